This design comes from an exercise in tuning for a short achievable clock period and few clock cycles on the open sky130 flow, not from production work.
Only simulation tests tie the RTL to the original design; equivalence was not proved.
The runs stand in the order in which they began. Some may have run side by side, so a run need not build on the results above it, and the first need not be the original design.
The series may have gaps, and a smaller design here may also do less where the tests do not look.
No activity file was given, so power comes from the tool's default toggle rates.

### flow/run.sh
#!/bin/bash
# synth_recipe.tcl (not shown) runs the flow's synth.tcl, then flattens the netlist and writes it again
# the make line also repeats each setting of config.mk as NAME=value (left out here)
make -C /OpenROAD-flow-scripts/flow DESIGN_CONFIG=/design/flow/config.mk WORK_HOME=/design/flow/orfs CLKGATE_MAP_FILE= SYNTH_SCRIPT=/design/flow/synth_recipe.tcl finish
### flow/config.mk
export PLATFORM = sky130hd
export DESIGN_NAME = CHIP
export DESIGN_NICKNAME = CHIP
export VERILOG_FILES = /design/flow/design.v
export SDC_FILE = /design/flow/constraint.sdc
export NUM_CORES = 4
export LEC_CHECK = 0
export CAP_MARGIN = 20
export CORE_MARGIN = 2
export CORE_UTILIZATION = 40
export SLEW_MARGIN = 20
### flow/constraint.sdc
create_clock -name core_clock -period 10.5 [get_ports {clk}]
set_input_delay 2.1000 -clock core_clock [delete_from_list [all_inputs] [get_ports {clk}]]
set_output_delay 2.1000 -clock core_clock [all_outputs]
set_load 0.01 [all_outputs]
### flow/design.v
module CHIP(clk,
            rst_n,
            mem_wen_D,
            mem_addr_D,
            mem_wdata_D,
            mem_rdata_D,
            mem_addr_I,
            mem_rdata_I
    );
    parameter width = 32;
    input         clk, rst_n ;
    output        mem_wen_D  ;   
    output [31:0] mem_addr_D ;   
    output [31:0] mem_wdata_D;   
    input  [31:0] mem_rdata_D;   
    output [31:0] mem_addr_I ;   
    input  [31:0] mem_rdata_I;   
    reg  [width-1:0] PC_r,PC_w ;
    wire [width-1:0] reg_rdata_1 , reg_rdata_2, alusrc_data , o_immgen ,alu_result ,write_data_reg,final_read;
    wire [width-1:0] i_r_instruction  ,o_addr_mem,i_data_mem ,PC_PLUS4;
    wire [6:0] i_opcode,i_func7;
    wire [4:0] i_rs1,i_rs2,i_rd_or_imm;
    wire [3:0] o_aluctrol;
    wire [2:0] i_func3;
    wire [1:0] aluop;
    wire zero , jalr,jal, jal_or_jalr, branch ,memread,memtoreg ,memwrite,alusrc,regwrite;
    wire PCINS_CTRL;
    assign mem_addr_I    = PC_r;
    assign mem_addr_D    = alu_result;  
    assign mem_wdata_D   = o_addr_mem;
    assign mem_wen_D     = memwrite ;
    assign i_opcode      = i_r_instruction[6:0];
    assign i_rd_or_imm   = i_r_instruction[11:7];
    assign i_func3       = i_r_instruction[14:12];
    assign i_rs1         = i_r_instruction[19:15];
    assign i_rs2         = i_r_instruction[24:20];
    assign i_func7       = i_r_instruction[31:25];
    assign PCINS_CTRL    = jal | (branch & zero);
    assign PC_PLUS4      = PC_r+32'd4;
    REG_FILE #(.BITS(5),.WIDTH(32)) registerfile_01(.read_reg_1(i_rs1),.read_reg_2(i_rs2),.write_reg(i_rd_or_imm),
                                                    .regWrite(regwrite),.clk(clk),.rst_n(rst_n),.write_data(write_data_reg),
                                                    .read_data_1(reg_rdata_1),.read_data_2(reg_rdata_2));
    ALU #(.BITS(32)) chipalu01(.i_a(reg_rdata_1),.i_b(alusrc_data),.i_ctrl(o_aluctrol),.o_zero(zero),.o_result(alu_result));
    ENDIAN_CONV endconv01(.i_endians(mem_rdata_I),.o_endians(i_r_instruction));  
    ENDIAN_CONV endconv02(.i_endians(reg_rdata_2),.o_endians(o_addr_mem));   
    ENDIAN_CONV endconv03(.i_endians(mem_rdata_D),.o_endians(i_data_mem));   
    MUX2to1 #(.BITS(32)) MUX_01(.i_a(PC_PLUS4),.i_b(final_read),.muxctrol(jal_or_jalr),.o_result(write_data_reg));
    MUX2to1 #(.BITS(32)) MUX_02(.i_a(o_immgen),.i_b(reg_rdata_2),.muxctrol(alusrc),.o_result(alusrc_data));  
    MUX2to1 #(.BITS(32)) MUX_03(.i_a(i_data_mem),.i_b(alu_result),.muxctrol(memtoreg),.o_result(final_read));   
    immGEN #(.WIDTH(32)) immedgene01(.i_instruction(i_r_instruction),.gen_instruction(o_immgen));
    ALU_CTRL alu_control(.OP(aluop),.funct3(i_func3),.funct7(i_func7[5]),.alu_control(o_aluctrol));
    INS_CONTROL insCtrol01(.opcode(i_opcode),.jalr(jalr),.jal(jal),.jal_or_jalr(jal_or_jalr),.branch(branch),
                           .memread(memread),.memtoreg(memtoreg),.aluop(aluop),
                           .memwrite(memwrite),.alusrc(alusrc),.regwrite(regwrite));
    always @(*) begin 
         PC_w       = (jalr) ? reg_rdata_1 + o_immgen : (PCINS_CTRL) ? PC_r + o_immgen : PC_r + 4 ;
    end
    always @(posedge clk) begin 
          if(!rst_n) begin  
            PC_r <= 32'd0; 
          end
          else  begin       
            PC_r <= PC_w;
          end
    end
endmodule
module INS_CONTROL(
        input [6:0]opcode,
        output jalr,
        output jal,
        output jal_or_jalr,
        output branch,
        output memread,
        output memtoreg,
        output memwrite,
        output alusrc,
        output regwrite,
        output [1:0] aluop
 );
 reg [10:0] control;
 assign {jalr,jal,jal_or_jalr,branch,memread,memtoreg,memwrite,alusrc,regwrite,aluop[1:0]} = control;
 parameter JAL        = 7'b1101111;    
 parameter JALR       = 7'b1100111;    
 parameter BRANCH     = 7'b1100011;    
 parameter LOAD       = 7'b0000011;    
 parameter STORE      = 7'b0100011;    
 parameter ARITH      = 7'b0110011;    
 always@(*)
 begin
  case (opcode)  
    JAL:     control = 11'b01100101100;   
    JALR:    control = 11'b10100101100;   
    BRANCH:  control = 11'b00010000000;    
    LOAD:    control = 11'b00001101100;  
    STORE:   control = 11'b00000011000;  
    ARITH:   control = 11'b00000000110;  
    default: control = 11'b00000000000; 
  endcase
 end
endmodule
module REG_FILE #( parameter BITS=5,parameter WIDTH =32)(  
    input  [BITS-1:0] read_reg_1,
    input  [BITS-1:0] read_reg_2,
    input  [BITS-1:0] write_reg,
    input  regWrite,
    input  clk,
    input  rst_n,
    input  [WIDTH-1:0] write_data,
    output [WIDTH-1:0] read_data_1,
    output [WIDTH-1:0] read_data_2
 );
  integer  idx;
  reg [WIDTH-1:0] reg_r [0:WIDTH-1];
  reg [WIDTH-1:0] reg_w [0:WIDTH-1];
  assign  read_data_1  =   reg_r[read_reg_1];
  assign  read_data_2  =   reg_r[read_reg_2];
  always @(*) begin
    for(idx=0; idx<WIDTH; idx=idx+1) begin 
         reg_w[idx]  = reg_r[idx]; 
      end
  end
 always @(posedge clk   ) begin
  if(!rst_n) begin
    for(idx=0; idx<WIDTH; idx=idx+1) begin 
         reg_r[idx] <= 32'd0; 
    end
  end
  else begin 
      if(regWrite == 1'b1 & write_reg != 5'd0) begin
        reg_r[ write_reg ] <= write_data;
      end
      else begin 
          for(idx=0; idx<WIDTH; idx=idx+1) begin 
              reg_r[idx] <= reg_w[idx]; 
           end
      end
  end
 end
endmodule
module ALU #( parameter BITS =32
 )(
    input [BITS-1:0] i_a,
    input [BITS-1:0] i_b,
    input [3:0] i_ctrl,
    output  o_zero,  
    output  [BITS-1:0] o_result
 );
   parameter AND      = 4'b0000;
   parameter OR       = 4'b0001;
   parameter ADD      = 4'b0010;  
   parameter SUBTRACT = 4'b0110;   
   parameter SLT      = 4'b1000;
  reg [31:0 ] in_result ;
  reg in_zero;
   assign   o_result = in_result ;
   assign   o_zero   = in_zero  ;
    always @(*) begin
      case(i_ctrl)
        AND:begin
            in_zero     = 1'b0;
            in_result   = i_a & i_b;
        end
        OR: begin
            in_zero     = 1'b0;
            in_result   = i_a | i_b;
        end
        ADD :begin 
             in_zero     = 1'b0;
             in_result = i_a + i_b;
        end
        SUBTRACT: begin 
            in_zero     =  (i_a == i_b) ? 1'b1 : 1'b0;
            in_result   =  i_a - i_b;
        end
        SLT : begin 
            in_zero     = 1'b0 ;
            in_result   = ($signed(i_a) < $signed(i_b)) ? 32'd1 : 32'd0;
        end
        default: begin 
            in_zero     = 1'b0;
            in_result   = 32'd0;
        end
      endcase
    end
endmodule
module immGEN #(parameter WIDTH =32)(    
    input [WIDTH-1:0] i_instruction,
    output [WIDTH-1:0] gen_instruction
 );
 reg [WIDTH-1:0] gened;
 assign gen_instruction = gened;
 always @(*) begin
    case(i_instruction[6:0]) 
    7'b1100011:  begin  
         gened  = {{{WIDTH-12}{i_instruction[31]}},i_instruction[7],i_instruction[30:25],i_instruction[11:8],1'b0};
    end
    7'b1101111: begin   
         gened  = {{{WIDTH-20}{i_instruction[31]}},i_instruction[19:12], i_instruction[20] ,i_instruction[30:25],i_instruction[24:21],1'b0};
    end
    7'b1100111: begin   
        gened  ={{{WIDTH-11}{i_instruction[31]}},i_instruction[30:25],i_instruction[24:21],i_instruction[20]};
    end
    7'b0000011: begin   
        gened  ={{{WIDTH-11}{i_instruction[31]}},i_instruction[30:25],i_instruction[24:21],i_instruction[20]};
    end
    7'b0100011: begin   
        gened  ={{{WIDTH-11}{i_instruction[31]}},i_instruction[30:25],i_instruction[11:8],i_instruction[7]};
    end
    default: begin
         gened  = {WIDTH{1'b0}};
    end
  endcase
 end
endmodule
module ALU_CTRL(  
   input [1:0] OP,  
   input [2:0] funct3,
   input   funct7,
   output [3:0]alu_control
 );  
  assign  alu_control[0] = OP[1] & funct3[2] & funct3[1] & (!funct3[0]);
  assign  alu_control[1] = !(OP[1] & (!OP[0]) & funct3[1]);
  assign  alu_control[2] = ((!OP[1])  & (!funct3[1])) | (funct7 & OP[1]);
  assign  alu_control[3] = OP[1] & (!funct3[2]) & funct3[1];
endmodule
module  ENDIAN_CONV(
    input [31:0] i_endians,
    output [31:0] o_endians
 );
 assign  o_endians ={{i_endians[7:0]} ,{i_endians[15:8]} ,{i_endians[23:16]} ,{i_endians[31:24]}};
endmodule
module MUX2to1#(parameter BITS=32) ( 
 input [BITS-1:0] i_a ,
 input [BITS-1:0] i_b ,
 input muxctrol,
 output [BITS-1:0] o_result
 );
 assign o_result =(muxctrol) ? i_a : i_b ;
endmodule
module adder #(parameter BITS=32) (
 input [BITS-1:0] i_a ,
 input [BITS-1:0] i_b,
 output o_result
 );
 assign o_result = i_a + i_b;
endmodule
==> results.yml, run 1 <==
sta:
  fin_setup_tns_ns: 0
  fmax_mhz: 97.0
  period_minus_slack_ns: 10.31
  period_share: 0.982
  tightestPinTransition_ns: 1.16
  timing.hold.ws_ns: 0.693
  rsz0062_at_grt: "no"
  relSlewSlack: 0.223
  hold_viol: 0
  skew_ns: 0.0461
  timing_max_transition_violations_final: 0
  setup-violations-final: 0
floorplanning:
  die_area_um2: 160000
  fp.coreArea_um2: 156000
  pin_count: 163
  die_h_um: 400
  initial_utilization: 0.402
  fp.dieW_um: 400
  core.rowCount: 145
global_route:
  grt.overflow.total: 0
  grt_max_degree: 65
  grt_util_all_layers: 0.316
  grt_pass1_wl_um: 351000
  antenna_found_initial: 9
  grt_pass1_vias: 45100
place:
  numPortBuffers: 162
  gp_congestion: 1.03
  dpl.hpwl_um: 162000
  placed_cell_area_um2: 67700
clock_network:
  cts_sinks: 1056
  clock-root-buffer: "clkbuf_16"
  clockBufferDepth: 3
  h-tree-depth: 3
  clk_latency_ns: 0.76
  cts_hold_buffers: 0
  cts.repair.resized: 0
  cts_buffers: 108
  cts_setup_buffers: 0
  clk_pin_slew_ns: 0.06
  cts_tree: "done"
detailed_routing:
  drt_iter0_markers: 7361
  remaining_drc_errors: 0
  wl_um: 255000
  drtPass1Iterations: 8
  postRouteAntennaNets: 0
  num_vias: 46800
  wl_per_cell_um: 36.2
  vias_per_cell: 6.65
yosys:
  synthArstFlopShare: 0
  synth-seq-area-share: 0.501
  synth_compound_area_frac: 0.0724
  syn-cell-area_um2: 62700
  synth_xor_area_frac: 0.0113
  synth_edf_count: 1024
  synthAdderAreaFrac: 0.0330
  synth.avg_cell_area_um2: 13.1
  synth.area.mux_share: 0.243
  synth_top_family_by_area: "multiplexers"
  syn-instance-count: 4785
  synthSimpleGateAreaFrac: 0.104
  yosys.cell_types.count: 92
  yosys_warnings: 6
  synth-main-ff-cell: "edfxtp_1"
  ys_ff_latch: 1056
worst_setup_path:
  critPathRequiredTime_ns: 8.40
  cp_slowest_cell: "clkdlybuf4s50_1"
  start_kind: "input port"
  crit_top_cell: "or3_1"
  arrival_ns: 8.21
  slowest_delay_ns: 0.59
  endpoint_kind: "output port"
  crit_chain: "clkdlybuf4s50_1 > or3_1 > or2_2 > or3_1 > nand2_1 > a22o_1 > o21ai_0 > buf_4 > inv_1 > ha_1 > a211oi_1 > o31ai_1 > and3_1 > a211o_1 > a21boi_0 > buf_4 > o311ai_1 > xor2_1 > o22ai_1 > or3_1 > clkdlybuf4s50_1"
  critPathKind: "input port to output port"
  path_max_fanout: 7
cells_and_area:
  n_fill_cell: 13800
  mostFrequentLayoutCells: "nor2_1, edfxtp_1, mux4_2"
  final_cell_area_um2: 71300
  area_growth_pct: 13.7
  nets: 5113
  drive_gt1_frac: 0.252
  final_common_cell: "nor2_1"
run_status:
  status: "finished clean"
flow_run:
  drv_cap: 0
power:
  power.leakage_nw: 25.5
  p_per_area_nw_per_um2: 170
  peakVddDrop_mv: 0.137
  power_w: 0.0121
hold_path:
  hold_class: "flip-flop to flip-flop"
[final timing paths]
check / to / slack, ns / startpoint / cells past startpoint
setup / recovery: mem_addr_D[29] / 0.19 / mem_rdata_I[27] / 21
hold / removal: PC_r[0] / 0.69 / PC_r[0] / 2
setup reg to reg: registerfile_01.reg_r[5][24] / 3.70 / registerfile_01.reg_r[31][0] / 19
hold reg to reg: PC_r[0] / 0.69 / PC_r[0] / 2
[cells in the mapped netlist, types with 8 or more instances]
master | instances | share of area
a22o_1 | 9 | 0.0013
o31ai_1 | 9 | 0.0011
a31oi_1 | 16 | 0.0016
nor2_1 | 1071 | 0.064
o21a_1 | 27 | 0.0032
or3_1 | 10 | 0.0010
a21oi_1 | 177 | 0.014
o221a_2 | 9 | 0.0016
o22ai_1 | 23 | 0.0023
xnor2_1 | 50 | 0.0070
and2_1 | 13 | 0.0013
nand4_1 | 15 | 0.0015
xor2_1 | 31 | 0.0043
nor3_1 | 81 | 0.0065
dfxtp_1 | 32 | 0.010
inv_1 | 111 | 0.0067
clkbuf_1 | 319 | 0.019
nor4_1 | 36 | 0.0036
mux4_2 | 640 | 0.23
and3_1 | 21 | 0.0021
a211oi_1 | 43 | 0.0052
or2_2 | 25 | 0.0025
nand3_1 | 37 | 0.0030
mux2_2 | 56 | 0.010
o21ai_0 | 114 | 0.0091
o211ai_1 | 11 | 0.0013
mux2i_1 | 16 | 0.0026
nand2b_1 | 23 | 0.0023
ha_1 | 159 | 0.032
o31a_1 | 8 | 0.0011
buf_1 | 67 | 0.0040
a221oi_1 | 25 | 0.0035
nor2b_1 | 16 | 0.0016
o21bai_1 | 20 | 0.0024
a21o_1 | 59 | 0.0071
buf_2 | 48 | 0.0038
nand2_1 | 177 | 0.011
edfxtp_1 | 1024 | 0.49
[area by class of cell]
cell class / instances / area (um^2) / area share
multi-input combinational: 3206 / 29700 / 0.417
clock buffer: 135 / 2830 / 0.0396
sequential: 1056 / 31400 / 0.441
clock inverter: 67 / 674 / 0.00946
inverter: 111 / 418 / 0.00586
tap: 2058 / 2570 / 0.0361
timing repair buffer: 401 / 3650 / 0.0512
antenna: 7 / 17.5 / 0.000246
[worst max-delay path, delay by kind of cell]
kind / cells / cell delay (ns)
adder cells (fa/ha/maj): 1 / 0.20
AO/OA/AOI/OAI: 8 / 2.05
AND/OR/NAND/NOR: 6 / 2.14
buffers and inverters: 5 / 1.55
XOR/XNOR: 1 / 0.18
[layer usage]
layer | part of all wire | GRT usage
met1 | 0.36 | 0.415
met2 | 0.45 | 0.483
met3 | 0.13 | 0.0852
met4 | 0.058 | 0.158
met5 | 0.00013 | 0
[logic make-up after synthesis]
logic type	count (synthesis)
AOI/OAI and AO/OA	662
xor gates and xnor gates	81
adders and majority gates	163
buffers and inverters	554
DFF	1056
muxes	712
other	1
and+or+nand+nor	1556
[sequential cells by signal (all words and copies together) (netlist names)]
name and flops:
PC_r 32, registerfile_01.reg_r 1024
[per-stage QoR]
stage / util / std cells / setup WS (ns)
floorplan: - / 4816 / 1.06
global placement: 0.435 / 6832 / 0.393
detailed placement: 0.435 / 6832 / 0.334
CTS: 0.457 / 7034 / 0.324
global route: 0.457 / 7035 / 0.0268
finish: 0.457 / 7041 / 0.194
[power by group]
group,total [W],switching [W],internal (W)
clock,0.00392,0.00174,0.00218
combinational,0.00334,0.00219,0.00115
sequential,0.00484,0.0000758,0.00476
Testbench counts, summed over its fixed seeds: cycles 86,026.
==> inputs of run 2 (changes only) <==
==> flow/design.v (replaced) <==
module CHIP(clk,
            rst_n,
            mem_wen_D,
            mem_addr_D,
            mem_wdata_D,
            mem_rdata_D,
            mem_addr_I,
            mem_rdata_I
    );
    input         clk, rst_n ;
    output        mem_wen_D  ;
    output [31:0] mem_addr_D ;
    output [31:0] mem_wdata_D;
    input  [31:0] mem_rdata_D;
    output [31:0] mem_addr_I ;
    input  [31:0] mem_rdata_I;
    localparam [31:0] NOP = 32'h00000033;    
    function [31:0] bswap(input [31:0] v);
        bswap = {v[7:0], v[15:8], v[23:16], v[31:24]};
    endfunction
    reg  [31:0] pc_f;
    reg  [31:0] ir_d;
    reg  [31:0] pc_d;
    reg  [31:0] a_e, b_e, imm_e, link_e, alt_e;
    reg         fwda_e, fwdb_e;
    reg         use_imm_e, is_sub_e, is_and_e, is_or_e, is_slt_e, is_link_e;
    reg         is_lw_e, is_sw_e, is_beq_e, is_jalr_e, pred_e;
    reg         wen_e;
    reg  [4:0]  rd_e;
    reg  [31:0] res_m, addr_m, wdata_m;
    reg         st_m, lw_m, wen_m;
    reg  [4:0]  rd_m;
    reg  [31:0] rf [1:31];
    wire [31:0] ld_m = bswap(mem_rdata_D);
    wire [31:0] wb_m = lw_m ? ld_m : res_m;
    assign mem_addr_I  = pc_f;
    assign mem_addr_D  = addr_m;
    assign mem_wdata_D = wdata_m;
    assign mem_wen_D   = st_m;
    wire [6:0] op_d  = ir_d[6:0];
    wire [4:0] rd_d  = ir_d[11:7];
    wire [4:0] rs1_d = ir_d[19:15];
    wire [4:0] rs2_d = ir_d[24:20];
    wire d_alu  = op_d == 7'b0110011;
    wire d_lw   = op_d == 7'b0000011;
    wire d_sw   = op_d == 7'b0100011;
    wire d_beq  = op_d == 7'b1100011;
    wire d_jal  = op_d == 7'b1101111;
    wire d_jalr = op_d == 7'b1100111;
    wire use1_d = d_alu | d_lw | d_sw | d_beq | d_jalr;
    wire use2_d = d_alu | d_sw | d_beq;
    wire wr_d   = (d_alu | d_lw | d_jal | d_jalr) & (rd_d != 5'd0);
    wire [31:0] imm_i = {{21{ir_d[31]}}, ir_d[30:20]};
    wire [31:0] imm_s = {{21{ir_d[31]}}, ir_d[30:25], ir_d[11:7]};
    wire [31:0] imm_b = {{20{ir_d[31]}}, ir_d[7], ir_d[30:25], ir_d[11:8], 1'b0};
    wire [31:0] imm_j = {{12{ir_d[31]}}, ir_d[19:12], ir_d[20], ir_d[30:21], 1'b0};
    wire [31:0] tgt_b  = pc_d + imm_b;
    wire [31:0] tgt_j  = pc_d + imm_j;
    wire [31:0] link_d = pc_d + 32'd4;
    wire back_d = d_beq & ir_d[31];       
    wire [31:0] rf1 = (rs1_d == 5'd0) ? 32'd0 : rf[rs1_d];
    wire [31:0] rf2 = (rs2_d == 5'd0) ? 32'd0 : rf[rs2_d];
    wire hit1_m = wen_m & (rd_m == rs1_d);
    wire hit2_m = wen_m & (rd_m == rs2_d);
    wire hit1_e = wen_e & (rd_e == rs1_d);
    wire hit2_e = wen_e & (rd_e == rs2_d);
    wire stall = is_lw_e & ((hit1_e & use1_d) | (hit2_e & use2_d));
    wire [31:0] a_x  = fwda_e ? res_m : a_e;
    wire [31:0] b_x  = fwdb_e ? res_m : b_e;
    wire [31:0] op2  = use_imm_e ? imm_e : b_x;
    wire [31:0] sum  = a_x + op2;
    wire [31:0] diff = a_x - b_x;
    wire        lt   = $signed(a_x) < $signed(b_x);
    wire        eq   = a_x == b_x;
    reg  [31:0] alu;
    always @(*) begin
        if (is_link_e)     alu = link_e;
        else if (is_sub_e) alu = diff;
        else if (is_and_e) alu = a_x & b_x;
        else if (is_or_e)  alu = a_x | b_x;
        else if (is_slt_e) alu = {31'd0, lt};
        else               alu = sum;
    end
    wire br_miss = is_beq_e & (eq != pred_e);
    wire redir_e = br_miss | is_jalr_e;
    wire [31:0] tgt_e = is_jalr_e ? sum : alt_e;
    wire redir_d = !redir_e & !stall & (d_jal | back_d);
    wire [31:0] tgt_d = d_jal ? tgt_j : tgt_b;
    integer i;
    always @(posedge clk) begin
        if (!rst_n) begin
            pc_f <= 32'd0;
            ir_d <= NOP;
            pc_d <= 32'd0;
            a_e <= 32'd0; b_e <= 32'd0; imm_e <= 32'd0; link_e <= 32'd0; alt_e <= 32'd0;
            fwda_e <= 1'b0; fwdb_e <= 1'b0;
            use_imm_e <= 1'b0; is_sub_e <= 1'b0; is_and_e <= 1'b0; is_or_e <= 1'b0;
            is_slt_e <= 1'b0; is_link_e <= 1'b0; is_lw_e <= 1'b0; is_sw_e <= 1'b0;
            is_beq_e <= 1'b0; is_jalr_e <= 1'b0; pred_e <= 1'b0; wen_e <= 1'b0; rd_e <= 5'd0;
            res_m <= 32'd0; addr_m <= 32'd0; wdata_m <= 32'd0;
            st_m <= 1'b0; lw_m <= 1'b0; wen_m <= 1'b0; rd_m <= 5'd0;
            for (i = 1; i < 32; i = i + 1) rf[i] <= 32'd0;
        end else begin
            if (redir_e)      pc_f <= tgt_e;
            else if (redir_d) pc_f <= tgt_d;
            else if (!stall)  pc_f <= pc_f + 32'd4;
            if (redir_e | redir_d) ir_d <= NOP;
            else if (!stall)       ir_d <= bswap(mem_rdata_I);
            if (!stall) pc_d <= pc_f;
            a_e    <= hit1_m ? wb_m : rf1;
            b_e    <= hit2_m ? wb_m : rf2;
            fwda_e <= hit1_e;
            fwdb_e <= hit2_e;
            imm_e  <= d_sw ? imm_s : imm_i;
            link_e <= link_d;
            alt_e  <= back_d ? link_d : tgt_b;
            rd_e   <= rd_d;
            pred_e <= back_d;
            if (redir_e | stall) begin
                use_imm_e <= 1'b0; is_sub_e <= 1'b0; is_and_e <= 1'b0; is_or_e <= 1'b0;
                is_slt_e <= 1'b0; is_link_e <= 1'b0; is_lw_e <= 1'b0; is_sw_e <= 1'b0;
                is_beq_e <= 1'b0; is_jalr_e <= 1'b0; wen_e <= 1'b0;
            end else begin
                use_imm_e <= d_lw | d_sw | d_jalr;
                is_sub_e  <= d_alu & (ir_d[14:12] == 3'b000) & ir_d[30];
                is_and_e  <= d_alu & (ir_d[14:12] == 3'b111);
                is_or_e   <= d_alu & (ir_d[14:12] == 3'b110);
                is_slt_e  <= d_alu & (ir_d[14:12] == 3'b010);
                is_link_e <= d_jal | d_jalr;
                is_lw_e   <= d_lw;
                is_sw_e   <= d_sw;
                is_beq_e  <= d_beq;
                is_jalr_e <= d_jalr;
                wen_e     <= wr_d;
            end
            res_m   <= alu;
            addr_m  <= sum;
            wdata_m <= bswap(b_x);
            st_m    <= is_sw_e;
            lw_m    <= is_lw_e;
            wen_m   <= wen_e;
            rd_m    <= rd_e;
            if (wen_m) rf[rd_m] <= wb_m;
        end
    end
endmodule
==> run 2 against run 1 <==
  * Wire length rose by 3.2%
  * Design area rose by 17%
  * Sequential cell count rose by 336
  * Clock power rose by 42%
  * First-iteration DRC count fell by 14%
  * Register-to-register slack improved by 1.0 ns
  * Clock-buffer cell count rose by 61
  * Sequential power rose by about 30%
  * Fmax rose by 78%
  * Sequential share of layout area rose by 1.6 points
  * Non-clock buffer count fell by 118
==> results.yml, run 2 <==
floorplanning:
  fp.coreArea_um2: 183000
  pin_count: 163
  die_area_um2: 188000
  fp.dieW_um: 434
  initial_utilization: 0.403
  die_h_um: 434
  core.rowCount: 157
place:
  dp.cells: 8181
  gp_congestion: 0.959
  numPortBuffers: 162
  dpl.hpwl_um: 175000
detailed_routing:
  postRouteAntennaNets: 0
  remaining_drc_errors: 0
  vias_per_cell: 6.15
  num_vias: 52100
  wl_um: 263000
  wl_per_cell_um: 31.1
  drt_iter0_markers: 6355
  drtPass1Iterations: 8
sta:
  timing_max_transition_violations_final: 0
  period_minus_slack_ns: 5.78
  hold_viol: 0
  skew_ns: 0.0535
  setup-violations-final: 0
  rsz0062_at_grt: "no"
  tightestPinTransition_ns: 1.25
  fin_setup_tns_ns: 0
  relSlewSlack: 0.162
  period_share: 0.550
  fmax_mhz: 173
yosys:
  synth_common_cells: "nor2_1, edfxtp_1, mux4_2"
  synth_top_area_frac: 0.417
  yosys_warnings: 1
  syn-instance-count: 5937
  synth-main-ff-cell: "edfxtp_1"
  synth_edf_count: 1024
  synth_most_common_cell: "nor2_1"
  synth_area_leader_cell: "edfxtp_1"
  synthArstFlopShare: 0
  syn-cell-area_um2: 73800
  ys_ff_latch: 1392
  yosys.cell_types.count: 83
  synth.avg_cell_area_um2: 12.4
  synth_area_leaders: "edfxtp_1, mux4_2, dfxtp_1"
  synth-seq-area-share: 0.516
cells_and_area:
  largest_register_ffs: 1024
  fin_cells: 8468
  mostFrequentLayoutCells: "nor2_1, edfxtp_1, mux4_2"
  multi_input_area_um2: 33800
  final_common_cell: "nor2_1"
  seq_area_um2: 38200
  area_growth_pct: 13.1
  top_register: "rf"
  n_fill_cell: 16500
  nets: 6119
  post-route-util: 0.456
  drive_gt1_frac: 0.190
clock_network:
  h-tree-depth: 4
  clockBufferDepth: 3
  clk_pin_slew_ns: 0.06
  cts_sinks: 1392
  cts_setup_buffers: 0
  clk_latency_ns: 0.83
  clock-root-buffer: "clkbuf_16"
  cts_tree: "done"
  cts.repair.resized: 0
  cts_hold_buffers: 0
  cts_buffers: 156
power:
  peakVddDrop_mv: 0.139
  power.leakage_nw: 28.9
  power_w: 0.0140
  p_per_area_nw_per_um2: 167
worst_setup_path:
  crit_chain: "buf_4 > mux2i_1 > ha_1 > or3_1 > or4_4 > o41a_1 > a2111oi_4 > o21a_4 > and2_1 > nand2_1 > o41ai_2 > a221oi_1 > a21oi_1"
  path_max_fanout: 32
  start_kind: "flip-flop"
  endpoint_kind: "flip-flop"
  arrival_ns: 6.52
  cp_slowest_cell: "a2111oi_4"
  critPathRequiredTime_ns: 11.24
  r2r_slack_ns: 4.72
  cpLargestDelayFamily: "compound AO/OA/AOI/OAI gates"
  critPathKind: "flip-flop to flip-flop"
  crit_buf_inv: 1
  slowest_delay_ns: 0.92
global_route:
  grt_max_degree: 138
  grt_util_all_layers: 0.278
  antenna_found_initial: 9
  grt.overflow.total: 0
  grt_pass1_vias: 51600
  grt_pass1_wl_um: 374000
hold_path:
  hold_class: "flip-flop to flip-flop"
run_status:
  status: "finished clean"
flow_run:
  drv_cap: 0
-- run 2: routing by layer --
layer  part of all wire  global-route usage  vias up
met5           0.000046                   0        -
met4              0.064               0.152        4
met3               0.10              0.0635      568
met2               0.46               0.437     2902
met1               0.37               0.358    26600
li1                   -                   -    22000
-- run 2: worst register-to-register path: cells and delay by family (launching register included) --
family,cells,cell delay (ns)
DFF,1,0.31
AOI/OAI and AO/OA,6,2.34
buffers and inverters,1,0.56
and+or+nand+nor,4,1.65
adders and majority gates,1,0.36
muxes,1,0.48
-- run 2: stage by stage --
stage | setup WS [ns] | cell area, um^2 | hold slack, ns
2_1_floorplan | 6.03 | 73800 | 0.401
5_1_grt | 4.50 | 83500 | 0.479
3_5_place_dp | 4.73 | 78300 | 0.454
4_1_cts | 4.79 | 83400 | 0.461
3_3_place_gp | 4.82 | 78200 | 0.446
6_report | 4.72 | 83500 | 0.461
-- run 2: where the power goes --
group          internal, W  switching, W
Clock              0.00316       0.00241
Sequential         0.00611      0.000187
Combinational     0.000790       0.00133
Total               0.0101       0.00393
-- run 2: cell families after synthesis --
family / Yosys count / share of synthesized area
buffers and inverters: 666 / 0.0342
DFF: 1392 / 0.516
AOI/OAI and AO/OA: 758 / 0.0702
adders and majority gates: 176 / 0.0302
xor gates and xnor gates: 168 / 0.0199
and+or+nand+nor: 1956 / 0.109
muxes: 821 / 0.220
-- run 2: area by class of cell --
type                    count  share of cell area
flip-flops and latches   1392               0.457
multi-input cells        3879               0.405
clock buffers             196              0.0503
well taps                2464              0.0369
repair buffers            283              0.0322
clock inverters            85              0.0109
inverters                 165             0.00751
diodes                      4            0.000120
-- run 2: final timing paths --
| kind | start | to | cells past startpoint |
|---|---|---|---|
| min | link_e[29] | res_m[29] | 2 |
| min reg2reg | link_e[29] | res_m[29] | 2 |
| max | fwdb_e | pc_f[28] | 13 |
| max reg2reg | fwdb_e | pc_f[28] | 13 |
Testbench counts for the RTL of run 2, summed over its fixed seeds: cycles 106,108.
==> inputs of run 3 (changes only) <==
--- a/flow/config.mk
+++ b/flow/config.mk
@@ -6,6 +6,8 @@
 export NUM_CORES = 4
 export LEC_CHECK = 0
+export ABC_CLOCK_PERIOD_IN_PS = 3000
 export CAP_MARGIN = 20
 export CORE_MARGIN = 2
 export CORE_UTILIZATION = 40
+export SETUP_SLACK_MARGIN = 5
 export SLEW_MARGIN = 20
==> run 3 against run 2 <==
  * Still clean on timing, DRC and antenna
  * Critical path depth rose by 1
  * Via count rose by 0.25%
  * Design area about the same
  * Register-to-register slack better by 0.68 ns
  * Non-clock buffer count grew 4
  * Global-route usage barely moved
==> results.yml, run 3 <==
cells_and_area:
  area_growth_pct: 13.1
  multi_input_area_um2: 33800
  final_common_cell: "nor2_1"
  largest_register_ffs: 1024
  mostFrequentLayoutCells: "nor2_1, edfxtp_1, mux4_2"
  final_cell_area_um2: 83500
  n_fill_cell: 16500
  seq_area_um2: 38200
  top_register: "rf"
  nets: 6123
  drive_gt1_frac: 0.190
clock_network:
  cts_hold_buffers: 0
  cts_sinks: 1392
  clock-root-buffer: "clkbuf_16"
  clk_latency_ns: 0.83
  clk_pin_slew_ns: 0.06
  cts_tree: "done"
  clockBufferDepth: 3
  h-tree-depth: 4
  cts_buffers: 156
global_route:
  antenna_found_initial: 10
  top_usage_layer: "met2"
  grt_pass1_wl_um: 374000
  met2_usage: 0.436
  grtUsageMet3: 0.0631
  grt_util_all_layers: 0.278
  grt_pass1_vias: 51600
  grt_use_met1: 0.359
  grt.overflow.total: 0
  grt_max_degree: 138
worst_setup_path:
  endpoint_kind: "flip-flop"
  critPathKind: "flip-flop to flip-flop"
  startpoint: "fwda_e"
  start_kind: "flip-flop"
  r2r_slack_ns: 5.40
  arrival_ns: 5.84
  r2r_end: "pc_f[28]"
  path_max_fanout: 32
  reg2reg_depth: 14
  critPathRequiredTime_ns: 11.24
  r2r_start: "fwda_e"
sta:
  hold_viol: 0
  timing_max_transition_violations_final: 0
  tightestPinTransition_ns: 1.21
  skew_ns: 0.0572
  fin_setup_tns_ns: 0
  period_minus_slack_ns: 5.10
  relSlewSlack: 0.189
  rsz0062_at_grt: "no"
  period_share: 0.486
  fmax_mhz: 196
  setup-violations-final: 0
  timing.hold.ws_ns: 0.465
detailed_routing:
  drtPass1Iterations: 10
  num_vias: 52200
  wl_um: 263000
  drt_iter0_markers: 6384
  remaining_drc_errors: 0
  vias_per_cell: 6.17
  postRouteAntennaNets: 0
  wl_per_cell_um: 31.0
yosys:
  synth-main-ff-cell: "edfxtp_1"
  syn-cell-area_um2: 73800
  synth_area_leader_cell: "edfxtp_1"
  synth.avg_cell_area_um2: 12.4
  yosys_warnings: 1
  synth_edf_count: 1024
  synth_top_area_frac: 0.417
  synth_common_cells: "nor2_1, edfxtp_1, mux4_2"
  synthArstFlopShare: 0
  synth_area_leaders: "edfxtp_1, mux4_2, dfxtp_1"
  syn-instance-count: 5937
  ys_ff_latch: 1392
  yosys.cell_types.count: 83
  synth-seq-area-share: 0.516
  synth_most_common_cell: "nor2_1"
power:
  power_w: 0.0140
  p_per_area_nw_per_um2: 167
  power.leakage_nw: 28.9
  peakVddDrop_mv: 0.139
place:
  numPortBuffers: 162
  placed_cell_area_um2: 78300
  dpl.hpwl_um: 175000
  gp_congestion: 0.959
floorplanning:
  die_h_um: 434
  initial_utilization: 0.403
  pin_count: 163
  core.rowCount: 157
  die_area_um2: 188000
  fp.coreArea_um2: 183000
  fp.dieW_um: 434
flow_run:
  drv_cap: 0
hold_path:
  hold_end: "res_m[29]"
  hold_class: "flip-flop to flip-flop"
  worstHoldStart: "link_e[29]"
  hold_depth: 2
run_status:
  status: "finished clean"
run 3: cell counts after synthesis:
No cell type changed its count.
run 3: per-stage QoR:
stage	cells	util	setup slack, ns
finish	8470	0.456	5.40
global route	8468	0.456	5.15
CTS	8466	0.455	5.32
detailed placement	8181	0.427	4.73
global placement	8178	0.427	4.82
floorplan	5937	-	6.03
run 3: cells by family after synthesis:
| group | share of synthesized area |
|---|---|
| flops | 0.516 |
| compound gates | 0.0702 |
| fa+ha+maj | 0.0302 |
| buf+inv | 0.0342 |
| mux | 0.220 |
| simple gates | 0.109 |
| xor+xnor | 0.0199 |
run 3: report_power, final:
group          switching (W)  total (W)  internal [W]
registers           0.000187    0.00630       0.00611
logic                0.00133    0.00212      0.000790
clock network        0.00241    0.00557       0.00316
total                0.00393     0.0140        0.0101
run 3: final cells by class:
| cell class | instances | share of cell area |
|---|---|---|
| multi-input cells | 3879 | 0.405 |
| clock buffers | 196 | 0.0503 |
| flip-flops and latches | 1392 | 0.457 |
| repair buffers | 287 | 0.0326 |
| well taps | 2464 | 0.0369 |
| diodes | 2 | 0.0000599 |
| clock inverters | 85 | 0.0109 |
| inverters | 165 | 0.00751 |
run 3: how the worst max path moves through the flow:
stage	slack [ns]	to	depth (start not counted)
2_1_floorplan	6.03	rf[1][0]	6
3_3_place_gp	4.82	rf[7][20]	5
3_5_place_dp	4.73	rf[7][20]	5
4_1_cts	5.32	pc_f[28]	14
5_1_grt	5.15	pc_f[28]	15
6_report	5.40	pc_f[28]	14
run 3: critical path, cell delays in order, from the launching register on:
cell       delay [ns]
dfxtp_2          0.31
buf_4            0.55
mux2i_1          0.34
ha_1             0.36
or3_1            0.40
or4_4            0.50
o41a_1           0.48
a2111oi_4        0.27
buf_4            0.21
o21a_4           0.25
and2_1           0.53
nand2_1          0.19
o41ai_2          0.33
a221oi_1         0.09
a21oi_1          0.16
run 3: per-layer routing:
metal	up-vias	routed length (um)
li1	22000	-
met1	26600	97400
met2	2970	122000
met4	4	16600
met5	-	22
met3	575	27300
run 3: timing repair:
action | CTS | global route
pin swaps | 1 | 0
resized for setup | 0 | 1
buffers inserted | 4 | 0
setup endpoints to repair | 3 | 1
==> inputs of run 4 (changes only) <==
--- a/flow/design.v
+++ b/flow/design.v
@@ -15,15 +15,16 @@
     output [31:0] mem_addr_I ;
     input  [31:0] mem_rdata_I;
-    localparam [31:0] NOP = 32'h00000033;    
     function [31:0] bswap(input [31:0] v);
         bswap = {v[7:0], v[15:8], v[23:16], v[31:24]};
     endfunction
     reg  [31:0] pc_f;
+    reg  [31:0] ll_f;             
     reg  [31:0] ir_d;
     reg  [31:0] pc_d;
-    reg  [31:0] a_e, b_e, imm_e, link_e, alt_e;
+    reg         v_d, pt_d;
+    reg  [31:0] a_e, b_e, imm_e, link_e, tgt_e, chk_e;
     reg         fwda_e, fwdb_e;
     reg         use_imm_e, is_sub_e, is_and_e, is_or_e, is_slt_e, is_link_e;
-    reg         is_lw_e, is_sw_e, is_beq_e, is_jalr_e, pred_e;
+    reg         is_lw_e, is_sw_e, is_beq_e, is_jalr_e, pt_e;
     reg         wen_e;
     reg  [4:0]  rd_e;
@@ -38,14 +39,27 @@
     assign mem_wdata_D = wdata_m;
     assign mem_wen_D   = st_m;
+    wire [31:0] in_f   = bswap(mem_rdata_I);
+    wire        f_jal  = in_f[6:0] == 7'b1101111;
+    wire        f_beq  = in_f[6:0] == 7'b1100011;
+    wire        f_jalr = in_f[6:0] == 7'b1100111;
+    wire        f_btk  = f_beq & (in_f[31] | (in_f[19:15] == in_f[24:20]));
+    wire [31:0] fimm_j = {{12{in_f[31]}}, in_f[19:12], in_f[20], in_f[30:21], 1'b0};
+    wire [31:0] fimm_b = {{20{in_f[31]}}, in_f[7], in_f[30:25], in_f[11:8], 1'b0};
+    wire [31:0] fimm_i = {{21{in_f[31]}}, in_f[30:20]};
+    wire [31:0] seq_f  = pc_f + 32'd4;
+    wire [31:0] pred_f = f_jal  ? pc_f + fimm_j :
+                         f_btk  ? pc_f + fimm_b :
+                         f_jalr ? ll_f + fimm_i : seq_f;
+    wire        ptk_f  = f_btk;
     wire [6:0] op_d  = ir_d[6:0];
     wire [4:0] rd_d  = ir_d[11:7];
     wire [4:0] rs1_d = ir_d[19:15];
     wire [4:0] rs2_d = ir_d[24:20];
-    wire d_alu  = op_d == 7'b0110011;
-    wire d_lw   = op_d == 7'b0000011;
-    wire d_sw   = op_d == 7'b0100011;
-    wire d_beq  = op_d == 7'b1100011;
-    wire d_jal  = op_d == 7'b1101111;
-    wire d_jalr = op_d == 7'b1100111;
+    wire d_alu  = v_d & (op_d == 7'b0110011);
+    wire d_lw   = v_d & (op_d == 7'b0000011);
+    wire d_sw   = v_d & (op_d == 7'b0100011);
+    wire d_beq  = v_d & (op_d == 7'b1100011);
+    wire d_jal  = v_d & (op_d == 7'b1101111);
+    wire d_jalr = v_d & (op_d == 7'b1100111);
     wire use1_d = d_alu | d_lw | d_sw | d_beq | d_jalr;
     wire use2_d = d_alu | d_sw | d_beq;
@@ -54,9 +68,4 @@
     wire [31:0] imm_s = {{21{ir_d[31]}}, ir_d[30:25], ir_d[11:7]};
     wire [31:0] imm_b = {{20{ir_d[31]}}, ir_d[7], ir_d[30:25], ir_d[11:8], 1'b0};
-    wire [31:0] imm_j = {{12{ir_d[31]}}, ir_d[19:12], ir_d[20], ir_d[30:21], 1'b0};
-    wire [31:0] tgt_b  = pc_d + imm_b;
-    wire [31:0] tgt_j  = pc_d + imm_j;
-    wire [31:0] link_d = pc_d + 32'd4;
-    wire back_d = d_beq & ir_d[31];       
     wire [31:0] rf1 = (rs1_d == 5'd0) ? 32'd0 : rf[rs1_d];
     wire [31:0] rf2 = (rs2_d == 5'd0) ? 32'd0 : rf[rs2_d];
@@ -82,30 +91,38 @@
         else               alu = sum;
     end
-    wire br_miss = is_beq_e & (eq != pred_e);
-    wire redir_e = br_miss | is_jalr_e;
-    wire [31:0] tgt_e = is_jalr_e ? sum : alt_e;
-    wire redir_d = !redir_e & !stall & (d_jal | back_d);
-    wire [31:0] tgt_d = d_jal ? tgt_j : tgt_b;
+    wire br_miss   = is_beq_e & (eq != pt_e);
+    wire jalr_miss = is_jalr_e & (a_x != chk_e);
+    wire redir_e   = br_miss | jalr_miss;
+    wire [31:0] tgx_e = is_jalr_e ? sum : eq ? tgt_e : link_e;
     integer i;
     always @(posedge clk) begin
         if (!rst_n) begin
             pc_f <= 32'd0;
-            ir_d <= NOP;
+            ll_f <= 32'd0;
+            ir_d <= 32'd0;
             pc_d <= 32'd0;
-            a_e <= 32'd0; b_e <= 32'd0; imm_e <= 32'd0; link_e <= 32'd0; alt_e <= 32'd0;
+            v_d  <= 1'b0;
+            pt_d <= 1'b0;
+            a_e <= 32'd0; b_e <= 32'd0; imm_e <= 32'd0; link_e <= 32'd0; tgt_e <= 32'd0;
+            chk_e <= 32'd0;
             fwda_e <= 1'b0; fwdb_e <= 1'b0;
             use_imm_e <= 1'b0; is_sub_e <= 1'b0; is_and_e <= 1'b0; is_or_e <= 1'b0;
             is_slt_e <= 1'b0; is_link_e <= 1'b0; is_lw_e <= 1'b0; is_sw_e <= 1'b0;
-            is_beq_e <= 1'b0; is_jalr_e <= 1'b0; pred_e <= 1'b0; wen_e <= 1'b0; rd_e <= 5'd0;
+            is_beq_e <= 1'b0; is_jalr_e <= 1'b0; pt_e <= 1'b0;
+            wen_e <= 1'b0; rd_e <= 5'd0;
             res_m <= 32'd0; addr_m <= 32'd0; wdata_m <= 32'd0;
             st_m <= 1'b0; lw_m <= 1'b0; wen_m <= 1'b0; rd_m <= 5'd0;
             for (i = 1; i < 32; i = i + 1) rf[i] <= 32'd0;
         end else begin
-            if (redir_e)      pc_f <= tgt_e;
-            else if (redir_d) pc_f <= tgt_d;
-            else if (!stall)  pc_f <= pc_f + 32'd4;
-            if (redir_e | redir_d) ir_d <= NOP;
-            else if (!stall)       ir_d <= bswap(mem_rdata_I);
-            if (!stall) pc_d <= pc_f;
+            if (redir_e)     pc_f <= tgx_e;
+            else if (!stall) pc_f <= pred_f;
+            if (!redir_e && !stall && f_jal && in_f[11:7] != 5'd0) ll_f <= seq_f;
+            if (!stall) begin
+                ir_d <= in_f;
+                pc_d <= pc_f;
+                pt_d <= ptk_f;
+            end
+            if (redir_e)     v_d <= 1'b0;
+            else if (!stall) v_d <= 1'b1;
             a_e    <= hit1_m ? wb_m : rf1;
             b_e    <= hit2_m ? wb_m : rf2;
@@ -113,8 +130,9 @@
             fwdb_e <= hit2_e;
             imm_e  <= d_sw ? imm_s : imm_i;
-            link_e <= link_d;
-            alt_e  <= back_d ? link_d : tgt_b;
+            link_e <= pc_d + 32'd4;
+            tgt_e  <= pc_d + imm_b;
+            chk_e  <= pc_f - imm_i;
+            pt_e   <= pt_d;
             rd_e   <= rd_d;
-            pred_e <= back_d;
             if (redir_e | stall) begin
                 use_imm_e <= 1'b0; is_sub_e <= 1'b0; is_and_e <= 1'b0; is_or_e <= 1'b0;
==> flow/flow/run.sh (new file) <==
#!/bin/bash
# Standard ORFS layout, with timing repair aimed below the clock period:
# repair_timing keeps working until the setup slack reaches the margin.
set -euo pipefail
MARGIN=${MARGIN:-7.0}
bash standard.sh SETUP_SLACK_MARGIN=$MARGIN finish > flow_standard.log 2>&1
==> flow/standard.sh (new file) <==
#!/bin/bash
# synth_recipe.tcl (not shown) runs the flow's synth.tcl, then flattens the netlist and writes it again
# the make line also repeats each setting of config.mk as NAME=value (left out here)
make -C /OpenROAD-flow-scripts/flow DESIGN_CONFIG=/design/flow/config.mk WORK_HOME=/design/flow/orfs CLKGATE_MAP_FILE= SYNTH_SCRIPT=/design/flow/synth_recipe.tcl "${@:-finish}"
--- a/flow/config.mk
+++ b/flow/config.mk
@@ -6,8 +6,6 @@
 export NUM_CORES = 4
 export LEC_CHECK = 0
-export ABC_CLOCK_PERIOD_IN_PS = 3000
 export CAP_MARGIN = 20
 export CORE_MARGIN = 2
 export CORE_UTILIZATION = 40
-export SETUP_SLACK_MARGIN = 5
 export SLEW_MARGIN = 20
removed: flow/run.sh
==> run 4 against run 3 <==
  * Non-clock buffer count grew 383
  * Die area up 10%
  * Critical endpoint is now pc_f[24]
  * Clock skew fell by 0.0047 ns
  * Via count grew 21%
  * Clock-buffer cell count increased by 23
  * Sequential power increased by 4.6%
  * Highest routed layer unchanged
  * Clock power up 3%
  * Largest cell class is now multi-input gates
==> results.yml, run 4 <==
run_status:
  status: "finished clean"
clock_network:
  clk_pin_slew_ns: 0.06
  clockBufferDepth: 3
  clk_latency_ns: 0.84
  cts_tree: "done"
  clock-root-buffer: "clkbuf_16"
  cts_buffers: 165
  cts_sinks: 1458
  cts_hold_buffers: 0
  h-tree-depth: 4
worst_setup_path:
  r2r_start: "fwdb_e"
  crit_chain: "buf_12 > buf_12 > buf_16 > buf_12 > buf_12 > buf_6 > mux2i_1 > buf_4 > buf_6 > ha_4 > or3_4 > nor3_4 > nand4_1 > buf_12 > xnor2_4 > nand2_4 > buf_4 > buf_6 > buf_4 > a21oi_4 > o211ai_1 > o211ai_1"
  arrival_ns: 5.00
  slowest_delay_ns: 0.41
  endpoint_kind: "flip-flop"
  start_kind: "flip-flop"
  startpoint: "fwdb_e"
  path_max_fanout: 5
  critPathRequiredTime_ns: 11.22
  critPathKind: "flip-flop to flip-flop"
  crit_top_cell: "buf_12"
  cp_slowest_cell: "or3_4"
power:
  power_w: 0.0151
  power.leakage_nw: 36.4
  peakVddDrop_mv: 0.179
  p_per_area_nw_per_um2: 150
sta:
  skew_ns: 0.0525
  fin_setup_tns_ns: 0
  setup-violations-final: 0
  period_share: 0.407
  tightestPinTransition_ns: 1.13
  fmax_mhz: 234
  finalWorstSetupSlack_ns: 6.22
  rsz0062_at_grt: "yes"
  hold_viol: 0
  period_minus_slack_ns: 4.28
  timing_max_transition_violations_final: 0
  relSlewSlack: 0.230
place:
  dpl.hpwl_um: 195000
  gp_congestion: 0.956
  numPortBuffers: 162
  place_ws_ns: 4.47
yosys:
  synth_edf_count: 1024
  synth_common_cells: "nor2_1, edfxtp_1, mux4_2"
  ys_ff_latch: 1458
  yosys.cell_types.count: 95
  synth-seq-area-share: 0.484
  syn-instance-count: 6911
  yosys_warnings: 1
  synth_area_leaders: "edfxtp_1, mux4_2, dfxtp_1"
  synth_area_leader_cell: "edfxtp_1"
  synth_most_common_cell: "nor2_1"
  syn-cell-area_um2: 81400
  synth-main-ff-cell: "edfxtp_1"
  synth.avg_cell_area_um2: 11.8
  synthArstFlopShare: 0
  synth_top_area_frac: 0.378
detailed_routing:
  wl_um: 323000
  drtPass1Iterations: 5
  num_vias: 63300
  vias_per_cell: 6.30
  remaining_drc_errors: 0
  postRouteAntennaNets: 0
  drt_iter0_markers: 7692
  wl_per_cell_um: 32.1
global_route:
  grt_util_all_layers: 0.305
  grt_pass1_wl_um: 453000
  grt_max_degree: 130
  grt_pass1_vias: 62500
  antenna_found_initial: 18
  grt.overflow.total: 0
floorplanning:
  core.rowCount: 165
  die_h_um: 455
  pin_count: 163
  initial_utilization: 0.402
  fp.dieW_um: 455
  fp.coreArea_um2: 202000
  die_area_um2: 207000
cells_and_area:
  mostFrequentLayoutCells: "nor2_1, edfxtp_1, mux4_2"
  drive_gt1_frac: 0.302
  nets: 7570
  area_growth_pct: 23.8
  top_register: "rf"
  final_common_cell: "nor2_1"
  largest_register_ffs: 1024
hold_path:
  worstHoldStart: "is_sw_e"
  hold_class: "flip-flop to flip-flop"
flow_run:
  drv_cap: 0
[run 4: cell types whose count changed after synthesis, sizes merged, moves of 56 or more]
cell and change:
nand2 +56, mux2i +56, nor2 +143, ha +92, a21oi +69, dfxtp +66
a21o +57, xnor2 +58
[run 4: cells by family (layout without fill, tap and decap cells)]
logic type / after synthesis / after routing / share of synthesized area
compound gates: 1021 / 1025 / 0.0840
xor+xnor: 273 / 273 / 0.0294
fa+ha+maj: 271 / 271 / 0.0423
buf+inv: 732 / 1177 / 0.0348
flops: 1458 / 1458 / 0.484
mux: 880 / 880 / 0.208
other cells: 0 / 11 / 0
simple gates: 2276 / 2288 / 0.118
[run 4: layout make-up]
cell class              count  area, um^2
fillers                 17500      102000
inverters                 200         764
flip-flops and latches   1458       39600
repair inverters            1        5.00
well taps                2672        3340
clock inverters            87         828
multi-input cells        4737       44500
clock buffers             219        4480
diodes                     11        27.5
repair buffers            670        7190
[run 4: per-layer routing]
layer  wire (um)  global-route usage  up-vias
met5          44                   0        -
met4       23500               0.185        8
met3       30500              0.0629      974
met2      151000               0.491     3762
met1      118000               0.380    32100
li1            -                   -    26400
[run 4: path summary, 6_finish.rpt]
kind | cells past startpoint | endpoint | slack [ns]
worst max register to register | 22 | pc_f[24] | 6.22
worst max-delay path | 22 | pc_f[24] | 6.22
worst min-delay path | 1 | st_m | 0.45
worst min register to register | 1 | st_m | 0.45
[run 4: critical path, delay by kind of cell (launching register included)]
| family | cells | cell delay [ns] |
|---|---|---|
| AO/OA/AOI/OAI | 3 | 0.83 |
| AND/OR/NAND/NOR | 4 | 0.83 |
| flip-flops | 1 | 0.37 |
| buffers and inverters | 12 | 1.65 |
| adder cells (fa/ha/maj) | 1 | 0.21 |
| XOR/XNOR | 1 | 0.15 |
| multiplexers | 1 | 0.10 |
[run 4: power breakdown]
group          total, W  switching (W)  internal (W)
Clock           0.00575        0.00257       0.00318
Sequential      0.00659       0.000225       0.00637
Combinational   0.00280        0.00162       0.00119
Total            0.0151        0.00441        0.0107
[run 4: through the flow]
| stage | hold WS [ns] | util | cells | instance area, um^2 |
|---|---|---|---|---|
| after CTS | 0.443 | 0.485 | 9934 | 98100 |
| after global routing | 0.481 | 0.498 | 10100 | 101000 |
| after global placement | 0.420 | 0.428 | 9319 | 86700 |
| final | 0.452 | 0.498 | 10100 | 101000 |
| after detailed placement | 0.429 | 0.429 | 9324 | 86800 |
| after floorplan | 0.412 | - | 6911 | 82600 |
[run 4: timing repair]
item                                    in CTS  in global routing
endpoints found under the setup margin    1303                316
hold endpoints to repair                     0                  0
cloned                                      32                  2
pin swaps                                  236                180
buffers inserted                           272                 85
resized for setup                         1105                312
Testbench counts for the RTL of run 4, summed over its fixed seeds: cycles 89,464.
==> inputs of run 5 (changes only) <==
--- a/flow/config.mk
+++ b/flow/config.mk
@@ -8,4 +8,4 @@
 export CAP_MARGIN = 20
 export CORE_MARGIN = 2
-export CORE_UTILIZATION = 40
+export CORE_UTILIZATION = 60
 export SLEW_MARGIN = 20
==> run 5 against run 4 <==
  * Final cell count decreased by 8.7%
  * Sequential power about the same
  * Power fell by 0.51%
  * Critical path type unchanged
  * Register-to-register slack worse by 0.08 ns
  * Worst hold slack better by 0.0074 ns
  * Worst setup slack lost 0.081 ns
==> results.yml, run 5 <==
worst_setup_path:
  slowest_delay_ns: 0.42
  critPathRequiredTime_ns: 11.17
  crit_top_cell: "buf_6"
  start_kind: "flip-flop"
  path_max_fanout: 6
  critPathKind: "flip-flop to flip-flop"
  cp_slowest_cell: "o31ai_4"
  arrival_ns: 5.02
  crit_buf_inv: 9
  cpLargestDelayFamily: "compound AO/OA/AOI/OAI gates"
  r2r_slack_ns: 6.14
  endpoint_kind: "flip-flop"
  crit_chain: "buf_12 > buf_6 > buf_8 > buf_16 > buf_12 > mux2i_4 > inv_2 > nor2_2 > nor2_2 > ha_4 > and3_4 > a31o_4 > a2111oi_4 > o21ai_4 > buf_4 > a31oi_4 > buf_6 > buf_6 > nand2_4 > xor2_4 > a221oi_4 > o31ai_4"
detailed_routing:
  wl_um: 323000
  drt_iter0_markers: 10200
  num_vias: 65400
  postRouteAntennaNets: 0
  wl_per_cell_um: 35.2
  vias_per_cell: 7.13
  remaining_drc_errors: 0
  drtPass1Iterations: 6
clock_network:
  cts_buffers: 156
  clk_pin_slew_ns: 0.06
  clockBufferDepth: 3
  clock-root-buffer: "clkbuf_16"
  cts_hold_buffers: 0
  cts_sinks: 1458
  cts_tree: "done"
  h-tree-depth: 4
  clk_latency_ns: 0.83
global_route:
  grt.overflow.total: 0
  grt_pass1_vias: 62700
  antenna_found_initial: 6
  grt_util_all_layers: 0.453
  grt_pass1_wl_um: 442000
  grt_max_degree: 113
yosys:
  yosys.cell_types.count: 95
  synth-main-ff-cell: "edfxtp_1"
  syn-instance-count: 6911
  synth_edf_count: 1024
  synth_area_leader_cell: "edfxtp_1"
  synth_most_common_cell: "nor2_1"
  synth-seq-area-share: 0.484
  ys_ff_latch: 1458
  synth_area_leaders: "edfxtp_1, mux4_2, dfxtp_1"
  syn-cell-area_um2: 81400
  synth_common_cells: "nor2_1, edfxtp_1, mux4_2"
  yosys_warnings: 1
  synth_top_area_frac: 0.378
  synthArstFlopShare: 0
  synth.avg_cell_area_um2: 11.8
sta:
  rsz0062_at_grt: "yes"
  timing_max_transition_violations_final: 0
  setup-violations-final: 0
  timing.hold.ws_ns: 0.459
  fmax_mhz: 229
  hold_viol: 0
  fin_setup_tns_ns: 0
  relSlewSlack: 0.261
  period_minus_slack_ns: 4.36
  tightestPinTransition_ns: 1.11
  period_share: 0.415
  skew_ns: 0.0391
cells_and_area:
  num_antenna_cells: 0
  n_fill_cell: 8776
  area_growth_pct: 22.5
  drive_gt1_frac: 0.306
  fin_cells: 9185
  final_common_cell: "nor2_1"
  largest_register_ffs: 1024
  nets: 7612
  mostFrequentLayoutCells: "nor2_1, edfxtp_1, mux4_2"
  top_register: "rf"
  post-route-util: 0.738
run_status:
  status: "finished clean"
floorplanning:
  fp.coreArea_um2: 135000
  die_area_um2: 139000
  pin_count: 163
  fp.dieW_um: 372
  initial_utilization: 0.602
  die_h_um: 372
  core.rowCount: 135
power:
  peakVddDrop_mv: 0.196
  power.leakage_nw: 36.6
  p_per_area_nw_per_um2: 151
hold_path:
  hold_class: "flip-flop to flip-flop"
flow_run:
  drv_cap: 0
place:
  gp_congestion: 1.03
  dpl.hpwl_um: 188000
  dp.cells: 8458
  numPortBuffers: 162
-- run 5: cell counts after synthesis --
Identical to the previous run, type by type.
-- run 5: worst register-to-register path: cells and delay by family, from the launching register on --
| family | cells | cell delay, ns |
|---|---|---|
| compound gates | 6 | 1.50 |
| xor+xnor | 1 | 0.32 |
| fa+ha+maj | 1 | 0.23 |
| buf+inv | 9 | 1.15 |
| flops | 1 | 0.36 |
| mux | 1 | 0.27 |
| simple gates | 4 | 0.42 |
-- run 5: area by class of cell --
cell class | count | area (um^2) | share of cell area
clock inverter | 86 | 858 | 0.00861
timing repair inverter | 1 | 7.51 | 0.0000753
inverter | 200 | 771 | 0.00773
tap | 1781 | 2230 | 0.0223
multi-input combinational | 4756 | 45000 | 0.451
sequential | 1458 | 39600 | 0.397
clock buffer | 201 | 4250 | 0.0426
timing repair buffer | 702 | 7010 | 0.0702
-- run 5: cell families (layout without fill, tap and decap cells) --
logic type / Yosys count / after routing / share of synthesized area
muxes: 880 / 880 / 0.208
DFF: 1458 / 1458 / 0.484
AOI/OAI and AO/OA: 1021 / 1027 / 0.0840
adders and majority gates: 271 / 271 / 0.0423
buffers and inverters: 732 / 1190 / 0.0348
xor gates and xnor gates: 273 / 273 / 0.0294
and+or+nand+nor: 2276 / 2305 / 0.118
-- run 5: metrics by stage --
| step | area, um^2 | total power (W) | setup slack [ns] |
|---|---|---|---|
| 2_1_floorplan | 82600 | 0.00805 | 5.86 |
| 3_3_place_gp | 85800 | 0.00894 | 4.73 |
| 3_5_place_dp | 85800 | 0.00896 | 4.70 |
| 4_1_cts | 96500 | 0.0147 | 6.21 |
| 5_1_grt | 99700 | 0.0153 | 6.10 |
| 6_report | 99700 | 0.0151 | 6.14 |
-- run 5: metal layers --
layer / GRT usage / vias to the layer above / wire [um]
met3: 0.107 / 1345 / 38200
met5: 0 / - / 56
li1: - / 26500 / -
met4: 0.383 / 8 / 34100
met2: 0.699 / 5236 / 146000
met1: 0.541 / 32300 / 105000
-- run 5: path summary, 6_finish.rpt --
check	cells past startpoint	to	start
hold / removal	1	pt_e	pt_d
setup reg to reg	22	res_m[23]	fwdb_e
setup / recovery	22	res_m[23]	fwdb_e
hold reg to reg	1	pt_e	pt_d
-- run 5: what timing repair did --
action,in CTS,in global routing
setup endpoints to repair,929,919
resized for setup,984,413
setup buffers,228,155
cloned,34,23
pin swaps,201,248
-- run 5: report_power, final --
part | switching (W) | internal (W)
clock | 0.00247 | 0.00311
combinational | 0.00170 | 0.00119
sequential | 0.000229 | 0.00637
==> inputs of run 6 (changes only) <==
==> flow/design.v (replaced) <==
module CHIP(clk,
            rst_n,
            mem_wen_D,
            mem_addr_D,
            mem_wdata_D,
            mem_rdata_D,
            mem_addr_I,
            mem_rdata_I
    );
    input         clk, rst_n ;
    output        mem_wen_D  ;
    output [31:0] mem_addr_D ;
    output [31:0] mem_wdata_D;
    input  [31:0] mem_rdata_D;
    output [31:0] mem_addr_I ;
    input  [31:0] mem_rdata_I;
    function [31:0] bswap(input [31:0] v);
        bswap = {v[7:0], v[15:8], v[23:16], v[31:24]};
    endfunction
    reg  [31:0] pc_f;
    reg  [31:0] ll_f;             
    reg  [31:0] ir_d;
    reg  [31:0] pc_d;
    reg         v_d, pt_d;
    reg  [31:0] a_e, b_e, imm_e, link_e, tgt_e, chk_e;
    reg         v_e;
    reg         s_add_e, s_sub_e, s_and_e, s_or_e, s_slt_e, s_link_e;
    reg         is_lw_e, is_sw_e, is_beq_e, is_jalr_e, pt_e;
    reg         wen_e;
    reg  [4:0]  rd_e;
    reg  [31:0] res_m, addr_m, wdata_m;
    reg         st_m, lw_m, wen_m;
    reg  [4:0]  rd_m;
    reg  [31:0] rf [1:31];
    wire [31:0] ld_m = bswap(mem_rdata_D);
    wire [31:0] wb_m = lw_m ? ld_m : res_m;
    assign mem_addr_I  = pc_f;
    assign mem_addr_D  = addr_m;
    assign mem_wdata_D = wdata_m;
    assign mem_wen_D   = st_m;
    wire [31:0] in_f   = bswap(mem_rdata_I);
    wire        f_jal  = in_f[6:0] == 7'b1101111;
    wire        f_beq  = in_f[6:0] == 7'b1100011;
    wire        f_jalr = in_f[6:0] == 7'b1100111;
    wire        f_btk  = f_beq & (in_f[31] | (in_f[19:15] == in_f[24:20]));
    wire [20:0] lo_j  = {1'b0, pc_f[19:0]} + {1'b0, in_f[19:12], in_f[20], in_f[30:21], 1'b0};
    wire [12:0] lo_b  = {1'b0, pc_f[11:0]} + {1'b0, in_f[7], in_f[30:25], in_f[11:8], 1'b0};
    wire [12:0] lo_i  = {1'b0, ll_f[11:0]} + {1'b0, in_f[31:20]};
    wire [11:0] pj_hi = pc_f[31:20];
    wire [11:0] pj_p1 = pc_f[31:20] + 12'd1;
    wire [11:0] pj_m1 = pc_f[31:20] - 12'd1;
    wire [19:0] pb_hi = pc_f[31:12];
    wire [19:0] pb_p1 = pc_f[31:12] + 20'd1;
    wire [19:0] pb_m1 = pc_f[31:12] - 20'd1;
    wire [19:0] li_hi = ll_f[31:12];
    wire [19:0] li_p1 = ll_f[31:12] + 20'd1;
    wire [19:0] li_m1 = ll_f[31:12] - 20'd1;
    wire        s_f   = in_f[31];
    wire [31:0] tj_f = {(s_f == lo_j[20]) ? pj_hi : lo_j[20] ? pj_p1 : pj_m1, lo_j[19:0]};
    wire [31:0] tb_f = {(s_f == lo_b[12]) ? pb_hi : lo_b[12] ? pb_p1 : pb_m1, lo_b[11:0]};
    wire [31:0] tr_f = {(s_f == lo_i[12]) ? li_hi : lo_i[12] ? li_p1 : li_m1, lo_i[11:0]};
    wire [31:0] seq_f  = pc_f + 32'd4;
    wire [31:0] pred_f = f_jal  ? tj_f :
                         f_btk  ? tb_f :
                         f_jalr ? tr_f : seq_f;
    wire [6:0] op_d  = ir_d[6:0];
    wire [4:0] rd_d  = ir_d[11:7];
    wire [4:0] rs1_d = ir_d[19:15];
    wire [4:0] rs2_d = ir_d[24:20];
    wire d_alu  = v_d & (op_d == 7'b0110011);
    wire d_lw   = v_d & (op_d == 7'b0000011);
    wire d_sw   = v_d & (op_d == 7'b0100011);
    wire d_beq  = v_d & (op_d == 7'b1100011);
    wire d_jal  = v_d & (op_d == 7'b1101111);
    wire d_jalr = v_d & (op_d == 7'b1100111);
    wire use1_d = d_alu | d_lw | d_sw | d_beq | d_jalr;
    wire use2_d = d_alu | d_sw | d_beq;
    wire wr_d   = (d_alu | d_lw | d_jal | d_jalr) & (rd_d != 5'd0);
    wire [31:0] imm_i = {{21{ir_d[31]}}, ir_d[30:20]};
    wire [31:0] imm_s = {{21{ir_d[31]}}, ir_d[30:25], ir_d[11:7]};
    wire [31:0] imm_b = {{20{ir_d[31]}}, ir_d[7], ir_d[30:25], ir_d[11:8], 1'b0};
    wire [31:0] rf1 = (rs1_d == 5'd0) ? 32'd0 : rf[rs1_d];
    wire [31:0] rf2 = (rs2_d == 5'd0) ? 32'd0 : rf[rs2_d];
    wire ex_wr  = v_e & wen_e;
    wire hit1_m = wen_m & (rd_m == rs1_d);
    wire hit2_m = wen_m & (rd_m == rs2_d);
    wire hit1_e = ex_wr & (rd_e == rs1_d);
    wire hit2_e = ex_wr & (rd_e == rs2_d);
    wire stall = v_e & is_lw_e & ((hit1_e & use1_d) | (hit2_e & use2_d));
    wire [31:0] sum  = a_e + b_e;
    wire [31:0] diff = a_e - b_e;
    wire [31:0] addr = a_e + imm_e;
    wire        lt   = $signed(a_e) < $signed(b_e);
    wire        eq   = a_e == b_e;
    wire [31:0] alu = ({32{s_add_e}}  & sum)
                    | ({32{s_sub_e}}  & diff)
                    | ({32{s_and_e}}  & (a_e & b_e))
                    | ({32{s_or_e}}   & (a_e | b_e))
                    | ({32{s_slt_e}}  & {31'd0, lt})
                    | ({32{s_link_e}} & link_e);
    wire br_miss   = is_beq_e & (eq != pt_e);
    wire jalr_miss = is_jalr_e & (a_e != chk_e);
    wire redir_e   = v_e & (br_miss | jalr_miss);
    wire [31:0] tgx_e = is_jalr_e ? addr : eq ? tgt_e : link_e;
    integer i;
    always @(posedge clk) begin
        if (!rst_n) begin
            pc_f <= 32'd0;
            ll_f <= 32'd0;
            ir_d <= 32'd0;
            pc_d <= 32'd0;
            v_d  <= 1'b0;
            pt_d <= 1'b0;
            a_e <= 32'd0; b_e <= 32'd0; imm_e <= 32'd0; link_e <= 32'd0; tgt_e <= 32'd0;
            chk_e <= 32'd0;
            v_e <= 1'b0;
            s_add_e <= 1'b0; s_sub_e <= 1'b0; s_and_e <= 1'b0; s_or_e <= 1'b0;
            s_slt_e <= 1'b0; s_link_e <= 1'b0; is_lw_e <= 1'b0; is_sw_e <= 1'b0;
            is_beq_e <= 1'b0; is_jalr_e <= 1'b0; pt_e <= 1'b0;
            wen_e <= 1'b0; rd_e <= 5'd0;
            res_m <= 32'd0; addr_m <= 32'd0; wdata_m <= 32'd0;
            st_m <= 1'b0; lw_m <= 1'b0; wen_m <= 1'b0; rd_m <= 5'd0;
            for (i = 1; i < 32; i = i + 1) rf[i] <= 32'd0;
        end else begin
            if (redir_e)     pc_f <= tgx_e;
            else if (!stall) pc_f <= pred_f;
            if (f_jal && in_f[11:7] != 5'd0) ll_f <= seq_f;
            if (!stall) begin
                ir_d <= in_f;
                pc_d <= pc_f;
                pt_d <= f_btk;
            end
            if (redir_e)     v_d <= 1'b0;
            else if (!stall) v_d <= 1'b1;
            a_e    <= hit1_e ? alu : hit1_m ? wb_m : rf1;
            b_e    <= hit2_e ? alu : hit2_m ? wb_m : rf2;
            imm_e  <= d_sw ? imm_s : imm_i;
            link_e <= pc_d + 32'd4;
            tgt_e  <= pc_d + imm_b;
            chk_e  <= pc_f - imm_i;
            pt_e   <= pt_d;
            rd_e   <= rd_d;
            v_e    <= !(redir_e | stall);
            s_add_e   <= d_alu & (ir_d[14:12] == 3'b000) & !ir_d[30];
            s_sub_e   <= d_alu & (ir_d[14:12] == 3'b000) & ir_d[30];
            s_and_e   <= d_alu & (ir_d[14:12] == 3'b111);
            s_or_e    <= d_alu & (ir_d[14:12] == 3'b110);
            s_slt_e   <= d_alu & (ir_d[14:12] == 3'b010);
            s_link_e  <= d_jal | d_jalr;
            is_lw_e   <= d_lw;
            is_sw_e   <= d_sw;
            is_beq_e  <= d_beq;
            is_jalr_e <= d_jalr;
            wen_e     <= wr_d;
            res_m   <= alu;
            addr_m  <= addr;
            wdata_m <= bswap(b_e);
            st_m    <= v_e & is_sw_e;
            lw_m    <= v_e & is_lw_e;
            wen_m   <= v_e & wen_e;
            rd_m    <= rd_e;
            if (wen_m) rf[rd_m] <= wb_m;
        end
    end
endmodule
--- a/flow/config.mk
+++ b/flow/config.mk
@@ -8,4 +8,4 @@
 export CAP_MARGIN = 20
 export CORE_MARGIN = 2
-export CORE_UTILIZATION = 60
+export CORE_UTILIZATION = 40
 export SLEW_MARGIN = 20
==> run 6 against run 5 <==
  * Power down 2.4%
  * Worst setup slack worse by 0.99 ns
  * Register-to-register slack got worse by 0.05 ns
  * Critical path depth decreased by 1
  * Die area rose by 50%
  * Via count shrank 3.5%
  * Clock-buffer cell count increased by 4
  * Largest power group unchanged
  * Still clean
  * Clock skew is 0.0091 ns higher
  * Final cell count rose by 8.6%
  * First-iteration DRC count is 21% lower
==> results.yml, run 6 <==
cells_and_area:
  top_register: "rf"
  final_cell_area_um2: 97500
  nets: 7518
  drive_gt1_frac: 0.258
  mostFrequentLayoutCells: "nor2_1, edfxtp_1, mux4_2"
  area_growth_pct: 19.3
  largest_register_ffs: 1024
  final_common_cell: "nor2_1"
  n_fill_cell: 17900
yosys:
  ys_ff_latch: 1457
  yosys_warnings: 1
  synth_top_area_frac: 0.376
  synth_edf_count: 1024
  synth-main-ff-cell: "edfxtp_1"
  syn-instance-count: 7013
  synthSimpleGateAreaFrac: 0.117
  synth_area_leader_cell: "edfxtp_1"
  synth-seq-area-share: 0.482
  synthAdderAreaFrac: 0.0443
  synthArstFlopShare: 0
  synth_common_cells: "nor2_1, edfxtp_1, mux4_2"
  synth_xor_area_frac: 0.0272
  yosys.cell_types.count: 103
  synth.avg_cell_area_um2: 11.7
  synth.area.mux_share: 0.194
  syn-cell-area_um2: 81700
  synth_top_family_by_area: "multiplexers"
  synth_compound_area_frac: 0.0980
  synth_most_common_cell: "nor2_1"
  synth_area_leaders: "edfxtp_1, mux4_2, dfxtp_1"
detailed_routing:
  postRouteAntennaNets: 0
  remaining_drc_errors: 0
  num_vias: 63200
  drt_iter0_markers: 8011
  vias_per_cell: 6.33
  drtPass1Iterations: 6
  wl_per_cell_um: 31.3
  wl_um: 312000
worst_setup_path:
  critPathRequiredTime_ns: 11.15
  path_max_fanout: 5
  endpoint_kind: "flip-flop"
  critPathKind: "input port to flip-flop"
  start_kind: "input port"
  arrival_ns: 6.00
floorplanning:
  pin_count: 163
  die_area_um2: 208000
  core.rowCount: 165
  fp.coreArea_um2: 203000
  fp.dieW_um: 456
  initial_utilization: 0.404
  die_h_um: 456
global_route:
  grt_pass1_wl_um: 439000
  grt.overflow.total: 0
  antenna_found_initial: 7
  grt_pass1_vias: 61700
  grt_util_all_layers: 0.291
  grt_max_degree: 168
sta:
  rsz0062_at_grt: "yes"
  timing_max_transition_violations_final: 0
  fin_setup_tns_ns: 0
  period_share: 0.510
  relSlewSlack: 0.248
  skew_ns: 0.0483
  finalWorstSetupSlack_ns: 5.15
  period_minus_slack_ns: 5.35
  hold_viol: 0
  setup-violations-final: 0
  tightestPinTransition_ns: 1.13
  fmax_mhz: 187
place:
  placed_cell_area_um2: 87000
  place_ws_ns: 3.31
  numPortBuffers: 162
  gp_congestion: 0.930
  dpl.hpwl_um: 186000
power:
  power.leakage_nw: 33.9
  switchingPower_w: 0.00413
  power_w: 0.0147
  power.internal_w: 0.0106
  swShare: 0.281
  p_per_area_nw_per_um2: 151
  pwr-share-clk: 0.391
  peakVddDrop_mv: 0.200
  combinationalPowerShare: 0.164
  power.share.sequential: 0.445
run_status:
  status: "finished clean"
flow_run:
  drv_cap: 0
clock_network:
  clk_latency_ns: 0.84
  cts_buffers: 159
  cts_tree: "done"
  cts_hold_buffers: 0
  clockBufferDepth: 3
  cts_sinks: 1457
  h-tree-depth: 4
  clk_pin_slew_ns: 0.06
  clock-root-buffer: "clkbuf_16"
hold_path:
  hold_class: "flip-flop to flip-flop"
==> run 6: cell families after synthesis <==
| logic type | Yosys count |
|---|---|
| AO/OA/AOI/OAI | 1209 |
| XOR/XNOR | 253 |
| adder cells (fa/ha/maj) | 283 |
| buffers and inverters | 766 |
| flip-flops | 1457 |
| multiplexers | 787 |
| AND/OR/NAND/NOR | 2258 |
==> run 6: worst paths after layout <==
kind | startpoint | to | slack, ns | cells after the start
worst max-delay path | mem_rdata_I[12] | pc_f[30] | 5.15 | 21
worst min-delay path | pc_d[0] | pc_d[0] | 0.45 | 2
worst max register to register | ll_f[0] | pc_f[30] | 6.09 | 20
worst min register to register | pc_d[0] | pc_d[0] | 0.45 | 2
==> run 6: power groups by stage <==
stage / sequential, W / clock [W] / combinational [W]
2_1_floorplan: 0.00657 / 0 / 0.00138
3_3_place_gp: 0.00667 / 0 / 0.00203
3_5_place_dp: 0.00668 / 0 / 0.00204
4_1_cts: 0.00655 / 0.00576 / 0.00221
5_1_grt: 0.00656 / 0.00601 / 0.00252
6_report: 0.00655 / 0.00575 / 0.00241
==> run 6: timing repair <==
item	4_1_cts	5_1_grt
pin swaps	112	126
endpoints found under the setup margin	1409	546
buffers inserted	140	85
gates cloned	24	10
gates resized for setup	720	277
==> run 6: stage by stage <==
step                std cells  utilization  hold slack (ns)
floorplan                7013            -            0.427
global placement         9409        0.429            0.433
detailed placement       9412        0.429            0.442
CTS                      9869        0.471            0.450
global route             9973        0.481            0.480
finish                   9974        0.481            0.453
==> run 6: layout make-up <==
| class | instances | area [um^2] | area share |
|---|---|---|---|
| Multi-Input combinational cell | 4813 | 43000 | 0.441 |
| Sequential cell | 1457 | 39700 | 0.407 |
| Tap cell | 2672 | 3340 | 0.0343 |
| Inverter | 224 | 863 | 0.00886 |
| Clock inverter | 88 | 935 | 0.00959 |
| Antenna cell | 1 | 2.50 | 0.0000257 |
| Clock buffer | 205 | 4330 | 0.0444 |
| Timing Repair Buffer | 514 | 5360 | 0.0550 |
==> run 6: metal layers <==
metal,vias to the layer above,track usage,part of all wire,wire length (um)
met5,-,0,0.00015,47
met1,31900,0.360,0.36,112000
met3,828,0.0674,0.11,33500
met4,6,0.164,0.065,20400
li1,26600,-,-,-
met2,3832,0.469,0.47,146000
==> run 6: critical path: stages <==
cell,delay (ns)
buf_12,0.08
ha_4,0.12
inv_2,0.03
fa_2,0.33
nand2b_4,0.17
a21oi_4,0.13
o211ai_1,0.14
o31a_1,0.39
buf_6,0.16
buf_16,0.13
buf_4,0.13
ha_4,0.16
or3_4,0.34
o32ai_4,0.31
o32ai_4,0.13
a311oi_2,0.28
xor2_1,0.17
a311o_1,0.26
o221ai_2,0.12
a22oi_1,0.19
a31oi_1,0.09
Testbench counts for the RTL of run 6, summed over its fixed seeds: cycles 89,464.
==> inputs of run 7 (changes only) <==
--- a/flow/design.v
+++ b/flow/design.v
@@ -17,4 +17,26 @@
     function [31:0] bswap(input [31:0] v);
         bswap = {v[7:0], v[15:8], v[23:16], v[31:24]};
+    endfunction
+    function [32:0] ks_add(input [31:0] a, input [31:0] b, input cin);
+        reg [31:0] g, p, gg, pp, gn, pn;
+        integer k, d;
+        begin
+            g = a & b;
+            p = a ^ b;
+            gg = g;
+            gg[0] = g[0] | (p[0] & cin);
+            pp = p;
+            for (d = 1; d < 32; d = d * 2) begin
+                gn = gg;
+                pn = pp;
+                for (k = d; k < 32; k = k + 1) begin
+                    gn[k] = gg[k] | (pp[k] & gg[k-d]);
+                    pn[k] = pp[k] & pp[k-d];
+                end
+                gg = gn;
+                pp = pn;
+            end
+            ks_add = {gg[31], p ^ {gg[30:0], cin}};
+        end
     endfunction
     reg  [31:0] pc_f;
@@ -44,21 +66,31 @@
     wire        f_jalr = in_f[6:0] == 7'b1100111;
     wire        f_btk  = f_beq & (in_f[31] | (in_f[19:15] == in_f[24:20]));
-    wire [20:0] lo_j  = {1'b0, pc_f[19:0]} + {1'b0, in_f[19:12], in_f[20], in_f[30:21], 1'b0};
-    wire [12:0] lo_b  = {1'b0, pc_f[11:0]} + {1'b0, in_f[7], in_f[30:25], in_f[11:8], 1'b0};
-    wire [12:0] lo_i  = {1'b0, ll_f[11:0]} + {1'b0, in_f[31:20]};
+    wire [32:0] lo_jx = ks_add({12'd0, pc_f[19:0]}, {12'd0, in_f[19:12], in_f[20], in_f[30:21], 1'b0}, 1'b0);
+    wire [32:0] lo_bx = ks_add({20'd0, pc_f[11:0]}, {20'd0, in_f[7], in_f[30:25], in_f[11:8], 1'b0}, 1'b0);
+    wire [32:0] lo_ix = ks_add({20'd0, ll_f[11:0]}, {20'd0, in_f[31:20]}, 1'b0);
+    wire [20:0] lo_j  = lo_jx[20:0];
+    wire [12:0] lo_b  = lo_bx[12:0];
+    wire [12:0] lo_i  = lo_ix[12:0];
+    wire [32:0] pb_p1x = ks_add({12'd0, pc_f[31:12]}, 32'd1, 1'b0);
+    wire [32:0] pb_m1x = ks_add({12'd0, pc_f[31:12]}, 32'h000fffff, 1'b0);
+    wire [32:0] li_p1x = ks_add({12'd0, ll_f[31:12]}, 32'd1, 1'b0);
+    wire [32:0] li_m1x = ks_add({12'd0, ll_f[31:12]}, 32'h000fffff, 1'b0);
+    wire [32:0] pj_p1x = ks_add({20'd0, pc_f[31:20]}, 32'd1, 1'b0);
+    wire [32:0] pj_m1x = ks_add({20'd0, pc_f[31:20]}, 32'h00000fff, 1'b0);
     wire [11:0] pj_hi = pc_f[31:20];
-    wire [11:0] pj_p1 = pc_f[31:20] + 12'd1;
-    wire [11:0] pj_m1 = pc_f[31:20] - 12'd1;
+    wire [11:0] pj_p1 = pj_p1x[11:0];
+    wire [11:0] pj_m1 = pj_m1x[11:0];
     wire [19:0] pb_hi = pc_f[31:12];
-    wire [19:0] pb_p1 = pc_f[31:12] + 20'd1;
-    wire [19:0] pb_m1 = pc_f[31:12] - 20'd1;
+    wire [19:0] pb_p1 = pb_p1x[19:0];
+    wire [19:0] pb_m1 = pb_m1x[19:0];
     wire [19:0] li_hi = ll_f[31:12];
-    wire [19:0] li_p1 = ll_f[31:12] + 20'd1;
-    wire [19:0] li_m1 = ll_f[31:12] - 20'd1;
+    wire [19:0] li_p1 = li_p1x[19:0];
+    wire [19:0] li_m1 = li_m1x[19:0];
     wire        s_f   = in_f[31];
     wire [31:0] tj_f = {(s_f == lo_j[20]) ? pj_hi : lo_j[20] ? pj_p1 : pj_m1, lo_j[19:0]};
     wire [31:0] tb_f = {(s_f == lo_b[12]) ? pb_hi : lo_b[12] ? pb_p1 : pb_m1, lo_b[11:0]};
     wire [31:0] tr_f = {(s_f == lo_i[12]) ? li_hi : lo_i[12] ? li_p1 : li_m1, lo_i[11:0]};
-    wire [31:0] seq_f  = pc_f + 32'd4;
+    wire [32:0] seq_x  = ks_add(pc_f, 32'd4, 1'b0);
+    wire [31:0] seq_f  = seq_x[31:0];
     wire [31:0] pred_f = f_jal  ? tj_f :
                          f_btk  ? tb_f :
@@ -82,4 +114,7 @@
     wire [31:0] rf1 = (rs1_d == 5'd0) ? 32'd0 : rf[rs1_d];
     wire [31:0] rf2 = (rs2_d == 5'd0) ? 32'd0 : rf[rs2_d];
+    wire [32:0] link_x = ks_add(pc_d, 32'd4, 1'b0);
+    wire [32:0] tgt_x  = ks_add(pc_d, imm_b, 1'b0);
+    wire [32:0] chk_x  = ks_add(pc_f, ~imm_i, 1'b1);
     wire ex_wr  = v_e & wen_e;
     wire hit1_m = wen_m & (rd_m == rs1_d);
@@ -88,8 +123,11 @@
     wire hit2_e = ex_wr & (rd_e == rs2_d);
     wire stall = v_e & is_lw_e & ((hit1_e & use1_d) | (hit2_e & use2_d));
-    wire [31:0] sum  = a_e + b_e;
-    wire [31:0] diff = a_e - b_e;
-    wire [31:0] addr = a_e + imm_e;
-    wire        lt   = $signed(a_e) < $signed(b_e);
+    wire [32:0] sum_x  = ks_add(a_e, b_e, 1'b0);
+    wire [32:0] diff_x = ks_add(a_e, ~b_e, 1'b1);
+    wire [32:0] addr_x = ks_add(a_e, imm_e, 1'b0);
+    wire [31:0] sum  = sum_x[31:0];
+    wire [31:0] diff = diff_x[31:0];
+    wire [31:0] addr = addr_x[31:0];
+    wire        lt   = (a_e[31] ^ b_e[31]) ? a_e[31] : diff[31];
     wire        eq   = a_e == b_e;
     wire [31:0] alu = ({32{s_add_e}}  & sum)
@@ -136,7 +174,7 @@
             b_e    <= hit2_e ? alu : hit2_m ? wb_m : rf2;
             imm_e  <= d_sw ? imm_s : imm_i;
-            link_e <= pc_d + 32'd4;
-            tgt_e  <= pc_d + imm_b;
-            chk_e  <= pc_f - imm_i;
+            link_e <= link_x[31:0];
+            tgt_e  <= tgt_x[31:0];
+            chk_e  <= chk_x[31:0];
             pt_e   <= pt_d;
             rd_e   <= rd_d;
==> run 7 against run 6 <==
  * Clock skew up 0.028 ns
  * Final cell count down 0.93%
  * Global-route usage up 0.99 points
  * Sequential cell count unchanged
  * Non-clock buffer count down 30
  * First-iteration DRC count up 5.7%
  * Register-to-register slack better by 0.69 ns
==> results.yml, run 7 <==
sta:
  rsz0062_at_grt: "yes"
  fmax_mhz: 244
  period_share: 0.391
  relSlewSlack: 0.224
  setup-violations-final: 0
  hold_viol: 0
  skew_ns: 0.0762
  fin_setup_tns_ns: 0
  period_minus_slack_ns: 4.10
  tightestPinTransition_ns: 1.16
  timing_max_transition_violations_final: 0
  finalWorstSetupSlack_ns: 6.40
floorplanning:
  pin_count: 163
  die_area_um2: 205000
  core.rowCount: 164
  fp.dieW_um: 453
  initial_utilization: 0.403
  die_h_um: 453
  fp.coreArea_um2: 200000
global_route:
  grt.overflow.total: 0
  grt_pass1_wl_um: 445000
  antenna_found_initial: 13
  grt_util_all_layers: 0.300
  grt_max_degree: 144
  grt_pass1_vias: 61400
detailed_routing:
  vias_per_cell: 6.39
  num_vias: 63200
  drt_iter0_markers: 8470
  remaining_drc_errors: 0
  wl_um: 315000
  postRouteAntennaNets: 0
  drtPass1Iterations: 6
  wl_per_cell_um: 31.8
clock_network:
  cts_buffers: 162
  clk_latency_ns: 0.85
  cts_sinks: 1457
  clockBufferDepth: 3
  clock-root-buffer: "clkbuf_16"
  clk_pin_slew_ns: 0.06
  h-tree-depth: 4
  cts_hold_buffers: 0
  cts_tree: "done"
hold_path:
  hold_depth: 2
  hold_class: "flip-flop to flip-flop"
yosys:
  syn-cell-area_um2: 80800
  synth_most_common_cell: "nor2_1"
  synth_common_cells: "nor2_1, edfxtp_1, mux4_2"
  syn-instance-count: 6969
  yosys_warnings: 1
  synth.avg_cell_area_um2: 11.6
  synth_edf_count: 1024
  synth-seq-area-share: 0.488
  synth_top_area_frac: 0.381
  synthArstFlopShare: 0
  synth_area_leaders: "edfxtp_1, mux4_2, dfxtp_1"
  ys_ff_latch: 1457
  synth-main-ff-cell: "edfxtp_1"
  synth_area_leader_cell: "edfxtp_1"
  yosys.cell_types.count: 87
cells_and_area:
  top_register: "rf"
  area_growth_pct: 19.4
  final_cell_area_um2: 96400
  final_common_cell: "nor2_1"
  nets: 7390
  mostFrequentLayoutCells: "nor2_1, edfxtp_1, mux4_2"
  post-route-util: 0.481
  drive_gt1_frac: 0.256
  largest_register_ffs: 1024
power:
  power_w: 0.0149
  power.leakage_nw: 33.5
  p_per_area_nw_per_um2: 154
  peakVddDrop_mv: 0.191
worst_setup_path:
  endpoint_kind: "flip-flop"
  critPathKind: "input port to flip-flop"
  start_kind: "input port"
  reg2reg_depth: 15
  r2r_slack_ns: 6.78
  critPathRequiredTime_ns: 11.26
  path_max_fanout: 5
  arrival_ns: 4.87
place:
  numPortBuffers: 162
  dpl.hpwl_um: 186000
  placed_cell_area_um2: 85700
  gp_congestion: 0.934
  place_ws_ns: 4.63
run_status:
  status: "finished clean"
flow_run:
  drv_cap: 0
[run 7: changes by cell type in the layout (fill, tap and decap cells not counted), moves of 16 or more]
cell	previous run	this run
xnor2_1	140	91
buf_2	18	60
xor2_1	95	136
buf_6	70	37
ha_1	212	185
buf_4	241	218
clkdlybuf4s15_1	39	16
nand3_1	60	83
nor2_1	1387	1407
nand2_8	35	54
mux2i_1	100	117
nor3_1	65	81
[run 7: repair_timing]
item,4_1_cts,5_1_grt
setup buffers,131,48
resized for setup,868,187
cloned,42,2
endpoints found under the setup margin,1311,959
pin swaps,117,97
[run 7: kinds of logic (layout without fill, tap and decap cells)]
| family | count (synthesis) | in the layout | share of synthesized area |
|---|---|---|---|
| other cells | 0 | 7 | 0 |
| simple gates | 2335 | 2362 | 0.123 |
| xor+xnor | 236 | 236 | 0.0256 |
| compound gates | 1122 | 1123 | 0.0901 |
| flops | 1457 | 1457 | 0.488 |
| buf+inv | 773 | 990 | 0.0362 |
| fa+ha+maj | 240 | 240 | 0.0379 |
| mux | 806 | 810 | 0.199 |
[run 7: worst max-delay path: stages]
cell and delay, ns:
buf_2 0.17, ha_4 0.23, nor2b_2 0.16, o31a_1 0.34, buf_4 0.17, o211a_4 0.28, o21ai_4 0.28, nor2_1 0.12
a31oi_1 0.23, xor2_1 0.11, a222oi_1 0.33, o221ai_1 0.16, nor3_1 0.19
[run 7: power by group]
group | leakage (nW) | switching [W] | internal [W] | total, W
clock | 2.70 | 0.00258 | 0.00345 | 0.00603
combinational | 16.7 | 0.00139 | 0.000922 | 0.00231
sequential | 14.1 | 0.000185 | 0.00635 | 0.00654
[run 7: path summary, 6_finish.rpt]
kind                                  to             from
worst min-delay path             pc_d[0]          pc_d[0]
worst max register to register   a_e[31]           a_e[1]
worst max-delay path            pc_f[29]  mem_rdata_I[14]
worst min register to register   pc_d[0]          pc_d[0]
[run 7: layout make-up]
class | count | area, um^2
clock inverter | 101 | 1270
timing repair inverter | 1 | 5.00
fill | 17700 | 104000
tap | 2656 | 3320
antenna | 7 | 17.5
sequential | 1457 | 39700
timing repair buffer | 484 | 5040
multi-input combinational | 4771 | 42000
clock buffer | 197 | 4300
inverter | 207 | 798
[run 7: metal layers]
layer,vias to the layer above,track usage,routed length [um]
met5,-,0,46
met2,4209,0.480,146000
met4,6,0.169,20700
met1,31800,0.371,112000
li1,26300,-,-
met3,856,0.0759,36100
[run 7: per-stage QoR]
stage | hold WS [ns] | std cells
global route | 0.487 | 9878
CTS | 0.457 | 9809
global placement | 0.438 | 9333
detailed placement | 0.447 | 9338
finish | 0.456 | 9881
floorplan | 0.430 | 6969
Testbench counts for the RTL of run 7, summed over its fixed seeds: cycles 89,464.
==> inputs of run 8 (changes only) <==
--- a/flow/design.v
+++ b/flow/design.v
@@ -44,5 +44,5 @@
     reg  [31:0] ir_d;
     reg  [31:0] pc_d;
-    reg         v_d, pt_d;
+    reg         v_d, pt_d, pok_d;
     reg  [31:0] a_e, b_e, imm_e, link_e, tgt_e, chk_e;
     reg         v_e;
@@ -66,29 +66,14 @@
     wire        f_jalr = in_f[6:0] == 7'b1100111;
     wire        f_btk  = f_beq & (in_f[31] | (in_f[19:15] == in_f[24:20]));
-    wire [32:0] lo_jx = ks_add({12'd0, pc_f[19:0]}, {12'd0, in_f[19:12], in_f[20], in_f[30:21], 1'b0}, 1'b0);
+    wire        s_f   = in_f[31];
+    wire [32:0] lo_jx = ks_add({20'd0, pc_f[11:0]}, {20'd0, in_f[20], in_f[30:21], 1'b0}, 1'b0);
     wire [32:0] lo_bx = ks_add({20'd0, pc_f[11:0]}, {20'd0, in_f[7], in_f[30:25], in_f[11:8], 1'b0}, 1'b0);
     wire [32:0] lo_ix = ks_add({20'd0, ll_f[11:0]}, {20'd0, in_f[31:20]}, 1'b0);
-    wire [20:0] lo_j  = lo_jx[20:0];
-    wire [12:0] lo_b  = lo_bx[12:0];
-    wire [12:0] lo_i  = lo_ix[12:0];
-    wire [32:0] pb_p1x = ks_add({12'd0, pc_f[31:12]}, 32'd1, 1'b0);
-    wire [32:0] pb_m1x = ks_add({12'd0, pc_f[31:12]}, 32'h000fffff, 1'b0);
-    wire [32:0] li_p1x = ks_add({12'd0, ll_f[31:12]}, 32'd1, 1'b0);
-    wire [32:0] li_m1x = ks_add({12'd0, ll_f[31:12]}, 32'h000fffff, 1'b0);
-    wire [32:0] pj_p1x = ks_add({20'd0, pc_f[31:20]}, 32'd1, 1'b0);
-    wire [32:0] pj_m1x = ks_add({20'd0, pc_f[31:20]}, 32'h00000fff, 1'b0);
-    wire [11:0] pj_hi = pc_f[31:20];
-    wire [11:0] pj_p1 = pj_p1x[11:0];
-    wire [11:0] pj_m1 = pj_m1x[11:0];
-    wire [19:0] pb_hi = pc_f[31:12];
-    wire [19:0] pb_p1 = pb_p1x[19:0];
-    wire [19:0] pb_m1 = pb_m1x[19:0];
-    wire [19:0] li_hi = ll_f[31:12];
-    wire [19:0] li_p1 = li_p1x[19:0];
-    wire [19:0] li_m1 = li_m1x[19:0];
-    wire        s_f   = in_f[31];
-    wire [31:0] tj_f = {(s_f == lo_j[20]) ? pj_hi : lo_j[20] ? pj_p1 : pj_m1, lo_j[19:0]};
-    wire [31:0] tb_f = {(s_f == lo_b[12]) ? pb_hi : lo_b[12] ? pb_p1 : pb_m1, lo_b[11:0]};
-    wire [31:0] tr_f = {(s_f == lo_i[12]) ? li_hi : lo_i[12] ? li_p1 : li_m1, lo_i[11:0]};
+    wire        ok_j  = (in_f[19:12] == {8{s_f}}) & (s_f == lo_jx[12]);
+    wire        ok_b  = s_f == lo_bx[12];
+    wire [31:0] tj_f = {pc_f[31:12], lo_jx[11:0]};
+    wire [31:0] tb_f = {pc_f[31:12], lo_bx[11:0]};
+    wire [31:0] tr_f = {ll_f[31:12], lo_ix[11:0]};
+    wire        pok_f = f_jal ? ok_j : f_btk ? ok_b : 1'b1;
     wire [32:0] seq_x  = ks_add(pc_f, 32'd4, 1'b0);
     wire [31:0] seq_f  = seq_x[31:0];
@@ -117,4 +102,6 @@
     wire [32:0] tgt_x  = ks_add(pc_d, imm_b, 1'b0);
     wire [32:0] chk_x  = ks_add(pc_f, ~imm_i, 1'b1);
+    wire [31:0] imm_j  = {{12{ir_d[31]}}, ir_d[19:12], ir_d[20], ir_d[30:21], 1'b0};
+    wire [32:0] tgj_x  = ks_add(pc_d, imm_j, 1'b0);
     wire ex_wr  = v_e & wen_e;
     wire hit1_m = wen_m & (rd_m == rs1_d);
@@ -123,4 +110,6 @@
     wire hit2_e = ex_wr & (rd_e == rs2_d);
     wire stall = v_e & is_lw_e & ((hit1_e & use1_d) | (hit2_e & use2_d));
+    wire        redir_d = v_d & !pok_d & !stall & !redir_e;
+    wire [31:0] tgt_d   = d_jal ? tgj_x[31:0] : tgt_x[31:0];
     wire [32:0] sum_x  = ks_add(a_e, b_e, 1'b0);
     wire [32:0] diff_x = ks_add(a_e, ~b_e, 1'b1);
@@ -150,4 +139,5 @@
             v_d  <= 1'b0;
             pt_d <= 1'b0;
+            pok_d <= 1'b1;
             a_e <= 32'd0; b_e <= 32'd0; imm_e <= 32'd0; link_e <= 32'd0; tgt_e <= 32'd0;
             chk_e <= 32'd0;
@@ -161,6 +151,7 @@
             for (i = 1; i < 32; i = i + 1) rf[i] <= 32'd0;
         end else begin
-            if (redir_e)     pc_f <= tgx_e;
-            else if (!stall) pc_f <= pred_f;
+            if (redir_e)      pc_f <= tgx_e;
+            else if (redir_d) pc_f <= tgt_d;
+            else if (!stall)  pc_f <= pred_f;
             if (f_jal && in_f[11:7] != 5'd0) ll_f <= seq_f;
             if (!stall) begin
@@ -168,7 +159,8 @@
                 pc_d <= pc_f;
                 pt_d <= f_btk;
+                pok_d <= pok_f;
             end
-            if (redir_e)     v_d <= 1'b0;
-            else if (!stall) v_d <= 1'b1;
+            if (redir_e | redir_d) v_d <= 1'b0;
+            else if (!stall)       v_d <= 1'b1;
             a_e    <= hit1_e ? alu : hit1_m ? wb_m : rf1;
             b_e    <= hit2_e ? alu : hit2_m ? wb_m : rf2;
==> run 8 against run 7 <==
  * Clock-buffer cell count up 11
  * Highest routed layer unchanged
  * Area after synthesis down 1.0%
  * First-iteration DRC count down 4.3%
  * Combinational power about the same
  * Clock skew down 0.010 ns
  * Via count down 3.1%
  * Register-to-register slack better by 0.03 ns
  * Critical path depth up 3
  * Clock power down 4.6%
  * Sequential power about the same
  * Still clean on timing, DRC and antenna
  * Wire length down 2.4%
==> results.yml, run 8 <==
yosys:
  synth_top_area_frac: 0.385
  ys_ff_latch: 1458
  synth_most_common_cell: "nor2_1"
  synth.avg_cell_area_um2: 11.7
  synth_edf_count: 1024
  synthArstFlopShare: 0
  yosys.cell_types.count: 99
  synth-seq-area-share: 0.493
  yosys_warnings: 1
  synth_area_leader_cell: "edfxtp_1"
  synth-main-ff-cell: "edfxtp_1"
  synth_area_leaders: "edfxtp_1, mux4_2, dfxtp_1"
  syn-instance-count: 6822
  syn-cell-area_um2: 79900
  synth_common_cells: "nor2_1, edfxtp_1, mux4_2"
power:
  combinationalPowerShare: 0.156
  power.leakage_nw: 32.8
  power.internal_w: 0.0105
  swShare: 0.280
  switchingPower_w: 0.00408
  p_per_area_nw_per_um2: 154
  pwr-share-clk: 0.394
  peakVddDrop_mv: 0.187
  power.share.sequential: 0.449
cells_and_area:
  top_register: "rf"
  final_cell_area_um2: 94600
  nets: 7228
  drive_gt1_frac: 0.254
  multi_input_area_um2: 40800
  seq_area_um2: 39700
  fin_cells: 9709
  n_fill_cell: 17700
  largest_register_ffs: 1024
  mostFrequentLayoutCells: "nor2_1, edfxtp_1, mux4_2"
  final_common_cell: "nor2_1"
  area_growth_pct: 18.3
worst_setup_path:
  critPathRequiredTime_ns: 11.20
  arrival_ns: 4.39
  cpLargestDelayFamily: "simple AND/OR/NAND/NOR gates"
  crit_buf_inv: 2
  cp_slowest_cell: "or4_4"
  r2r_start: "a_e[23]"
  r2r_end: "res_m[31]"
  r2r_slack_ns: 6.81
  start_kind: "flip-flop"
  slowest_delay_ns: 0.57
  crit_cells: 16
  reg2reg_depth: 16
  critPathKind: "flip-flop to flip-flop"
  endpoint_kind: "flip-flop"
  path_max_fanout: 5
  crit_top_cell: "nor2_2"
  crit_chain: "inv_4 > ha_4 > or4_4 > nor3_2 > nand3_1 > a31o_4 > nand4_1 > o311a_1 > a21oi_2 > nor2_2 > nor2_2 > fa_2 > o221ai_4 > a21oi_4 > buf_6 > nor2_2"
flow_run:
  drv_cap: 0
sta:
  period_share: 0.351
  fin_setup_tns_ns: 0
  skew_ns: 0.0662
  setup-violations-final: 0
  rsz0062_at_grt: "yes"
  hold_viol: 0
  timing_max_transition_violations_final: 0
  relSlewSlack: 0.231
  tightestPinTransition_ns: 1.15
  fmax_mhz: 271
  period_minus_slack_ns: 3.69
clock_network:
  clockBufferDepth: 3
  clock-root-buffer: "clkbuf_16"
  cts_tree: "done"
  h-tree-depth: 4
  clk_latency_ns: 0.85
  clk_pin_slew_ns: 0.06
  cts_sinks: 1458
  cts_buffers: 164
hold_path:
  hold_end: "pc_d[0]"
  hold_depth: 2
  hold_class: "flip-flop to flip-flop"
  worstHoldStart: "pc_d[0]"
run_status:
  status: "finished clean"
detailed_routing:
  remaining_drc_errors: 0
  postRouteAntennaNets: 0
  drtPass1Iterations: 6
  num_vias: 61300
  vias_per_cell: 6.31
  wl_um: 307000
  drt_iter0_markers: 8103
  wl_per_cell_um: 31.6
place:
  dp.cells: 9205
  dpl.hpwl_um: 187000
  gp_congestion: 0.941
  numPortBuffers: 162
  placed_cell_area_um2: 85100
global_route:
  grt.overflow.total: 0
  grt_util_all_layers: 0.293
  grt_pass1_vias: 59600
  grt_max_degree: 154
  antenna_found_initial: 10
  grt_pass1_wl_um: 431000
floorplanning:
  initial_utilization: 0.401
  die_h_um: 451
  fp.coreArea_um2: 199000
  core.rowCount: 164
  fp.dieW_um: 451
  pin_count: 163
  die_area_um2: 203000
[run 8: stage by stage]
stage                util  hold slack (ns)  total power (W)  setup WS, ns
finish              0.475            0.477           0.0146          6.81
global route        0.475            0.511           0.0150          6.71
CTS                 0.467            0.481           0.0145          6.75
detailed placement  0.427            0.474          0.00866          4.94
global placement    0.427            0.460          0.00863          4.88
floorplan               -            0.430          0.00787          6.54
[run 8: area by class of cell]
cell class | instances | area share
well taps | 2656 | 0.0351
inverters | 198 | 0.00824
clock inverters | 87 | 0.00926
multi-input cells | 4638 | 0.432
repair inverters | 1 | 0.0000529
flip-flops and latches | 1458 | 0.420
clock buffers | 208 | 0.0468
repair buffers | 462 | 0.0486
diodes | 1 | 0.0000265
[run 8: timing repair]
action                      CTS  global route
buffers inserted            118            55
resized for setup           781           199
setup endpoints to repair  1559           699
hold buffers                  0             0
cloned                       24             8
pin swaps                    84           106
[run 8: how the worst max path moves through the flow]
stage                    start         to
6_report               a_e[23]  res_m[31]
3_5_place_dp   mem_rdata_I[25]    pc_f[6]
5_1_grt                 a_e[1]   pc_f[27]
2_1_floorplan  mem_rdata_I[12]   pc_f[10]
4_1_cts         mem_rdata_I[4]   pc_f[11]
3_3_place_gp   mem_rdata_I[25]    pc_f[6]
[run 8: logic make-up (layout without fill, tap and decap cells)]
kind of cell / count (synthesis) / count (layout) / synth area share
simple gates: 2260 / 2274 / 0.119
buf+inv: 742 / 956 / 0.0357
compound gates: 1095 / 1096 / 0.0878
mux: 795 / 796 / 0.200
xor+xnor: 233 / 233 / 0.0256
other cells: 0 / 1 / 0
fa+ha+maj: 239 / 239 / 0.0383
flops: 1458 / 1458 / 0.493
[run 8: power by group through the flow]
stage                     sequential, W  combinational (W)  clock (W)
after floorplan                 0.00658            0.00129          0
after global placement          0.00668            0.00195          0
after detailed placement        0.00670            0.00196          0
after CTS                       0.00654            0.00215    0.00580
after global routing            0.00656            0.00238    0.00603
final                           0.00655            0.00228    0.00575
[run 8: routing by layer]
metal / routed length, um / track usage / part of all wire / vias to the layer above
met3: 32700 / 0.0653 / 0.11 / 761
met4: 19700 / 0.163 / 0.064 / 8
met5: 52 / 0 / 0.00017 / -
met1: 113000 / 0.373 / 0.37 / 31000
li1: - / - / - / 25600
met2: 142000 / 0.464 / 0.46 / 3862
[run 8: worst register-to-register path, cell delays in order (launching register included)]
cell,delay [ns]
dfxtp_4,0.40
inv_4,0.05
ha_4,0.25
or4_4,0.58
nor3_2,0.20
nand3_1,0.14
a31o_4,0.25
nand4_1,0.07
o311a_1,0.25
a21oi_2,0.10
nor2_2,0.10
nor2_2,0.05
fa_2,0.55
o221ai_4,0.11
a21oi_4,0.29
buf_6,0.16
nor2_2,0.03
Testbench counts for the RTL of run 8, summed over its fixed seeds: cycles 89,464.
==> inputs of run 9 (changes only) <==
--- a/flow/design.v
+++ b/flow/design.v
@@ -55,4 +55,5 @@
     reg  [4:0]  rd_m;
     reg  [31:0] rf [1:31];
+    reg  [31:0] rf_v;
     wire [31:0] ld_m = bswap(mem_rdata_D);
     wire [31:0] wb_m = lw_m ? ld_m : res_m;
@@ -97,6 +98,6 @@
     wire [31:0] imm_s = {{21{ir_d[31]}}, ir_d[30:25], ir_d[11:7]};
     wire [31:0] imm_b = {{20{ir_d[31]}}, ir_d[7], ir_d[30:25], ir_d[11:8], 1'b0};
-    wire [31:0] rf1 = (rs1_d == 5'd0) ? 32'd0 : rf[rs1_d];
-    wire [31:0] rf2 = (rs2_d == 5'd0) ? 32'd0 : rf[rs2_d];
+    wire [31:0] rf1 = (rs1_d != 5'd0 && rf_v[rs1_d]) ? rf[rs1_d] : 32'd0;
+    wire [31:0] rf2 = (rs2_d != 5'd0 && rf_v[rs2_d]) ? rf[rs2_d] : 32'd0;
     wire [32:0] link_x = ks_add(pc_d, 32'd4, 1'b0);
     wire [32:0] tgt_x  = ks_add(pc_d, imm_b, 1'b0);
@@ -130,24 +131,15 @@
     wire redir_e   = v_e & (br_miss | jalr_miss);
     wire [31:0] tgx_e = is_jalr_e ? addr : eq ? tgt_e : link_e;
-    integer i;
+    integer j;
     always @(posedge clk) begin
         if (!rst_n) begin
             pc_f <= 32'd0;
             ll_f <= 32'd0;
-            ir_d <= 32'd0;
-            pc_d <= 32'd0;
             v_d  <= 1'b0;
-            pt_d <= 1'b0;
-            pok_d <= 1'b1;
-            a_e <= 32'd0; b_e <= 32'd0; imm_e <= 32'd0; link_e <= 32'd0; tgt_e <= 32'd0;
-            chk_e <= 32'd0;
-            v_e <= 1'b0;
-            s_add_e <= 1'b0; s_sub_e <= 1'b0; s_and_e <= 1'b0; s_or_e <= 1'b0;
-            s_slt_e <= 1'b0; s_link_e <= 1'b0; is_lw_e <= 1'b0; is_sw_e <= 1'b0;
-            is_beq_e <= 1'b0; is_jalr_e <= 1'b0; pt_e <= 1'b0;
-            wen_e <= 1'b0; rd_e <= 5'd0;
-            res_m <= 32'd0; addr_m <= 32'd0; wdata_m <= 32'd0;
-            st_m <= 1'b0; lw_m <= 1'b0; wen_m <= 1'b0; rd_m <= 5'd0;
-            for (i = 1; i < 32; i = i + 1) rf[i] <= 32'd0;
+            v_e  <= 1'b0;
+            st_m <= 1'b0;
+            lw_m <= 1'b0;
+            wen_m <= 1'b0;
+            rf_v <= 32'd0;
         end else begin
             if (redir_e)      pc_f <= tgx_e;
@@ -155,41 +147,45 @@
             else if (!stall)  pc_f <= pred_f;
             if (f_jal && in_f[11:7] != 5'd0) ll_f <= seq_f;
-            if (!stall) begin
-                ir_d <= in_f;
-                pc_d <= pc_f;
-                pt_d <= f_btk;
-                pok_d <= pok_f;
-            end
             if (redir_e | redir_d) v_d <= 1'b0;
             else if (!stall)       v_d <= 1'b1;
-            a_e    <= hit1_e ? alu : hit1_m ? wb_m : rf1;
-            b_e    <= hit2_e ? alu : hit2_m ? wb_m : rf2;
-            imm_e  <= d_sw ? imm_s : imm_i;
-            link_e <= link_x[31:0];
-            tgt_e  <= tgt_x[31:0];
-            chk_e  <= chk_x[31:0];
-            pt_e   <= pt_d;
-            rd_e   <= rd_d;
-            v_e    <= !(redir_e | stall);
-            s_add_e   <= d_alu & (ir_d[14:12] == 3'b000) & !ir_d[30];
-            s_sub_e   <= d_alu & (ir_d[14:12] == 3'b000) & ir_d[30];
-            s_and_e   <= d_alu & (ir_d[14:12] == 3'b111);
-            s_or_e    <= d_alu & (ir_d[14:12] == 3'b110);
-            s_slt_e   <= d_alu & (ir_d[14:12] == 3'b010);
-            s_link_e  <= d_jal | d_jalr;
-            is_lw_e   <= d_lw;
-            is_sw_e   <= d_sw;
-            is_beq_e  <= d_beq;
-            is_jalr_e <= d_jalr;
-            wen_e     <= wr_d;
-            res_m   <= alu;
-            addr_m  <= addr;
-            wdata_m <= bswap(b_e);
-            st_m    <= v_e & is_sw_e;
-            lw_m    <= v_e & is_lw_e;
-            wen_m   <= v_e & wen_e;
-            rd_m    <= rd_e;
-            if (wen_m) rf[rd_m] <= wb_m;
+            v_e   <= !(redir_e | stall);
+            st_m  <= v_e & is_sw_e;
+            lw_m  <= v_e & is_lw_e;
+            wen_m <= v_e & wen_e;
+            for (j = 1; j < 32; j = j + 1)
+                if (wen_m && rd_m == j) rf_v[j] <= 1'b1;
         end
     end
+    always @(posedge clk) begin
+        if (!stall) begin
+            ir_d <= in_f;
+            pc_d <= pc_f;
+            pt_d <= f_btk;
+            pok_d <= pok_f;
+        end
+        a_e    <= hit1_e ? alu : hit1_m ? wb_m : rf1;
+        b_e    <= hit2_e ? alu : hit2_m ? wb_m : rf2;
+        imm_e  <= d_sw ? imm_s : imm_i;
+        link_e <= link_x[31:0];
+        tgt_e  <= tgt_x[31:0];
+        chk_e  <= chk_x[31:0];
+        pt_e   <= pt_d;
+        rd_e   <= rd_d;
+        s_add_e   <= d_alu & (ir_d[14:12] == 3'b000) & !ir_d[30];
+        s_sub_e   <= d_alu & (ir_d[14:12] == 3'b000) & ir_d[30];
+        s_and_e   <= d_alu & (ir_d[14:12] == 3'b111);
+        s_or_e    <= d_alu & (ir_d[14:12] == 3'b110);
+        s_slt_e   <= d_alu & (ir_d[14:12] == 3'b010);
+        s_link_e  <= d_jal | d_jalr;
+        is_lw_e   <= d_lw;
+        is_sw_e   <= d_sw;
+        is_beq_e  <= d_beq;
+        is_jalr_e <= d_jalr;
+        wen_e     <= wr_d;
+        res_m   <= alu;
+        addr_m  <= addr;
+        wdata_m <= bswap(b_e);
+        rd_m    <= rd_e;
+        if (wen_m) rf[rd_m] <= wb_m;
+    end
 endmodule
==> run 9 against run 8 <==
  * Still clean
  * Wire length is 14% lower
  * Core utilization is 0.31 points higher
  * Register-to-register slack worse by 0.07 ns
  * Critical path depth stayed put
  * Non-clock buffer count is 37 higher
  * Synthesized cell count is 21% lower
  * Die area is 7.0% lower
  * Clock skew is 0.016 ns lower
  * Combinational power is 45% lower
  * Sequential power is 3.7% lower
  * Worst setup slack worse by 0.072 ns
  * Power is 9.5% lower
  * Largest cell class is now flip-flops and latches
  * Highest routed layer unchanged
==> results.yml, run 9 <==
cells_and_area:
  fin_cells: 8337
  final_common_cell: "edfxtp_1"
  largest_register_ffs: 992
  drive_gt1_frac: 0.299
  top_register: "rf"
  area_growth_pct: 19.0
  post-route-util: 0.478
  mostFrequentLayoutCells: "edfxtp_1, mux4_2, nor2_1"
  nets: 6031
sta:
  period_share: 0.358
  rsz0062_at_grt: "yes"
  timing_max_transition_violations_final: 0
  fin_setup_tns_ns: 0
  period_minus_slack_ns: 3.76
  skew_ns: 0.0501
  timing.hold.ws_ns: 0.360
  relSlewSlack: 0.318
  setup-violations-final: 0
  hold_viol: 0
  tightestPinTransition_ns: 1.02
  fmax_mhz: 266
power:
  p_per_area_nw_per_um2: 149
  peakVddDrop_mv: 0.153
  power.leakage_nw: 30.5
yosys:
  synth_most_common_cell: "edfxtp_1"
  synth_top_area_frac: 0.428
  synth-seq-area-share: 0.535
  synth_edf_count: 1058
  syn-cell-area_um2: 74300
  synth.avg_cell_area_um2: 13.8
  synth_area_leader_cell: "edfxtp_1"
  synth-main-ff-cell: "edfxtp_1"
  syn-instance-count: 5390
  synth_area_leaders: "edfxtp_1, mux4_2, dfxtp_1"
  yosys_warnings: 1
  yosys.cell_types.count: 81
  synth_common_cells: "edfxtp_1, mux4_2, nor2_1"
  ys_ff_latch: 1457
  synthArstFlopShare: 0
floorplanning:
  die_h_um: 435
  initial_utilization: 0.401
  die_area_um2: 189000
  pin_count: 163
  fp.coreArea_um2: 185000
  fp.dieW_um: 435
  core.rowCount: 158
worst_setup_path:
  start_kind: "flip-flop"
  crit_buf_inv: 2
  path_max_fanout: 3
  arrival_ns: 4.43
  slowest_delay_ns: 0.56
  cp_slowest_cell: "or4_4"
  crit_chain: "inv_2 > ha_4 > or4_4 > o311a_4 > o211ai_1 > buf_4 > nand3b_1 > a31oi_2 > a21oi_1 > nor2_1 > nor2_2 > fa_2 > o22ai_2 > nand2b_4 > a21oi_4 > a21oi_2"
  endpoint_kind: "flip-flop"
  critPathKind: "flip-flop to flip-flop"
  critPathRequiredTime_ns: 11.17
  cpLargestDelayFamily: "compound AO/OA/AOI/OAI gates"
place:
  gp_congestion: 0.969
  dp.cells: 7806
  dpl.hpwl_um: 163000
  numPortBuffers: 162
clock_network:
  h-tree-depth: 4
  cts_sinks: 1457
  cts_hold_buffers: 0
  clock-root-buffer: "clkbuf_16"
  cts_buffers: 158
  clockBufferDepth: 3
  clk_latency_ns: 0.84
  cts_tree: "done"
  clk_pin_slew_ns: 0.06
detailed_routing:
  wl_um: 264000
  num_vias: 51900
  drt_iter0_markers: 6015
  drtPass1Iterations: 6
  postRouteAntennaNets: 0
  wl_per_cell_um: 31.7
  vias_per_cell: 6.22
  remaining_drc_errors: 0
global_route:
  grt_util_all_layers: 0.273
  grt_pass1_vias: 51200
  grt.overflow.total: 0
  grt_max_degree: 101
  grt_pass1_wl_um: 373000
  antenna_found_initial: 5
hold_path:
  hold_class: "flip-flop to flip-flop"
run_status:
  status: "finished clean"
flow_run:
  drv_cap: 0
## run 9: layer usage
| layer | global-route usage | part of all wire | vias up |
|---|---|---|---|
| li1 | - | - | 21900 |
| met1 | 0.353 | 0.39 | 26700 |
| met2 | 0.440 | 0.47 | 2698 |
| met3 | 0.0450 | 0.078 | 621 |
| met4 | 0.148 | 0.060 | 2 |
| met5 | 0 | 0.000042 | - |
## run 9: area by class of cell
class / instances / area (um^2)
Antenna cell: 2 / 5.00
Clock buffer: 218 / 4390
Clock inverter: 71 / 798
Fill cell: 16100 / 96700
Inverter: 213 / 825
Multi-Input combinational cell: 3396 / 34400
Sequential cell: 1457 / 40100
Tap cell: 2480 / 3100
Timing Repair Buffer: 499 / 4740
Timing Repair inverter: 1 / 5.00
## run 9: power breakdown
group	internal, W	leakage, nW	switching (W)	total [W]
sequential	0.00620	12.7	0.000105	0.00631
clock	0.00320	2.52	0.00243	0.00563
combinational	0.000564	15.2	0.000696	0.00126
total	0.00996	30.5	0.00323	0.0132
## run 9: through the flow
step | total power, W | worst slack (ns) | area [um^2]
detailed placement | 0.00754 | 5.04 | 79100
global placement | 0.00754 | 5.07 | 79100
CTS | 0.0132 | 6.78 | 87300
finish | 0.0132 | 6.74 | 88400
global route | 0.0135 | 6.65 | 88400
floorplan | 0.00712 | 6.46 | 74500
## run 9: what timing repair did
item | 4_1_cts | 5_1_grt
gates resized for setup | 902 | 159
setup endpoints to repair | 289 | 119
buffers inserted | 167 | 57
gates cloned | 15 | 1
pin swaps | 74 | 64
## run 9: cell families (layout without fill, tap and decap cells)
group / count (synthesis) / after routing / share of synthesized area
AND/OR/NAND/NOR: 1003 / 1005 / 0.0622
other: 0 / 2 / 0
flip-flops: 1457 / 1457 / 0.535
AO/OA/AOI/OAI: 1094 / 1097 / 0.0947
adder cells (fa/ha/maj): 239 / 239 / 0.0413
multiplexers: 804 / 804 / 0.209
buffers and inverters: 542 / 1002 / 0.0278
XOR/XNOR: 251 / 251 / 0.0296
## run 9: worst paths after layout
check	start	endpoint	slack (ns)	cells past startpoint
max	a_e[9]	b_e[31]	6.74	16
min reg2reg	b_e[5]	wdata_m[29]	0.36	0
max reg2reg	a_e[9]	b_e[31]	6.74	16
min	b_e[5]	wdata_m[29]	0.36	0
Testbench counts for the RTL of run 9, summed over its fixed seeds: cycles 89,464.
==> inputs of run 10 (changes only) <==
--- a/flow/design.v
+++ b/flow/design.v
@@ -111,5 +111,8 @@
     wire hit2_e = ex_wr & (rd_e == rs2_d);
     wire stall = v_e & is_lw_e & ((hit1_e & use1_d) | (hit2_e & use2_d));
-    wire        redir_d = v_d & !pok_d & !stall & !redir_e;
+    wire        dep0_d  = ((rs2_d == 5'd0) & (rs1_d == rd_e)) | ((rs1_d == 5'd0) & (rs2_d == rd_e));
+    wire        zsub_d  = d_beq & !pt_d & ex_wr & s_sub_e & dep0_d;
+    wire        ztk_d   = zsub_d & eq;
+    wire        redir_d = ((v_d & !pok_d) | ztk_d) & !stall & !redir_e;
     wire [31:0] tgt_d   = d_jal ? tgj_x[31:0] : tgt_x[31:0];
     wire [32:0] sum_x  = ks_add(a_e, b_e, 1'b0);
@@ -132,4 +135,6 @@
     wire [31:0] tgx_e = is_jalr_e ? addr : eq ? tgt_e : link_e;
     integer j;
+    wire        early_f = redir_e | redir_d | stall;
+    wire [31:0] early_v = redir_e ? tgx_e : redir_d ? tgt_d : pc_f;
     always @(posedge clk) begin
         if (!rst_n) begin
@@ -143,7 +148,5 @@
             rf_v <= 32'd0;
         end else begin
-            if (redir_e)      pc_f <= tgx_e;
-            else if (redir_d) pc_f <= tgt_d;
-            else if (!stall)  pc_f <= pred_f;
+            pc_f <= early_f ? early_v : pred_f;
             if (f_jal && in_f[11:7] != 5'd0) ll_f <= seq_f;
             if (redir_e | redir_d) v_d <= 1'b0;
@@ -170,5 +173,5 @@
         tgt_e  <= tgt_x[31:0];
         chk_e  <= chk_x[31:0];
-        pt_e   <= pt_d;
+        pt_e   <= pt_d | ztk_d;
         rd_e   <= rd_d;
         s_add_e   <= d_alu & (ir_d[14:12] == 3'b000) & !ir_d[30];
==> run 10 against run 9 <==
  * Highest routed layer unchanged
  * Largest power group unchanged
  * Clock skew fell by 0.0063 ns
  * Non-clock buffer count rose by 10
  * Combinational power rose by 6%
==> results.yml, run 10 <==
cells_and_area:
  fin_cells: 8373
  top_register: "rf"
  largest_register_ffs: 992
  area_growth_pct: 19.7
  multi_input_area_um2: 35000
  final_common_cell: "edfxtp_1"
  n_fill_cell: 15900
  nets: 6063
  final_cell_area_um2: 89200
  mostFrequentLayoutCells: "edfxtp_1, mux4_2, nor2_1"
  drive_gt1_frac: 0.313
  seq_area_um2: 40100
worst_setup_path:
  critPathRequiredTime_ns: 11.19
  critPathKind: "flip-flop to flip-flop"
  slowest_delay_ns: 0.40
  cp_slowest_cell: "fa_2"
  crit_top_cell: "nor2_2"
  path_max_fanout: 3
  r2r_slack_ns: 6.83
  startpoint: "b_e[1]"
  start_kind: "flip-flop"
  r2r_end: "a_e[0]"
  reg2reg_depth: 17
  crit_chain: "inv_4 > ha_4 > or2_4 > a221oi_4 > o21ai_4 > o211ai_2 > a2111oi_4 > o31a_1 > o21ai_2 > a21oi_2 > nor2_2 > nor2_2 > fa_2 > a221oi_2 > nand2_1 > nor2_1 > a21oi_1"
  endpoint_kind: "flip-flop"
  r2r_start: "b_e[1]"
  crit_path_end: "a_e[0]"
  arrival_ns: 4.36
sta:
  skew_ns: 0.0438
  relSlewSlack: 0.288
  timing.hold.ws_ns: 0.356
  tightestPinTransition_ns: 1.07
  rsz0062_at_grt: "yes"
  fmax_mhz: 273
  setup-violations-final: 0
  period_share: 0.349
  timing_max_transition_violations_final: 0
  period_minus_slack_ns: 3.67
  hold_viol: 0
  fin_setup_tns_ns: 0
clock_network:
  clock-root-buffer: "clkbuf_16"
  h-tree-depth: 4
  cts_sinks: 1457
  clk_pin_slew_ns: 0.06
  clockBufferDepth: 3
  clk_latency_ns: 0.83
  cts_tree: "done"
  cts_buffers: 159
  cts_hold_buffers: 0
floorplanning:
  core.rowCount: 158
  fp.coreArea_um2: 185000
  die_h_um: 436
  fp.dieW_um: 436
  pin_count: 163
  die_area_um2: 190000
  initial_utilization: 0.403
global_route:
  grt.overflow.total: 0
  grt_pass1_vias: 50600
  grt_pass1_wl_um: 370000
  grt_max_degree: 75
  grt_util_all_layers: 0.269
  antenna_found_initial: 10
yosys:
  ys_ff_latch: 1457
  syn-instance-count: 5413
  synth_area_leader_cell: "edfxtp_1"
  syn-cell-area_um2: 74600
  synth_area_leaders: "edfxtp_1, mux4_2, dfxtp_1"
  synth-main-ff-cell: "edfxtp_1"
  synth.avg_cell_area_um2: 13.8
  synthArstFlopShare: 0
  synth_common_cells: "edfxtp_1, mux4_2, nor2_1"
  yosys.cell_types.count: 97
  synth_most_common_cell: "edfxtp_1"
  synth-seq-area-share: 0.533
  synth_top_area_frac: 0.426
  yosys_warnings: 1
  synth_edf_count: 1058
detailed_routing:
  postRouteAntennaNets: 0
  num_vias: 51700
  drt_iter0_markers: 6016
  drtPass1Iterations: 8
  remaining_drc_errors: 0
  vias_per_cell: 6.18
  wl_um: 261000
  wl_per_cell_um: 31.2
place:
  gp_congestion: 0.949
  dp.cells: 7831
  numPortBuffers: 162
  dpl.hpwl_um: 160000
  placed_cell_area_um2: 79300
hold_path:
  hold_class: "flip-flop to flip-flop"
power:
  power.leakage_nw: 31.3
  peakVddDrop_mv: 0.154
  p_per_area_nw_per_um2: 151
  power_w: 0.0135
flow_run:
  drv_cap: 0
run_status:
  status: "finished clean"
run 10: cell types whose count changed in the layout (fill, tap and decap cells not counted), sizes merged, moves of 12 or more:
cell    before  now
o21a        48   36
o21ai      204  177
a22oi       32   20
mux2i      165  182
nand2      192  214
a21o        65   79
buf        415  428
nor2       432  411
a21oi      344  382
clkbuf     223  211
clkinv      51   65
run 10: worst min-delay path by stage:
stage,end,start,slack [ns],depth (start not counted)
2_1_floorplan,tgt_e[0],pc_d[0],0.35,0
3_3_place_gp,tgt_e[0],pc_d[0],0.36,0
3_5_place_dp,tgt_e[0],pc_d[0],0.36,0
4_1_cts,wdata_m[31],b_e[7],0.35,0
5_1_grt,wdata_m[9],b_e[17],0.36,0
6_report,wdata_m[31],b_e[7],0.36,0
run 10: per-stage QoR:
step | utilization | setup slack [ns]
3_3_place_gp | 0.428 | 4.90
2_1_floorplan | - | 6.38
6_report | 0.482 | 6.83
4_1_cts | 0.473 | 6.87
5_1_grt | 0.482 | 6.71
3_5_place_dp | 0.428 | 4.87
run 10: where the power goes:
group / total [W] / internal, W / switching [W]
sequential: 0.00630 / 0.00621 / 0.0000919
clock: 0.00587 / 0.00341 / 0.00246
combinational: 0.00133 / 0.000586 / 0.000749
total: 0.0135 / 0.0102 / 0.00330
run 10: layer usage:
layer,wire (um),global-route usage,up-vias
met5,13,0,-
met4,15700,0.141,2
met3,20900,0.0479,630
met2,123000,0.431,2639
met1,102000,0.349,26500
li1,-,-,22000
run 10: logic make-up (layout without fill, tap and decap cells):
group / Yosys count / count (layout) / synth area share
xor gates and xnor gates: 252 / 252 / 0.0297
AOI/OAI and AO/OA: 1097 / 1100 / 0.0952
other: 0 / 1 / 0
buffers and inverters: 543 / 1018 / 0.0282
DFF: 1457 / 1457 / 0.533
adders and majority gates: 239 / 239 / 0.0411
muxes: 815 / 815 / 0.210
and+or+nand+nor: 1010 / 1011 / 0.0630
run 10: layout make-up:
type	instances	area share
Timing Repair inverter	2	0.000112
Tap cell	2480	0.0348
Multi-Input combinational cell	3417	0.392
Timing Repair Buffer	509	0.0529
Clock inverter	93	0.0116
Inverter	212	0.00927
Clock buffer	202	0.0498
Sequential cell	1457	0.449
Antenna cell	1	0.0000280
run 10: timing repair:
action / in CTS / in global routing
setup endpoints to repair: 291 / 126
pin swaps: 73 / 123
cloned: 13 / 4
resized for setup: 870 / 263
buffers inserted: 138 / 91
run 10: worst max-delay path: cells and delay by family (launching register included):
kind / cells / cell delay (ns)
AO/OA/AOI/OAI: 9 / 1.79
AND/OR/NAND/NOR: 5 / 0.69
adder cells (fa/ha/maj): 2 / 0.63
flip-flops: 1 / 0.36
buffers and inverters: 1 / 0.04
Testbench counts for the RTL of run 10, summed over its fixed seeds: cycles 88,243.
==> inputs of run 11 (changes only) <==
--- a/flow/config.mk
+++ b/flow/config.mk
@@ -9,3 +9,5 @@
 export CORE_MARGIN = 2
 export CORE_UTILIZATION = 40
+export CTS_CLUSTER_DIAMETER = 200
+export CTS_CLUSTER_SIZE = 20
 export SLEW_MARGIN = 20
==> run 11 against run 10 <==
  * Still clean on timing, DRC and antenna
  * Design area fell by 3.4%
  * First-iteration DRC count rose by 4.9%
  * Global-route usage fell by 0.23 points
  * Clock-buffer cell count fell by 67
  * Clock power fell by 41%
  * Area after synthesis did not move
  * Fmax rose by 0.60%
  * Wire length fell by 0.56%
  * Core utilization fell by 1.7 points
  * Sequential cell count did not move
==> results.yml, run 11 <==
run_status:
  status: "finished clean"
detailed_routing:
  wl_per_cell_um: 31.6
  vias_per_cell: 6.22
  wl_um: 260000
  dr.max_layer_used: "met5"
  met2_length_um: 124000
  drtPass1Iterations: 6
  drt_iter0_markers: 6310
  wl_met1_um: 101000
  met3_length_um: 20600
  num_vias: 51100
  postRouteAntennaNets: 0
  remaining_drc_errors: 0
sta:
  relSlewSlack: 0.293
  timing_max_transition_violations_final: 0
  period_minus_slack_ns: 3.64
  period_share: 0.347
  rsz0062_at_grt: "yes"
  fin_setup_tns_ns: 0
  fmax_mhz: 274
  tightestPinTransition_ns: 1.06
  skew_ns: 0.0665
  hold_viol: 0
  setup-violations-final: 0
  timing.hold.ws_ns: 0.354
place:
  numPortBuffers: 162
  dpl.hpwl_um: 160000
  gp_congestion: 0.949
  dp.cells: 7831
worst_setup_path:
  critPathRequiredTime_ns: 11.16
  slowest_delay_ns: 0.42
  arrival_ns: 4.30
  endpoint_kind: "flip-flop"
  cp_slowest_cell: "o41ai_4"
  crit_buf_inv: 1
  critPathKind: "input port to flip-flop"
  cpLargestDelayFamily: "compound AO/OA/AOI/OAI gates"
  crit_chain: "buf_12 > ha_4 > a21o_1 > a21oi_4 > o21ai_4 > o41ai_4 > nor2_1 > a211oi_2 > xor2_1 > a2111oi_2 > a211oi_1 > a21oi_1"
  reg2reg_depth: 14
  r2r_end: "pc_f[27]"
  r2r_slack_ns: 6.86
  r2r_start: "b_e[22]"
  path_max_fanout: 4
  start_kind: "input port"
yosys:
  syn-cell-area_um2: 74600
  synth_most_common_cell: "edfxtp_1"
  synth_common_cells: "edfxtp_1, mux4_2, nor2_1"
  synth.avg_cell_area_um2: 13.8
  yosys.cell_types.count: 97
  synth-seq-area-share: 0.533
  synth-main-ff-cell: "edfxtp_1"
  ys_ff_latch: 1457
  synth_area_leader_cell: "edfxtp_1"
  synth_area_leaders: "edfxtp_1, mux4_2, dfxtp_1"
  synthArstFlopShare: 0
  synth_edf_count: 1058
  synth_top_area_frac: 0.426
  yosys_warnings: 1
  syn-instance-count: 5413
hold_path:
  worstHoldStart: "b_e[1]"
  hold_end: "wdata_m[25]"
  hold_depth: 0
  hold_class: "flip-flop to flip-flop"
cells_and_area:
  largest_register_ffs: 992
  seq_area_um2: 40100
  nets: 5982
  final_common_cell: "edfxtp_1"
  n_fill_cell: 16200
  fin_cells: 8215
  multi_input_area_um2: 34900
  area_growth_pct: 15.6
  drive_gt1_frac: 0.283
  mostFrequentLayoutCells: "edfxtp_1, mux4_2, nor2_1"
  top_register: "rf"
floorplanning:
  core.rowCount: 158
  die_h_um: 436
  fp.coreArea_um2: 185000
  die_area_um2: 190000
  fp.dieW_um: 436
  initial_utilization: 0.403
  pin_count: 163
clock_network:
  clk_latency_ns: 0.75
  clk_pin_slew_ns: 0.10
  h-tree-depth: 3
  cts_buffers: 82
  cts_tree: "done"
  cts_hold_buffers: 0
  clock-root-buffer: "clkbuf_16"
  cts_sinks: 1457
  clockBufferDepth: 3
power:
  p_per_area_nw_per_um2: 129
  peakVddDrop_mv: 0.112
  power_w: 0.0111
  power.leakage_nw: 29.8
global_route:
  antenna_found_initial: 7
  grt.overflow.total: 0
  grt_pass1_vias: 50000
  grt_max_degree: 75
  grt_pass1_wl_um: 367000
  grt_util_all_layers: 0.267
flow_run:
  drv_cap: 0
-- run 11: cell counts after synthesis --
Identical to the previous run, type by type.
-- run 11: report_power, final --
group | internal [W] | switching (W)
Sequential | 0.00620 | 0.0000891
Clock | 0.00150 | 0.00198
Combinational | 0.000588 | 0.000753
-- run 11: layer usage --
metal,vias up,global-route usage
met2,2527,0.432
met3,531,0.0379
met1,26300,0.351
met4,2,0.134
li1,21700,-
met5,-,0
-- run 11: worst register-to-register path, cell delays in order (launching register included) --
cell	delay, ns
dfxtp_2	0.35
inv_2	0.05
ha_4	0.24
or4_4	0.57
nor3_4	0.35
nand4_4	0.26
xnor2_4	0.29
a31oi_4	0.18
buf_12	0.19
buf_16	0.13
buf_6	0.11
a31oi_4	0.31
o2111ai_1	0.18
mux2_4	0.30
nand2_1	0.07
-- run 11: cell families (layout without fill, tap and decap cells) --
group / count (synthesis) / count (layout) / synth area share
AOI/OAI and AO/OA: 1097 / 1099 / 0.0952
xor gates and xnor gates: 252 / 252 / 0.0297
adders and majority gates: 239 / 239 / 0.0411
buffers and inverters: 543 / 862 / 0.0282
DFF: 1457 / 1457 / 0.533
muxes: 815 / 815 / 0.210
other: 0 / 1 / 0
and+or+nand+nor: 1010 / 1010 / 0.0630
-- run 11: worst max-delay path by stage --
stage | depth (start not counted) | from | endpoint | slack (ns)
global placement | 11 | mem_rdata_I[12] | pc_f[24] | 4.90
global route | 14 | b_e[21] | pc_f[27] | 6.78
finish | 12 | mem_rdata_I[13] | pc_f[9] | 6.86
CTS | 16 | b_e[1] | b_e[0] | 6.89
detailed placement | 12 | mem_rdata_I[12] | pc_f[29] | 4.87
floorplan | 13 | mem_rdata_I[11] | pc_f[27] | 6.38
-- run 11: layout make-up --
cell class / instances / area share
diodes: 1 / 0.0000290
clock buffers: 135 / 0.0261
clock inverters: 6 / 0.00145
inverters: 212 / 0.00960
multi-input cells: 3415 / 0.405
flip-flops and latches: 1457 / 0.465
well taps: 2480 / 0.0360
repair buffers: 507 / 0.0561
repair inverters: 2 / 0.000116
-- run 11: repair_timing --
action,4_1_cts,5_1_grt
gates resized for setup,779,204
setup buffers,168,60
gates cloned,13,1
endpoints found under the setup margin,289,109
pin swaps,105,108
-- run 11: metrics by stage --
stage / setup slack, ns / utilization / instance area [um^2]
3_5_place_dp: 4.87 / 0.428 / 79300
3_3_place_gp: 4.90 / 0.428 / 79300
4_1_cts: 6.89 / 0.459 / 85000
5_1_grt: 6.78 / 0.465 / 86200
6_report: 6.86 / 0.465 / 86200
2_1_floorplan: 6.38 / - / 74700
==> inputs of run 12 (changes only) <==
==> flow/flow/run.sh (replaced) <==
#!/bin/bash
# Standard ORFS layout, with timing repair aimed below the clock period:
# repair_timing keeps working until the setup slack reaches the margin.
set -euo pipefail
MARGIN=${MARGIN:-7.5}
bash standard.sh SETUP_SLACK_MARGIN=$MARGIN finish > flow_standard.log 2>&1
--- a/flow/config.mk
+++ b/flow/config.mk
@@ -8,6 +8,4 @@
 export CAP_MARGIN = 20
 export CORE_MARGIN = 2
-export CORE_UTILIZATION = 40
-export CTS_CLUSTER_DIAMETER = 200
-export CTS_CLUSTER_SIZE = 20
+export CORE_UTILIZATION = 55
 export SLEW_MARGIN = 20
==> run 12 against run 11 <==
  * Still clean on timing, DRC and antenna
  * Clock skew fell by 0.019 ns
  * Worst setup slack got worse by 0.055 ns
  * Register-to-register slack got worse by 0.05 ns
  * Final cell count fell by 4.3%
  * Worst hold slack improved by 0.0078 ns
  * Sequential power barely moved
  * Power rose by 22%
  * Sequential share of layout area fell by 3.3 points
  * Fmax fell by 1.5%
  * Area after synthesis did not move
  * Critical path type is now flip-flop to flip-flop
==> results.yml, run 12 <==
run_status:
  status: "finished clean"
yosys:
  synth-seq-area-share: 0.533
  ys_ff_latch: 1457
  synth_common_cells: "edfxtp_1, mux4_2, nor2_1"
  synth_top_area_frac: 0.426
  synth_most_common_cell: "edfxtp_1"
  syn-instance-count: 5413
  synth_edf_count: 1058
  yosys_warnings: 1
  syn-cell-area_um2: 74600
  synthArstFlopShare: 0
  yosys.cell_types.count: 97
  synth_area_leaders: "edfxtp_1, mux4_2, dfxtp_1"
  synth-main-ff-cell: "edfxtp_1"
  synth.avg_cell_area_um2: 13.8
  synth_area_leader_cell: "edfxtp_1"
clock_network:
  cts_tree: "done"
  clockBufferDepth: 3
  clk_pin_slew_ns: 0.07
  h-tree-depth: 4
  cts_sinks: 1457
  cts_buffers: 156
  clk_latency_ns: 0.83
  clock-root-buffer: "clkbuf_16"
cells_and_area:
  seq_area_um2: 40100
  n_fill_cell: 9282
  mostFrequentLayoutCells: "edfxtp_1, mux4_2, buf_4"
  final_common_cell: "edfxtp_1"
  final_cell_area_um2: 92900
  top_register: "rf"
  area_growth_pct: 24.5
  nets: 6255
  largest_register_ffs: 992
  post-route-util: 0.688
  multi_input_area_um2: 37100
  drive_gt1_frac: 0.377
sta:
  skew_ns: 0.0473
  relSlewSlack: 0.272
  hold_viol: 0
  tightestPinTransition_ns: 1.09
  period_share: 0.352
  fmax_mhz: 270
  period_minus_slack_ns: 3.70
  timing_max_transition_violations_final: 0
  timing.hold.ws_ns: 0.362
  setup-violations-final: 0
  rsz0062_at_grt: "yes"
  fin_setup_tns_ns: 0
detailed_routing:
  drtPass1Iterations: 6
  wl_per_cell_um: 35.7
  postRouteAntennaNets: 0
  drt_iter0_markers: 6674
  wl_um: 281000
  vias_per_cell: 6.88
  num_vias: 54100
  remaining_drc_errors: 0
global_route:
  grt_util_all_layers: 0.398
  grt_pass1_vias: 51700
  antenna_found_initial: 19
  grt.overflow.total: 0
  grt_max_degree: 65
  grt_pass1_wl_um: 384000
worst_setup_path:
  r2r_start: "b_e[1]"
  critPathRequiredTime_ns: 11.17
  reg2reg_depth: 17
  arrival_ns: 4.37
  r2r_end: "a_e[0]"
  path_max_fanout: 3
  start_kind: "flip-flop"
  endpoint_kind: "flip-flop"
  r2r_slack_ns: 6.80
  critPathKind: "flip-flop to flip-flop"
hold_path:
  hold_depth: 0
  hold_end: "wdata_m[17]"
  hold_class: "flip-flop to flip-flop"
  worstHoldStart: "b_e[9]"
flow_run:
  drv_cap: 0
power:
  power_w: 0.0136
  peakVddDrop_mv: 0.166
  power.leakage_nw: 32.9
  p_per_area_nw_per_um2: 146
floorplanning:
  die_h_um: 372
  initial_utilization: 0.552
  core.rowCount: 135
  die_area_um2: 139000
  fp.coreArea_um2: 135000
  fp.dieW_um: 372
  pin_count: 163
place:
  numPortBuffers: 162
  gp_congestion: 0.951
  placed_cell_area_um2: 78600
  dpl.hpwl_um: 168000
## run 12: cell families after synthesis
logic type               Yosys count  synth area share
flip-flops                      1457             0.533
multiplexers                     815             0.210
adder cells (fa/ha/maj)          239            0.0411
buffers and inverters            543            0.0282
AO/OA/AOI/OAI                   1097            0.0952
XOR/XNOR                         252            0.0297
AND/OR/NAND/NOR                 1010            0.0630
## run 12: how the worst max path moves through the flow
stage	start	to	slack (ns)	cells after the start
after floorplan	mem_rdata_I[13]	pc_f[9]	6.38	11
after global placement	mem_rdata_I[12]	pc_f[30]	4.92	12
after detailed placement	mem_rdata_I[12]	pc_f[30]	4.91	12
after CTS	b_e[1]	res_m[31]	6.90	16
after global routing	b_e[1]	a_e[0]	6.72	17
final	b_e[1]	a_e[0]	6.80	17
## run 12: metal layers
layer / part of all wire / wire (um) / track usage
met2: 0.47 / 132000 / 0.636
met1: 0.35 / 98000 / 0.495
met4: 0.079 / 22200 / 0.250
met3: 0.10 / 28400 / 0.0881
met5: 0.00025 / 70 / 0
## run 12: area by class of cell
type,instances,area share
Multi-Input combinational cell,3427,0.400
Tap cell,1781,0.0240
Sequential cell,1457,0.432
Timing Repair Buffer,691,0.0779
Antenna cell,6,0.000162
Clock inverter,92,0.0113
Timing Repair inverter,5,0.000404
Inverter,212,0.00934
Clock buffer,193,0.0452
## run 12: power by group
part           internal [W]  switching, W  total [W]
registers           0.00621      0.000101    0.00631
logic              0.000707      0.000872    0.00158
clock network       0.00326       0.00241    0.00566
## run 12: worst max-delay path: stages (launching register included)
cell and delay (ns):
dfxtp_4 0.37, inv_6 0.04, ha_4 0.23, or2_4 0.25, a221oi_4 0.32, o21ai_4 0.13, o211ai_4 0.28, a2111oi_4 0.13
o31a_1 0.29, o21ai_2 0.23, a21oi_2 0.08, nor2_1 0.12, nor2_2 0.06, fa_2 0.41, a221oi_2 0.25, nand2_1 0.14
nor2_1 0.16, a21oi_1 0.06
## run 12: through the flow
step           std cells  worst slack [ns]
2_1_floorplan       5413              6.38
3_3_place_gp        7128              4.92
3_5_place_dp        7128              4.91
4_1_cts             7711              6.90
5_1_grt             7859              6.72
6_report            7864              6.80
## run 12: repair_timing
item | in CTS | in global routing
endpoints found under the setup margin | 491 | 285
pin swaps | 212 | 203
hold buffers | 0 | 0
resized for setup | 1422 | 300
gates cloned | 38 | 12
setup buffers | 260 | 135
==> inputs of run 13 (changes only) <==
--- a/flow/design.v
+++ b/flow/design.v
@@ -17,4 +17,24 @@
     function [31:0] bswap(input [31:0] v);
         bswap = {v[7:0], v[15:8], v[23:16], v[31:24]};
+    endfunction
+    function [31:0] ks_carry(input [31:0] g, input [31:0] p, input cin);
+        reg [31:0] gg, pp, gn, pn;
+        integer k, d;
+        begin
+            gg = g;
+            gg[0] = g[0] | (p[0] & cin);
+            pp = p;
+            for (d = 1; d < 32; d = d * 2) begin
+                gn = gg;
+                pn = pp;
+                for (k = d; k < 32; k = k + 1) begin
+                    gn[k] = gg[k] | (pp[k] & gg[k-d]);
+                    pn[k] = pp[k] & pp[k-d];
+                end
+                gg = gn;
+                pp = pn;
+            end
+            ks_carry = gg;
+        end
     endfunction
     function [32:0] ks_add(input [31:0] a, input [31:0] b, input cin);
@@ -45,5 +65,6 @@
     reg  [31:0] pc_d;
     reg         v_d, pt_d, pok_d;
-    reg  [31:0] a_e, b_e, imm_e, link_e, tgt_e, chk_e;
+    reg  [31:0] a_e, b_e, imm_e, link_e, tgt_e;
+    reg  [31:0] p_e, pa_e, pk_e;
     reg         v_e;
     reg         s_add_e, s_sub_e, s_and_e, s_or_e, s_slt_e, s_link_e;
@@ -116,12 +137,16 @@
     wire        redir_d = ((v_d & !pok_d) | ztk_d) & !stall & !redir_e;
     wire [31:0] tgt_d   = d_jal ? tgj_x[31:0] : tgt_x[31:0];
-    wire [32:0] sum_x  = ks_add(a_e, b_e, 1'b0);
-    wire [32:0] diff_x = ks_add(a_e, ~b_e, 1'b1);
-    wire [32:0] addr_x = ks_add(a_e, imm_e, 1'b0);
-    wire [31:0] sum  = sum_x[31:0];
-    wire [31:0] diff = diff_x[31:0];
-    wire [31:0] addr = addr_x[31:0];
-    wire        lt   = (a_e[31] ^ b_e[31]) ? a_e[31] : diff[31];
-    wire        eq   = a_e == b_e;
+    wire [31:0] a_nx   = hit1_e ? alu : hit1_m ? wb_m : rf1;
+    wire [31:0] b_nx   = hit2_e ? alu : hit2_m ? wb_m : rf2;
+    wire [31:0] imm_nx = d_sw ? imm_s : imm_i;
+    wire [31:0] c_sum  = ks_carry(a_e & b_e, p_e, 1'b0);
+    wire [31:0] c_diff = ks_carry(a_e & ~b_e, ~p_e, 1'b1);
+    wire [31:0] c_addr = ks_carry(a_e & imm_e, pa_e, 1'b0);
+    wire [31:0] c_cmp  = ks_carry({~a_e[31] & b_e[31], a_e[30:0] & ~b_e[30:0]}, ~p_e, 1'b1);
+    wire [31:0] sum  = p_e ^ {c_sum[30:0], 1'b0};
+    wire [31:0] diff = ~p_e ^ {c_diff[30:0], 1'b1};
+    wire [31:0] addr = pa_e ^ {c_addr[30:0], 1'b0};
+    wire        lt   = !c_cmp[31];
+    wire        eq   = p_e == 32'd0;
     wire [31:0] alu = ({32{s_add_e}}  & sum)
                     | ({32{s_sub_e}}  & diff)
@@ -131,5 +156,5 @@
                     | ({32{s_link_e}} & link_e);
     wire br_miss   = is_beq_e & (eq != pt_e);
-    wire jalr_miss = is_jalr_e & (a_e != chk_e);
+    wire jalr_miss = is_jalr_e & (pk_e != 32'd0);
     wire redir_e   = v_e & (br_miss | jalr_miss);
     wire [31:0] tgx_e = is_jalr_e ? addr : eq ? tgt_e : link_e;
@@ -167,10 +192,12 @@
             pok_d <= pok_f;
         end
-        a_e    <= hit1_e ? alu : hit1_m ? wb_m : rf1;
-        b_e    <= hit2_e ? alu : hit2_m ? wb_m : rf2;
-        imm_e  <= d_sw ? imm_s : imm_i;
+        a_e    <= a_nx;
+        b_e    <= b_nx;
+        p_e    <= a_nx ^ b_nx;
+        pa_e   <= a_nx ^ imm_nx;
+        pk_e   <= a_nx ^ chk_x[31:0];
+        imm_e  <= imm_nx;
         link_e <= link_x[31:0];
         tgt_e  <= tgt_x[31:0];
-        chk_e  <= chk_x[31:0];
         pt_e   <= pt_d | ztk_d;
         rd_e   <= rd_d;
==> flow/flow/run.sh (replaced) <==
#!/bin/bash
# Standard ORFS layout, with timing repair aimed below the clock period:
# repair_timing keeps working until the setup slack reaches the margin.
set -euo pipefail
MARGIN=${MARGIN:-7.0}
bash standard.sh SETUP_SLACK_MARGIN=$MARGIN finish > flow_standard.log 2>&1
--- a/flow/config.mk
+++ b/flow/config.mk
@@ -8,4 +8,4 @@
 export CAP_MARGIN = 20
 export CORE_MARGIN = 2
-export CORE_UTILIZATION = 55
+export CORE_UTILIZATION = 40
 export SLEW_MARGIN = 20
==> run 13 against run 12 <==
  * Power increased by 0.79%
  * Sequential power increased by 4.3%
  * Core utilization decreased by 21 points
  * Global-route usage decreased by 13 points
  * Fmax decreased by 0.64%
  * Area after synthesis increased by 0.32%
  * Still clean on timing, DRC and antenna
  * Clock power increased by 1%
  * Non-clock buffer count decreased by 180
  * Wire length decreased by 7.5%
  * Worst hold slack improved by 0.021 ns
  * First-iteration DRC count decreased by 3.4%
==> results.yml, run 13 <==
detailed_routing:
  drt_iter0_markers: 6447
  wl_um: 260000
  vias_per_cell: 6.21
  num_vias: 51800
  wl_per_cell_um: 31.1
  drtPass1Iterations: 8
  remaining_drc_errors: 0
  postRouteAntennaNets: 0
cells_and_area:
  fin_cells: 8343
  largest_register_ffs: 992
  drive_gt1_frac: 0.304
  nets: 5904
  n_fill_cell: 16000
  final_common_cell: "edfxtp_1"
  top_register: "rf"
  area_growth_pct: 19.5
  mostFrequentLayoutCells: "edfxtp_1, mux4_2, dfxtp_1"
sta:
  timing_max_transition_violations_final: 0
  fmax_mhz: 269
  timing.hold.ws_ns: 0.383
  hold_viol: 0
  rsz0062_at_grt: "yes"
  fin_setup_tns_ns: 0
  setup-violations-final: 0
  relSlewSlack: 0.272
  skew_ns: 0.0522
  tightestPinTransition_ns: 1.09
  period_minus_slack_ns: 3.72
  period_share: 0.354
clock_network:
  cts_buffers: 162
  h-tree-depth: 4
  clockBufferDepth: 3
  clock-root-buffer: "clkbuf_16"
  clk_pin_slew_ns: 0.06
  cts_tree: "done"
  cts_hold_buffers: 0
  clk_latency_ns: 0.84
  cts_sinks: 1521
yosys:
  synth_area_leaders: "edfxtp_1, mux4_2, dfxtp_1"
  synth.avg_cell_area_um2: 13.9
  synth_area_leader_cell: "edfxtp_1"
  syn-instance-count: 5382
  synth_most_common_cell: "edfxtp_1"
  synth-main-ff-cell: "edfxtp_1"
  ys_ff_latch: 1521
  yosys_warnings: 1
  yosys.cell_types.count: 95
  synth_top_area_frac: 0.425
  synth-seq-area-share: 0.549
  syn-cell-area_um2: 74800
  synth_common_cells: "edfxtp_1, mux4_2, dfxtp_1"
  synth_edf_count: 1058
  synthArstFlopShare: 0
power:
  p_per_area_nw_per_um2: 153
  power.internal_w: 0.0103
  power.leakage_nw: 31.0
  peakVddDrop_mv: 0.136
  switchingPower_w: 0.00333
  power.share.sequential: 0.482
  pwr-share-clk: 0.420
  combinationalPowerShare: 0.098
  swShare: 0.244
global_route:
  grt.overflow.total: 0
  antenna_found_initial: 11
  grt_pass1_wl_um: 364000
  grt_util_all_layers: 0.264
  grt_pass1_vias: 50100
  grt_max_degree: 79
place:
  dpl.hpwl_um: 159000
  gp_congestion: 0.952
  dp.cells: 7786
  numPortBuffers: 162
flow_run:
  drv_cap: 0
floorplanning:
  fp.dieW_um: 436
  core.rowCount: 158
  die_area_um2: 190000
  initial_utilization: 0.403
  die_h_um: 436
  pin_count: 163
  fp.coreArea_um2: 186000
run_status:
  status: "finished clean"
hold_path:
  hold_depth: 0
  hold_class: "flip-flop to flip-flop"
worst_setup_path:
  critPathKind: "input port to flip-flop"
  reg2reg_depth: 16
  path_max_fanout: 2
  arrival_ns: 4.48
  critPathRequiredTime_ns: 11.26
  endpoint_kind: "flip-flop"
  start_kind: "input port"
-- run 13: changes by cell type after synthesis, moves of 24 or more --
cell / change
a21oi_1: -84
a222oi_1: +24
dfxtp_1: +64
ha_1: -124
inv_1: -49
nand2_1: +44
o21ai_1: +28
xnor2_1: +80
-- run 13: final cells by class --
| class | instances | area (um^2) | share of cell area |
|---|---|---|---|
| clock buffer | 227 | 4580 | 0.0512 |
| timing repair buffer | 511 | 4780 | 0.0535 |
| inverter | 159 | 649 | 0.00727 |
| sequential | 1521 | 41300 | 0.462 |
| clock inverter | 71 | 734 | 0.00822 |
| antenna | 2 | 5.00 | 0.0000560 |
| tap | 2480 | 3100 | 0.0347 |
| multi-input combinational | 3363 | 34200 | 0.383 |
| timing repair inverter | 9 | 48.8 | 0.000546 |
-- run 13: repair_timing --
action                     CTS  global route
gates cloned                17             9
setup endpoints to repair  332           201
resized for setup          788           252
setup buffers              139            92
pin swaps                   64           130
-- run 13: kinds of logic after synthesis --
kind of cell,synth area share
XOR/XNOR,0.0417
AND/OR/NAND/NOR,0.0617
buffers and inverters,0.0259
multiplexers,0.207
adder cells (fa/ha/maj),0.0192
AO/OA/AOI/OAI,0.0955
flip-flops,0.549
-- run 13: power groups by stage --
stage          logic (W)  registers (W)  clock network [W]
3_5_place_dp     0.00113        0.00673                  0
4_1_cts          0.00125        0.00658            0.00581
3_3_place_gp     0.00113        0.00673                  0
2_1_floorplan   0.000798        0.00664                  0
5_1_grt          0.00141        0.00659            0.00605
6_report         0.00134        0.00658            0.00574
-- run 13: critical path: stages --
cell and delay [ns]:
buf_12 0.11, ha_4 0.15, fa_2 0.35, a21o_1 0.18, a21oi_2 0.17, o21bai_2 0.10
a21oi_2 0.16, o21bai_1 0.09, a21oi_2 0.15, o21bai_1 0.09, a21oi_1 0.16, xnor2_1 0.14
o21ai_1 0.09, a221oi_2 0.30, o21a_1 0.13
-- run 13: metal layers --
layer  wire (um)  track usage
met1      100000        0.348
met2      122000        0.425
met5          57            0
met3       23400       0.0473
met4       13800        0.125
-- run 13: worst paths after layout --
path	start	slack, ns	to
setup / recovery	mem_rdata_I[12]	6.78	pc_f[10]
setup reg to reg	ir_d[22]	6.95	pc_f[28]
hold / removal	b_e[1]	0.38	wdata_m[25]
hold reg to reg	b_e[1]	0.38	wdata_m[25]
-- run 13: per-stage QoR --
stage | instance area, um^2 | power (W) | utilization | setup WS (ns)
detailed placement | 79700 | 0.00786 | 0.429 | 5.24
floorplan | 75300 | 0.00744 | - | 6.28
finish | 89400 | 0.0137 | 0.481 | 6.78
global placement | 79700 | 0.00786 | 0.429 | 5.24
global route | 89400 | 0.0140 | 0.481 | 6.58
CTS | 87500 | 0.0136 | 0.471 | 6.74
Testbench counts for the RTL of run 13, summed over its fixed seeds: cycles 88,243.
==> inputs of run 14 (changes only) <==
--- a/flow/design.v
+++ b/flow/design.v
@@ -100,7 +100,9 @@
     wire [32:0] seq_x  = ks_add(pc_f, 32'd4, 1'b0);
     wire [31:0] seq_f  = seq_x[31:0];
-    wire [31:0] pred_f = f_jal  ? tj_f :
-                         f_btk  ? tb_f :
-                         f_jalr ? tr_f : seq_f;
+    wire        f_seq  = !f_jal & !f_btk & !f_jalr;
+    wire [31:0] pred_f = ({32{f_jal}}  & tj_f)
+                       | ({32{f_btk}}  & tb_f)
+                       | ({32{f_jalr}} & tr_f)
+                       | ({32{f_seq}}  & seq_f);
     wire [6:0] op_d  = ir_d[6:0];
     wire [4:0] rd_d  = ir_d[11:7];
@@ -160,9 +162,10 @@
     wire [31:0] tgx_e = is_jalr_e ? addr : eq ? tgt_e : link_e;
     integer j;
-    wire        early_f = redir_e | redir_d | stall;
-    wire [31:0] early_v = redir_e ? tgx_e : redir_d ? tgt_d : pc_f;
+    wire        early_f = !rst_n | redir_e | redir_d | stall;
+    wire [31:0] early_v = !rst_n ? 32'd0 : redir_e ? tgx_e : redir_d ? tgt_d : pc_f;
+    always @(posedge clk)
+        pc_f <= early_f ? early_v : pred_f;
     always @(posedge clk) begin
         if (!rst_n) begin
-            pc_f <= 32'd0;
             ll_f <= 32'd0;
             v_d  <= 1'b0;
@@ -173,5 +176,4 @@
             rf_v <= 32'd0;
         end else begin
-            pc_f <= early_f ? early_v : pred_f;
             if (f_jal && in_f[11:7] != 5'd0) ll_f <= seq_f;
             if (redir_e | redir_d) v_d <= 1'b0;
==> run 14 against run 13 <==
  * Still clean on timing, DRC and antenna
  * Register-to-register slack better by 0.06 ns
  * Sequential share of layout area is 0.38 points higher
  * First-iteration DRC count is 8.1% lower
  * Clock-buffer cell count is 13 lower
  * Design area is 0.31% lower
  * Synthesized cell count is 1.3% lower
  * Clock power is 4.5% higher
  * Worst hold slack better by 0.0081 ns
  * Power is 6.6% higher
  * Area after synthesis is 0.87% higher
  * Worst setup slack better by 0.014 ns
  * Critical endpoint is now pc_f[10]
  * Largest cell class unchanged
  * Highest routed layer unchanged
==> results.yml, run 14 <==
clock_network:
  clockBufferDepth: 3
  clk_pin_slew_ns: 0.06
  clk_latency_ns: 0.83
  cts_sinks: 1521
  h-tree-depth: 4
  cts_tree: "done"
  cts_buffers: 161
  clock-root-buffer: "clkbuf_16"
detailed_routing:
  wl_per_cell_um: 31.4
  drt_iter0_markers: 5927
  postRouteAntennaNets: 0
  vias_per_cell: 6.25
  drtPass1Iterations: 12
  wl_um: 258000
  remaining_drc_errors: 0
  num_vias: 51300
global_route:
  antenna_found_initial: 8
  grt_pass1_vias: 50000
  grt.overflow.total: 0
  grt_util_all_layers: 0.263
  grt_max_degree: 64
  grt_pass1_wl_um: 364000
sta:
  fin_setup_tns_ns: 0
  period_minus_slack_ns: 3.71
  timing_max_transition_violations_final: 0
  rsz0062_at_grt: "yes"
  skew_ns: 0.0522
  period_share: 0.353
  relSlewSlack: 0.248
  hold_viol: 0
  tightestPinTransition_ns: 1.13
  setup-violations-final: 0
  fmax_mhz: 270
  finalWorstSetupSlack_ns: 6.79
floorplanning:
  die_h_um: 438
  initial_utilization: 0.402
  fp.coreArea_um2: 188000
  die_area_um2: 192000
  pin_count: 163
  fp.dieW_um: 438
  core.rowCount: 159
yosys:
  synth-main-ff-cell: "edfxtp_1"
  synth_area_leaders: "edfxtp_1, mux4_2, dfxtp_1"
  synth_edf_count: 1090
  synthArstFlopShare: 0
  syn-cell-area_um2: 75400
  synth_common_cells: "edfxtp_1, mux4_2, dfxtp_1"
  yosys_warnings: 1
  ys_ff_latch: 1521
  synth.avg_cell_area_um2: 14.2
  synth_most_common_cell: "edfxtp_1"
  synth_top_area_frac: 0.434
  synth_area_leader_cell: "edfxtp_1"
  yosys.cell_types.count: 97
  synth-seq-area-share: 0.548
  syn-instance-count: 5311
hold_path:
  hold_end: "rd_m[0]"
  hold_depth: 0
  hold_class: "flip-flop to flip-flop"
  worstHoldStart: "rd_e[0]"
place:
  dp.cells: 7711
  dpl.hpwl_um: 159000
  place_ws_ns: 5.24
  gp_congestion: 0.941
  numPortBuffers: 162
power:
  power.leakage_nw: 32.6
  p_per_area_nw_per_um2: 163
  peakVddDrop_mv: 0.136
worst_setup_path:
  endpoint_kind: "flip-flop"
  arrival_ns: 4.26
  critPathKind: "input port to flip-flop"
  start_kind: "input port"
  critPathRequiredTime_ns: 11.05
  r2r_slack_ns: 7.01
  reg2reg_depth: 15
  path_max_fanout: 4
  r2r_end: "pc_f[26]"
  r2r_start: "ir_d[21]"
cells_and_area:
  fin_cells: 8218
  n_fill_cell: 16200
  largest_register_ffs: 992
  mostFrequentLayoutCells: "edfxtp_1, mux4_2, dfxtp_1"
  final_common_cell: "edfxtp_1"
  area_growth_pct: 18.1
  top_register: "rf"
  drive_gt1_frac: 0.280
  multi_input_area_um2: 34000
  seq_area_um2: 41500
  nets: 5754
  post-route-util: 0.475
run_status:
  status: "finished clean"
flow_run:
  drv_cap: 0
run 14: report_power, final:
group	switching, W	internal [W]
registers	0.000183	0.00653
logic	0.00104	0.000801
clock network	0.00251	0.00349
run 14: logic make-up after synthesis:
kind of cell    count (synthesis)  share of synthesized area
flops                        1521                      0.548
xor+xnor                      353                     0.0412
compound gates               1100                      0.101
fa+ha+maj                     111                     0.0190
buf+inv                       495                     0.0265
mux                           826                      0.208
simple gates                  905                     0.0570
run 14: metal layers:
metal	routed length (um)	share of wire	vias to the layer above	track usage
li1	-	-	21700	-
met1	101000	0.39	26600	0.344
met2	124000	0.48	2489	0.427
met3	20600	0.080	496	0.0469
met4	12900	0.050	4	0.121
met5	32	0.00012	-	0
run 14: final cells by class:
| type | instances | area share |
|---|---|---|
| Sequential cell | 1521 | 0.466 |
| Multi-Input combinational cell | 3299 | 0.381 |
| Clock buffer | 214 | 0.0506 |
| Timing Repair Buffer | 444 | 0.0483 |
| Tap cell | 2495 | 0.0350 |
| Clock inverter | 89 | 0.0121 |
| Inverter | 144 | 0.00632 |
| Timing Repair inverter | 6 | 0.000478 |
| Antenna cell | 6 | 0.000169 |
run 14: timing repair:
item / in CTS / in global routing
hold buffers: 0 / 0
setup endpoints to repair: 516 / 257
gates resized for setup: 683 / 184
cloned: 16 / 6
buffers inserted: 106 / 70
pin swaps: 45 / 82
run 14: per-stage QoR:
stage / power, W / hold WS, ns / area, um^2
after CTS: 0.0145 / 0.384 / 87800
after detailed placement: 0.00844 / 0.366 / 80200
final: 0.0146 / 0.391 / 89100
after global placement: 0.00843 / 0.380 / 80100
after global routing: 0.0150 / 0.395 / 89100
after floorplan: 0.00790 / 0.331 / 75900
run 14: worst max path at each step:
stage | start | slack [ns] | end
finish | mem_rdata_I[17] | 6.79 | pc_f[10]
global placement | mem_rdata_I[12] | 5.27 | pc_f[10]
detailed placement | mem_rdata_I[12] | 5.24 | pc_f[10]
global route | mem_rdata_I[12] | 6.73 | pc_f[10]
floorplan | mem_rdata_I[12] | 6.22 | pc_f[10]
CTS | mem_rdata_I[12] | 6.79 | pc_f[10]
run 14: critical path: stages:
cell and delay [ns]:
dlygate4sd2_1 0.30, ha_1 0.29, a21o_1 0.19, a21oi_2 0.18, o21bai_2 0.10, a21oi_2 0.14, o21a_1 0.16, o21ai_1 0.10
a221o_1 0.34, a221oi_2 0.24, o22ai_1 0.11
Testbench counts for the RTL of run 14, summed over its fixed seeds: cycles 88,243.
==> inputs of run 15 (changes only) <==
--- a/flow/design.v
+++ b/flow/design.v
@@ -100,9 +100,4 @@
     wire [32:0] seq_x  = ks_add(pc_f, 32'd4, 1'b0);
     wire [31:0] seq_f  = seq_x[31:0];
-    wire        f_seq  = !f_jal & !f_btk & !f_jalr;
-    wire [31:0] pred_f = ({32{f_jal}}  & tj_f)
-                       | ({32{f_btk}}  & tb_f)
-                       | ({32{f_jalr}} & tr_f)
-                       | ({32{f_seq}}  & seq_f);
     wire [6:0] op_d  = ir_d[6:0];
     wire [4:0] rd_d  = ir_d[11:7];
@@ -162,8 +157,17 @@
     wire [31:0] tgx_e = is_jalr_e ? addr : eq ? tgt_e : link_e;
     integer j;
-    wire        early_f = !rst_n | redir_e | redir_d | stall;
-    wire [31:0] early_v = !rst_n ? 32'd0 : redir_e ? tgx_e : redir_d ? tgt_d : pc_f;
+    wire        early_f = redir_e | redir_d | stall;
+    wire [31:0] early_v = redir_e ? tgx_e : redir_d ? tgt_d : pc_f;
+    wire        go_f    = rst_n & !early_f;
+    wire        sel_e   = rst_n & early_f;
+    wire        sel_j   = go_f & f_jal;
+    wire        sel_b   = go_f & f_btk;
+    wire        sel_r   = go_f & f_jalr;
+    wire        sel_s   = go_f & !f_jal & !f_btk & !f_jalr;
+    wire [31:0] next_f  = ({32{sel_j}} & tj_f) | ({32{sel_b}} & tb_f)
+                        | ({32{sel_r}} & tr_f) | ({32{sel_s}} & seq_f)
+                        | ({32{sel_e}} & early_v);
     always @(posedge clk)
-        pc_f <= early_f ? early_v : pred_f;
+        pc_f <= next_f;
     always @(posedge clk) begin
         if (!rst_n) begin
==> run 15 against run 14 <==
  * Register-to-register slack got worse by 0.12 ns
  * Fmax up 0.88%
  * Still clean
  * Critical endpoint is now pc_f[9]
  * Synthesized cell count shrank 0.70%
  * Wire length rose by 1.5%
  * Worst hold slack improved by 0.0019 ns
  * Largest power group unchanged
==> results.yml, run 15 <==
run_status:
  status: "finished clean"
yosys:
  yosys_warnings: 1
  synth_common_cells: "edfxtp_1, mux4_2, dfxtp_1"
  synth_area_leaders: "edfxtp_1, mux4_2, dfxtp_1"
  syn-instance-count: 5274
  synth_top_area_frac: 0.425
  synth_edf_count: 1058
  synth-main-ff-cell: "edfxtp_1"
  synth-seq-area-share: 0.549
  syn-cell-area_um2: 74700
  synth_area_leader_cell: "edfxtp_1"
  yosys.cell_types.count: 85
  synthArstFlopShare: 0
  synth_most_common_cell: "edfxtp_1"
  ys_ff_latch: 1521
  synth.avg_cell_area_um2: 14.2
sta:
  period_share: 0.350
  hold_viol: 0
  fin_setup_tns_ns: 0
  relSlewSlack: 0.240
  rsz0062_at_grt: "yes"
  setup-violations-final: 0
  fmax_mhz: 272
  timing_max_transition_violations_final: 0
  tightestPinTransition_ns: 1.14
  skew_ns: 0.0370
  period_minus_slack_ns: 3.68
power:
  p_per_area_nw_per_um2: 159
  power.leakage_nw: 31.9
  power_w: 0.0141
  peakVddDrop_mv: 0.160
floorplanning:
  fp.coreArea_um2: 185000
  die_h_um: 436
  pin_count: 163
  fp.dieW_um: 436
  initial_utilization: 0.403
  die_area_um2: 190000
  core.rowCount: 158
worst_setup_path:
  critPathKind: "input port to flip-flop"
  path_max_fanout: 6
  start_kind: "input port"
  critPathRequiredTime_ns: 11.26
  endpoint_kind: "flip-flop"
  arrival_ns: 4.44
cells_and_area:
  drive_gt1_frac: 0.291
  n_fill_cell: 16100
  largest_register_ffs: 992
  nets: 5725
  final_common_cell: "edfxtp_1"
  top_register: "rf"
  mostFrequentLayoutCells: "edfxtp_1, mux4_2, dfxtp_1"
  area_growth_pct: 18.8
place:
  numPortBuffers: 162
  dpl.hpwl_um: 161000
  gp_congestion: 0.942
detailed_routing:
  drt_iter0_markers: 6349
  wl_per_cell_um: 32.2
  num_vias: 51500
  vias_per_cell: 6.31
  wl_um: 262000
  drtPass1Iterations: 7
  postRouteAntennaNets: 0
  remaining_drc_errors: 0
clock_network:
  cts_hold_buffers: 0
  clk_pin_slew_ns: 0.06
  cts_buffers: 165
  clock-root-buffer: "clkbuf_16"
  h-tree-depth: 4
  cts_sinks: 1521
  cts_tree: "done"
  clk_latency_ns: 0.83
  clockBufferDepth: 3
global_route:
  grt_pass1_vias: 50000
  grt_pass1_wl_um: 368000
  grt.overflow.total: 0
  grt_max_degree: 69
  grt_util_all_layers: 0.268
  antenna_found_initial: 6
hold_path:
  hold_class: "flip-flop to flip-flop"
flow_run:
  drv_cap: 0
[run 15: report_power, final]
| part | internal, W | switching (W) |
|---|---|---|
| Clock | 0.00341 | 0.00247 |
| Combinational | 0.000719 | 0.000869 |
| Sequential | 0.00648 | 0.000178 |
| Total | 0.0106 | 0.00352 |
[run 15: kinds of logic after synthesis]
group	Yosys count	synth area share
DFF	1521	0.549
AOI/OAI and AO/OA	1064	0.0978
and+or+nand+nor	936	0.0577
muxes	813	0.209
buffers and inverters	466	0.0245
xor gates and xnor gates	362	0.0425
adders and majority gates	112	0.0194
[run 15: path summary, 6_finish.rpt]
| check | from | slack [ns] | cells after the start | end |
|---|---|---|---|---|
| worst max-delay path | rst_n | 6.82 | 8 | pc_f[9] |
| worst min-delay path | rd_e[4] | 0.39 | 0 | rd_m[4] |
| worst max register to register | p_e[28] | 6.89 | 14 | pc_f[22] |
| worst min register to register | rd_e[4] | 0.39 | 0 | rd_m[4] |
[run 15: per-layer routing]
| layer | GRT usage | share of wire | vias to the layer above |
|---|---|---|---|
| li1 | - | - | 21500 |
| met1 | 0.364 | 0.40 | 26600 |
| met2 | 0.419 | 0.46 | 2802 |
| met3 | 0.0414 | 0.083 | 596 |
| met4 | 0.136 | 0.057 | 2 |
| met5 | 0 | 0.000069 | - |
[run 15: area by class of cell]
type / count / area [um^2] / area share
Sequential cell: 1521 / 41200 / 0.465
Multi-Input combinational cell: 3292 / 33900 / 0.382
Clock buffer: 231 / 4770 / 0.0537
Timing Repair Buffer: 447 / 4580 / 0.0515
Tap cell: 2480 / 3100 / 0.0350
Clock inverter: 65 / 653 / 0.00736
Inverter: 118 / 479 / 0.00540
Timing Repair inverter: 2 / 13.8 / 0.000155
Antenna cell: 3 / 7.51 / 0.0000846
[run 15: through the flow]
step | hold WS (ns) | cells | worst slack (ns) | util | area, um^2
after global routing | 0.409 | 8157 | 6.76 | 0.479 | 88800
after floorplan | 0.331 | 5274 | 6.30 | - | 75100
final | 0.393 | 8159 | 6.82 | 0.479 | 88800
after global placement | 0.385 | 7669 | 5.21 | 0.428 | 79400
after detailed placement | 0.385 | 7670 | 5.24 | 0.428 | 79400
after CTS | 0.392 | 8102 | 6.87 | 0.472 | 87500
[run 15: what timing repair did]
action                     CTS  global route
gates cloned                15             7
setup endpoints to repair  341           146
pin swaps                   74           101
gates resized for setup    745           171
setup buffers              121            47
[run 15: critical path, stage by stage]
cell and delay (ns):
clkdlybuf4s50_1 0.81, inv_2 0.14, or4_4 0.64, nor2_4 0.25
buf_4 0.17, a221oi_2 0.05, o22ai_1 0.15, a211o_1 0.12
Testbench counts for the RTL of run 15, summed over its fixed seeds: cycles 88,243.
==> inputs of run 16 (changes only) <==
--- a/flow/design.v
+++ b/flow/design.v
@@ -89,7 +89,11 @@
     wire        f_btk  = f_beq & (in_f[31] | (in_f[19:15] == in_f[24:20]));
     wire        s_f   = in_f[31];
-    wire [32:0] lo_jx = ks_add({20'd0, pc_f[11:0]}, {20'd0, in_f[20], in_f[30:21], 1'b0}, 1'b0);
-    wire [32:0] lo_bx = ks_add({20'd0, pc_f[11:0]}, {20'd0, in_f[7], in_f[30:25], in_f[11:8], 1'b0}, 1'b0);
-    wire [32:0] lo_ix = ks_add({20'd0, ll_f[11:0]}, {20'd0, in_f[31:20]}, 1'b0);
+    wire [11:0] lj_s, lb_s;
+    wire [12:0] lo_jx, lo_bx, lo_ix;
+    add11 u_addj (.a(pc_f[11:1]), .b({in_f[20], in_f[30:21]}), .s(lj_s));
+    add11 u_addb (.a(pc_f[11:1]), .b({in_f[7], in_f[30:25], in_f[11:8]}), .s(lb_s));
+    add12 u_addi (.a(ll_f[11:0]), .b(in_f[31:20]), .s(lo_ix));
+    assign lo_jx = {lj_s, pc_f[0]};
+    assign lo_bx = {lb_s, pc_f[0]};
     wire        ok_j  = (in_f[19:12] == {8{s_f}}) & (s_f == lo_jx[12]);
     wire        ok_b  = s_f == lo_bx[12];
@@ -226,2 +230,44 @@
     end
 endmodule
+module add11(input [10:0] a, input [10:0] b, output [11:0] s);
+    wire [10:0] g = a & b;
+    wire [10:0] p = a ^ b;
+    reg  [10:0] gg, pp, gn, pn;
+    integer k, d;
+    always @(*) begin
+        gg = g;
+        pp = p;
+        for (d = 1; d < 11; d = d * 2) begin
+            gn = gg;
+            pn = pp;
+            for (k = d; k < 11; k = k + 1) begin
+                gn[k] = gg[k] | (pp[k] & gg[k-d]);
+                pn[k] = pp[k] & pp[k-d];
+            end
+            gg = gn;
+            pp = pn;
+        end
+    end
+    assign s = {gg[10], p ^ {gg[9:0], 1'b0}};
+endmodule
+module add12(input [11:0] a, input [11:0] b, output [12:0] s);
+    wire [11:0] g = a & b;
+    wire [11:0] p = a ^ b;
+    reg  [11:0] gg, pp, gn, pn;
+    integer k, d;
+    always @(*) begin
+        gg = g;
+        pp = p;
+        for (d = 1; d < 12; d = d * 2) begin
+            gn = gg;
+            pn = pp;
+            for (k = d; k < 12; k = k + 1) begin
+                gn[k] = gg[k] | (pp[k] & gg[k-d]);
+                pn[k] = pp[k] & pp[k-d];
+            end
+            gg = gn;
+            pp = pn;
+        end
+    end
+    assign s = {gg[11], p ^ {gg[10:0], 1'b0}};
+endmodule
--- a/flow/config.mk
+++ b/flow/config.mk
@@ -10,2 +10,3 @@
 export CORE_UTILIZATION = 40
 export SLEW_MARGIN = 20
+export SYNTH_HIERARCHICAL = 1
==> run 16 against run 15 <==
  * Worst setup slack gained 0.046 ns
  * Final cell count up 1.9%
  * Global-route usage barely moved
  * Critical path type unchanged
  * Critical endpoint is now rf[4][5]
==> results.yml, run 16 <==
place:
  numPortBuffers: 162
  placed_cell_area_um2: 80600
  gp_congestion: 0.969
  dpl.hpwl_um: 166000
yosys:
  yosys_warnings: 9
  synth.avg_cell_area_um2: 14.0
  syn-instance-count: 5460
  syn-cell-area_um2: 76200
cells_and_area:
  seq_area_um2: 41200
  multi_input_area_um2: 34600
  final_common_cell: "edfxtp_1"
  n_fill_cell: 16600
  mostFrequentLayoutCells: "edfxtp_1, mux4_2, dfxtp_1"
  drive_gt1_frac: 0.271
  nets: 5853
  post-route-util: 0.467
  top_register: "rf"
  area_growth_pct: 16.5
  final_cell_area_um2: 88700
  largest_register_ffs: 992
sta:
  timing_max_transition_violations_final: 0
  period_share: 0.346
  skew_ns: 0.0418
  setup-violations-final: 0
  fmax_mhz: 275
  period_minus_slack_ns: 3.63
  hold_viol: 0
  tightestPinTransition_ns: 1.07
  fin_setup_tns_ns: 0
  rsz0062_at_grt: "yes"
  relSlewSlack: 0.286
worst_setup_path:
  r2r_start: "b_e[8]"
  critPathRequiredTime_ns: 10.92
  startpoint: "mem_rdata_D[29]"
  cp_slowest_cell: "mux2i_2"
  arrival_ns: 4.05
  endpoint_kind: "flip-flop"
  cpLargestDelayFamily: "buffers and inverters"
  critPathKind: "input port to flip-flop"
  path_max_fanout: 16
  r2r_end: "pk_e[24]"
  reg2reg_depth: 9
  crit_chain: "clkdlybuf4s50_1 > mux2i_2 > clkinvlp_4"
  crit_buf_inv: 2
  start_kind: "input port"
  r2r_slack_ns: 6.96
  slowest_delay_ns: 0.80
floorplanning:
  fp.coreArea_um2: 190000
  die_area_um2: 194000
  pin_count: 163
  core.rowCount: 160
  initial_utilization: 0.401
  die_h_um: 440
  fp.dieW_um: 440
power:
  swShare: 0.233
  combinationalPowerShare: 0.060
  power.internal_w: 0.0101
  power.leakage_nw: 28.4
  peakVddDrop_mv: 0.184
  power.share.sequential: 0.491
  switchingPower_w: 0.00307
  pwr-share-clk: 0.449
  p_per_area_nw_per_um2: 149
  power_w: 0.0132
global_route:
  antenna_found_initial: 9
  top_usage_layer: "met2"
  grtUsageMet3: 0.0567
  grt_pass1_wl_um: 372000
  grt_util_all_layers: 0.268
  grt_pass1_vias: 50800
  met2_usage: 0.423
  grt_max_degree: 64
  grt.overflow.total: 0
  grt_use_met1: 0.351
hold_path:
  hold_end: "tgt_e[0]"
  hold_class: "flip-flop to flip-flop"
  worstHoldStart: "pc_d[0]"
  hold_depth: 0
clock_network:
  clk_latency_ns: 0.84
  clk_pin_slew_ns: 0.06
  clock-root-buffer: "clkbuf_16"
  cts_buffers: 163
  clockBufferDepth: 3
  cts_sinks: 1521
  cts_tree: "done"
  cts_hold_buffers: 0
  h-tree-depth: 4
detailed_routing:
  remaining_drc_errors: 0
  postRouteAntennaNets: 0
  vias_per_cell: 6.29
  drt_iter0_markers: 6836
  drtPass1Iterations: 9
  num_vias: 52300
  wl_um: 264000
  wl_per_cell_um: 31.8
flow_run:
  drv_cap: 0
run_status:
  status: "finished clean"
[run 16: routing by layer]
metal	vias to the layer above	share of wire
met1	26700	0.39
met5	-	0.00016
met4	6	0.056
met2	2872	0.46
li1	22100	-
met3	599	0.093
[run 16: metrics by stage]
step           hold slack [ns]  cells  setup slack, ns
6_report                 0.387   8316             6.87
5_1_grt                  0.403   8315             6.94
4_1_cts                  0.375   8272             6.96
3_5_place_dp             0.369   7868             4.94
3_3_place_gp             0.369   7868             4.90
2_1_floorplan            0.331   5460             6.65
[run 16: area by class of cell]
class | count | area share
diodes | 1 | 0.0000282
clock inverters | 80 | 0.0104
repair buffers | 401 | 0.0419
repair inverters | 5 | 0.000395
flip-flops and latches | 1521 | 0.465
multi-input cells | 3457 | 0.390
well taps | 2511 | 0.0354
inverters | 119 | 0.00527
clock buffers | 221 | 0.0512
[run 16: timing repair]
action,in CTS,in global routing
setup endpoints to repair,329,281
buffers inserted,91,33
hold endpoints to repair,0,0
resized for setup,725,160
cloned,12,9
pin swaps,26,29
[run 16: worst max path at each step]
stage	end	slack, ns	depth (start not counted)
after floorplan	pc_f[0]	6.65	10
after global placement	pc_f[0]	4.90	10
after detailed placement	pc_f[0]	4.94	10
after CTS	mem_addr_I[0]	6.96	2
after global routing	pk_e[24]	6.94	12
final	rf[4][5]	6.87	3
[run 16: power groups by stage]
stage / clock network, W / registers [W] / logic [W]
finish: 0.00592 / 0.00647 / 0.000792
global placement: 0 / 0.00662 / 0.000696
CTS: 0.00599 / 0.00647 / 0.000770
detailed placement: 0 / 0.00662 / 0.000697
floorplan: 0 / 0.00656 / 0.000493
global route: 0.00623 / 0.00647 / 0.000838
Testbench counts for the RTL of run 16, summed over its fixed seeds: cycles 88,243.
==> inputs of run 17 (changes only) <==
--- a/flow/design.v
+++ b/flow/design.v
@@ -61,4 +61,5 @@
     endfunction
     reg  [31:0] pc_f;
+    reg  [31:0] pc_o;             
     reg  [31:0] ll_f;             
     reg  [31:0] ir_d;
@@ -79,5 +80,5 @@
     wire [31:0] ld_m = bswap(mem_rdata_D);
     wire [31:0] wb_m = lw_m ? ld_m : res_m;
-    assign mem_addr_I  = pc_f;
+    assign mem_addr_I  = pc_o;
     assign mem_addr_D  = addr_m;
     assign mem_wdata_D = wdata_m;
@@ -174,4 +175,7 @@
     always @(posedge clk)
         pc_f <= next_f;
+    always @(posedge clk)
+        if (!rst_n) pc_o <= 32'd0;
+        else        pc_o <= next_f;
     always @(posedge clk) begin
         if (!rst_n) begin
==> flow/flow/run.sh (replaced) <==
#!/bin/bash
# Standard ORFS layout, with timing repair aimed below the clock period:
# repair_timing keeps working until the setup slack reaches the margin.
set -euo pipefail
MARGIN=${MARGIN:-7.5}
bash standard.sh SETUP_SLACK_MARGIN=$MARGIN finish > flow_standard.log 2>&1
==> run 17 against run 16 <==
  * Critical path depth down 2
  * Area after synthesis grew 0.89%
  * Die area increased by 0.88%
  * Non-clock buffer count increased by 168
  * Wire length grew 5.4%
  * Sequential share of layout area shrank 2.2 points
  * First-iteration DRC count grew 8.0%
  * Worst setup slack better by 0.16 ns
  * Critical path type is now flip-flop to output port
==> results.yml, run 17 <==
detailed_routing:
  vias_per_cell: 6.38
  drtPass1Iterations: 9
  postRouteAntennaNets: 0
  num_vias: 54500
  drt_iter0_markers: 7381
  wl_um: 279000
  wl_per_cell_um: 32.6
  remaining_drc_errors: 0
yosys:
  yosys_warnings: 9
  syn-instance-count: 5510
  syn-cell-area_um2: 76900
  synth.avg_cell_area_um2: 13.9
power:
  pwr-share-clk: 0.446
  power.share.sequential: 0.486
  swShare: 0.234
  power.internal_w: 0.0104
  combinationalPowerShare: 0.068
  p_per_area_nw_per_um2: 144
  switchingPower_w: 0.00318
  peakVddDrop_mv: 0.164
  power.leakage_nw: 30.8
clock_network:
  cts_sinks: 1553
  cts_buffers: 167
  clk_pin_slew_ns: 0.06
  clk_latency_ns: 0.85
  clock-root-buffer: "clkbuf_16"
  h-tree-depth: 4
  cts_tree: "done"
  clockBufferDepth: 3
sta:
  fmax_mhz: 288
  period_minus_slack_ns: 3.47
  tightestPinTransition_ns: 1.09
  fin_setup_tns_ns: 0
  hold_viol: 0
  timing_max_transition_violations_final: 0
  period_share: 0.330
  rsz0062_at_grt: "yes"
  relSlewSlack: 0.274
  setup-violations-final: 0
  skew_ns: 0.0701
worst_setup_path:
  r2r_slack_ns: 7.12
  endpoint_kind: "output port"
  critPathKind: "flip-flop to output port"
  critPathRequiredTime_ns: 8.40
  slowest_delay_ns: 0.41
  r2r_start: "ir_d[15]"
  start_kind: "flip-flop"
  r2r_end: "pk_e[31]"
  crit_chain: "buf_6"
  cp_slowest_cell: "dfxtp_4"
  arrival_ns: 1.37
  path_max_fanout: 1
  cpLargestDelayFamily: "flip-flops"
  crit_buf_inv: 1
  reg2reg_depth: 13
global_route:
  antenna_found_initial: 12
  grt_util_all_layers: 0.275
  grt_pass1_wl_um: 388000
  grt_max_degree: 64
  grt.overflow.total: 0
  grt_pass1_vias: 52700
floorplanning:
  die_area_um2: 196000
  core.rowCount: 160
  fp.coreArea_um2: 191000
  die_h_um: 442
  initial_utilization: 0.403
  pin_count: 163
  fp.dieW_um: 442
cells_and_area:
  n_fill_cell: 16000
  drive_gt1_frac: 0.345
  fin_cells: 8547
  post-route-util: 0.496
  top_register: "rf"
  largest_register_ffs: 992
  nets: 6077
  area_growth_pct: 23.0
  mostFrequentLayoutCells: "edfxtp_1, mux4_2, dfxtp_1"
  final_common_cell: "edfxtp_1"
  seq_area_um2: 41900
  multi_input_area_um2: 36800
hold_path:
  hold_depth: 0
  worstHoldStart: "pc_d[0]"
  hold_end: "tgt_e[0]"
  hold_class: "flip-flop to flip-flop"
place:
  dp.cells: 7915
  gp_congestion: 0.938
  numPortBuffers: 162
  dpl.hpwl_um: 166000
run_status:
  status: "finished clean"
flow_run:
  drv_cap: 0
==> run 17: per-layer routing <==
metal	up-vias	wire [um]	GRT usage	part of all wire
li1	22700	-	-	-
met3	650	26200	0.0534	0.094
met5	-	41	0	0.00015
met2	3169	129000	0.432	0.46
met4	6	16400	0.144	0.059
met1	28000	108000	0.362	0.39
==> run 17: how the worst max path moves through the flow <==
stage	to	slack, ns	cells after the start	from
6_report	mem_wdata_D[16]	7.03	1	wdata_m[16]
4_1_cts	mem_wdata_D[25]	6.99	1	wdata_m[25]
3_5_place_dp	pc_f[14]	4.85	10	mem_rdata_I[0]
5_1_grt	pc_o[6]	6.97	12	mem_rdata_I[12]
3_3_place_gp	pc_f[14]	4.93	10	mem_rdata_I[14]
2_1_floorplan	pc_f[11]	6.51	9	mem_rdata_I[3]
==> run 17: what timing repair did <==
item / CTS / global route
setup endpoints to repair: 438 / 375
gates resized for setup: 1231 / 233
setup buffers: 195 / 77
gates cloned: 36 / 11
hold buffers: 0 / 0
pin swaps: 164 / 143
==> run 17: layout make-up <==
type,instances,area share
flip-flops and latches,1553,0.443
multi-input cells,3503,0.390
repair buffers,569,0.0697
clock buffers,221,0.0491
well taps,2511,0.0332
clock inverters,90,0.0108
inverters,98,0.00422
diodes,2,0.0000530
==> run 17: metrics by stage <==
| step | total power [W] | setup WS [ns] | hold WS (ns) | instance area, um^2 |
|---|---|---|---|---|
| after detailed placement | 0.00746 | 4.85 | 0.367 | 81600 |
| after floorplan | 0.00720 | 6.51 | 0.331 | 77600 |
| after global routing | 0.0139 | 6.97 | 0.396 | 94500 |
| after CTS | 0.0136 | 6.99 | 0.394 | 92600 |
| after global placement | 0.00746 | 4.93 | 0.360 | 81600 |
| final | 0.0136 | 7.03 | 0.403 | 94500 |
==> run 17: power groups by stage <==
stage               Clock, W  Sequential, W  Combinational (W)
global placement           0        0.00676           0.000700
floorplan                  0        0.00669           0.000513
finish               0.00607        0.00661           0.000926
global route         0.00637        0.00661           0.000968
CTS                  0.00613        0.00660           0.000880
detailed placement         0        0.00676           0.000704
Testbench counts for the RTL of run 17, summed over its fixed seeds: cycles 88,243.
==> inputs of run 18 (changes only) <==
==> flow/flow/run.sh (replaced) <==
#!/bin/bash
# Standard ORFS layout, with timing repair aimed below the clock period
# (repair_timing keeps working until the setup slack reaches the margin) and
# the port buffers made of plain buffers instead of delay cells.
set -euo pipefail
MARGIN=${MARGIN:-7.5}
bash standard.sh SETUP_SLACK_MARGIN=$MARGIN \
  "BUFFER_PORTS_ARGS=-buffer_cell sky130_fd_sc_hd__buf_4" \
  finish > flow_standard.log 2>&1
==> run 18 against run 17 <==
  * Wire length increased by 1.4%
  * Largest power group unchanged
  * Core utilization fell by 0.30 points
  * Still clean on timing, DRC and antenna
  * Sequential cell count is the same
  * Clock skew is 0.019 ns lower
==> results.yml, run 18 <==
global_route:
  grt_util_all_layers: 0.282
  grt_pass1_wl_um: 396000
  grt_max_degree: 64
  grt_pass1_vias: 52900
  grt.overflow.total: 0
  antenna_found_initial: 15
worst_setup_path:
  cp_slowest_cell: "nor4_2"
  crit_cells: 14
  crit_chain: "buf_12 > xor2_1 > nor3_2 > a31oi_2 > nor4_2 > buf_4 > nand2b_4 > buf_12 > buf_12 > or4_4 > nor2_1 > nor2_1 > a21oi_2 > a211o_1"
  reg2reg_depth: 13
  endpoint_kind: "flip-flop"
  r2r_start: "ir_d[31]"
  cpLargestDelayFamily: "simple AND/OR/NAND/NOR gates"
  crit_buf_inv: 4
  r2r_slack_ns: 7.12
  crit_path_end: "pc_f[12]"
  slowest_delay_ns: 0.31
  r2r_end: "pc_o[26]"
  path_max_fanout: 5
  critPathRequiredTime_ns: 11.21
  startpoint: "mem_rdata_I[0]"
  crit_top_cell: "buf_12"
  critPathKind: "input port to flip-flop"
  start_kind: "input port"
  arrival_ns: 4.26
detailed_routing:
  vias_per_cell: 6.37
  remaining_drc_errors: 0
  wl_per_cell_um: 33.2
  num_vias: 54200
  postRouteAntennaNets: 0
  drtPass1Iterations: 9
  drt_iter0_markers: 7638
  wl_um: 283000
clock_network:
  cts_sinks: 1553
  clk_pin_slew_ns: 0.07
  clock-root-buffer: "clkbuf_16"
  h-tree-depth: 4
  cts_tree: "done"
  cts_buffers: 169
  clk_latency_ns: 0.85
  clockBufferDepth: 3
cells_and_area:
  final_common_cell: "edfxtp_1"
  nets: 6039
  area_growth_pct: 22.2
  post-route-util: 0.493
  largest_register_ffs: 992
  mostFrequentLayoutCells: "edfxtp_1, mux4_2, dfxtp_1"
  top_register: "rf"
  drive_gt1_frac: 0.348
power:
  power_w: 0.0137
  p_per_area_nw_per_um2: 146
  peakVddDrop_mv: 0.184
  power.leakage_nw: 30.4
run_status:
  status: "finished clean"
yosys:
  syn-cell-area_um2: 76900
  yosys_warnings: 9
  synth.avg_cell_area_um2: 13.9
  syn-instance-count: 5510
sta:
  fmax_mhz: 282
  fin_setup_tns_ns: 0
  tightestPinTransition_ns: 1.08
  timing_max_transition_violations_final: 0
  timing.hold.ws_ns: 0.372
  hold_viol: 0
  period_share: 0.338
  rsz0062_at_grt: "yes"
  period_minus_slack_ns: 3.55
  skew_ns: 0.0508
  relSlewSlack: 0.280
  setup-violations-final: 0
floorplanning:
  die_h_um: 442
  core.rowCount: 160
  pin_count: 163
  die_area_um2: 196000
  fp.coreArea_um2: 191000
  initial_utilization: 0.403
  fp.dieW_um: 442
place:
  dpl.hpwl_um: 170000
  numPortBuffers: 162
  gp_congestion: 0.940
hold_path:
  hold_class: "flip-flop to flip-flop"
flow_run:
  drv_cap: 0
[run 18: worst min-delay path by stage]
| stage | start | end | slack (ns) | depth (start not counted) |
|---|---|---|---|---|
| after floorplan | pa_e[0] | addr_m[0] | 0.33 | 0 |
| after global placement | pc_d[0] | tgt_e[0] | 0.38 | 0 |
| after detailed placement | pc_d[0] | tgt_e[0] | 0.38 | 0 |
| after CTS | rd_e[4] | rd_m[4] | 0.37 | 0 |
| after global routing | rd_e[4] | rd_m[4] | 0.38 | 0 |
| final | rd_e[4] | rd_m[4] | 0.37 | 0 |
[run 18: layer usage]
layer  routed length [um]  vias to the layer above  GRT usage
li1                     -                    22600          -
met1               111000                    27900      0.382
met2               132000                     3094      0.450
met3                25200                      586     0.0419
met4                14000                        2      0.129
met5                   11                        -          0
[run 18: repair_timing]
action,in CTS,in global routing
pin swaps,172,128
hold buffers,0,0
cloned,40,2
endpoints found under the setup margin,426,348
setup buffers,169,63
resized for setup,762,172
[run 18: final cells by class]
type	count	area (um^2)
Tap cell	2511	3140
Timing Repair Buffer	531	6260
Multi-Input combinational cell	3500	36400
Inverter	98	410
Clock buffer	231	4760
Antenna cell	3	7.51
Clock inverter	76	927
Sequential cell	1553	42000
Fill cell	16100	96700
Timing Repair inverter	1	8.76
[run 18: report_power, final]
part | leakage (nW) | total (W) | switching (W) | internal (W)
Sequential | 12.0 | 0.00660 | 0.0000823 | 0.00652
Combinational | 15.6 | 0.000934 | 0.000517 | 0.000418
Clock | 2.79 | 0.00614 | 0.00256 | 0.00358
Total | 30.4 | 0.0137 | 0.00316 | 0.0105
[run 18: per-stage QoR]
step | cells | setup slack (ns) | area, um^2
after floorplan | 5510 | 6.51 | 77600
after global placement | 7919 | 5.52 | 81300
after detailed placement | 7919 | 5.50 | 81300
after CTS | 8435 | 6.99 | 92600
after global routing | 8502 | 6.87 | 93900
final | 8504 | 6.95 | 93900
==> inputs of run 19 (changes only) <==
--- a/flow/flow/run.sh
+++ b/flow/flow/run.sh
@@ -4,5 +4,5 @@
 # the port buffers made of plain buffers instead of delay cells.
 set -euo pipefail
-MARGIN=${MARGIN:-7.5}
+MARGIN=${MARGIN:-8.0}
 bash standard.sh SETUP_SLACK_MARGIN=$MARGIN \
   "BUFFER_PORTS_ARGS=-buffer_cell sky130_fd_sc_hd__buf_4" \
==> run 19 against run 18 <==
  * Worst setup slack worse by 0.050 ns
  * Clock skew shrank 0.0083 ns
  * Core utilization rose by 1.6 points
  * Still clean
  * Clock power shrank 3.4%
  * Wire length is 0.32% higher
  * Synthesized cell count is the same
  * Final cell count grew 1.3%
  * Area after synthesis did not move
  * Critical path depth shrank 2
  * Sequential power about the same
  * Sequential cell count stayed put
==> results.yml, run 19 <==
hold_path:
  hold_class: "flip-flop to flip-flop"
detailed_routing:
  vias_per_cell: 6.40
  wl_um: 284000
  drt_iter0_markers: 6901
  drtPass1Iterations: 9
  wl_per_cell_um: 32.9
  remaining_drc_errors: 0
  postRouteAntennaNets: 0
  num_vias: 55100
cells_and_area:
  post-route-util: 0.509
  final_common_cell: "edfxtp_1"
  largest_register_ffs: 992
  drive_gt1_frac: 0.393
  mostFrequentLayoutCells: "edfxtp_1, mux4_2, dfxtp_1"
  nets: 6146
  area_growth_pct: 26.2
  n_fill_cell: 15700
  top_register: "rf"
floorplanning:
  die_area_um2: 196000
  fp.dieW_um: 442
  die_h_um: 442
  initial_utilization: 0.403
  fp.coreArea_um2: 191000
  core.rowCount: 160
  pin_count: 163
run_status:
  status: "finished clean"
sta:
  relSlewSlack: 0.175
  timing_max_transition_violations_final: 0
  skew_ns: 0.0425
  hold_viol: 0
  tightestPinTransition_ns: 1.24
  rsz0062_at_grt: "yes"
  fmax_mhz: 278
  setup-violations-final: 0
  fin_setup_tns_ns: 0
  period_share: 0.343
  period_minus_slack_ns: 3.60
yosys:
  syn-instance-count: 5510
  yosys_warnings: 9
  syn-cell-area_um2: 76900
  synth.avg_cell_area_um2: 13.9
clock_network:
  cts_hold_buffers: 0
  clk_pin_slew_ns: 0.06
  cts_tree: "done"
  clockBufferDepth: 3
  clk_latency_ns: 0.85
  h-tree-depth: 4
  cts_buffers: 166
  clock-root-buffer: "clkbuf_16"
  cts_sinks: 1553
flow_run:
  drv_cap: 0
global_route:
  grt_pass1_wl_um: 399000
  grt_util_all_layers: 0.283
  antenna_found_initial: 8
  grt_pass1_vias: 53500
  grt.overflow.total: 0
  grt_max_degree: 64
worst_setup_path:
  crit_chain: "buf_12 > xor2_4 > nor3_2 > a31oi_2 > nor4_4 > buf_4 > nand2b_4 > or4_4 > buf_6 > nor3b_2 > a221oi_2 > o21ai_1"
  arrival_ns: 4.33
  critPathKind: "input port to flip-flop"
  cp_slowest_cell: "or4_4"
  start_kind: "input port"
  crit_buf_inv: 3
  endpoint_kind: "flip-flop"
  path_max_fanout: 7
  cpLargestDelayFamily: "simple AND/OR/NAND/NOR gates"
  critPathRequiredTime_ns: 11.24
  slowest_delay_ns: 0.65
power:
  p_per_area_nw_per_um2: 140
  peakVddDrop_mv: 0.164
  power.leakage_nw: 31.5
place:
  dpl.hpwl_um: 164000
  numPortBuffers: 162
  gp_congestion: 0.943
[run 19: worst paths after layout]
check	startpoint	endpoint	slack, ns	depth (start not counted)
setup reg to reg	ir_d[31]	pc_o[26]	7.05	12
setup / recovery	mem_rdata_I[11]	pc_f[25]	6.90	12
hold / removal	pc_d[0]	tgt_e[0]	0.38	0
hold reg to reg	pc_d[0]	tgt_e[0]	0.38	0
[run 19: layout make-up]
class	count	area, um^2	share of cell area
inverters	98	442	0.00455
well taps	2511	3140	0.0324
repair inverters	3	23.8	0.000245
multi-input cells	3501	38100	0.393
clock buffers	234	4640	0.0478
diodes	1	2.50	0.0000258
clock inverters	72	810	0.00834
flip-flops and latches	1553	42000	0.433
repair buffers	638	7830	0.0807
[run 19: through the flow]
stage	setup slack, ns	power, W	hold WS, ns	area, um^2	cells
finish	6.90	0.0135	0.382	97000	8611
CTS	6.98	0.0135	0.380	95500	8560
detailed placement	5.36	0.00746	0.363	81400	7906
global placement	5.41	0.00745	0.357	81400	7906
floorplan	6.51	0.00721	0.331	77900	5510
global route	6.88	0.0139	0.389	97000	8610
[run 19: metal layers]
metal	vias up	global-route usage	wire length [um]
li1	22800	-	-
met1	28500	0.368	108000
met2	3167	0.450	132000
met3	655	0.0553	26800
met4	4	0.147	16600
met5	-	0	24
[run 19: power breakdown]
| part | switching [W] | internal (W) |
|---|---|---|
| Clock | 0.00258 | 0.00335 |
| Combinational | 0.000543 | 0.000468 |
| Sequential | 0.0000854 | 0.00652 |
[run 19: what timing repair did]
action                                  4_1_cts  5_1_grt
buffers inserted                            281       50
gates resized for setup                    1068      246
pin swaps                                   241      136
gates cloned                                 67        0
endpoints found under the setup margin      550      618
==> inputs of run 20 (changes only) <==
--- a/flow/design.v
+++ b/flow/design.v
@@ -61,5 +61,4 @@
     endfunction
     reg  [31:0] pc_f;
-    reg  [31:0] pc_o;             
     reg  [31:0] ll_f;             
     reg  [31:0] ir_d;
@@ -80,5 +79,5 @@
     wire [31:0] ld_m = bswap(mem_rdata_D);
     wire [31:0] wb_m = lw_m ? ld_m : res_m;
-    assign mem_addr_I  = pc_o;
+    assign mem_addr_I  = pc_f;
     assign mem_addr_D  = addr_m;
     assign mem_wdata_D = wdata_m;
@@ -175,7 +174,4 @@
     always @(posedge clk)
         pc_f <= next_f;
-    always @(posedge clk)
-        if (!rst_n) pc_o <= 32'd0;
-        else        pc_o <= next_f;
     always @(posedge clk) begin
         if (!rst_n) begin
==> flow/flow/run.sh (replaced) <==
#!/bin/bash
# Standard ORFS layout, with timing repair aimed below the clock period:
# repair_timing keeps working until the setup slack reaches the margin.
set -euo pipefail
MARGIN=${MARGIN:-7.5}
bash standard.sh SETUP_SLACK_MARGIN=$MARGIN finish > flow_standard.log 2>&1
==> run 20 against run 19 <==
  * Core utilization is 0.51 points higher
  * Non-clock buffer count is 121 higher
  * Power hardly changed
  * Clock-buffer cell count is 19 lower
  * Via count is 1.0% higher
  * Sequential cell count is 32 lower
  * Sequential power is 2% lower
  * Worst hold slack better by 0.011 ns
  * Synthesized cell count is 0.91% lower
  * Final cell count is 1.2% higher
  * Register-to-register slack better by 0.09 ns
  * Still clean
==> results.yml, run 20 <==
floorplanning:
  core.rowCount: 160
  fp.coreArea_um2: 190000
  die_h_um: 440
  initial_utilization: 0.401
  die_area_um2: 194000
  fp.dieW_um: 440
  pin_count: 163
worst_setup_path:
  start_kind: "flip-flop"
  arrival_ns: 1.39
  r2r_end: "pc_f[23]"
  crit_buf_inv: 1
  endpoint_kind: "output port"
  cp_slowest_cell: "dfxtp_4"
  critPathKind: "flip-flop to output port"
  path_max_fanout: 1
  r2r_start: "ir_d[8]"
  cpLargestDelayFamily: "flip-flops"
  r2r_slack_ns: 7.14
  critPathRequiredTime_ns: 8.40
  crit_chain: "buf_6"
  slowest_delay_ns: 0.41
  reg2reg_depth: 13
detailed_routing:
  drtPass1Iterations: 9
  remaining_drc_errors: 0
  vias_per_cell: 6.39
  wl_per_cell_um: 33.6
  wl_um: 292000
  drt_iter0_markers: 7344
  postRouteAntennaNets: 0
  num_vias: 55700
global_route:
  antenna_found_initial: 13
  grt.overflow.total: 0
  grt_util_all_layers: 0.292
  grt_pass1_wl_um: 403000
  grt_pass1_vias: 53700
  grt_max_degree: 64
sta:
  fin_setup_tns_ns: 0
  fmax_mhz: 287
  tightestPinTransition_ns: 1.13
  setup-violations-final: 0
  relSlewSlack: 0.244
  period_minus_slack_ns: 3.49
  rsz0062_at_grt: "yes"
  timing_max_transition_violations_final: 0
  skew_ns: 0.0573
  timing.hold.ws_ns: 0.394
  period_share: 0.332
  hold_viol: 0
cells_and_area:
  nets: 6233
  area_growth_pct: 28.1
  largest_register_ffs: 992
  final_cell_area_um2: 97600
  top_register: "rf"
  mostFrequentLayoutCells: "edfxtp_1, mux4_2, buf_4"
  drive_gt1_frac: 0.390
  fin_cells: 8715
  post-route-util: 0.514
  final_common_cell: "edfxtp_1"
clock_network:
  cts_hold_buffers: 0
  clk_latency_ns: 0.87
  cts_tree: "done"
  clock-root-buffer: "clkbuf_16"
  cts_sinks: 1521
  cts_buffers: 167
  clockBufferDepth: 3
  h-tree-depth: 4
  clk_pin_slew_ns: 0.06
power:
  p_per_area_nw_per_um2: 139
  power.leakage_nw: 31.8
  peakVddDrop_mv: 0.139
hold_path:
  hold_depth: 0
  worstHoldStart: "b_e[3]"
  hold_end: "wdata_m[27]"
  hold_class: "flip-flop to flip-flop"
place:
  numPortBuffers: 162
  placed_cell_area_um2: 80900
  dp.cells: 7866
  gp_congestion: 0.968
  dpl.hpwl_um: 164000
run_status:
  status: "finished clean"
yosys:
  yosys_warnings: 9
  synth.avg_cell_area_um2: 14.0
  syn-cell-area_um2: 76200
  syn-instance-count: 5460
flow_run:
  drv_cap: 0
[run 20: per-stage QoR]
step / worst slack [ns] / power, W
6_report: 7.01 / 0.0135
5_1_grt: 6.99 / 0.0139
4_1_cts: 6.98 / 0.0135
3_5_place_dp: 4.95 / 0.00731
3_3_place_gp: 4.94 / 0.00731
2_1_floorplan: 6.65 / 0.00705
[run 20: timing repair]
item,in CTS,in global routing
hold endpoints to repair,0,0
resized for setup,1403,425
gates cloned,71,19
buffers inserted,319,114
pin swaps,200,210
setup endpoints to repair,743,608
[run 20: cell type report]
cell class              count  area (um^2)
well taps                2511         3140
inverters                 119          551
clock inverters           101         1120
repair inverters           17          128
diodes                      9         22.5
multi-input cells        3463        37900
clock buffers             215         4550
repair buffers            759         8800
flip-flops and latches   1521        41400
fillers                 15600        92200
[run 20: routing by layer]
metal  routed length [um]  GRT usage
met5                   53          0
met1               108000      0.377
met3                29600     0.0578
met2               135000      0.460
met4                19100      0.168
[run 20: worst max-delay path by stage]
stage,startpoint,endpoint,slack (ns),cells after the start
after global placement,mem_rdata_I[14],pc_f[0],4.94,10
after global routing,pc_f[0],mem_addr_I[0],6.99,2
final,wdata_m[30],mem_wdata_D[30],7.01,1
after floorplan,mem_rdata_I[13],pc_f[0],6.65,10
after detailed placement,mem_rdata_I[14],pc_f[0],4.95,10
after CTS,wdata_m[27],mem_wdata_D[27],6.98,1
[run 20: power by group]
group          internal [W]  leakage, nW  total, W  switching [W]
clock network       0.00344         2.76   0.00606        0.00262
logic              0.000463         17.3   0.00102       0.000553
registers           0.00638         11.7   0.00646      0.0000742
Testbench counts for the RTL of run 20, summed over its fixed seeds: cycles 88,243.
==> inputs of run 21 (changes only) <==
--- a/flow/design.v
+++ b/flow/design.v
@@ -61,4 +61,5 @@
     endfunction
     reg  [31:0] pc_f;
+    reg  [31:0] pc_o;             
     reg  [31:0] ll_f;             
     reg  [31:0] ir_d;
@@ -79,12 +80,12 @@
     wire [31:0] ld_m = bswap(mem_rdata_D);
     wire [31:0] wb_m = lw_m ? ld_m : res_m;
-    assign mem_addr_I  = pc_f;
+    assign mem_addr_I  = pc_o;
     assign mem_addr_D  = addr_m;
     assign mem_wdata_D = wdata_m;
     assign mem_wen_D   = st_m;
     wire [31:0] in_f   = bswap(mem_rdata_I);
-    wire        f_jal  = in_f[6:0] == 7'b1101111;
-    wire        f_beq  = in_f[6:0] == 7'b1100011;
-    wire        f_jalr = in_f[6:0] == 7'b1100111;
+    wire        f_jal  = in_f[6] & in_f[3];
+    wire        f_beq  = in_f[6] & !in_f[2];
+    wire        f_jalr = in_f[6] & in_f[2] & !in_f[3];
     wire        f_btk  = f_beq & (in_f[31] | (in_f[19:15] == in_f[24:20]));
     wire        s_f   = in_f[31];
@@ -108,10 +109,10 @@
     wire [4:0] rs1_d = ir_d[19:15];
     wire [4:0] rs2_d = ir_d[24:20];
-    wire d_alu  = v_d & (op_d == 7'b0110011);
-    wire d_lw   = v_d & (op_d == 7'b0000011);
-    wire d_sw   = v_d & (op_d == 7'b0100011);
-    wire d_beq  = v_d & (op_d == 7'b1100011);
-    wire d_jal  = v_d & (op_d == 7'b1101111);
-    wire d_jalr = v_d & (op_d == 7'b1100111);
+    wire d_alu  = v_d & !op_d[6] & op_d[4];
+    wire d_lw   = v_d & !op_d[6] & !op_d[5];
+    wire d_sw   = v_d & !op_d[6] & op_d[5] & !op_d[4];
+    wire d_beq  = v_d & op_d[6] & !op_d[2];
+    wire d_jal  = v_d & op_d[6] & op_d[3];
+    wire d_jalr = v_d & op_d[6] & op_d[2] & !op_d[3];
     wire use1_d = d_alu | d_lw | d_sw | d_beq | d_jalr;
     wire use2_d = d_alu | d_sw | d_beq;
@@ -160,5 +161,4 @@
     wire redir_e   = v_e & (br_miss | jalr_miss);
     wire [31:0] tgx_e = is_jalr_e ? addr : eq ? tgt_e : link_e;
-    integer j;
     wire        early_f = redir_e | redir_d | stall;
     wire [31:0] early_v = redir_e ? tgx_e : redir_d ? tgt_d : pc_f;
@@ -174,4 +174,8 @@
     always @(posedge clk)
         pc_f <= next_f;
+    always @(posedge clk)
+        if (!rst_n) pc_o <= 32'd0;
+        else        pc_o <= next_f;
+    integer j;
     always @(posedge clk) begin
         if (!rst_n) begin
==> run 21 against run 20 <==
  * Largest cell class unchanged
  * Core utilization is 0.84 points lower
  * Global-route usage is 1.2 points lower
  * Clock skew is 0.019 ns higher
  * Sequential power is 7.4% higher
  * Fmax is 0.84% lower
  * Still clean on timing, DRC and antenna
  * Combinational power is 140% higher
==> results.yml, run 21 <==
global_route:
  antenna_found_initial: 9
  grt_util_all_layers: 0.280
  grt_max_degree: 67
  grt_pass1_wl_um: 388000
  grt.overflow.total: 0
  grt_pass1_vias: 52500
worst_setup_path:
  slowest_delay_ns: 0.55
  cpLargestDelayFamily: "simple AND/OR/NAND/NOR gates"
  crit_path_end: "pc_o[24]"
  critPathRequiredTime_ns: 11.18
  start_kind: "flip-flop"
  r2r_slack_ns: 6.98
  crit_cells: 14
  crit_buf_inv: 5
  reg2reg_depth: 14
  endpoint_kind: "flip-flop"
  path_max_fanout: 8
  crit_chain: "or4_4 > nand4bb_4 > nor3_4 > buf_4 > o211ai_1 > buf_4 > nand2_8 > or4_4 > nor2_4 > buf_12 > buf_16 > buf_12 > a222oi_1 > o31ai_1"
  r2r_end: "pc_o[24]"
  startpoint: "p_e[25]"
  arrival_ns: 4.19
  cp_slowest_cell: "or4_4"
  critPathKind: "flip-flop to flip-flop"
  r2r_start: "p_e[25]"
clock_network:
  clockBufferDepth: 3
  cts_buffers: 165
  cts_sinks: 1551
  clk_pin_slew_ns: 0.07
  clk_latency_ns: 0.84
  h-tree-depth: 4
  clock-root-buffer: "clkbuf_16"
  cts_tree: "done"
  cts_hold_buffers: 0
cells_and_area:
  largest_register_ffs: 992
  nets: 6144
  drive_gt1_frac: 0.366
  fin_cells: 8606
  area_growth_pct: 25.8
  final_common_cell: "edfxtp_1"
  mostFrequentLayoutCells: "edfxtp_1, mux4_2, dfxtp_1"
  final_cell_area_um2: 96100
  top_register: "rf"
power:
  power.internal_w: 0.0112
  p_per_area_nw_per_um2: 158
  pwr-share-clk: 0.384
  combinationalPowerShare: 0.160
  switchingPower_w: 0.00404
  power.share.sequential: 0.457
  swShare: 0.266
  power_w: 0.0152
  power.leakage_nw: 33.6
  peakVddDrop_mv: 0.177
sta:
  period_minus_slack_ns: 3.52
  period_share: 0.335
  hold_viol: 0
  setup-violations-final: 0
  relSlewSlack: 0.261
  tightestPinTransition_ns: 1.11
  fmax_mhz: 284
  rsz0062_at_grt: "yes"
  skew_ns: 0.0767
  timing_max_transition_violations_final: 0
  fin_setup_tns_ns: 0
detailed_routing:
  wl_per_cell_um: 32.5
  postRouteAntennaNets: 0
  drt_iter0_markers: 7068
  wl_um: 280000
  remaining_drc_errors: 0
  drtPass1Iterations: 9
  num_vias: 54500
  vias_per_cell: 6.33
run_status:
  status: "finished clean"
place:
  gp_congestion: 0.927
  dpl.hpwl_um: 159000
  dp.cells: 7893
  placed_cell_area_um2: 81500
  numPortBuffers: 160
yosys:
  yosys_warnings: 9
  syn-instance-count: 5483
  synth.avg_cell_area_um2: 13.9
  syn-cell-area_um2: 76400
floorplanning:
  die_area_um2: 195000
  fp.coreArea_um2: 190000
  core.rowCount: 160
  pin_count: 163
  initial_utilization: 0.402
  fp.dieW_um: 441
  die_h_um: 441
hold_path:
  worstHoldStart: "b_e[30]"
  hold_class: "flip-flop to flip-flop"
flow_run:
  drv_cap: 0
[run 21: worst min-delay path by stage]
| stage | depth (start not counted) | slack, ns | endpoint |
|---|---|---|---|
| 2_1_floorplan | 0 | 0.33 | addr_m[0] |
| 3_3_place_gp | 0 | 0.36 | tgt_e[0] |
| 3_5_place_dp | 0 | 0.36 | tgt_e[0] |
| 4_1_cts | 0 | 0.37 | tgt_e[0] |
| 5_1_grt | 0 | 0.40 | wdata_m[6] |
| 6_report | 0 | 0.40 | wdata_m[6] |
[run 21: repair_timing]
item	4_1_cts	5_1_grt
gates cloned	64	18
setup buffers	218	110
endpoints found under the setup margin	867	659
gates resized for setup	1238	343
pin swaps	138	142
[run 21: power groups by stage]
stage / Combinational (W) / Sequential, W / Clock, W
after global placement: 0.00177 / 0.00708 / 0
after global routing: 0.00256 / 0.00695 / 0.00614
after detailed placement: 0.00179 / 0.00708 / 0
final: 0.00243 / 0.00694 / 0.00583
after floorplan: 0.00131 / 0.00695 / 0
after CTS: 0.00221 / 0.00693 / 0.00588
[run 21: layout make-up]
| class | instances | area (um^2) |
|---|---|---|
| Multi-Input combinational cell | 3465 | 37400 |
| Clock buffer | 216 | 4490 |
| Fill cell | 15700 | 93900 |
| Tap cell | 2511 | 3140 |
| Clock inverter | 84 | 855 |
| Antenna cell | 3 | 7.51 |
| Timing Repair Buffer | 635 | 7620 |
| Inverter | 122 | 564 |
| Timing Repair inverter | 19 | 144 |
| Sequential cell | 1551 | 41800 |
[run 21: through the flow]
stage / hold WS [ns] / util / setup WS, ns
after CTS: 0.375 / 0.490 / 7.01
final: 0.395 / 0.506 / 6.98
after global placement: 0.359 / 0.429 / 5.31
after floorplan: 0.331 / - / 6.60
after detailed placement: 0.360 / 0.429 / 5.34
after global routing: 0.401 / 0.506 / 6.90
[run 21: metal layers]
layer,track usage,vias to the layer above,part of all wire
met1,0.368,28000,0.38
met3,0.0504,667,0.092
met5,0,-,0.000046
li1,-,22800,-
met2,0.444,3073,0.47
met4,0.147,2,0.061
Testbench counts for the RTL of run 21, summed over its fixed seeds: cycles 88,243.
==> inputs of run 22 (changes only) <==
--- a/flow/design.v
+++ b/flow/design.v
@@ -61,5 +61,4 @@
     endfunction
     reg  [31:0] pc_f;
-    reg  [31:0] pc_o;             
     reg  [31:0] ll_f;             
     reg  [31:0] ir_d;
@@ -80,5 +79,5 @@
     wire [31:0] ld_m = bswap(mem_rdata_D);
     wire [31:0] wb_m = lw_m ? ld_m : res_m;
-    assign mem_addr_I  = pc_o;
+    assign mem_addr_I  = pc_f;
     assign mem_addr_D  = addr_m;
     assign mem_wdata_D = wdata_m;
@@ -174,7 +173,4 @@
     always @(posedge clk)
         pc_f <= next_f;
-    always @(posedge clk)
-        if (!rst_n) pc_o <= 32'd0;
-        else        pc_o <= next_f;
     integer j;
     always @(posedge clk) begin
==> run 22 against run 21 <==
  * Clock-buffer cell count up 16
  * Final cell count decreased by 0.46%
  * Sequential cell count fell by 32
  * Critical path type is now flip-flop to output port
  * Core utilization up 0.77 points
  * Sequential power fell by 2%
  * Worst setup slack worse by 0.014 ns
  * Fmax decreased by 0.41%
  * Clock skew fell by 0.026 ns
  * Design area is essentially flat
  * Register-to-register slack is essentially flat
  * Power down 0.43%
  * Combinational power hardly changed
==> results.yml, run 22 <==
run_status:
  status: "finished clean"
floorplanning:
  die_area_um2: 191000
  initial_utilization: 0.402
  die_h_um: 438
  core.rowCount: 159
  fp.coreArea_um2: 187000
  pin_count: 163
  fp.dieW_um: 438
global_route:
  grt_max_degree: 66
  grt.overflow.total: 0
  grtUsageMet3: 0.0558
  grt_use_met1: 0.366
  grt_pass1_vias: 52100
  antenna_found_initial: 12
  met2_usage: 0.446
  grt_util_all_layers: 0.281
  grt_pass1_wl_um: 384000
  top_usage_layer: "met2"
clock_network:
  cts_sinks: 1519
  clk_pin_slew_ns: 0.06
  clock-root-buffer: "clkbuf_16"
  cts_buffers: 162
  h-tree-depth: 4
  clockBufferDepth: 3
  cts_tree: "done"
  clk_latency_ns: 0.85
cells_and_area:
  fin_cells: 8566
  mostFrequentLayoutCells: "edfxtp_1, mux4_2, buf_4"
  final_cell_area_um2: 96100
  largest_register_ffs: 992
  top_register: "rf"
  final_common_cell: "edfxtp_1"
  area_growth_pct: 27.9
  drive_gt1_frac: 0.381
  n_fill_cell: 15300
  nets: 6121
yosys:
  syn-cell-area_um2: 75200
  yosys_warnings: 9
  syn-instance-count: 5339
  synth.avg_cell_area_um2: 14.1
sta:
  period_minus_slack_ns: 3.53
  timing.hold.ws_ns: 0.355
  fmax_mhz: 283
  hold_viol: 0
  fin_setup_tns_ns: 0
  tightestPinTransition_ns: 1.27
  setup-violations-final: 0
  skew_ns: 0.0510
  relSlewSlack: 0.156
  period_share: 0.336
  timing_max_transition_violations_final: 0
  rsz0062_at_grt: "yes"
worst_setup_path:
  crit_cells: 2
  endpoint_kind: "output port"
  path_max_fanout: 2
  slowest_delay_ns: 0.35
  crit_buf_inv: 2
  critPathKind: "flip-flop to output port"
  critPathRequiredTime_ns: 8.40
  cp_slowest_cell: "dfxtp_4"
  reg2reg_depth: 14
  r2r_start: "ir_d[21]"
  crit_chain: "buf_8 > buf_6"
  r2r_slack_ns: 6.99
  arrival_ns: 1.43
  cpLargestDelayFamily: "flip-flops"
  r2r_end: "pc_f[31]"
  start_kind: "flip-flop"
detailed_routing:
  postRouteAntennaNets: 0
  wl_um: 279000
  num_vias: 54100
  drtPass1Iterations: 8
  remaining_drc_errors: 0
  wl_per_cell_um: 32.5
  vias_per_cell: 6.31
  drt_iter0_markers: 7785
power:
  peakVddDrop_mv: 0.178
  power.leakage_nw: 34.2
  p_per_area_nw_per_um2: 157
flow_run:
  drv_cap: 0
hold_path:
  worstHoldStart: "pc_d[0]"
  hold_end: "tgt_e[0]"
  hold_depth: 0
  hold_class: "flip-flop to flip-flop"
place:
  dpl.hpwl_um: 158000
  dp.cells: 7745
  gp_congestion: 0.920
  placed_cell_area_um2: 80200
  numPortBuffers: 160
-- run 22: final cells by class --
type                       instances  area [um^2]  area share
antenna                            4         10.0    0.000104
sequential                      1519        41300       0.430
timing repair inverter            14          105     0.00109
timing repair buffer             747         8700      0.0905
tap                             2495         3120      0.0325
multi-input combinational       3356        36800       0.383
inverter                         136          608     0.00633
clock inverter                    63          806     0.00838
clock buffer                     232         4660      0.0485
-- run 22: layer usage --
| metal | wire length (um) | part of all wire | up-vias |
|---|---|---|---|
| met1 | 104000 | 0.37 | 27700 |
| met2 | 130000 | 0.47 | 3225 |
| met5 | 64 | 0.00023 | - |
| met4 | 16000 | 0.057 | 12 |
| li1 | - | - | 22500 |
| met3 | 28300 | 0.10 | 701 |
-- run 22: worst max path at each step --
stage                    endpoint            start  slack [ns]
finish              mem_addr_I[2]          pc_f[2]        6.97
global route             pc_f[31]         ir_d[21]        6.90
CTS                 mem_addr_I[2]          pc_f[2]        6.93
detailed placement       pc_f[10]  mem_rdata_I[12]        5.55
global placement            pok_d  mem_rdata_I[14]        5.54
floorplan                pc_f[11]  mem_rdata_I[13]        6.73
-- run 22: worst register-to-register path, cell delays in order, from the launching register on --
cell and delay [ns]:
edfxtp_1 0.41, buf_6 0.15, ha_4 0.16, fa_2 0.37, a21o_1 0.18, a21oi_2 0.19, o21ai_2 0.10, a41o_1 0.24
or4_4 0.50, and2_4 0.16, a311oi_4 0.23, nor3_4 0.11, or4_1 0.42, nand2_1 0.11, a21oi_1 0.06
-- run 22: power by group --
group	switching (W)	leakage, nW	internal [W]
clock network	0.00249	2.67	0.00343
logic	0.00129	17.8	0.00112
registers	0.000217	13.7	0.00659
total	0.00400	34.2	0.0111
-- run 22: metrics by stage --
step	total power, W	worst slack, ns	util
after floorplan	0.00809	6.73	-
after global placement	0.00869	5.54	0.428
after detailed placement	0.00870	5.55	0.428
after CTS	0.0150	6.93	0.496
after global routing	0.0156	6.90	0.513
final	0.0151	6.97	0.513
-- run 22: timing repair --
item,CTS,global route
gates resized for setup,1311,336
endpoints found under the setup margin,903,662
hold buffers,0,0
buffers inserted,274,155
gates cloned,74,19
pin swaps,181,184
Testbench counts for the RTL of run 22, summed over its fixed seeds: cycles 88,243.
==> inputs of run 23 (changes only) <==
--- a/flow/config.mk
+++ b/flow/config.mk
@@ -9,4 +9,6 @@
 export CORE_MARGIN = 2
 export CORE_UTILIZATION = 40
+export CTS_CLUSTER_DIAMETER = 200
+export CTS_CLUSTER_SIZE = 20
 export SLEW_MARGIN = 20
 export SYNTH_HIERARCHICAL = 1
==> run 23 against run 22 <==
  * Wire length fell by 1.6%
  * Clock-buffer cell count decreased by 90
  * Core utilization down 1.8 points
==> results.yml, run 23 <==
run_status:
  status: "finished clean"
detailed_routing:
  wl_um: 274000
  num_vias: 53600
  wl_per_cell_um: 32.5
  vias_per_cell: 6.35
  remaining_drc_errors: 0
  postRouteAntennaNets: 0
  drtPass1Iterations: 8
  drt_iter0_markers: 7459
cells_and_area:
  final_cell_area_um2: 92800
  largest_register_ffs: 992
  top_register: "rf"
  post-route-util: 0.496
  nets: 6060
  n_fill_cell: 15700
  mostFrequentLayoutCells: "edfxtp_1, mux4_2, buf_4"
  area_growth_pct: 23.5
  multi_input_area_um2: 36600
  seq_area_um2: 41300
  drive_gt1_frac: 0.368
  final_common_cell: "edfxtp_1"
worst_setup_path:
  critPathRequiredTime_ns: 11.14
  r2r_slack_ns: 6.98
  critPathKind: "flip-flop to flip-flop"
  endpoint_kind: "flip-flop"
  arrival_ns: 4.16
  start_kind: "flip-flop"
  path_max_fanout: 7
global_route:
  met2_usage: 0.444
  antenna_found_initial: 11
  top_usage_layer: "met2"
  grt_pass1_wl_um: 378000
  grt_pass1_vias: 51200
  grt_use_met1: 0.362
  grt.overflow.total: 0
  grt_util_all_layers: 0.276
  grtUsageMet3: 0.0464
  grt_max_degree: 66
yosys:
  yosys_warnings: 9
  syn-cell-area_um2: 75200
  synth.avg_cell_area_um2: 14.1
  syn-instance-count: 5339
floorplanning:
  core.rowCount: 159
  initial_utilization: 0.402
  fp.coreArea_um2: 187000
  die_area_um2: 191000
  die_h_um: 438
  fp.dieW_um: 438
  pin_count: 163
sta:
  rsz0062_at_grt: "yes"
  timing.hold.ws_ns: 0.311
  hold_viol: 0
  finalWorstSetupSlack_ns: 6.98
  tightestPinTransition_ns: 1.20
  skew_ns: 0.0820
  timing_max_transition_violations_final: 0
  fmax_mhz: 284
  period_minus_slack_ns: 3.52
  setup-violations-final: 0
  period_share: 0.335
  fin_setup_tns_ns: 0
  relSlewSlack: 0.198
power:
  peakVddDrop_mv: 0.129
  p_per_area_nw_per_um2: 138
  power.leakage_nw: 32.6
clock_network:
  cts_tree: "done"
  clk_pin_slew_ns: 0.10
  cts_sinks: 1519
  clockBufferDepth: 3
  cts_buffers: 85
  clock-root-buffer: "clkbuf_16"
  h-tree-depth: 3
  clk_latency_ns: 0.78
place:
  numPortBuffers: 160
  place_ws_ns: 5.55
  placed_cell_area_um2: 80200
  dpl.hpwl_um: 158000
  gp_congestion: 0.920
flow_run:
  drv_cap: 0
hold_path:
  hold_class: "flip-flop to flip-flop"
## run 23: timing repair
| action | CTS | global route |
|---|---|---|
| hold endpoints to repair | 0 | 0 |
| buffers inserted | 286 | 172 |
| setup endpoints to repair | 957 | 608 |
| gates cloned | 70 | 10 |
| resized for setup | 1300 | 333 |
| pin swaps | 177 | 168 |
| hold buffers | 0 | 0 |
## run 23: worst max-delay path, stage by stage (launching register included)
cell and delay [ns]:
dfxtp_4 0.37, or4_1 0.57, or3_4 0.45, nor3_4 0.25, buf_12 0.18, xnor2_4 0.10, o22ai_4 0.25, nor4_4 0.05
buf_4 0.16, buf_6 0.12, buf_8 0.13, nand3_4 0.19, buf_6 0.14, o21ai_2 0.05, a221oi_2 0.29, nand2_1 0.09
## run 23: metrics by stage
step | std cells | power (W)
CTS | 8249 | 0.0126
global route | 8431 | 0.0132
global placement | 7745 | 0.00869
finish | 8435 | 0.0128
detailed placement | 7745 | 0.00870
floorplan | 5339 | 0.00809
## run 23: cell type report
class | instances | area share
Antenna cell | 4 | 0.000108
Clock buffer | 142 | 0.0254
Clock inverter | 6 | 0.00139
Inverter | 136 | 0.00667
Multi-Input combinational cell | 3359 | 0.395
Sequential cell | 1519 | 0.445
Tap cell | 2495 | 0.0336
Timing Repair Buffer | 760 | 0.0920
Timing Repair inverter | 14 | 0.00113
## run 23: path summary, 6_finish.rpt
check               start  endpoint  depth (start not counted)
hold reg to reg   pc_d[0]  tgt_e[0]                          0
setup / recovery  p_e[25]  pc_f[21]                         15
hold / removal    pc_d[0]  tgt_e[0]                          0
setup reg to reg  p_e[25]  pc_f[21]                         15
## run 23: power by group
| part | internal (W) | switching [W] | leakage [nW] |
|---|---|---|---|
| clock | 0.00156 | 0.00203 | 1.18 |
| sequential | 0.00658 | 0.000215 | 13.7 |
| combinational | 0.00112 | 0.00129 | 17.7 |
## run 23: metal layers
layer | vias up | wire (um) | part of all wire
li1 | 22200 | - | -
met4 | 14 | 16000 | 0.058
met1 | 27600 | 104000 | 0.38
met2 | 3046 | 128000 | 0.47
met5 | - | 80 | 0.00029
met3 | 687 | 25800 | 0.094
==> inputs of run 24 (changes only) <==
--- a/flow/design.v
+++ b/flow/design.v
@@ -84,7 +84,7 @@
     assign mem_wen_D   = st_m;
     wire [31:0] in_f   = bswap(mem_rdata_I);
-    wire        f_jal  = in_f[6] & in_f[3];
-    wire        f_beq  = in_f[6] & !in_f[2];
-    wire        f_jalr = in_f[6] & in_f[2] & !in_f[3];
+    wire        f_jal  = in_f[6:0] == 7'b1101111;
+    wire        f_beq  = in_f[6:0] == 7'b1100011;
+    wire        f_jalr = in_f[6:0] == 7'b1100111;
     wire        f_btk  = f_beq & (in_f[31] | (in_f[19:15] == in_f[24:20]));
     wire        s_f   = in_f[31];
@@ -108,10 +108,10 @@
     wire [4:0] rs1_d = ir_d[19:15];
     wire [4:0] rs2_d = ir_d[24:20];
-    wire d_alu  = v_d & !op_d[6] & op_d[4];
-    wire d_lw   = v_d & !op_d[6] & !op_d[5];
-    wire d_sw   = v_d & !op_d[6] & op_d[5] & !op_d[4];
-    wire d_beq  = v_d & op_d[6] & !op_d[2];
-    wire d_jal  = v_d & op_d[6] & op_d[3];
-    wire d_jalr = v_d & op_d[6] & op_d[2] & !op_d[3];
+    wire d_alu  = v_d & (op_d == 7'b0110011);
+    wire d_lw   = v_d & (op_d == 7'b0000011);
+    wire d_sw   = v_d & (op_d == 7'b0100011);
+    wire d_beq  = v_d & (op_d == 7'b1100011);
+    wire d_jal  = v_d & (op_d == 7'b1101111);
+    wire d_jalr = v_d & (op_d == 7'b1100111);
     wire use1_d = d_alu | d_lw | d_sw | d_beq | d_jalr;
     wire use2_d = d_alu | d_sw | d_beq;
@@ -160,4 +160,5 @@
     wire redir_e   = v_e & (br_miss | jalr_miss);
     wire [31:0] tgx_e = is_jalr_e ? addr : eq ? tgt_e : link_e;
+    integer j;
     wire        early_f = redir_e | redir_d | stall;
     wire [31:0] early_v = redir_e ? tgx_e : redir_d ? tgt_d : pc_f;
@@ -173,5 +174,4 @@
     always @(posedge clk)
         pc_f <= next_f;
-    integer j;
     always @(posedge clk) begin
         if (!rst_n) begin
==> run 24 against run 23 <==
  * Synthesized cell count rose by 2.3%
  * Sequential cell count rose by 2
  * Critical path depth is 13 lower
  * Non-clock buffer count is 2 lower
  * Clock power rose by 3%
  * Combinational power is 59% lower
  * Fmax grew 2.2%
  * Die area rose by 1.3%
==> results.yml, run 24 <==
run_status:
  status: "finished clean"
power:
  power.leakage_nw: 30.3
  peakVddDrop_mv: 0.120
  switchingPower_w: 0.00272
  combinationalPowerShare: 0.090
  power.share.sequential: 0.579
  pwr-share-clk: 0.331
  p_per_area_nw_per_um2: 118
  swShare: 0.244
  power.internal_w: 0.00841
floorplanning:
  initial_utilization: 0.401
  fp.coreArea_um2: 190000
  die_h_um: 440
  pin_count: 163
  core.rowCount: 160
  die_area_um2: 194000
  fp.dieW_um: 440
worst_setup_path:
  slowest_delay_ns: 0.34
  critPathRequiredTime_ns: 8.40
  critPathKind: "flip-flop to output port"
  cp_slowest_cell: "dfxtp_2"
  path_max_fanout: 2
  endpoint_kind: "output port"
  arrival_ns: 1.34
  crit_chain: "buf_12 > buf_6"
  start_kind: "flip-flop"
place:
  dp.cells: 7866
  gp_congestion: 0.968
  numPortBuffers: 162
  placed_cell_area_um2: 80900
  place_ws_ns: 4.95
  dpl.hpwl_um: 164000
global_route:
  grt_pass1_vias: 53300
  antenna_found_initial: 22
  grt_util_all_layers: 0.291
  grt.overflow.total: 0
  grt_max_degree: 64
  grt_pass1_wl_um: 402000
cells_and_area:
  fin_cells: 8543
  area_growth_pct: 23.8
  nets: 6155
  mostFrequentLayoutCells: "edfxtp_1, mux4_2, buf_4"
  drive_gt1_frac: 0.372
  final_common_cell: "edfxtp_1"
  final_cell_area_um2: 94300
  post-route-util: 0.497
  top_register: "rf"
  largest_register_ffs: 992
yosys:
  synth.avg_cell_area_um2: 14.0
  yosys_warnings: 9
  syn-cell-area_um2: 76200
  syn-instance-count: 5460
sta:
  fmax_mhz: 291
  period_minus_slack_ns: 3.44
  hold_viol: 0
  finalWorstSetupSlack_ns: 7.06
  skew_ns: 0.0558
  timing_max_transition_violations_final: 0
  rsz0062_at_grt: "yes"
  tightestPinTransition_ns: 1.05
  fin_setup_tns_ns: 0
  setup-violations-final: 0
  period_share: 0.328
  relSlewSlack: 0.303
flow_run:
  drv_cap: 0
detailed_routing:
  num_vias: 55100
  drtPass1Iterations: 10
  wl_per_cell_um: 34.1
  postRouteAntennaNets: 0
  drt_iter0_markers: 7366
  vias_per_cell: 6.45
  remaining_drc_errors: 0
  wl_um: 291000
clock_network:
  clk_pin_slew_ns: 0.11
  cts_buffers: 86
  clk_latency_ns: 0.77
  h-tree-depth: 3
  cts_tree: "done"
  cts_hold_buffers: 0
  clock-root-buffer: "clkbuf_16"
  clockBufferDepth: 3
  cts_sinks: 1521
hold_path:
  hold_class: "flip-flop to flip-flop"
==> run 24: routing by layer <==
| layer | vias up | GRT usage | share of wire |
|---|---|---|---|
| met5 | - | 0 | 0.00047 |
| li1 | 22700 | - | - |
| met3 | 721 | 0.0488 | 0.095 |
| met1 | 28400 | 0.381 | 0.38 |
| met4 | 20 | 0.159 | 0.062 |
| met2 | 3309 | 0.463 | 0.47 |
==> run 24: layout make-up <==
| cell class | instances | area, um^2 |
|---|---|---|
| Clock inverter | 7 | 145 |
| Multi-Input combinational cell | 3467 | 37800 |
| Sequential cell | 1521 | 41400 |
| Antenna cell | 1 | 2.50 |
| Fill cell | 15900 | 95500 |
| Timing Repair Buffer | 758 | 8780 |
| Clock buffer | 142 | 2380 |
| Inverter | 119 | 541 |
| Tap cell | 2511 | 3140 |
| Timing Repair inverter | 17 | 128 |
==> run 24: repair_timing <==
| action | 4_1_cts | 5_1_grt |
|---|---|---|
| endpoints found under the setup margin | 862 | 547 |
| setup buffers | 334 | 99 |
| pin swaps | 226 | 195 |
| cloned | 81 | 12 |
| gates resized for setup | 1456 | 363 |
==> run 24: power groups by stage <==
stage	registers [W]	clock network (W)	logic, W
floorplan	0.00656	0	0.000495
global placement	0.00662	0	0.000696
detailed placement	0.00662	0	0.000698
CTS	0.00644	0.00374	0.000938
global route	0.00645	0.00392	0.00104
finish	0.00645	0.00368	0.000997
==> run 24: through the flow <==
stage,hold WS [ns],power [W]
after floorplan,0.331,0.00705
after global placement,0.367,0.00731
after detailed placement,0.365,0.00731
after CTS,0.384,0.0111
after global routing,0.391,0.0114
final,0.383,0.0111
==> run 24: path summary, 6_finish.rpt <==
path	startpoint	end	slack, ns	depth (start not counted)
worst max register to register	p_e[30]	pc_f[0]	7.12	13
worst max-delay path	pc_f[2]	mem_addr_I[2]	7.06	2
worst min-delay path	pa_e[0]	addr_m[0]	0.38	0
worst min register to register	pa_e[0]	addr_m[0]	0.38	0
==> run 24: critical path: cells and delay by family (launching register included) <==
family / cells / cell delay [ns]
buf+inv: 2 / 0.23
flops: 1 / 0.34
Testbench counts for the RTL of run 24, summed over its fixed seeds: cycles 88,243.

## separate check: timing with driven ports
In the flow no input, the clock included, has a driving cell. The finished layouts below were timed again as built, in two steps.
Step 1 assumes that a clkbuf_16 drives the clock port and a buf_2 every other input.
Step 2 moves the port delays by t, midway between the first and last clock arrival at a register: inputs arrive t later, outputs are due t later. That takes back most of the time a late clock gives input paths.
a / b / c = ideal / step 1 / step 2; a / b = the first two.
run | t (ns) | setup slack, ns | hold slack, ns | cell pins on the clock port's net
run 1 | 0.821 | 0.194 / 0.164 / 0.164 | 0.693 / 0.693 / 0.693 | 1
run 2 | 0.881 | 4.720 / 4.720 / 4.531 | 0.461 / 0.461 / 0.461 | 1
run 3 | 0.882 | 5.397 / 5.397 / 4.533 | 0.465 / 0.465 / 0.465 | 1
run 4 | 0.901 | 6.222 / 6.222 / 5.377 | 0.452 / 0.452 / 0.452 | 1
run 5 | 0.897 | 6.141 / 6.141 / 5.347 | 0.459 / 0.459 / 0.459 | 1
run 6 | 0.913 | 5.149 / 5.179 / 4.266 | 0.453 / 0.453 / 0.453 | 1
run 7 | 0.908 | 6.395 / 6.428 / 5.520 | 0.456 / 0.456 / 0.456 | 1
run 8 | 0.907 | 6.810 / 6.804 / 5.897 | 0.477 / 0.477 / 0.477 | 1
run 9 | 0.907 | 6.738 / 6.738 / 6.017 | 0.360 / 0.360 / 0.360 | 1
run 10 | 0.903 | 6.835 / 6.835 / 6.060 | 0.356 / 0.356 / 0.356 | 1
run 11 | 0.810 | 6.857 / 6.859 / 6.089 | 0.354 / 0.354 / 0.354 | 1
run 12 | 0.879 | 6.802 / 6.802 / 6.037 | 0.362 / 0.362 / 0.362 | 1
run 13 | 0.897 | 6.778 / 6.815 / 5.918 | 0.383 / 0.383 / 0.383 | 1
run 14 | 0.889 | 6.792 / 6.842 / 5.970 | 0.391 / 0.391 / 0.391 | 1
run 15 | 0.897 | 6.824 / 6.876 / 5.979 | 0.393 / 0.393 / 0.393 | 1
run 16 | 0.904 | 6.870 / 6.910 / 6.019 | 0.387 / 0.387 / 0.387 | 1
run 17 | 0.907 | 7.032 / 6.942 / 6.163 | 0.403 / 0.403 / 0.403 | 1
run 18 | 0.911 | 6.953 / 6.947 / 6.078 | 0.372 / 0.372 / 0.372 | 1
run 19 | 0.925 | 6.902 / 6.945 / 6.027 | 0.382 / 0.382 / 0.382 | 1
run 20 | 0.933 | 7.013 / 6.921 / 6.297 | 0.394 / 0.394 / 0.394 | 1
run 21 | 0.893 | 6.984 / 6.966 / 6.177 | 0.395 / 0.395 / 0.395 | 1
run 22 | 0.913 | 6.969 / 6.878 / 6.193 | 0.355 / 0.355 / 0.355 | 1
run 23 | 0.819 | 6.983 / 6.955 / 6.243 | 0.311 / 0.311 / 0.311 | 1
run 24 | 0.836 | 7.059 / 6.966 / 6.306 | 0.383 / 0.383 / 0.383 | 1
After both steps setup and hold are still met in every run listed. For run 8, which loses most, drivers alone change the setup slack by -0.006 ns; drivers and shift together by -0.913 ns.
